From an optimization exercise on the open Yosys and OpenROAD flow, aimed at small area, a short achievable clock period and few clock cycles; shortcuts taken in it are not production practice.
Only simulation tests tie the RTL to the original design; equivalence was not proved.
Runs are listed by start time; runs that overlapped did not see each other's results, and the first one shown may already differ from the original design.
The series may have gaps, and a smaller design here may also do less where the tests do not look.

**design/flow/config.mk**
```make
export PLATFORM = sky130hd
export DESIGN_NAME = rpn_calc
export DESIGN_NICKNAME = rpn_calc
export VERILOG_FILES = /design/flow/design.v
export SDC_FILE = /design/flow/constraint.sdc
export NUM_CORES = 4
export LEC_CHECK = 0
export CAP_MARGIN = 20
export CORE_MARGIN = 2
export CORE_UTILIZATION = 40
export PLACE_DENSITY = 0.6
export SLEW_MARGIN = 20
```
**design/flow/constraint.sdc**
```tcl
create_clock -name core_clock -period 9.0 [get_ports {i_clk}]
set_input_delay 1.8000 -clock core_clock [delete_from_list [all_inputs] [get_ports {i_clk}]]
set_output_delay 1.8000 -clock core_clock [all_outputs]
set_load 0.01 [all_outputs]
```
**design/flow/design.v**
```verilog
`timescale 1ns / 1ps
module reg_file #(
    parameter REG_WIDTH  = 4,                    
    parameter NUM_REGS   = 4,                    
    parameter ADDR_WIDTH = $clog2(NUM_REGS)      
)(
    input wire                  i_clk,           
    input wire                  i_rst,           
    input wire                  i_wr_en,         
    input wire [ADDR_WIDTH-1:0] i_wr_addr,       
    input wire  [REG_WIDTH-1:0] i_wr_data,       
    input wire [ADDR_WIDTH-1:0] i_rd_addr_a,     
    output wire [REG_WIDTH-1:0] o_rd_data_a,     
    input wire [ADDR_WIDTH-1:0] i_rd_addr_b,     
    output wire [REG_WIDTH-1:0] o_rd_data_b      
);
    reg [REG_WIDTH-1:0] r_mem [NUM_REGS-1:0];
    integer n;
    always @(posedge i_clk) begin
        if (i_rst) begin
            for (n = 0; n < NUM_REGS; n = n + 1) r_mem[n] <= {REG_WIDTH{1'b0}};
        end else if (i_wr_en) begin
            r_mem[i_wr_addr] <= i_wr_data;
        end
    end
    assign o_rd_data_a = r_mem[i_rd_addr_a];
    assign o_rd_data_b = r_mem[i_rd_addr_b];
endmodule
`timescale 1ns / 1ps
module bcd_adder #(
    parameter NUM_DIGITS = 4                 
)(
    input wire  [NUM_DIGITS*4-1:0] i_num_a,  
    input wire  [NUM_DIGITS*4-1:0] i_num_b,  
    input wire                     i_carry,  
    output wire [NUM_DIGITS*4-1:0] o_num,    
    output wire                    o_carry   
);
    wire [4:0] S [NUM_DIGITS-1:0];
    wire [NUM_DIGITS-1:0] G;
    wire [NUM_DIGITS-1:0] P;
    wire [NUM_DIGITS:0] C;
    assign C[0]    = i_carry;
    assign o_carry = C[NUM_DIGITS];
    genvar n, m;
    generate
        for (n = 0; n < NUM_DIGITS; n = n + 1) begin
            assign S[n] = (i_num_a[4*n+:4] + i_num_b[4*n+:4]);
            assign G[n] = (S[n] > 5'd9);
            assign P[n] = (S[n] == 5'd9);
        end
    endgenerate
    generate
        for (n = 0; n < NUM_DIGITS; n = n + 1) begin
            reg [n:0] and_terms;
            for (m = 0; m <= n; m = m + 1) begin
                always @* begin
                    if (m == n) and_terms[m] = (&P[n:0] & C[0]);
                    else        and_terms[m] = (&P[n:n-m] & G[n-m-1]);
                end
            end
            assign C[n+1] = (|and_terms | G[n]);
        end
    endgenerate
    generate
        for (n = 0; n < NUM_DIGITS; n = n + 1) begin
            wire       correct = (G[n] | P[n] & C[n]);
            wire [4:0] result  = (S[n] + {2'b0, {2{correct}}, C[n]});
            assign o_num[4*n+:4] = result[3:0];
        end
    endgenerate
endmodule
`timescale 1ns / 1ps
module bcd_9s_complementor #(
    parameter NUM_DIGITS = 4                 
)(
    input wire  [4*NUM_DIGITS-1:0] i_num,    
    output wire [4*NUM_DIGITS-1:0] o_num     
);
    generate
        genvar n;
        for (n = 0; n < NUM_DIGITS; n = n + 1) begin
            assign o_num[4*n+:4] = (4'd9 - i_num[4*n+:4]);
        end
    endgenerate
endmodule
`timescale 1ns / 1ps
module bcd_comparator #(
    parameter NUM_DIGITS = 4                 
)(
    input wire [NUM_DIGITS*4-1:0] i_num_a,   
    input wire [NUM_DIGITS*4-1:0] i_num_b,   
    output wire                   o_gt,      
    output wire                   o_eq       
);
    assign o_gt = (i_num_a > i_num_b);
    assign o_eq = (i_num_a == i_num_b);
endmodule
`timescale 1ns / 1ps
module bcd_left_shifter #(
    parameter NUM_DIGITS = 4,                    
    parameter NUM_STAGES = $clog2(NUM_DIGITS)    
)(
    input wire  [NUM_DIGITS*4-1:0] i_num,        
    input wire               [3:0] i_digit,      
    input wire    [NUM_STAGES-1:0] i_amt,        
    output wire [NUM_DIGITS*4-1:0] o_num,        
    output wire              [3:0] o_digit       
);
    wire [3:0] dummy_digit;
    assign {o_digit, o_num, dummy_digit} = ({4'b0, i_num, i_digit} << (i_amt * 4));
endmodule
`timescale 1ns / 1ps
module bcd_right_shifter #(
    parameter NUM_DIGITS = 4,                    
    parameter NUM_STAGES = $clog2(NUM_DIGITS)    
)(
    input wire  [NUM_DIGITS*4-1:0] i_num,        
    input wire               [3:0] i_digit,      
    input wire    [NUM_STAGES-1:0] i_amt,        
    output wire [NUM_DIGITS*4-1:0] o_num,        
    output wire              [3:0] o_digit       
);
    wire [3:0] dummy_digit;
    assign {dummy_digit, o_num, o_digit} = ({i_digit, i_num, 4'b0} >> (i_amt * 4));
endmodule
`timescale 1ns / 1ps
module bcd_alu #(
    parameter NUM_DIGITS      = 4,                           
    parameter SHIFT_AMT_WIDTH = $clog2(NUM_DIGITS + 1)       
)(
    input wire [2-1:0] i_op_code,       
    input wire        [SHIFT_AMT_WIDTH-1:0] i_shl_amt,       
    input wire        [SHIFT_AMT_WIDTH-1:0] i_shr_amt,       
    input wire                        [3:0] i_shl_digit,     
    input wire                        [3:0] i_shr_digit,     
    input wire                              i_add_cin,       
    input wire           [NUM_DIGITS*4-1:0] i_num_a,         
    input wire           [NUM_DIGITS*4-1:0] i_num_b,         
    output reg           [NUM_DIGITS*4-1:0] o_num,           
    output wire                       [3:0] o_shl_digit,     
    output wire                       [3:0] o_shr_digit,     
    output wire                             o_shl_zero,      
    output wire                             o_shr_zero,      
    output wire                             o_add_zero,      
    output wire                             o_add_cout,      
    output wire                             o_cmp_gt,        
    output wire                             o_cmp_eq         
);
    wire [NUM_DIGITS*4-1:0] shl_num_out;
    assign o_shl_zero = (shl_num_out == 0);
    bcd_left_shifter #(
        .NUM_DIGITS(NUM_DIGITS),
        .NUM_STAGES(SHIFT_AMT_WIDTH)
    ) u_shl (
        .i_num(i_num_a),
        .i_digit(i_shl_digit),
        .i_amt(i_shl_amt),
        .o_num(shl_num_out),
        .o_digit(o_shl_digit)
    );
    wire [NUM_DIGITS*4-1:0] shr_num_out;
    assign o_shr_zero = (shr_num_out == 0);
    bcd_right_shifter #(
        .NUM_DIGITS(NUM_DIGITS),
        .NUM_STAGES(SHIFT_AMT_WIDTH)
    ) u_shr (
        .i_num(i_num_a),
        .i_digit(i_shr_digit),
        .i_amt(i_shr_amt),
        .o_num(shr_num_out),
        .o_digit(o_shr_digit)
    );
    wire [NUM_DIGITS*4-1:0] add_num_out;
    assign o_add_zero = (add_num_out == 0);
    bcd_adder #(
        .NUM_DIGITS(NUM_DIGITS)
    ) u_add (
        .i_num_a(i_num_a),
        .i_num_b(i_num_b),
        .i_carry(i_add_cin),
        .o_num(add_num_out),
        .o_carry(o_add_cout)
    );
    bcd_comparator #(
        .NUM_DIGITS(NUM_DIGITS)
    ) u_cmp (
        .i_num_a(i_num_a),
        .i_num_b(i_num_b),
        .o_gt(o_cmp_gt),
        .o_eq(o_cmp_eq)
    );
    always @* begin
        o_num = 0;
        case (i_op_code)
            2'h0: begin
                o_num = shl_num_out;
            end
            2'h1: begin
                o_num = shr_num_out;
            end
            2'h2: begin
                o_num = add_num_out;
            end
        endcase
    end
endmodule
`timescale 1ns / 1ps
module bcdu_controller #(
    parameter NUM_DIGITS      = 4,       
    parameter ADDR_WIDTH      = 2,       
    parameter SHIFT_AMT_WIDTH = 3        
)(
    input wire                               i_clk,          
    input wire                               i_rst,          
    input wire                               i_valid,        
    input wire                        [15:0] i_instr,        
    input wire                         [3:0] i_digit,        
    output wire                              o_wr_en,        
    output wire             [ADDR_WIDTH-1:0] o_wr_addr,      
    output wire             [ADDR_WIDTH-1:0] o_rd_addr_a,    
    output wire             [ADDR_WIDTH-1:0] o_rd_addr_b,    
    output wire                              o_ncp_en,       
    output wire [2-1:0] o_alu_op_code,  
    output wire        [SHIFT_AMT_WIDTH-1:0] o_shl_amt,      
    output wire        [SHIFT_AMT_WIDTH-1:0] o_shr_amt,      
    output wire                        [3:0] o_shl_digit,    
    output wire                        [3:0] o_shr_digit,    
    output wire                              o_add_cin,      
    output wire        [5-1:0] o_flags_mask,   
    output wire                              o_flags_save,   
    output wire                              o_ready         
);
    reg       r_mcycle_en, n_mcycle_en;
    reg       r_mcycle_cnt_ld, n_mcycle_cnt_ld;
    reg [3:0] r_mcycle_cnt, n_mcycle_cnt;
    wire [4-1:0] op_code = i_instr[15-:4];
    wire [ADDR_WIDTH-1:0] addr0 = i_instr[8+:ADDR_WIDTH];
    wire [ADDR_WIDTH-1:0] addr1 = i_instr[4+:ADDR_WIDTH];
    wire [ADDR_WIDTH-1:0] addr2 = i_instr[0+:ADDR_WIDTH];
    wire                       shift_wr       = i_instr[7];                      
    wire                       shift_digit_ld = i_instr[6];                      
    wire                 [3:0] shift_digit    = i_instr[3:0];                    
    wire [SHIFT_AMT_WIDTH-1:0] shift_amt      = i_instr[SHIFT_AMT_WIDTH-1:0];    
    wire [SHIFT_AMT_WIDTH-1:0] shift_inv_amt  = (NUM_DIGITS - shift_amt);        
    wire [3:0] acc_digit = i_instr[3:0];
    wire sub = (op_code == 4'h4);
    reg r_wr_en, n_wr_en;                               
    reg [ADDR_WIDTH-1:0] r_wr_addr, n_wr_addr;          
    reg [ADDR_WIDTH-1:0] r_rd_addr_a, n_rd_addr_a;      
    reg [ADDR_WIDTH-1:0] r_rd_addr_b, n_rd_addr_b;      
    assign o_wr_en     = r_wr_en;
    assign o_wr_addr   = r_wr_addr;
    assign o_rd_addr_a = (r_mcycle_en ? r_rd_addr_a : n_rd_addr_a);
    assign o_rd_addr_b = (r_mcycle_en ? r_rd_addr_b : n_rd_addr_b);
    reg r_ncp_en, n_ncp_en;
    assign o_ncp_en = (r_mcycle_en ? r_ncp_en: n_ncp_en);
    reg [2-1:0] r_alu_op_code, n_alu_op_code;
    assign o_alu_op_code = r_alu_op_code;
    reg [SHIFT_AMT_WIDTH-1:0] r_shl_amt, n_shl_amt;
    reg [SHIFT_AMT_WIDTH-1:0] r_shr_amt, n_shr_amt;
    assign o_shl_amt = r_shl_amt;
    assign o_shr_amt = r_shr_amt;
    reg [3:0] r_shl_digit, n_shl_digit;
    reg [3:0] r_shr_digit, n_shr_digit;
    assign o_shl_digit = r_shl_digit;
    assign o_shr_digit = r_shr_digit;
    reg r_add_cin, n_add_cin;
    assign o_add_cin = r_add_cin;
    reg [5-1:0] r_flags_mask, n_flags_mask;
    reg                       r_flags_save, n_flags_save;
    assign o_flags_mask = r_flags_mask;
    assign o_flags_save = r_flags_save;
    assign o_ready = ~r_mcycle_en;
    always @* begin
        n_mcycle_en     = r_mcycle_en;
        n_mcycle_cnt_ld = 1'b0;
        n_mcycle_cnt    = r_mcycle_cnt;
        n_wr_en     = 1'b0;
        n_wr_addr   = addr0;
        n_rd_addr_a = addr0;
        n_rd_addr_b = addr2;
        n_ncp_en    = 1'b0;
        n_alu_op_code = 2'h3;
        n_shl_amt     = 0;
        n_shr_amt     = 0;
        n_shl_digit   = 4'd0;
        n_shr_digit   = 4'd0;
        n_add_cin     = 1'b0;
        n_flags_mask  = 0;
        n_flags_save  = 1'b0;
        if (r_mcycle_cnt_ld) n_mcycle_cnt = i_digit;
        if (r_mcycle_en) begin
            n_flags_save = 1'b1;
            if (r_mcycle_cnt == 4'd0) n_mcycle_en  = 1'b0;
            else                      n_mcycle_cnt = (r_mcycle_cnt - 4'd1);
        end else if (i_valid) begin
            case (op_code)
                4'h1: begin  
                    n_mcycle_cnt_ld = 1'b1;
                    n_wr_en = shift_wr;
                    n_alu_op_code = 2'h0;
                    n_flags_mask[0] = 1'b1;
                    n_flags_mask[1] = 1'b1;
                    if (shift_digit_ld) begin
                        n_shl_digit = (shift_digit > 4'd9) ? i_digit : shift_digit;
                        n_shl_amt   = 1;
                        n_shr_amt   = (NUM_DIGITS - 1);
                    end else begin
                        n_shl_amt = shift_amt;
                        n_shr_amt = shift_inv_amt;
                    end
                end
                4'h2: begin  
                    n_mcycle_cnt_ld = 1'b1;
                    n_wr_en = shift_wr;
                    n_alu_op_code = 2'h1;
                    n_flags_mask[0] = 1'b1;
                    n_flags_mask[1] = 1'b1;
                    if (shift_digit_ld) begin
                        n_shr_digit = shift_digit;
                        n_shr_amt   = 1;
                        n_shl_amt   = (NUM_DIGITS - 1);
                    end else begin
                        n_shr_amt = shift_amt;
                        n_shl_amt = shift_inv_amt;
                    end
                end
                4'h3, 4'h4: begin  
                    n_wr_en     = 1'b1;
                    n_rd_addr_a = addr1;
                    n_ncp_en    = sub;
                    n_alu_op_code = 2'h2;
                    n_add_cin     = sub;
                    n_flags_mask[0] = 1'b1;
                    n_flags_mask[2] = 1'b1;
                end
                4'h5: begin  
                    n_rd_addr_b = addr1;
                    n_flags_mask[3] = 1'b1;
                    n_flags_mask[4] = 1'b1;
                end
                4'h6: begin  
                    n_wr_en = 1'b1;
                end
                4'h7: begin  
                    n_wr_en     = 1'b1;
                    n_rd_addr_a = addr1;
                    n_alu_op_code = 2'h0;
                end
                4'h8: begin  
                    if ((acc_digit != 0) || (i_digit != 0) || (r_mcycle_cnt != 0)) n_wr_en = 1'b1;
                    n_rd_addr_b = addr1;
                    n_alu_op_code = 2'h2;
                    n_flags_mask[0] = 1'b1;
                    n_flags_mask[2] = 1'b1;
                    if (acc_digit > 4'd1) begin
                        n_mcycle_en  = 1'b1;
                        n_mcycle_cnt = (acc_digit - 4'd2);
                    end else if ((i_digit > 4'd2) && (i_digit <= 4'd9)) begin
                        n_mcycle_en  = 1'b1;
                        n_mcycle_cnt = (i_digit - 4'd2);
                    end else if (r_mcycle_cnt > 4'd1) begin
                        n_mcycle_en  = 1'b1;
                        n_mcycle_cnt = (r_mcycle_cnt - 4'd2);
                    end
                end
            endcase
        end
    end
    always @(posedge i_clk) begin
        if (i_rst) begin
            r_mcycle_en     <= 1'b0;
            r_mcycle_cnt_ld <= 1'b0;
            r_mcycle_cnt    <= 0;
            r_wr_en         <= 1'b0;
            r_wr_addr       <= 0;
            r_rd_addr_a     <= 0;
            r_rd_addr_b     <= 0;
            r_ncp_en        <= 1'b0;
            r_alu_op_code   <= 2'h3;
            r_shl_amt       <= 0;
            r_shr_amt       <= 0;
            r_shl_digit     <= 4'd0;
            r_shr_digit     <= 4'd0;
            r_add_cin       <= 1'b0;
            r_flags_mask    <= 0;
            r_flags_save    <= 1'b0;
        end else begin
            r_mcycle_en     <= n_mcycle_en;
            r_mcycle_cnt_ld <= n_mcycle_cnt_ld;
            r_mcycle_cnt    <= n_mcycle_cnt;
            r_flags_save    <= n_flags_save;
            if (!r_mcycle_en) begin
                r_wr_en       <= n_wr_en;
                r_wr_addr     <= n_wr_addr;
                r_rd_addr_a   <= n_rd_addr_a;
                r_rd_addr_b   <= n_rd_addr_b;
                r_ncp_en      <= n_ncp_en;
                r_alu_op_code <= n_alu_op_code;
                r_shl_amt     <= n_shl_amt;
                r_shr_amt     <= n_shr_amt;
                r_shl_digit   <= n_shl_digit;
                r_shr_digit   <= n_shr_digit;
                r_add_cin     <= n_add_cin;
                r_flags_mask  <= n_flags_mask;
            end
        end
    end
endmodule
`timescale 1ns / 1ps
module bcdu #(
    parameter NUM_DIGITS = 4,        
    parameter NUM_REGS   = 4         
)(
    input wire                        i_clk,     
    input wire                        i_rst,     
    input wire                        i_valid,   
    input wire                 [15:0] i_instr,   
    output wire                 [3:0] o_digit,   
    output wire [5-1:0] o_flags,   
    output wire                       o_ready    
);
    wire wr_en;  
    localparam ADDR_WIDTH = $clog2(NUM_REGS);  
    wire [ADDR_WIDTH-1:0] wr_addr;
    wire [ADDR_WIDTH-1:0] rd_addr_a;
    wire [ADDR_WIDTH-1:0] rd_addr_b;
    wire [NUM_DIGITS*4-1:0] wr_num;
    wire [NUM_DIGITS*4-1:0] rd_num_a;
    wire [NUM_DIGITS*4-1:0] rd_num_b;
    reg_file #(
        .REG_WIDTH(NUM_DIGITS * 4),
        .NUM_REGS(NUM_REGS),
        .ADDR_WIDTH(ADDR_WIDTH)
    ) u_reg_file (
        .i_clk(i_clk),
        .i_rst(i_rst),
        .i_wr_en(wr_en),
        .i_wr_addr(wr_addr),
        .i_wr_data(wr_num),
        .i_rd_addr_a(rd_addr_a),
        .o_rd_data_a(rd_num_a),
        .i_rd_addr_b(rd_addr_b),
        .o_rd_data_b(rd_num_b)
    );
    wire [NUM_DIGITS*4-1:0] num_a_mux = ((wr_en && (wr_addr == rd_addr_a)) ? wr_num: rd_num_a);
    wire [NUM_DIGITS*4-1:0] num_b_mux = ((wr_en && (wr_addr == rd_addr_b)) ? wr_num: rd_num_b);
    wire [NUM_DIGITS*4-1:0] ncp_num_b;
    bcd_9s_complementor #(
        .NUM_DIGITS(NUM_DIGITS)
    ) u_ncp (
        .i_num(num_b_mux),
        .o_num(ncp_num_b)
    );
    wire ncp_en;  
    reg  [NUM_DIGITS*4-1:0] r_num_a;
    wire [NUM_DIGITS*4-1:0] n_num_a = num_a_mux;
    reg  [NUM_DIGITS*4-1:0] r_num_b;
    wire [NUM_DIGITS*4-1:0] n_num_b = (ncp_en ? ncp_num_b : num_b_mux);
    wire [2-1:0] alu_op_code;  
    localparam SHIFT_AMT_WIDTH = $clog2(NUM_DIGITS + 1);
    wire [SHIFT_AMT_WIDTH-1:0] shl_amt;
    wire [SHIFT_AMT_WIDTH-1:0] shr_amt;
    wire [3:0] shl_digit_in;
    wire [3:0] shr_digit_in;
    wire [3:0] shl_digit_out;
    wire [3:0] shr_digit_out;
    wire op_shl = (alu_op_code == 2'h0);  
    wire op_shr = (alu_op_code == 2'h1);  
    reg  [3:0] r_digit_out;
    wire [3:0] n_digit_out = (op_shl ? shl_digit_out : (op_shr ? shr_digit_out : 4'hF));
    wire add_cin;  
    wire shl_zero;
    wire shr_zero;
    wire add_zero;
    wire add_cout;
    wire cmp_gt;
    wire cmp_eq;
    wire zero  = (op_shl ? shl_zero : (op_shr ? shr_zero : add_zero));
    wire trunc = ~(op_shl ? shr_zero : shl_zero);
    reg  [5-1:0] r_flags, n_flags;
    wire [5-1:0] flags_mask;
    wire                       flags_save;
    assign o_digit = r_digit_out;
    assign o_flags = r_flags;
    bcd_alu #(
        .NUM_DIGITS(NUM_DIGITS),
        .SHIFT_AMT_WIDTH(SHIFT_AMT_WIDTH)
    ) u_alu (
        .i_op_code(alu_op_code),
        .i_shl_amt(shl_amt),
        .i_shr_amt(shr_amt),
        .i_shl_digit(shl_digit_in),
        .i_shr_digit(shr_digit_in),
        .i_add_cin(add_cin),
        .i_num_a(r_num_a),
        .i_num_b(r_num_b),
        .o_num(wr_num),
        .o_shl_digit(shl_digit_out),
        .o_shr_digit(shr_digit_out),
        .o_shl_zero(shl_zero),
        .o_shr_zero(shr_zero),
        .o_add_zero(add_zero),
        .o_add_cout(add_cout),
        .o_cmp_gt(cmp_gt),
        .o_cmp_eq(cmp_eq)
    );
    bcdu_controller #(
        .NUM_DIGITS(NUM_DIGITS),
        .ADDR_WIDTH(ADDR_WIDTH),
        .SHIFT_AMT_WIDTH(SHIFT_AMT_WIDTH)
    ) u_ctrl (
        .i_clk(i_clk),
        .i_rst(i_rst),
        .i_valid(i_valid),
        .i_instr(i_instr),
        .i_digit(n_digit_out),
        .o_wr_en(wr_en),
        .o_wr_addr(wr_addr),
        .o_rd_addr_a(rd_addr_a),
        .o_rd_addr_b(rd_addr_b),
        .o_ncp_en(ncp_en),
        .o_alu_op_code(alu_op_code),
        .o_shl_amt(shl_amt),
        .o_shr_amt(shr_amt),
        .o_shl_digit(shl_digit_in),
        .o_shr_digit(shr_digit_in),
        .o_add_cin(add_cin),
        .o_flags_mask(flags_mask),
        .o_flags_save(flags_save),
        .o_ready(o_ready)
    );
    wire sub = add_cin;
    always @* begin
        n_flags = ({cmp_eq, cmp_gt, add_cout, trunc, zero} & flags_mask);
        if (flags_save) begin
            if      (!sub && r_flags[2]) n_flags[2] = 1'b1;
            else if (sub && !r_flags[2]) n_flags[2] = 1'b0;
        end
    end
    always @(posedge i_clk) begin
        if (i_rst) begin
            r_num_a     <= 0;
            r_num_b     <= 0;
            r_digit_out <= 4'hF;
            r_flags     <= 0;
        end else begin
            r_num_a     <= n_num_a;
            r_num_b     <= n_num_b;
            r_digit_out <= n_digit_out;
            r_flags     <= n_flags;
        end
    end
endmodule
`timescale 1ns / 1ps
module input_interpreter #(
    parameter NUM_DIGITS  = 4,   
    parameter STACK_DEPTH = 7    
)(
    input wire                   i_clk,                  
    input wire                   i_rst,                  
    input wire                   i_valid,                
    input wire  [5-1:0] i_symbol,               
    input wire             [3:0] i_stack_ptr,            
    input wire                   i_operation_done,       
    output wire                  o_bcdu_instr_valid,     
    output wire           [15:0] o_bcdu_instr,           
    output wire                  o_loopback_en,          
    output wire [5-1:0] o_loopback_symbol,      
    output wire                  o_print_start,          
    output wire                  o_add_start,            
    output wire                  o_sub_start,            
    output wire                  o_mul_start,            
    output wire                  o_div_start,            
    output wire                  o_comma_inc,            
    output wire                  o_comma_clr,            
    output wire                  o_sign_set,             
    output wire                  o_sign_clr,             
    output reg             [3:0] o_stack_ptr_next,       
    output wire                  o_ready                 
);
    localparam DIGIT_CNT_WIDTH = $clog2(NUM_DIGITS / 2 + 1);
    reg [5-1:0] r_symbol_buf, n_symbol_buf;
    reg [DIGIT_CNT_WIDTH-1:0] r_digit_cnt, n_digit_cnt;
    reg r_got_comma, n_got_comma;
    reg r_got_sign, n_got_sign;
    reg r_got_operator, n_got_operator;
    reg r_got_last_num, n_got_last_num;
    reg r_clr, n_clr;
    reg r_internal_rst, n_internal_rst;
    reg        r_bcdu_instr_valid, n_bcdu_instr_valid;
    reg [15:0] r_bcdu_instr, n_bcdu_instr;
    assign o_bcdu_instr_valid = r_bcdu_instr_valid;
    assign o_bcdu_instr       = r_bcdu_instr;
    reg                  r_loopback_en, n_loopback_en;
    reg [5-1:0] r_loopback_symbol, n_loopback_symbol;
    assign o_loopback_en     = r_loopback_en;
    assign o_loopback_symbol = r_loopback_symbol;
    reg r_print_start, n_print_start;
    reg r_add_start, n_add_start;
    reg r_sub_start, n_sub_start;
    reg r_mul_start, n_mul_start;
    reg r_div_start, n_div_start;
    assign o_print_start = r_print_start;
    assign o_add_start   = r_add_start;
    assign o_sub_start   = r_sub_start;
    assign o_mul_start   = r_mul_start;
    assign o_div_start   = r_div_start;
    reg r_comma_inc, n_comma_inc;
    reg r_comma_clr, n_comma_clr;
    reg r_sign_set, n_sign_set;
    reg r_sign_clr, n_sign_clr;
    reg r_ready, n_ready;
    assign o_comma_inc     = r_comma_inc;
    assign o_comma_clr     = r_comma_clr;
    assign o_sign_set      = r_sign_set;
    assign o_sign_clr      = r_sign_clr;
    assign o_ready         = r_ready;
    always @* begin
        n_symbol_buf   = r_symbol_buf;
        n_digit_cnt    = r_digit_cnt;
        n_got_comma    = r_got_comma;
        n_got_sign     = r_got_sign;
        n_got_operator = 1'b0;
        n_got_last_num = r_got_last_num;
        n_clr          = r_clr;
        n_internal_rst = 1'b0;
        n_bcdu_instr_valid = 1'b0;
        n_bcdu_instr       = {4'h0, 12'b0};
        n_loopback_en     = 1'b0;
        n_loopback_symbol = 5'h00;
        n_print_start = 1'b0;
        n_add_start   = 1'b0;
        n_sub_start   = 1'b0;
        n_mul_start   = 1'b0;
        n_div_start   = 1'b0;
        n_comma_inc = 1'b0;
        n_comma_clr = 1'b0;
        n_sign_set  = 1'b0;
        n_sign_clr  = 1'b0;
        n_ready     = r_ready;
        o_stack_ptr_next = i_stack_ptr;
        n_internal_rst = 1'b0;
        if (i_operation_done) n_ready = 1'b1;
        if (r_clr) begin
            if (r_loopback_symbol == 5'h0D) begin
                n_loopback_en     = 1'b1;
                n_loopback_symbol = 5'h0A;
            end
            if (i_stack_ptr == 0) n_internal_rst = 1'b1;
            else                  o_stack_ptr_next = (i_stack_ptr - 1);
            n_comma_clr = 1'b1;
            n_sign_clr  = 1'b1;
            n_bcdu_instr_valid = 1'b1;
            n_bcdu_instr       = {4'h6, i_stack_ptr, 8'b0};
        end
        if (i_valid && r_ready) begin
            if ((i_symbol >= 5'h10) && (i_symbol <= 5'h19) && (r_symbol_buf != 5'h0D) && (i_stack_ptr != STACK_DEPTH)) begin
                if (r_digit_cnt < (NUM_DIGITS / 2)) begin
                    n_digit_cnt = (r_digit_cnt + 1);
                    n_bcdu_instr_valid = 1'b1;
                    n_bcdu_instr       = {4'h1, i_stack_ptr, 2'b11, {6-5{1'b0}}, i_symbol};
                    n_loopback_en     = 1'b1;
                    n_loopback_symbol = i_symbol;
                    if (r_got_comma) n_comma_inc = 1'b1;
                    if ((r_symbol_buf == 5'h1D) && !r_got_sign) begin
                        n_got_sign = 1'b1;
                        n_sign_set = 1'b1;
                    end
                    n_symbol_buf = i_symbol;
                end
            end else if ((i_symbol == 5'h1C) && !r_got_comma) begin
                n_got_comma = 1'b1;
                n_loopback_en     = 1'b1;
                n_loopback_symbol = i_symbol;
                if ((r_symbol_buf == 5'h1D) && !r_got_sign) begin
                    n_got_sign = 1'b1;
                    n_sign_set = 1'b1;
                end
                n_symbol_buf = i_symbol;
            end else if (((i_symbol == 5'h1B) || (i_symbol == 5'h1D)) && ((r_symbol_buf == 5'h00) || (r_symbol_buf == 5'h02))) begin
                n_loopback_en     = 1'b1;
                n_loopback_symbol = i_symbol;
                n_symbol_buf = i_symbol;
            end else if (((i_symbol == 5'h1A) || (i_symbol == 5'h1F)) && (r_symbol_buf == 5'h02)) begin
                n_loopback_en     = 1'b1;
                n_loopback_symbol = i_symbol;
                n_symbol_buf = i_symbol;
            end else if ((i_symbol == 5'h02) && (r_symbol_buf != 5'h02) && (r_symbol_buf != 5'h00)) begin
                if (i_stack_ptr != (STACK_DEPTH - 1)) begin
                    n_digit_cnt = 0;
                    n_got_comma = 1'b0;
                    n_got_sign  = 1'b0;
                end
                n_loopback_en     = 1'b1;
                n_loopback_symbol = i_symbol;
                if ((((r_symbol_buf >= 5'h10) && (r_symbol_buf <= 5'h19)) || (r_symbol_buf == 5'h0D)) && (i_stack_ptr != STACK_DEPTH)) o_stack_ptr_next = (i_stack_ptr + 1);
                if (((r_symbol_buf == 5'h1B) || (r_symbol_buf == 5'h1D) || (r_symbol_buf == 5'h1A) || (r_symbol_buf == 5'h1F)) && (i_stack_ptr > 1)) begin
                    n_add_start = (r_symbol_buf == 5'h1B);
                    n_sub_start = (r_symbol_buf == 5'h1D);
                    n_mul_start = (r_symbol_buf == 5'h1A);
                    n_div_start = (r_symbol_buf == 5'h1F);
                    n_ready     = 1'b0;
                    if (i_stack_ptr != 0) o_stack_ptr_next = (i_stack_ptr - 1);
                end
                n_symbol_buf = i_symbol;
            end else if ((i_symbol == 5'h0D) && (r_symbol_buf == 5'h02)) begin
                n_loopback_en     = 1'b1;
                n_loopback_symbol = i_symbol;
                n_print_start = 1'b1;
                n_ready = 1'b0;
                o_stack_ptr_next = (i_stack_ptr - 1);
                n_symbol_buf = i_symbol;
            end else if (i_symbol == 5'h07) begin
                n_loopback_en     = 1'b1;
                n_loopback_symbol = 5'h0D;
                n_clr = 1'b1;
                n_ready = 1'b0;
            end
        end
    end
    always @(posedge i_clk) begin
        if (i_rst || r_internal_rst) begin
            r_symbol_buf   <= 5'h00;
            r_digit_cnt    <= 0;
            r_got_comma    <= 1'b0;
            r_got_sign     <= 1'b0;
            r_got_operator <= 1'b0;
            r_got_last_num <= 1'b0;
            r_clr          <= 1'b0;
            r_internal_rst <= 1'b0;
            r_bcdu_instr_valid <= 1'b0;
            r_bcdu_instr       <= {4'h0, 12'b0};
            r_loopback_en     <= 1'b0;
            r_loopback_symbol <= 5'h00;
            r_print_start <= 1'b0;
            r_add_start   <= 1'b0;
            r_sub_start   <= 1'b0;
            r_mul_start   <= 1'b0;
            r_div_start   <= 1'b0;
            r_comma_inc <= 1'b0;
            r_comma_clr <= 1'b0;
            r_sign_set  <= 1'b0;
            r_sign_clr  <= 1'b0;
            r_ready     <= 1'b1;
        end else begin
            r_symbol_buf   <= n_symbol_buf;
            r_digit_cnt    <= n_digit_cnt;
            r_got_comma    <= n_got_comma;
            r_got_sign     <= n_got_sign;
            r_got_operator <= n_got_operator;
            r_got_last_num <= n_got_last_num;
            r_clr          <= n_clr;
            r_internal_rst <= n_internal_rst;
            r_bcdu_instr_valid <= n_bcdu_instr_valid;
            r_bcdu_instr       <= n_bcdu_instr;
            r_loopback_en     <= n_loopback_en;
            r_loopback_symbol <= n_loopback_symbol;
            r_print_start <= n_print_start;
            r_add_start   <= n_add_start;
            r_sub_start   <= n_sub_start;
            r_mul_start   <= n_mul_start;
            r_div_start   <= n_div_start;
            r_comma_inc <= n_comma_inc;
            r_comma_clr <= n_comma_clr;
            r_sign_set  <= n_sign_set;
            r_sign_clr  <= n_sign_clr;
            r_ready     <= n_ready;
        end
    end
endmodule
`timescale 1ns / 1ps
module output_formatter #(
    parameter NUM_DIGITS      = 4,  
    parameter COMMA_POS_WIDTH = 2   
)(
    input wire                       i_clk,                  
    input wire                       i_rst,                  
    input wire                       i_loopback_en,          
    input wire      [5-1:0] i_loopback_symbol,      
    input wire                       i_stream_start,         
    input wire                       i_sign,                 
    input wire [COMMA_POS_WIDTH-1:0] i_comma,                
    input wire                 [3:0] i_bcdu_addr,            
    input wire                 [3:0] i_bcdu_digit,           
    input wire [5-1:0] i_bcdu_flags,           
    output wire               [15:0] o_bcdu_instr,           
    output wire                      o_bcdu_instr_valid,     
    output wire     [5-1:0] o_symbol,               
    output wire                      o_symbol_valid,         
    output wire                      o_stream_done           
);
    localparam STATE_WIDTH = 3;
    localparam STATE_LOOPBACK = 0,
               STATE_NEW_LINE = 1,
               STATE_SIGN     = 2,
               STATE_DIGITS   = 3,
               STATE_DONE     = 4;
    reg [STATE_WIDTH-1:0] state_reg, state_next;
    localparam DIGIT_IDX_WIDTH = $clog2(NUM_DIGITS);
    localparam SHIFT_AMT_WIDTH = $clog2(NUM_DIGITS + 1);
    reg [DIGIT_IDX_WIDTH-1:0] digit_idx_reg, digit_idx_next;
    reg [SHIFT_AMT_WIDTH-1:0] shift_amt_reg, shift_amt_next;
    assign o_bcdu_instr       = {4'h2, i_bcdu_addr, 2'b00, {6-SHIFT_AMT_WIDTH{1'b0}}, shift_amt_reg};
    assign o_bcdu_instr_valid = ((state_reg == STATE_DIGITS) && (shift_amt_reg != 0));
    reg  got_msd_reg, got_msd_next;
    wire got_msd = (got_msd_reg ? 1'b1 : got_msd_next);
    reg  got_comma_reg, got_comma_next;
    wire got_comma = (got_comma_reg ? 1'b1 : got_comma_next);
    reg [5-1:0] symbol_buf_reg, symbol_buf_next;
    reg [5-1:0] symbol_out_reg, symbol_out_next;
    reg                      symbol_out_valid_reg, symbol_out_valid_next;
    assign o_symbol       = symbol_out_reg;
    assign o_symbol_valid = symbol_out_valid_reg;
    assign o_stream_done = (state_reg == STATE_DONE);
    wire zero_left = ((i_bcdu_digit == 4'd0) && !i_bcdu_flags[1]);
    reg zero_left_reg;
    always @(posedge i_clk) begin
        if (i_rst) zero_left_reg <= 1'b0;
        else if ((state_reg == STATE_DIGITS) && !zero_left_reg) zero_left_reg <= zero_left;
        else if (state_reg == STATE_LOOPBACK) zero_left_reg <= 1'b0;
    end
    function automatic [5-1:0] digit_to_symbol;
        input [3:0] digit;
        digit_to_symbol = {{5-4{1'b1}}, digit};
    endfunction
    always @* begin
        state_next            = state_reg;
        digit_idx_next        = digit_idx_reg;
        shift_amt_next        = shift_amt_reg;
        got_msd_next          = got_msd_reg;
        got_comma_next        = got_comma_reg;
        symbol_buf_next       = symbol_buf_reg;
        symbol_out_next       = symbol_out_reg;
        symbol_out_valid_next = 1'b0;
        case (state_reg)
            STATE_LOOPBACK: begin
                digit_idx_next = (NUM_DIGITS - 1);
                shift_amt_next = NUM_DIGITS;
                got_msd_next   = 1'b0;
                got_comma_next = 1'b0;
                if (i_loopback_en) begin
                    symbol_out_next       = i_loopback_symbol;
                    symbol_out_valid_next = 1'b1;
                end
                if (i_stream_start) state_next = STATE_NEW_LINE;
            end
            STATE_NEW_LINE: begin
                symbol_out_next       = 5'h0A;
                symbol_out_valid_next = 1'b1;
                state_next = STATE_SIGN;
            end
            STATE_SIGN: begin
                if (i_sign == 1'b1) begin
                    symbol_out_next       = 5'h1D;
                    symbol_out_valid_next = 1'b1;
                end
                state_next = STATE_DIGITS;
            end
            STATE_DIGITS: begin
                if (shift_amt_reg != 0) shift_amt_next = (shift_amt_reg - 1);
                if (i_bcdu_digit != 4'hF) begin
                    digit_idx_next = (digit_idx_reg - 1);
                    if (!got_msd_reg && ((i_bcdu_digit != 4'd0) || (i_comma == digit_idx_reg))) got_msd_next = 1'b1;
                    if ((i_comma != 0) && ((i_comma - 1) == digit_idx_reg)) begin
                        got_comma_next = 1'b1;
                        symbol_buf_next = digit_to_symbol(i_bcdu_digit);
                        symbol_out_next = 5'h1C;
                        if (!zero_left) symbol_out_valid_next = 1'b1;
                    end else if (got_msd_reg || got_msd_next) begin
                        symbol_out_valid_next = 1'b1;
                        if (got_comma_reg) begin
                            symbol_buf_next = digit_to_symbol(i_bcdu_digit);
                            symbol_out_next = symbol_buf_reg;
                        end else begin
                            symbol_out_next = digit_to_symbol(i_bcdu_digit);
                        end
                    end
                end
                if ((digit_idx_reg == 0) || ((got_comma_reg || got_comma_next) && zero_left)) state_next = STATE_DONE;
            end
            STATE_DONE: begin
                state_next = STATE_LOOPBACK;
                if (got_comma_reg && !zero_left_reg) begin
                    symbol_out_next       = symbol_buf_reg;
                    symbol_out_valid_next = 1'b1;
                end
            end
        endcase
    end
    always @(posedge i_clk) begin
        if (i_rst) begin
            state_reg            <= STATE_LOOPBACK;
            digit_idx_reg        <= (NUM_DIGITS - 1);
            shift_amt_reg        <= NUM_DIGITS;
            got_msd_reg          <= 1'b0;
            got_comma_reg        <= 1'b0;
            symbol_buf_reg       <= 5'h00;
            symbol_out_reg       <= 5'h00;
            symbol_out_valid_reg <= 1'b0;
        end else begin
            state_reg            <= state_next;
            digit_idx_reg        <= digit_idx_next;
            shift_amt_reg        <= shift_amt_next;
            got_msd_reg          <= got_msd_next;
            got_comma_reg        <= got_comma_next;
            symbol_buf_reg       <= symbol_buf_next;
            symbol_out_reg       <= symbol_out_next;
            symbol_out_valid_reg <= symbol_out_valid_next;
        end
    end
endmodule
`timescale 1ns / 1ps
module add_sub_seq #(
    parameter COMMA_POS_WIDTH = 4    
)(
    input wire                        i_clk,             
    input wire                        i_rst,             
    input wire                        i_start,           
    input wire                        i_sub,             
    input wire                        i_sign_a,          
    input wire                        i_sign_b,          
    input wire  [COMMA_POS_WIDTH-1:0] i_comma_pos_a,     
    input wire  [COMMA_POS_WIDTH-1:0] i_comma_pos_b,     
    input wire                  [3:0] i_digits_addr_a,   
    input wire                  [3:0] i_digits_addr_b,   
    input wire                        i_gt_flag,         
    input wire                        i_eq_flag,         
    input wire                        i_instr_accept,    
    output wire                       o_instr_valid,     
    output wire                [15:0] o_instr,           
    output wire                       o_sign,            
    output wire [COMMA_POS_WIDTH-1:0] o_comma_pos,       
    output wire                       o_ready            
);
    localparam STATE_IDLE    = 3'h0;     
    localparam STATE_COMPARE = 3'h1;     
    localparam STATE_ADD_SUB = 3'h2;     
    localparam STATE_WAIT    = 3'h3;     
    localparam STATE_CLEAR   = 3'h4;     
    localparam STATE_CORRECT = 3'h5;     
    reg [2:0] r_state, n_state;
    reg                       r_start;
    reg                       r_sub;
    reg                       r_sign_a;
    reg                       r_sign_b;
    reg [COMMA_POS_WIDTH-1:0] r_comma_pos_a;
    reg [COMMA_POS_WIDTH-1:0] r_comma_pos_b;
    reg                 [3:0] r_digits_addr_a;
    reg                 [3:0] r_digits_addr_b;
    always @(posedge i_clk) begin
        if (i_rst) begin
            r_start         <= 1'b0;
            r_sub           <= 1'b0;
            r_sign_a        <= 1'b0;
            r_sign_b        <= 1'b0;
            r_comma_pos_a   <= 0;
            r_comma_pos_b   <= 0;
            r_digits_addr_a <= 4'b0;
            r_digits_addr_b <= 4'b0;
        end else if (r_state == STATE_IDLE) begin
            if (i_start) begin
                r_start         <= 1'b1;
                r_sub           <= i_sub;
                r_sign_a        <= i_sign_a;
                r_sign_b        <= i_sign_b;
                r_comma_pos_a   <= i_comma_pos_a;
                r_comma_pos_b   <= i_comma_pos_b;
                r_digits_addr_a <= i_digits_addr_a;
                r_digits_addr_b <= i_digits_addr_b;
            end
        end else begin
            r_start <= 1'b0;
        end
    end
    reg        r_instr_valid, n_instr_valid;
    reg [15:0] r_instr, n_instr;
    assign o_instr_valid = r_instr_valid;
    assign o_instr       = r_instr;
    assign o_ready = (r_state == STATE_IDLE);
    always @(posedge i_clk) begin
        if (i_rst) begin
            r_state       <= STATE_IDLE;
            r_instr_valid <= 1'b0;
            r_instr       <= {4'h0, 12'b0};
        end else begin
            r_state       <= n_state;
            r_instr_valid <= n_instr_valid;
            r_instr       <= n_instr;
        end
    end
    reg                       r_sign;
    reg [COMMA_POS_WIDTH-1:0] r_comma_pos;
    assign o_sign      = r_sign;
    assign o_comma_pos = r_comma_pos;
    wire comma_pos_a_gt_b = (r_comma_pos_a > r_comma_pos_b);
    always @(posedge i_clk) begin
        if (i_rst) begin
            r_sign      <= 1'b0;
            r_comma_pos <= 0;
        end else if (r_state == STATE_CLEAR) begin
            r_sign      <= ~i_eq_flag & ((i_gt_flag & r_sign_a) | (~i_gt_flag & (r_sub ^ r_sign_b)));
            r_comma_pos <= comma_pos_a_gt_b ? r_comma_pos_a : r_comma_pos_b;
        end
    end
    wire subtract = (r_sub & ~(r_sign_a ^ r_sign_b)) | (~r_sub & (r_sign_a ^ r_sign_b));
    always @* begin
        n_state       = r_state;
        n_instr_valid = 1'b0;
        n_instr       = {4'h0, 12'b0};
        if (r_state == STATE_WAIT) n_state = STATE_CLEAR;
        if (i_instr_accept) begin
            case (r_state)
                STATE_IDLE: begin
                    if (i_start || r_start) begin
                        n_state       = STATE_COMPARE;
                        n_instr_valid = 1'b1;
                    end
                    if (r_start) begin
                        if (r_comma_pos_a > r_comma_pos_b) n_instr = {4'h1, r_digits_addr_b, 2'b10, {6-COMMA_POS_WIDTH{1'b0}}, r_comma_pos_a - r_comma_pos_b};
                        else                               n_instr = {4'h1, r_digits_addr_a, 2'b10, {6-COMMA_POS_WIDTH{1'b0}}, r_comma_pos_b - r_comma_pos_a};
                    end else begin
                        if (i_comma_pos_a > i_comma_pos_b) n_instr = {4'h1, i_digits_addr_b, 2'b10, {6-COMMA_POS_WIDTH{1'b0}}, i_comma_pos_a - i_comma_pos_b};
                        else                               n_instr = {4'h1, i_digits_addr_a, 2'b10, {6-COMMA_POS_WIDTH{1'b0}}, i_comma_pos_b - i_comma_pos_a};
                    end
                end
                STATE_COMPARE: begin
                    n_state       = STATE_ADD_SUB;
                    n_instr_valid = 1'b1;
                    n_instr       = {4'h5, i_digits_addr_a, i_digits_addr_b, 4'b0};
                end
                STATE_ADD_SUB: begin
                    n_state       = STATE_WAIT;
                    n_instr_valid = 1'b1;
                    n_instr       = {(subtract ? 4'h4 : 4'h3), r_digits_addr_a, r_digits_addr_a, r_digits_addr_b};
                end
                STATE_CLEAR: begin
                    n_state       = STATE_CLEAR;
                    n_instr_valid = 1'b1;
                    n_instr       = {4'h6, r_digits_addr_b, 8'b0};
                    if (!i_gt_flag && subtract) n_state = STATE_CORRECT;
                    else                        n_state = STATE_IDLE;
                end
                STATE_CORRECT: begin
                    n_state       = STATE_IDLE;
                    n_instr_valid = 1'b1;
                    n_instr       = {4'h4, r_digits_addr_a, r_digits_addr_b, r_digits_addr_a};
                end
            endcase
        end
    end
endmodule
`timescale 1ns / 1ps
module mul_seq #(
    parameter       NUM_DIGITS      = 4,     
    parameter       COMMA_POS_WIDTH = 4,     
    parameter [3:0] ACC_ADDR        = 7      
)(
    input wire                        i_clk,             
    input wire                        i_rst,             
    input wire                        i_start,           
    input wire                        i_sign_a,          
    input wire                        i_sign_b,          
    input wire  [COMMA_POS_WIDTH-1:0] i_comma_pos_a,     
    input wire  [COMMA_POS_WIDTH-1:0] i_comma_pos_b,     
    input wire                  [3:0] i_digits_addr_a,   
    input wire                  [3:0] i_digits_addr_b,   
    input wire                        i_instr_accept,    
    output wire                       o_instr_valid,     
    output wire                [15:0] o_instr,           
    output wire                       o_sign,            
    output wire [COMMA_POS_WIDTH-1:0] o_comma_pos,       
    output wire                       o_ready            
);
    localparam STATE_IDLE      = 3'h0;   
    localparam STATE_LD_DIGIT  = 3'h1;   
    localparam STATE_SHIFT_ACC = 3'h2;   
    localparam STATE_START_ACC = 3'h3;   
    localparam STATE_WAIT      = 3'h4;   
    localparam STATE_MOVE      = 3'h5;   
    reg [2:0] r_state, n_state;
    reg [$clog2(NUM_DIGITS)-1:0] r_digit_cnt, n_digit_cnt;
    reg       r_start;
    reg [3:0] r_digits_addr_a;
    reg [3:0] r_digits_addr_b;
    always @(posedge i_clk) begin
        if (i_rst) begin
            r_start         <= 1'b0;
            r_digits_addr_a <= 4'b0;
            r_digits_addr_b <= 4'b0;
        end else if (r_state == STATE_IDLE) begin
            if (i_start) begin
                r_start         <= 1'b1;
                r_digits_addr_a <= i_digits_addr_a;
                r_digits_addr_b <= i_digits_addr_b;
            end
        end else begin
            r_start <= 1'b0;
        end
    end
    reg        r_instr_valid, n_instr_valid;
    reg [15:0] r_instr, n_instr;
    assign o_instr_valid = r_instr_valid;
    assign o_instr       = r_instr;
    assign o_ready = (r_state == STATE_IDLE);
    always @(posedge i_clk) begin
        if (i_rst) begin
            r_state       <= STATE_IDLE;
            r_digit_cnt   <= NUM_DIGITS;
            r_instr_valid <= 1'b0;
            r_instr       <= {4'h0, 12'b0};
        end else begin
            r_state       <= n_state;
            r_digit_cnt   <= n_digit_cnt;
            r_instr_valid <= n_instr_valid;
            r_instr       <= n_instr;
        end
    end
    reg                       r_sign;
    reg [COMMA_POS_WIDTH-1:0] r_comma_pos;
    assign o_sign      = r_sign;
    assign o_comma_pos = r_comma_pos;
    always @(posedge i_clk) begin
        if (i_rst) begin
            r_sign      <= 1'b0;
            r_comma_pos <= 0;
        end else if ((r_state == STATE_IDLE) && i_start) begin
            r_sign      <= i_sign_a ^ i_sign_b;
            r_comma_pos <= i_comma_pos_a + i_comma_pos_b;
        end
    end
    always @* begin
        n_state       = r_state;
        n_digit_cnt   = r_digit_cnt;
        n_instr_valid = 1'b0;
        n_instr       = {4'h0, 12'b0};
        if (i_instr_accept) begin
            case (r_state)
                STATE_IDLE: begin
                    if (i_start || r_start) begin
                        n_state       = STATE_LD_DIGIT;
                        n_digit_cnt   = NUM_DIGITS;
                        n_instr_valid = 1'b1;
                        n_instr       = {4'h6, ACC_ADDR, 8'b0};
                    end
                end
                STATE_LD_DIGIT: begin
                    if (r_digit_cnt != 4'd0) begin
                        n_state       = STATE_SHIFT_ACC;
                        n_digit_cnt   = r_digit_cnt - 1;
                        n_instr_valid = 1'b1;
                        n_instr       = {4'h1, r_digits_addr_b, 2'b11, 6'b0};
                    end else begin
                        n_state = STATE_MOVE;
                    end
                end
                STATE_SHIFT_ACC: begin
                    n_state       = STATE_START_ACC;
                    n_instr_valid = 1'b1;
                    n_instr       = {4'h1, ACC_ADDR, 2'b11, 6'b0};
                end
                STATE_START_ACC: begin
                    n_state       = STATE_WAIT;
                    n_instr_valid = 1'b1;
                    n_instr       = {4'h8, ACC_ADDR, r_digits_addr_a, 4'b0};
                end
                STATE_WAIT: begin
                    n_state = STATE_LD_DIGIT;
                end
                STATE_MOVE: begin
                    n_state       = STATE_IDLE;
                    n_instr_valid = 1'b1;
                    n_instr       = {4'h7, r_digits_addr_a, ACC_ADDR, 4'b0};
                end
            endcase
        end
    end
endmodule
`timescale 1ns / 1ps
module div_seq #(
    parameter       NUM_DIGITS      = 4,     
    parameter       COMMA_POS_WIDTH = 4,     
    parameter [3:0] REM_ADDR        = 6,     
    parameter [3:0] QUO_ADDR        = 7      
)(
    input wire                        i_clk,             
    input wire                        i_rst,             
    input wire                        i_start,           
    input wire                        i_sign_a,          
    input wire                        i_sign_b,          
    input wire  [COMMA_POS_WIDTH-1:0] i_comma_pos_a,     
    input wire  [COMMA_POS_WIDTH-1:0] i_comma_pos_b,     
    input wire                  [3:0] i_digits_addr_a,   
    input wire                  [3:0] i_digits_addr_b,   
    input wire  [5-1:0] i_flags,           
    input wire                        i_instr_accept,    
    output wire                       o_instr_valid,     
    output wire                [15:0] o_instr,           
    output wire                       o_sign,            
    output wire [COMMA_POS_WIDTH-1:0] o_comma_pos,       
    output wire                       o_ready            
);
    localparam STATE_IDLE     = 4'h0;    
    localparam STATE_ZERO_CMP = 4'h1;    
    localparam STATE_QUO_CLR  = 4'h2;    
    localparam STATE_DIV_SHL  = 4'h3;    
    localparam STATE_REM_SHL  = 4'h4;    
    localparam STATE_REM_SUB  = 4'h5;    
    localparam STATE_QUO_SHL  = 4'h6;    
    localparam STATE_REM_ADD  = 4'h7;    
    localparam STATE_DVSR_CLR = 4'h8;    
    localparam STATE_QUO_MOV  = 4'h9;    
    localparam [5:0] DIV_DIGIT_LIMIT = 6'd63;
    reg [3:0] r_state, n_state;
    reg [3:0] r_sub_cnt, n_sub_cnt;
    reg [5:0] r_quo_digit_cnt, n_quo_digit_cnt;
    reg [5:0] r_div_digit_cnt, n_div_digit_cnt;
    reg r_got_msd, n_got_msd;
    reg                       r_start;
    reg [COMMA_POS_WIDTH-1:0] r_comma_pos_a;
    reg [COMMA_POS_WIDTH-1:0] r_comma_pos_b;
    reg                 [3:0] r_digits_addr_a;
    reg                 [3:0] r_digits_addr_b;
    always @(posedge i_clk) begin
        if (i_rst) begin
            r_start         <= 1'b0;
            r_comma_pos_a   <= 0;
            r_comma_pos_b   <= 0;
            r_digits_addr_a <= 4'b0;
            r_digits_addr_b <= 4'b0;
        end else if (r_state == STATE_IDLE) begin
            if (i_start) begin
                r_start         <= 1'b1;
                r_comma_pos_a   <= i_comma_pos_a;
                r_comma_pos_b   <= i_comma_pos_b;
                r_digits_addr_a <= i_digits_addr_a;
                r_digits_addr_b <= i_digits_addr_b;
            end
        end else begin
            r_start <= 1'b0;
        end
    end
    reg        r_instr_valid, n_instr_valid;
    reg [15:0] r_instr, n_instr;
    assign o_instr_valid = r_instr_valid;
    assign o_instr       = r_instr;
    assign o_ready = (r_state == STATE_IDLE);
    always @(posedge i_clk) begin
        if (i_rst) begin
            r_state         <= STATE_IDLE;
            r_sub_cnt       <= 4'd0;
            r_quo_digit_cnt <= 6'd0;
            r_div_digit_cnt <= 6'd0;
            r_got_msd       <= 1'b0;
            r_instr_valid   <= 1'b0;
            r_instr         <= {4'h0, 12'b0};
        end else begin
            r_state         <= n_state;
            r_sub_cnt       <= n_sub_cnt;
            r_quo_digit_cnt <= n_quo_digit_cnt;
            r_div_digit_cnt <= n_div_digit_cnt;
            r_got_msd       <= n_got_msd;
            r_instr_valid   <= n_instr_valid;
            r_instr         <= n_instr;
        end
    end
    reg                       r_sign;
    reg [COMMA_POS_WIDTH-1:0] r_comma_pos;
    assign o_sign      = r_sign;
    assign o_comma_pos = r_comma_pos;
    always @(posedge i_clk) begin
        if (i_rst) begin
            r_sign      <= 1'b0;
            r_comma_pos <= 0;
        end else begin
            if ((r_state == STATE_IDLE) && i_start) r_sign <= i_sign_a ^ i_sign_b;
            if (r_state == STATE_QUO_MOV) r_comma_pos <= (r_div_digit_cnt - NUM_DIGITS) + r_comma_pos_a - r_comma_pos_b;
            if ((r_state == STATE_QUO_MOV) && (r_div_digit_cnt == DIV_DIGIT_LIMIT)) begin
                r_sign      <= 1'b0;
                r_comma_pos <= 0;
            end
        end
    end
    always @* begin
        n_state         = r_state;
        n_sub_cnt       = r_sub_cnt;
        n_quo_digit_cnt = r_quo_digit_cnt;
        n_div_digit_cnt = r_div_digit_cnt;
        n_got_msd       = r_got_msd;
        n_instr_valid   = 1'b0;
        n_instr         = {4'h0, 12'b0};
        if (i_instr_accept) begin
            case (r_state)
                STATE_IDLE: begin
                    if (i_start || r_start) begin
                        n_state         = STATE_ZERO_CMP;
                        n_sub_cnt       = 4'd0;
                        n_quo_digit_cnt = 6'd0;
                        n_div_digit_cnt = 6'd0;
                        n_got_msd       = 1'b0;
                        n_instr_valid   = 1'b1;
                        n_instr         = {4'h6, REM_ADDR, 8'b0};
                    end
                end
                STATE_ZERO_CMP: begin
                    n_state       = STATE_QUO_CLR;
                    n_instr_valid = 1'b1;
                    n_instr       = {4'h5, REM_ADDR, r_digits_addr_b, 4'b0};
                end
                STATE_QUO_CLR: begin
                    n_state       = STATE_DIV_SHL;
                    n_instr_valid = 1'b1;
                    n_instr       = {4'h6, QUO_ADDR, 8'b0};
                end
                STATE_DIV_SHL: begin
                    if ((r_quo_digit_cnt != NUM_DIGITS) && (r_div_digit_cnt != DIV_DIGIT_LIMIT)) begin
                        n_state         = STATE_REM_SHL;
                        n_div_digit_cnt = r_div_digit_cnt + 1;
                        n_instr_valid   = 1'b1;
                        n_instr         = {4'h1, r_digits_addr_a, 2'b11, 6'b0};
                    end else begin
                        n_state       = STATE_QUO_MOV;
                        n_instr_valid = 1'b1;
                        n_instr       = {4'h6, r_digits_addr_b, 8'b0};
                    end
                end
                STATE_REM_SHL: begin
                    if (i_flags[4]) begin
                        n_state       = STATE_QUO_MOV;
                        n_instr_valid = 1'b1;
                        n_instr       = {4'h6, r_digits_addr_b, 8'b0};
                    end else begin
                        n_state       = STATE_REM_SUB;
                        n_instr_valid = 1'b1;
                        n_instr       = {4'h1, REM_ADDR, 2'b11, 6'hA};
                    end
                end
                STATE_REM_SUB: begin
                    if ((r_sub_cnt == 4'd1) && !i_flags[1] && !r_got_msd) begin
                        n_state       = STATE_DIV_SHL;
                        n_sub_cnt     = 4'd0;
                        n_instr_valid = 1'b1;
                        n_instr       = {4'h3, REM_ADDR, REM_ADDR, r_digits_addr_b};
                    end else if ((r_sub_cnt >= 4'd2) && i_flags[0] && (r_div_digit_cnt > NUM_DIGITS)) begin
                        n_state       = STATE_DVSR_CLR;
                        n_sub_cnt     = 4'd0;
                        n_instr_valid = 1'b1;
                        n_instr       = {4'h1, QUO_ADDR, 4'b1100, r_sub_cnt - 4'd2};
                    end else if ((r_sub_cnt < 4'd3) || i_flags[2]) begin
                        n_sub_cnt     = r_sub_cnt + 1;
                        n_instr_valid = 1'b1;
                        n_instr       = {4'h4, REM_ADDR, REM_ADDR, r_digits_addr_b};
                    end else begin
                        n_state = STATE_QUO_SHL;
                    end
                    if (r_sub_cnt == 4'd2) n_got_msd = 1'b1;
                end
                STATE_QUO_SHL: begin
                    n_state         = STATE_REM_ADD;
                    n_sub_cnt       = 4'd3;
                    n_quo_digit_cnt = r_quo_digit_cnt + 1;
                    n_instr_valid   = 1'b1;
                    n_instr         = {4'h1, QUO_ADDR, 4'b1100, r_sub_cnt - 4'd3};
                end
                STATE_REM_ADD: begin
                    if (r_sub_cnt != 0) begin
                        n_sub_cnt     = r_sub_cnt - 1;
                        n_instr_valid = 1'b1;
                        n_instr       = {4'h3, REM_ADDR, REM_ADDR, r_digits_addr_b};
                    end else begin
                        n_state = STATE_DIV_SHL;
                    end
                end
                STATE_DVSR_CLR: begin
                    n_state       = STATE_QUO_MOV;
                    n_instr_valid = 1'b1;
                    n_instr       = {4'h6, r_digits_addr_b, 8'b0};
                end
                STATE_QUO_MOV: begin
                    n_state       = STATE_IDLE;
                    n_instr_valid = 1'b1;
                    n_instr       = {4'h7, r_digits_addr_a, QUO_ADDR, 4'b0};
                end
            endcase
        end
    end
endmodule
`timescale 1ns / 1ps
module calc_core #(
    parameter NUM_DIGITS  = 4,   
    parameter STACK_DEPTH = 7    
)(
    input wire                   i_clk,           
    input wire                   i_rst,           
    input wire                   i_valid,         
    input wire  [5-1:0] i_symbol,        
    output wire [5-1:0] o_symbol,        
    output wire                  o_symbol_valid,  
    output wire                  o_ready          
);
    localparam COMMA_POS_WIDTH = $clog2(NUM_DIGITS);
    localparam ADDR_WIDTH      = $clog2(STACK_DEPTH);
    reg  [3:0] stack_ptr_reg;
    wire [3:0] stack_ptr_next;
    wire [3:0] stack_ptr      = stack_ptr_reg;
    wire [3:0] prev_stack_ptr = ((stack_ptr_reg == 0) ? 0 : (stack_ptr_reg - 1));
    reg                     wr_sign_comma_en;
    reg [COMMA_POS_WIDTH:0] wr_sign_comma;
    wire rd_prev_sign;
    wire rd_sign;
    wire [COMMA_POS_WIDTH-1:0] rd_prev_comma;
    wire [COMMA_POS_WIDTH-1:0] rd_comma;
    reg_file #(
        .REG_WIDTH(COMMA_POS_WIDTH + 1),
        .NUM_REGS(1 << ADDR_WIDTH),   
        .ADDR_WIDTH(ADDR_WIDTH)
    ) sign_comma_reg_file_inst (
        .i_clk(i_clk),
        .i_rst(i_rst),
        .i_wr_en(wr_sign_comma_en),
        .i_wr_addr(stack_ptr[ADDR_WIDTH-1:0]),
        .i_wr_data(wr_sign_comma),
        .i_rd_addr_a(prev_stack_ptr[ADDR_WIDTH-1:0]),
        .o_rd_data_a({rd_prev_sign, rd_prev_comma}),
        .i_rd_addr_b(stack_ptr[ADDR_WIDTH-1:0]),
        .o_rd_data_b({rd_sign, rd_comma})
    );
    reg                        bcdu_instr_valid;
    reg                 [15:0] bcdu_instr;
    wire                 [3:0] bcdu_digit;
    wire [5-1:0] bcdu_flags;
    wire                       bcdu_ready;
    bcdu #(
        .NUM_DIGITS(NUM_DIGITS),
        .NUM_REGS(STACK_DEPTH + 2)
    ) bcdu_inst (
        .i_clk(i_clk),
        .i_rst(i_rst),
        .i_valid(bcdu_instr_valid),
        .i_instr(bcdu_instr),
        .o_digit(bcdu_digit),
        .o_flags(bcdu_flags),
        .o_ready(bcdu_ready)
    );
    wire        inp_dec_bcdu_instr_valid;
    wire [15:0] inp_dec_bcdu_instr;
    wire                      loopback_en;
    wire [5-1:0] loopback_symbol;
    wire print_start;
    wire print_done;
    wire add_start;
    wire sub_start;
    wire mul_start;
    wire div_start;
    reg add_sub_done_reg, add_sub_done_next, add_sub_done;
    reg mul_done_reg, mul_done_next, mul_done;
    reg div_done_reg, div_done_next, div_done;
    always @(posedge i_clk) begin
        if (i_rst) begin
            add_sub_done_reg <= 1'b1;
            mul_done_reg     <= 1'b1;
            div_done_reg     <= 1'b1;
        end else begin 
            add_sub_done_reg <= add_sub_done_next;
            mul_done_reg     <= mul_done_next;
            div_done_reg     <= div_done_next;
        end
    end
    wire comma_inc;
    wire comma_clr;
    wire sign_set;
    wire sign_clr;
    wire op_done = print_done | add_sub_done | mul_done | div_done;
    input_interpreter #(
        .NUM_DIGITS(NUM_DIGITS),
        .STACK_DEPTH(STACK_DEPTH)
    ) u_input_interpreter (
        .i_clk(i_clk),
        .i_rst(i_rst),
        .i_valid(i_valid),
        .i_symbol(i_symbol),
        .i_stack_ptr(stack_ptr),
        .i_operation_done(op_done),
        .o_bcdu_instr_valid(inp_dec_bcdu_instr_valid),
        .o_bcdu_instr(inp_dec_bcdu_instr),
        .o_loopback_en(loopback_en),
        .o_loopback_symbol(loopback_symbol),
        .o_print_start(print_start),
        .o_add_start(add_start),
        .o_sub_start(sub_start),
        .o_mul_start(mul_start),
        .o_div_start(div_start),
        .o_comma_inc(comma_inc),
        .o_comma_clr(comma_clr),
        .o_sign_set(sign_set),
        .o_sign_clr(sign_clr),
        .o_stack_ptr_next(stack_ptr_next),
        .o_ready(o_ready)
    );
    wire        out_fmt_bcdu_instr_valid;
    wire [15:0] out_fmt_bcdu_instr;
    output_formatter #(
        .NUM_DIGITS(NUM_DIGITS),
        .COMMA_POS_WIDTH(COMMA_POS_WIDTH)
    ) u_output_formatter (
        .i_clk(i_clk),
        .i_rst(i_rst),
        .i_loopback_en(loopback_en),
        .i_loopback_symbol(loopback_symbol),
        .i_stream_start(print_start),
        .i_sign(rd_sign),
        .i_comma(rd_comma),
        .i_bcdu_addr(stack_ptr),
        .i_bcdu_digit(bcdu_digit),
        .i_bcdu_flags(bcdu_flags),
        .o_bcdu_instr(out_fmt_bcdu_instr),
        .o_bcdu_instr_valid(out_fmt_bcdu_instr_valid),
        .o_symbol(o_symbol),
        .o_symbol_valid(o_symbol_valid),
        .o_stream_done(print_done)
    );
    wire                       add_sub_instr_valid;
    wire                [15:0] add_sub_instr;
    wire                       add_sub_sign;
    wire [COMMA_POS_WIDTH-1:0] add_sub_comma_pos;
    wire                       add_sub_ready;
    add_sub_seq #(
        .COMMA_POS_WIDTH(COMMA_POS_WIDTH)
    ) u_add_sub_seq (
        .i_clk(i_clk),
        .i_rst(i_rst),
        .i_start(add_start | sub_start),
        .i_sub(sub_start),
        .i_sign_a(rd_prev_sign),
        .i_sign_b(rd_sign),
        .i_comma_pos_a(rd_prev_comma),
        .i_comma_pos_b(rd_comma),
        .i_digits_addr_a(prev_stack_ptr),
        .i_digits_addr_b(stack_ptr),
        .i_gt_flag(bcdu_flags[3]),
        .i_eq_flag(bcdu_flags[4]),
        .i_instr_accept(bcdu_ready),
        .o_instr_valid(add_sub_instr_valid),
        .o_instr(add_sub_instr),
        .o_sign(add_sub_sign),
        .o_comma_pos(add_sub_comma_pos),
        .o_ready(add_sub_ready)
    );
    wire                       mul_instr_valid;
    wire                [15:0] mul_instr;
    wire                       mul_sign;
    wire [COMMA_POS_WIDTH-1:0] mul_comma_pos;
    wire                       mul_ready;
    mul_seq #(
        .NUM_DIGITS(NUM_DIGITS),
        .COMMA_POS_WIDTH(COMMA_POS_WIDTH),
        .ACC_ADDR(STACK_DEPTH)
    ) u_mul_seq (
        .i_clk(i_clk),
        .i_rst(i_rst),
        .i_start(mul_start),
        .i_sign_a(rd_prev_sign),
        .i_sign_b(rd_sign),
        .i_comma_pos_a(rd_prev_comma),
        .i_comma_pos_b(rd_comma),
        .i_digits_addr_a(prev_stack_ptr),
        .i_digits_addr_b(stack_ptr),
        .i_instr_accept(bcdu_ready),
        .o_instr_valid(mul_instr_valid),
        .o_instr(mul_instr),
        .o_sign(mul_sign),
        .o_comma_pos(mul_comma_pos),
        .o_ready(mul_ready)
    );
    wire                       div_instr_valid;
    wire                [15:0] div_instr;
    wire                       div_sign;
    wire [COMMA_POS_WIDTH-1:0] div_comma_pos;
    wire                       div_ready;
    div_seq #(
        .NUM_DIGITS(NUM_DIGITS),
        .COMMA_POS_WIDTH(COMMA_POS_WIDTH),
        .REM_ADDR(STACK_DEPTH),
        .QUO_ADDR(STACK_DEPTH + 1)
    ) u_div_seq (
        .i_clk(i_clk),
        .i_rst(i_rst),
        .i_start(div_start),
        .i_sign_a(rd_prev_sign),
        .i_sign_b(rd_sign),
        .i_comma_pos_a(rd_prev_comma),
        .i_comma_pos_b(rd_comma),
        .i_flags(bcdu_flags),
        .i_digits_addr_a(prev_stack_ptr),
        .i_digits_addr_b(stack_ptr),
        .i_instr_accept(bcdu_ready),
        .o_instr_valid(div_instr_valid),
        .o_instr(div_instr),
        .o_sign(div_sign),
        .o_comma_pos(div_comma_pos),
        .o_ready(div_ready)
    );
    localparam BCDU_INSTR_SRC_WIDTH = 3;
    localparam BCDU_INSTR_SRC_INP_DEC = 0,
               BCDU_INSTR_SRC_OUT_FMT = 1,
               BCDU_INSTR_SRC_ADD_SUB_SEQ = 2,
               BCDU_INSTR_SRC_MUL_SEQ = 3,
               BCDU_INSTR_SRC_DIV_SEQ = 4;
    reg [BCDU_INSTR_SRC_WIDTH-1:0] bcdu_instr_src_reg, bcdu_instr_src_next;
    always @* begin
        bcdu_instr_src_next = bcdu_instr_src_reg;
        if                 (print_start) bcdu_instr_src_next = BCDU_INSTR_SRC_OUT_FMT;
        else if (add_start || sub_start) bcdu_instr_src_next = BCDU_INSTR_SRC_ADD_SUB_SEQ;
        else if              (mul_start) bcdu_instr_src_next = BCDU_INSTR_SRC_MUL_SEQ;
        else if              (div_start) bcdu_instr_src_next = BCDU_INSTR_SRC_DIV_SEQ;
        else if                (op_done) bcdu_instr_src_next = BCDU_INSTR_SRC_INP_DEC;
        bcdu_instr_valid = inp_dec_bcdu_instr_valid;
        bcdu_instr       = inp_dec_bcdu_instr;
        case (bcdu_instr_src_reg)
            BCDU_INSTR_SRC_OUT_FMT: begin
                bcdu_instr_valid = out_fmt_bcdu_instr_valid;
                bcdu_instr       = out_fmt_bcdu_instr;
            end
            BCDU_INSTR_SRC_ADD_SUB_SEQ: begin
                bcdu_instr_valid = add_sub_instr_valid;
                bcdu_instr       = add_sub_instr;
            end
            BCDU_INSTR_SRC_MUL_SEQ: begin
                bcdu_instr_valid = mul_instr_valid;
                bcdu_instr       = mul_instr;
            end
            BCDU_INSTR_SRC_DIV_SEQ: begin
                bcdu_instr_valid = div_instr_valid;
                bcdu_instr       = div_instr;
            end
        endcase
    end
    always @(posedge i_clk) begin
        if (i_rst) bcdu_instr_src_reg <= BCDU_INSTR_SRC_INP_DEC;
        else       bcdu_instr_src_reg <= bcdu_instr_src_next;
    end
    always @(posedge i_clk) begin
        if (i_rst) stack_ptr_reg <= 0;
        else if ((add_sub_done_reg && !add_sub_ready) || (mul_done_reg && !mul_ready) || (div_done_reg && !div_ready)) stack_ptr_reg <= stack_ptr_reg - 1;
        else if ((!add_sub_done_reg && add_sub_ready) || (!mul_done_reg && mul_ready) || (!div_done_reg && div_ready)) stack_ptr_reg <= stack_ptr_reg + 1;
        else stack_ptr_reg <= stack_ptr_next;
    end
    always @* begin
        wr_sign_comma_en = 1'b0;
        wr_sign_comma    = {rd_sign, rd_comma};
        add_sub_done_next = add_sub_ready;
        add_sub_done      = 1'b0;
        mul_done_next = mul_ready;
        mul_done      = 1'b0;
        div_done_next = div_ready;
        div_done      = 1'b0;
        if (comma_clr) begin
            wr_sign_comma_en                   = 1'b1;
            wr_sign_comma[COMMA_POS_WIDTH-1:0] = 0;
        end else if (comma_inc) begin
            wr_sign_comma_en                   = 1'b1;
            wr_sign_comma[COMMA_POS_WIDTH-1:0] = (rd_comma + 1);
        end
        if (sign_clr) begin
            wr_sign_comma_en               = 1'b1;
            wr_sign_comma[COMMA_POS_WIDTH] = 1'b0;
        end else if (sign_set) begin
            wr_sign_comma_en               = 1'b1;
            wr_sign_comma[COMMA_POS_WIDTH] = 1'b1;
        end
        if (!add_sub_done_reg && add_sub_ready) begin
            wr_sign_comma_en = 1'b1;
            wr_sign_comma    = {add_sub_sign, add_sub_comma_pos};
            add_sub_done     = 1'b1;
        end else if (add_sub_done_reg && !add_sub_ready) begin
            wr_sign_comma_en = 1'b1;
            wr_sign_comma    = 0;
        end
        if (!mul_done_reg && mul_ready) begin
            wr_sign_comma_en = 1'b1;
            wr_sign_comma    = {mul_sign, mul_comma_pos};
            mul_done         = 1'b1;
        end else if (mul_done_reg && !mul_ready) begin
            wr_sign_comma_en = 1'b1;
            wr_sign_comma    = 0;
        end
        if (!div_done_reg && div_ready) begin
            wr_sign_comma_en = 1'b1;
            wr_sign_comma    = {div_sign, div_comma_pos};
            div_done         = 1'b1;
        end else if (div_done_reg && !div_ready) begin
            wr_sign_comma_en = 1'b1;
            wr_sign_comma    = 0;
        end
    end
endmodule
`timescale 1ns / 1ps
module rpn_calc (
    input wire                   i_clk,           
    input wire                   i_rst,           
    input wire                   i_valid,         
    input wire  [5-1:0] i_symbol,        
    output wire [5-1:0] o_symbol,        
    output wire                  o_symbol_valid,  
    output wire                  o_ready          
);
    localparam NUM_DIGITS  = 20;
    localparam STACK_DEPTH = 6;
    calc_core #(
        .NUM_DIGITS(NUM_DIGITS),
        .STACK_DEPTH(STACK_DEPTH)
    ) u_calc_core (
        .i_clk(i_clk),
        .i_rst(i_rst),
        .i_valid(i_valid),
        .i_symbol(i_symbol),
        .o_symbol(o_symbol),
        .o_symbol_valid(o_symbol_valid),
        .o_ready(o_ready)
    );
endmodule
```
**design/flow/run.sh**
```bash
#!/bin/bash
# synth_recipe.tcl (not shown) runs the flow's synth.tcl, then flattens the netlist and writes it again
# the make line also repeats each setting of config.mk as NAME=value (left out here)
make -C /OpenROAD-flow-scripts/flow DESIGN_CONFIG=/design/flow/config.mk WORK_HOME=/design/flow/orfs CLKGATE_MAP_FILE= SYNTH_SCRIPT=/design/flow/synth_recipe.tcl finish
```
==> reports/qor.yml, run 1 <==
outcome: "finished clean"
fin_crit_ns: 7.84
cp.arrival_ns: 8.56
die_height_um: 436
worstMarginPinSlew_ns: 1.34
critical_path.cell_chain: "ha_1 > inv_1 > fa_1 > nand2b_1 > o31a_1 > nor4_1 > nand2_1 > o311ai_0 > a31oi_1 > or2_1 > a21oi_1 > o31ai_1 > ha_1 > fa_1 > nor4b_1 > nand4_1 > nor3_1 > and4b_1 > nand4_1 > nor2_1 > nor3_1 > nor4b_2"
seq_area_frac_synth: 0.391
unrepaired_setup_endpoints_after_global_routing: "no"
groute.usage.overall: 0.349
core.rowCount: 158
grt_first_pass_wirelength_um: 483000
fin_setup_tns_ns: 0
critical_path_class: "register to register"
final-setup-viol-count: 0
drc: 0
required_ns: 9.72
maxSlewViolCount: 0
layout-drive-gt1-share: 0.100
share_of_the_cycle_needed_by_the_critical_path_after_routing: 0.871
numPortBuffers: 14
slowest_stage_cell_crit_path: "sky130_fd_sc_hd__nor4_1"
largest_register_ffs: 640
area_of_the_die_um2: 190000
number_of_iterations_in_the_first_detailed_routing_pass: 9
syn-instance-count: 8358
fmax_mhz: 128
grt_max_degree: 113
place.detailed.hpwl_um: 240000
synth_ff_type: "sky130_fd_sc_hd__edfxtp_1"
grt_pass1_vias: 65400
cp_max_fanout: 9
gpl.final_weighted_congestion: 1.09
synth.area.top_cells: "sky130_fd_sc_hd__edfxtp_1, sky130_fd_sc_hd__dfxtp_1, sky130_fd_sc_hd__mux2i_1, sky130_fd_sc_hd__nor2_1, sky130_fd_sc_hd__nand2_1"
fp.coreArea_um2: 185000
synth_edf_count: 688
synth_area_leader_cell: "sky130_fd_sc_hd__edfxtp_1"
synth_fp_nets: 8721
post_cts.repair.setup_buffers: 0
route.final.wire_length_um: 343000
asyncSetResetFlopFracSynth: 0
slowest_delay_ns: 0.77
fin_nets: 8450
clkTransAtPathRegs_ns: 0.07
finClkSkew_ns: 0.0561
registers.top_by_ff_count: "u_calc_core.bcdu_inst.u_reg_file.r_mem"
ctsHoldBuffers: 0
mappedNetlistArea_um2: 74600
fin_cells: 10700
worstSetupStartpointType: "register"
clk-insertion-delay-late_ns: 0.83
cts_tree: "done"
postCtsResizedCells: 0
areaGrowthSynthToFinish_pct: 9.71
clock-root-buffer: "sky130_fd_sc_hd__clkbuf_16"
num-fill-cells: 18100
synth.ff_latch_count: 1114
hold_violations: 0
dr_total_vias: 69500
routed_wire_length_per_instance_um: 32.1
placedCellCount: 10400
multiInputGateArea_um2: 41900
dr.first_iter.drc_count: 10100
seq_area_um2: 29200
synth_top_area_frac: 0.277
io_pins: 15
clock_h_tree_levels: 4
die-width_um: 436
cp-end-kind: "register"
synthesis.yosys.warnings: 12
floorplan.initialDensity: 0.402
tritoncts_num_sinks: 1114
slew_headroom: 0.104
globalRoute.totalOverflow: 0
cts_buffer_depth: 3
viasPerCell: 6.51
cts-buffers-inserted: 132
min_path_type: "register to register"
synth.avg_cell_area_um2: 8.93
initial_antenna_violation_count: 42
cap_violations: 0
worst_hold_slack_ns: 0.416
synth_cell_types: 102
drtAntennaViolNets: 0
## cell usage after synthesis (53+ instances only)
| master | number |
|---|---|
| sky130_fd_sc_hd__a211oi_1 | 105 |
| sky130_fd_sc_hd__a21o_1 | 68 |
| sky130_fd_sc_hd__a21oi_1 | 482 |
| sky130_fd_sc_hd__a221oi_1 | 53 |
| sky130_fd_sc_hd__a22oi_1 | 70 |
| sky130_fd_sc_hd__buf_2 | 117 |
| sky130_fd_sc_hd__clkbuf_1 | 437 |
| sky130_fd_sc_hd__dfxtp_1 | 426 |
| sky130_fd_sc_hd__edfxtp_1 | 688 |
| sky130_fd_sc_hd__ha_1 | 306 |
| sky130_fd_sc_hd__inv_1 | 313 |
| sky130_fd_sc_hd__mux2_2 | 84 |
| sky130_fd_sc_hd__mux2i_1 | 517 |
| sky130_fd_sc_hd__mux4_2 | 134 |
| sky130_fd_sc_hd__nand2_1 | 1156 |
| sky130_fd_sc_hd__nand3_1 | 254 |
| sky130_fd_sc_hd__nand4_1 | 165 |
| sky130_fd_sc_hd__nor2_1 | 1256 |
| sky130_fd_sc_hd__nor2b_1 | 63 |
| sky130_fd_sc_hd__nor3_1 | 106 |
| sky130_fd_sc_hd__o2111ai_1 | 77 |
| sky130_fd_sc_hd__o211ai_1 | 86 |
| sky130_fd_sc_hd__o21ai_0 | 210 |
| sky130_fd_sc_hd__or2_2 | 80 |
| sky130_fd_sc_hd__xnor2_1 | 85 |
| sky130_fd_sc_hd__xor2_1 | 56 |
## layer usage
metal  vias up  part of all wire  global-route usage  wire length [µm]
met5         -           0.00086                   0               296
met2      4791              0.41               0.491            140000
met4        42             0.057               0.176             19400
met3       962              0.13               0.107             44900
li1      29600                 -                   -                 -
met1     34100              0.40               0.480            138000
## worst max-delay path, delay by kind of cell, from the launching register on
| kind | cells | cell delay [ns] |
|---|---|---|
| flops | 1 | 0.73 |
| compound gates | 5 | 1.72 |
| buf+inv | 1 | 0.08 |
| fa+ha+maj | 4 | 1.61 |
| simple gates | 12 | 3.55 |
## logic make-up after synthesis
group | Yosys count | share of synthesized area
AND/OR/NAND/NOR | 3376 | 0.198
AO/OA/AOI/OAI | 1670 | 0.153
flip-flops | 1114 | 0.391
buffers and inverters | 958 | 0.0524
multiplexers | 744 | 0.124
adder cells (fa/ha/maj) | 355 | 0.0645
XOR/XNOR | 141 | 0.0166
## through the flow
stage          cell area (µm²)  setup slack [ns]  utilization
5_1_grt                  81800             0.699        0.441
3_5_place_dp             77300              1.20        0.417
3_3_place_gp             77200              1.25        0.416
2_1_floorplan            74600              3.15            -
4_1_cts                  81700              1.17        0.441
6_report                 81800              1.16        0.441
## layout by cell type (no fill, tap or decap), types with 80 or more instances in the layout
cell type and instances:
sky130_fd_sc_hd__nor2_1 1249, sky130_fd_sc_hd__nand2_1 1141, sky130_fd_sc_hd__edfxtp_1 688, sky130_fd_sc_hd__mux2i_1 516, sky130_fd_sc_hd__a21oi_1 469, sky130_fd_sc_hd__dfxtp_1 416
sky130_fd_sc_hd__inv_1 311, sky130_fd_sc_hd__ha_1 306, sky130_fd_sc_hd__nand3_1 250, sky130_fd_sc_hd__o21ai_0 205, sky130_fd_sc_hd__buf_4 197, sky130_fd_sc_hd__nand4_1 165
sky130_fd_sc_hd__clkbuf_16 138, sky130_fd_sc_hd__mux4_2 134, sky130_fd_sc_hd__nor3_1 106, sky130_fd_sc_hd__a211oi_1 100, sky130_fd_sc_hd__o211ai_1 86, sky130_fd_sc_hd__xnor2_1 85
sky130_fd_sc_hd__mux2_2 84, sky130_fd_sc_hd__or2_2 80
## worst paths after layout
path	startpoint	endpoint	slack (ns)	cells past startpoint
worst min register to register	u_calc_core.u_input_interpreter.r_got_sign	u_calc_core.u_input_interpreter.r_sign_set	0.42	1
worst max-delay path	u_calc_core.bcdu_inst.r_num_a[40]	u_calc_core.bcdu_inst.r_flags[0]	1.16	22
worst max register to register	u_calc_core.bcdu_inst.r_num_a[40]	u_calc_core.bcdu_inst.r_flags[0]	1.16	22
worst min-delay path	u_calc_core.u_input_interpreter.r_got_sign	u_calc_core.u_input_interpreter.r_sign_set	0.42	1
## cell type report
cell class              instances  area share
diodes                         13    0.000397
inverters                     326      0.0150
flip-flops and latches       1114       0.357
clock buffers                 169      0.0446
clock inverters                70     0.00983
multi-input cells            6286       0.512
repair buffers                227      0.0234
well taps                    2480      0.0379
Testbench counts, summed over its fixed seeds: cycles 116,805.
Power of run 1 is not shown: the default activity estimate is doubtful for this run.
==> run 2, diff against run 1 <==
==> design/flow/design.v (replaced) <==
`timescale 1ns / 1ps
module bcd_adder #(
    parameter NUM_DIGITS = 4                 
)(
    input wire  [NUM_DIGITS*4-1:0] i_num_a,  
    input wire  [NUM_DIGITS*4-1:0] i_num_b,  
    input wire                     i_carry,  
    output wire [NUM_DIGITS*4-1:0] o_num,    
    output wire                    o_carry   
);
    localparam N      = NUM_DIGITS;
    localparam LEVELS = $clog2(N + 1);
    wire [4*N-1:0] s0, s1;    
    wire [N-1:0]   g0, p0;    
    genvar i, l;
    generate
        for (i = 0; i < N; i = i + 1) begin : g_digit
            wire [4:0] t0 = i_num_a[4*i+:4] + i_num_b[4*i+:4];
            wire [4:0] t1 = t0 + 5'd1;
            assign g0[i] = (t0 > 5'd9);
            assign p0[i] = (t0 == 5'd9);
            assign s0[4*i+:4] = (t0 > 5'd9) ? (t0[3:0] + 4'd6) : t0[3:0];
            assign s1[4*i+:4] = (t1 > 5'd9) ? (t1[3:0] + 4'd6) : t1[3:0];
        end
    endgenerate
    wire [(N+1)*(LEVELS+1)-1:0] G, P;
    assign G[N:0] = {g0, i_carry};
    assign P[N:0] = {p0, 1'b0};
    generate
        for (l = 0; l < LEVELS; l = l + 1) begin : g_level
            for (i = 0; i <= N; i = i + 1) begin : g_pos
                if (i >= (1 << l)) begin : g_comb
                    assign G[(l+1)*(N+1)+i] = G[l*(N+1)+i] | (P[l*(N+1)+i] & G[l*(N+1)+i-(1<<l)]);
                    assign P[(l+1)*(N+1)+i] = P[l*(N+1)+i] & P[l*(N+1)+i-(1<<l)];
                end else begin : g_pass
                    assign G[(l+1)*(N+1)+i] = G[l*(N+1)+i];
                    assign P[(l+1)*(N+1)+i] = P[l*(N+1)+i];
                end
            end
        end
    endgenerate
    wire [N:0] c = G[LEVELS*(N+1)+:(N+1)];
    generate
        for (i = 0; i < N; i = i + 1) begin : g_sum
            assign o_num[4*i+:4] = c[i] ? s1[4*i+:4] : s0[4*i+:4];
        end
    endgenerate
    assign o_carry = c[N];
endmodule
`timescale 1ns / 1ps
module bcd_double #(
    parameter NUM_DIGITS = 4
)(
    input wire  [NUM_DIGITS*4-1:0] i_num,
    output wire [NUM_DIGITS*4+3:0] o_num
);
    function [2:0] dbl_hi;
        input [3:0] d;
        case (d)
            4'd0, 4'd5: dbl_hi = 3'd0;
            4'd1, 4'd6: dbl_hi = 3'd1;
            4'd2, 4'd7: dbl_hi = 3'd2;
            4'd3, 4'd8: dbl_hi = 3'd3;
            4'd4, 4'd9: dbl_hi = 3'd4;
            default:    dbl_hi = 3'd0;
        endcase
    endfunction
    function dbl_carry;
        input [3:0] d;
        dbl_carry = d[3] | (d[2] & (d[1] | d[0]));
    endfunction
    genvar n;
    generate
        for (n = 0; n <= NUM_DIGITS; n = n + 1) begin : g_digit
            wire [3:0] cur = (n < NUM_DIGITS) ? i_num[4*n+:4] : 4'd0;
            wire [3:0] low = (n > 0) ? i_num[4*n-4+:4] : 4'd0;
            assign o_num[4*n+:4] = {dbl_hi(cur), dbl_carry(low)};
        end
    endgenerate
endmodule
module bcd_times5 #(
    parameter NUM_DIGITS = 4
)(
    input wire  [NUM_DIGITS*4-1:0] i_num,
    output wire [NUM_DIGITS*4+3:0] o_num
);
    function [3:0] x5_digit;
        input [2:0] lh;         
        input       odd;
        case ({odd, lh})
            4'b0_000: x5_digit = 4'd0;
            4'b0_001: x5_digit = 4'd1;
            4'b0_010: x5_digit = 4'd2;
            4'b0_011: x5_digit = 4'd3;
            4'b0_100: x5_digit = 4'd4;
            4'b1_000: x5_digit = 4'd5;
            4'b1_001: x5_digit = 4'd6;
            4'b1_010: x5_digit = 4'd7;
            4'b1_011: x5_digit = 4'd8;
            4'b1_100: x5_digit = 4'd9;
            default:  x5_digit = 4'd0;
        endcase
    endfunction
    genvar n;
    generate
        for (n = 0; n <= NUM_DIGITS; n = n + 1) begin : g_digit
            wire [3:0] cur = (n < NUM_DIGITS) ? i_num[4*n+:4] : 4'd0;
            wire [3:0] low = (n > 0) ? i_num[4*n-4+:4] : 4'd0;
            assign o_num[4*n+:4] = x5_digit(low[3:1], cur[0]);
        end
    endgenerate
endmodule
`timescale 1ns / 1ps
module input_interpreter #(
    parameter NUM_DIGITS  = 4,   
    parameter STACK_DEPTH = 7    
)(
    input wire                   i_clk,                  
    input wire                   i_rst,                  
    input wire                   i_valid,                
    input wire  [5-1:0] i_symbol,               
    input wire             [3:0] i_stack_ptr,            
    input wire                   i_operation_done,       
    output wire                  o_bcdu_instr_valid,     
    output wire           [15:0] o_bcdu_instr,           
    output wire                  o_loopback_en,          
    output wire [5-1:0] o_loopback_symbol,      
    output wire                  o_print_start,          
    output wire                  o_add_start,            
    output wire                  o_sub_start,            
    output wire                  o_mul_start,            
    output wire                  o_div_start,            
    output wire                  o_op_accept,            
    output wire                  o_op_sub,               
    output wire                  o_op_mul,               
    output wire                  o_op_div,               
    output wire                  o_comma_inc,            
    output wire                  o_comma_clr,            
    output wire                  o_sign_set,             
    output wire                  o_sign_clr,             
    output reg             [3:0] o_stack_ptr_next,       
    output wire                  o_ready                 
);
    localparam DIGIT_CNT_WIDTH = $clog2(NUM_DIGITS / 2 + 1);
    reg [5-1:0] r_symbol_buf, n_symbol_buf;
    reg [DIGIT_CNT_WIDTH-1:0] r_digit_cnt, n_digit_cnt;
    reg r_got_comma, n_got_comma;
    reg r_got_sign, n_got_sign;
    reg r_got_operator, n_got_operator;
    reg r_got_last_num, n_got_last_num;
    reg r_clr, n_clr;
    reg r_internal_rst, n_internal_rst;
    reg        r_bcdu_instr_valid, n_bcdu_instr_valid;
    reg [15:0] r_bcdu_instr, n_bcdu_instr;
    assign o_bcdu_instr_valid = r_bcdu_instr_valid;
    assign o_bcdu_instr       = r_bcdu_instr;
    reg                  r_loopback_en, n_loopback_en;
    reg [5-1:0] r_loopback_symbol, n_loopback_symbol;
    assign o_loopback_en     = r_loopback_en;
    assign o_loopback_symbol = r_loopback_symbol;
    reg r_print_start, n_print_start;
    reg r_add_start, n_add_start;
    reg r_sub_start, n_sub_start;
    reg r_mul_start, n_mul_start;
    reg r_div_start, n_div_start;
    assign o_print_start = r_print_start;
    assign o_add_start   = r_add_start;
    assign o_sub_start   = r_sub_start;
    assign o_mul_start   = r_mul_start;
    assign o_div_start   = r_div_start;
    assign o_op_accept   = n_add_start | n_sub_start | n_mul_start | n_div_start;
    assign o_op_sub      = n_sub_start;
    assign o_op_mul      = n_mul_start;
    assign o_op_div      = n_div_start;
    reg r_comma_inc, n_comma_inc;
    reg r_comma_clr, n_comma_clr;
    reg r_sign_set, n_sign_set;
    reg r_sign_clr, n_sign_clr;
    reg r_ready, n_ready;
    assign o_comma_inc     = r_comma_inc;
    assign o_comma_clr     = r_comma_clr;
    assign o_sign_set      = r_sign_set;
    assign o_sign_clr      = r_sign_clr;
    assign o_ready         = r_ready;
    always @* begin
        n_symbol_buf   = r_symbol_buf;
        n_digit_cnt    = r_digit_cnt;
        n_got_comma    = r_got_comma;
        n_got_sign     = r_got_sign;
        n_got_operator = 1'b0;
        n_got_last_num = r_got_last_num;
        n_clr          = r_clr;
        n_internal_rst = 1'b0;
        n_bcdu_instr_valid = 1'b0;
        n_bcdu_instr       = {4'h0, 12'b0};
        n_loopback_en     = 1'b0;
        n_loopback_symbol = 5'h00;
        n_print_start = 1'b0;
        n_add_start   = 1'b0;
        n_sub_start   = 1'b0;
        n_mul_start   = 1'b0;
        n_div_start   = 1'b0;
        n_comma_inc = 1'b0;
        n_comma_clr = 1'b0;
        n_sign_set  = 1'b0;
        n_sign_clr  = 1'b0;
        n_ready     = r_ready;
        o_stack_ptr_next = i_stack_ptr;
        n_internal_rst = 1'b0;
        if (i_operation_done) n_ready = 1'b1;
        if (r_clr) begin
            if (r_loopback_symbol == 5'h0D) begin
                n_loopback_en     = 1'b1;
                n_loopback_symbol = 5'h0A;
            end
            if (i_stack_ptr == 0) begin
                n_symbol_buf   = 5'h00;
                n_digit_cnt    = 0;
                n_got_comma    = 1'b0;
                n_got_sign     = 1'b0;
                n_got_last_num = 1'b0;
                n_clr          = 1'b0;
                n_ready        = 1'b1;
            end else begin
                o_stack_ptr_next = (i_stack_ptr - 1);
            end
            n_comma_clr = 1'b1;
            n_sign_clr  = 1'b1;
            n_bcdu_instr_valid = 1'b1;
            n_bcdu_instr       = {4'h6, i_stack_ptr, 8'b0};
        end
        if (i_valid && r_ready) begin
            if ((i_symbol >= 5'h10) && (i_symbol <= 5'h19) && (r_symbol_buf != 5'h0D) && (i_stack_ptr != STACK_DEPTH)) begin
                if (r_digit_cnt < (NUM_DIGITS / 2)) begin
                    n_digit_cnt = (r_digit_cnt + 1);
                    n_bcdu_instr_valid = 1'b1;
                    n_bcdu_instr       = {4'h1, i_stack_ptr, 2'b11, {6-5{1'b0}}, i_symbol};
                    n_loopback_en     = 1'b1;
                    n_loopback_symbol = i_symbol;
                    if (r_got_comma) n_comma_inc = 1'b1;
                    if ((r_symbol_buf == 5'h1D) && !r_got_sign) begin
                        n_got_sign = 1'b1;
                        n_sign_set = 1'b1;
                    end
                    n_symbol_buf = i_symbol;
                end
            end else if ((i_symbol == 5'h1C) && !r_got_comma) begin
                n_got_comma = 1'b1;
                n_loopback_en     = 1'b1;
                n_loopback_symbol = i_symbol;
                if ((r_symbol_buf == 5'h1D) && !r_got_sign) begin
                    n_got_sign = 1'b1;
                    n_sign_set = 1'b1;
                end
                n_symbol_buf = i_symbol;
            end else if (((i_symbol == 5'h1B) || (i_symbol == 5'h1D)) && ((r_symbol_buf == 5'h00) || (r_symbol_buf == 5'h02))) begin
                n_loopback_en     = 1'b1;
                n_loopback_symbol = i_symbol;
                n_symbol_buf = i_symbol;
            end else if (((i_symbol == 5'h1A) || (i_symbol == 5'h1F)) && (r_symbol_buf == 5'h02)) begin
                n_loopback_en     = 1'b1;
                n_loopback_symbol = i_symbol;
                n_symbol_buf = i_symbol;
            end else if ((i_symbol == 5'h02) && (r_symbol_buf != 5'h02) && (r_symbol_buf != 5'h00)) begin
                if (i_stack_ptr != (STACK_DEPTH - 1)) begin
                    n_digit_cnt = 0;
                    n_got_comma = 1'b0;
                    n_got_sign  = 1'b0;
                end
                n_loopback_en     = 1'b1;
                n_loopback_symbol = i_symbol;
                if ((((r_symbol_buf >= 5'h10) && (r_symbol_buf <= 5'h19)) || (r_symbol_buf == 5'h0D)) && (i_stack_ptr != STACK_DEPTH)) o_stack_ptr_next = (i_stack_ptr + 1);
                if (((r_symbol_buf == 5'h1B) || (r_symbol_buf == 5'h1D) || (r_symbol_buf == 5'h1A) || (r_symbol_buf == 5'h1F)) && (i_stack_ptr > 1)) begin
                    n_add_start = (r_symbol_buf == 5'h1B);
                    n_sub_start = (r_symbol_buf == 5'h1D);
                    n_mul_start = (r_symbol_buf == 5'h1A);
                    n_div_start = (r_symbol_buf == 5'h1F);
                    n_ready     = 1'b0;
                    if (i_stack_ptr != 0) o_stack_ptr_next = (i_stack_ptr - 1);
                end
                n_symbol_buf = i_symbol;
            end else if ((i_symbol == 5'h0D) && (r_symbol_buf == 5'h02)) begin
                n_loopback_en     = 1'b1;
                n_loopback_symbol = i_symbol;
                n_print_start = 1'b1;
                n_ready = 1'b0;
                o_stack_ptr_next = (i_stack_ptr - 1);
                n_symbol_buf = i_symbol;
            end else if (i_symbol == 5'h07) begin
                n_loopback_en     = 1'b1;
                n_loopback_symbol = 5'h0D;
                n_clr = 1'b1;
                n_ready = 1'b0;
            end
        end
    end
    always @(posedge i_clk) begin
        if (i_rst || r_internal_rst) begin
            r_symbol_buf   <= 5'h00;
            r_digit_cnt    <= 0;
            r_got_comma    <= 1'b0;
            r_got_sign     <= 1'b0;
            r_got_operator <= 1'b0;
            r_got_last_num <= 1'b0;
            r_clr          <= 1'b0;
            r_internal_rst <= 1'b0;
            r_bcdu_instr_valid <= 1'b0;
            r_bcdu_instr       <= {4'h0, 12'b0};
            r_loopback_en     <= 1'b0;
            r_loopback_symbol <= 5'h00;
            r_print_start <= 1'b0;
            r_add_start   <= 1'b0;
            r_sub_start   <= 1'b0;
            r_mul_start   <= 1'b0;
            r_div_start   <= 1'b0;
            r_comma_inc <= 1'b0;
            r_comma_clr <= 1'b0;
            r_sign_set  <= 1'b0;
            r_sign_clr  <= 1'b0;
            r_ready     <= 1'b1;
        end else begin
            r_symbol_buf   <= n_symbol_buf;
            r_digit_cnt    <= n_digit_cnt;
            r_got_comma    <= n_got_comma;
            r_got_sign     <= n_got_sign;
            r_got_operator <= n_got_operator;
            r_got_last_num <= n_got_last_num;
            r_clr          <= n_clr;
            r_internal_rst <= n_internal_rst;
            r_bcdu_instr_valid <= n_bcdu_instr_valid;
            r_bcdu_instr       <= n_bcdu_instr;
            r_loopback_en     <= n_loopback_en;
            r_loopback_symbol <= n_loopback_symbol;
            r_print_start <= n_print_start;
            r_add_start   <= n_add_start;
            r_sub_start   <= n_sub_start;
            r_mul_start   <= n_mul_start;
            r_div_start   <= n_div_start;
            r_comma_inc <= n_comma_inc;
            r_comma_clr <= n_comma_clr;
            r_sign_set  <= n_sign_set;
            r_sign_clr  <= n_sign_clr;
            r_ready     <= n_ready;
        end
    end
endmodule
`timescale 1ns / 1ps
module output_formatter #(
    parameter NUM_DIGITS      = 4,  
    parameter COMMA_POS_WIDTH = 2   
)(
    input wire                       i_clk,                  
    input wire                       i_rst,                  
    input wire                       i_loopback_en,          
    input wire      [5-1:0] i_loopback_symbol,      
    input wire                       i_stream_start,         
    input wire                       i_sign,                 
    input wire [COMMA_POS_WIDTH-1:0] i_comma,                
    input wire  [NUM_DIGITS*4-1:0]   i_num,                  
    output wire     [5-1:0] o_symbol,               
    output wire                      o_symbol_valid,         
    output wire                      o_stream_done           
);
    localparam STATE_LOOPBACK = 3'd0,
               STATE_NEW_LINE = 3'd1,
               STATE_SIGN     = 3'd2,
               STATE_DIGITS   = 3'd3,
               STATE_DONE     = 3'd4;
    localparam IDX_WIDTH = $clog2(NUM_DIGITS);
    reg [2:0]           state_reg, state_next;
    reg [IDX_WIDTH-1:0] idx_reg, idx_next;
    reg got_msd_reg, got_msd_next;
    reg got_comma_reg, got_comma_next;
    reg zero_left_reg, zero_left_next;
    reg [5-1:0] symbol_buf_reg, symbol_buf_next;
    reg [5-1:0] symbol_out_reg, symbol_out_next;
    reg                  symbol_out_valid_reg, symbol_out_valid_next;
    assign o_symbol       = symbol_out_reg;
    assign o_symbol_valid = symbol_out_valid_reg;
    assign o_stream_done  = (state_reg != STATE_LOOPBACK) && (state_reg != STATE_DONE) && (state_next == STATE_DONE);
    wire [NUM_DIGITS-1:0] nz;           
    wire [NUM_DIGITS-1:0] low_zero;     
    wire [NUM_DIGITS-1:0] first_cand;   
    genvar n;
    generate
        for (n = 0; n < NUM_DIGITS; n = n + 1) begin : g_digit
            assign nz[n]         = |i_num[4*n+:4];
            assign low_zero[n]   = ~|i_num[4*n+3:0];
            assign first_cand[n] = nz[n] | (i_comma == n) | ((i_comma != 0) && (i_comma - 1'b1 == n));
        end
    endgenerate
    reg [IDX_WIDTH-1:0] start_idx;
    integer k;
    always @* begin
        start_idx = 0;
        for (k = 0; k < NUM_DIGITS; k = k + 1)
            if (first_cand[k]) start_idx = k;
    end
    wire       any_cand = |first_cand;
    wire [3:0] digit     = i_num[4*idx_reg+:4];
    wire       zero_left = low_zero[idx_reg];
    wire [5-1:0] digit_sym = {1'b1, digit};
    always @* begin
        state_next            = state_reg;
        idx_next              = idx_reg;
        got_msd_next          = got_msd_reg;
        got_comma_next        = got_comma_reg;
        zero_left_next        = zero_left_reg;
        symbol_buf_next       = symbol_buf_reg;
        symbol_out_next       = symbol_out_reg;
        symbol_out_valid_next = 1'b0;
        case (state_reg)
            STATE_LOOPBACK: begin
                got_msd_next   = 1'b0;
                got_comma_next = 1'b0;
                zero_left_next = 1'b0;
                if (i_loopback_en) begin
                    symbol_out_next       = i_loopback_symbol;
                    symbol_out_valid_next = 1'b1;
                end
                if (i_stream_start) state_next = STATE_NEW_LINE;
            end
            STATE_NEW_LINE: begin
                symbol_out_next       = 5'h0A;
                symbol_out_valid_next = 1'b1;
                idx_next              = start_idx;
                if (i_sign)         state_next = STATE_SIGN;
                else if (any_cand)  state_next = STATE_DIGITS;
                else                state_next = STATE_DONE;
            end
            STATE_SIGN: begin
                symbol_out_next       = 5'h1D;
                symbol_out_valid_next = 1'b1;
                state_next = any_cand ? STATE_DIGITS : STATE_DONE;
            end
            STATE_DIGITS: begin
                idx_next       = idx_reg - 1'b1;
                zero_left_next = zero_left_reg | zero_left;
                if ((digit != 4'd0) || (i_comma == idx_reg)) got_msd_next = 1'b1;
                if ((i_comma != 0) && ((i_comma - 1'b1) == idx_reg)) begin
                    got_comma_next = 1'b1;
                    symbol_buf_next = digit_sym;
                    symbol_out_next = 5'h1C;
                    if (!zero_left) symbol_out_valid_next = 1'b1;
                end else if (got_msd_next) begin
                    symbol_out_valid_next = 1'b1;
                    if (got_comma_reg) begin
                        symbol_buf_next = digit_sym;
                        symbol_out_next = symbol_buf_reg;
                    end else begin
                        symbol_out_next = digit_sym;
                    end
                end
                if ((idx_reg == 0) || (got_comma_next && zero_left)) state_next = STATE_DONE;
            end
            STATE_DONE: begin
                state_next = STATE_LOOPBACK;
                if (got_comma_reg && !zero_left_reg) begin
                    symbol_out_next       = symbol_buf_reg;
                    symbol_out_valid_next = 1'b1;
                end
            end
            default: state_next = STATE_LOOPBACK;
        endcase
    end
    always @(posedge i_clk) begin
        if (i_rst) begin
            state_reg            <= STATE_LOOPBACK;
            idx_reg              <= 0;
            got_msd_reg          <= 1'b0;
            got_comma_reg        <= 1'b0;
            zero_left_reg        <= 1'b0;
            symbol_buf_reg       <= 5'h00;
            symbol_out_reg       <= 5'h00;
            symbol_out_valid_reg <= 1'b0;
        end else begin
            state_reg            <= state_next;
            idx_reg              <= idx_next;
            got_msd_reg          <= got_msd_next;
            got_comma_reg        <= got_comma_next;
            zero_left_reg        <= zero_left_next;
            symbol_buf_reg       <= symbol_buf_next;
            symbol_out_reg       <= symbol_out_next;
            symbol_out_valid_reg <= symbol_out_valid_next;
        end
    end
endmodule
`timescale 1ns / 1ps
module calc_core #(
    parameter NUM_DIGITS  = 4,   
    parameter STACK_DEPTH = 7    
)(
    input wire                   i_clk,           
    input wire                   i_rst,           
    input wire                   i_valid,         
    input wire  [5-1:0] i_symbol,        
    output wire [5-1:0] o_symbol,        
    output wire                  o_symbol_valid,  
    output wire                  o_ready          
);
    localparam CW = $clog2(NUM_DIGITS);           
    localparam AW = $clog2(STACK_DEPTH);          
    localparam W  = NUM_DIGITS * 4;               
    localparam IW = $clog2(NUM_DIGITS);           
    localparam [AW-1:0] ACC_ADDR = STACK_DEPTH;        
    localparam [AW-1:0] QUO_ADDR = STACK_DEPTH + 1;    
    reg  [3:0] stack_ptr_reg;
    wire [3:0] stack_ptr_next;
    wire [3:0] stack_ptr      = stack_ptr_reg;
    wire [3:0] prev_stack_ptr = ((stack_ptr_reg == 0) ? 4'd0 : (stack_ptr_reg - 4'd1));
    wire [2:0] stack_ptr_m1   = stack_ptr_reg[2:0] - 3'd1;
    wire [2:0] stack_ptr_m2   = stack_ptr_reg[2:0] - 3'd2;
    always @(posedge i_clk) begin
        if (i_rst) stack_ptr_reg <= 0;
        else       stack_ptr_reg <= stack_ptr_next;
    end
    reg [CW:0] sc_mem [0:(1<<AW)-1];
    wire [CW:0] sc_cur  = sc_mem[stack_ptr[AW-1:0]];
    wire [CW:0] sc_prev = sc_mem[prev_stack_ptr[AW-1:0]];
    wire          rd_sign       = sc_cur[CW];
    wire [CW-1:0] rd_comma      = sc_cur[CW-1:0];
    wire          rd_prev_sign  = sc_prev[CW];
    wire [CW-1:0] rd_prev_comma = sc_prev[CW-1:0];
    reg          sc_wr_en;
    reg [AW-1:0] sc_wr_addr;
    reg [CW:0]   sc_wr_data;
    integer m;
    always @(posedge i_clk) begin
        if (i_rst) begin
            for (m = 0; m < (1 << AW); m = m + 1) sc_mem[m] <= 0;
        end else if (sc_wr_en) begin
            sc_mem[sc_wr_addr] <= sc_wr_data;
        end
    end
    wire        inp_instr_valid;
    wire [15:0] inp_instr;
    wire                  loopback_en;
    wire [5-1:0] loopback_symbol;
    wire print_start;
    wire print_done;
    wire add_start;
    wire sub_start;
    wire mul_start;
    wire div_start;
    wire op_accept;      
    wire op_accept_sub;
    wire op_accept_mul;
    wire op_accept_div;
    wire comma_inc;
    wire comma_clr;
    wire sign_set;
    wire sign_clr;
    reg  eng_done;
    wire op_done = print_done | eng_done;
    input_interpreter #(
        .NUM_DIGITS(NUM_DIGITS),
        .STACK_DEPTH(STACK_DEPTH)
    ) u_input_interpreter (
        .i_clk(i_clk),
        .i_rst(i_rst),
        .i_valid(i_valid),
        .i_symbol(i_symbol),
        .i_stack_ptr(stack_ptr),
        .i_operation_done(op_done),
        .o_bcdu_instr_valid(inp_instr_valid),
        .o_bcdu_instr(inp_instr),
        .o_loopback_en(loopback_en),
        .o_loopback_symbol(loopback_symbol),
        .o_print_start(print_start),
        .o_add_start(add_start),
        .o_sub_start(sub_start),
        .o_mul_start(mul_start),
        .o_div_start(div_start),
        .o_op_accept(op_accept),
        .o_op_sub(op_accept_sub),
        .o_op_mul(op_accept_mul),
        .o_op_div(op_accept_div),
        .o_comma_inc(comma_inc),
        .o_comma_clr(comma_clr),
        .o_sign_set(sign_set),
        .o_sign_clr(sign_clr),
        .o_stack_ptr_next(stack_ptr_next),
        .o_ready(o_ready)
    );
    wire          inp_shl   = inp_instr_valid && (inp_instr[15:12] == 4'h1);
    wire          inp_clr   = inp_instr_valid && (inp_instr[15:12] == 4'h6);
    wire [AW-1:0] inp_addr  = inp_instr[8+:AW];
    wire [3:0]    inp_digit = inp_instr[3:0];
    localparam S_IDLE   = 5'd0,
               S_AS_LD  = 5'd1,
               S_AS_SHX = 5'd2,
               S_AS_SHA = 5'd3,
               S_AS_CMP = 5'd4,
               S_AS_RES = 5'd5,
               S_MU_FIX = 5'd6,
               S_MU_LD  = 5'd7,
               S_MU_CHK = 5'd8,
               S_MU_DIG = 5'd9,
               S_MU_D2  = 5'd10,
               S_MU_MOV = 5'd11,
               S_DV_LD  = 5'd12,
               S_DV_CHK = 5'd13,
               S_DV_DIG = 5'd14,
               S_DV_T4  = 5'd15,
               S_DV_T2  = 5'd16,
               S_DV_T1  = 5'd17,
               S_DV_ET  = 5'd18,
               S_DV_FIN = 5'd19;
    reg [4:0] state, state_next;
    reg       r_busy;             
    reg  [W-1:0] r_num [0:(1<<AW)-1];
    reg  [AW-1:0] r_rpa, n_rpa;      
    wire [AW-1:0] rp_addr = r_rpa;
    wire [W-1:0]  rp      = r_num[rp_addr];
    reg           wb_en;
    reg  [AW-1:0] wb_addr;
    reg  [W-1:0]  wb_data;
    reg           acc_en;
    reg  [W-1:0]  acc_data;
    reg           quo_en;
    reg  [W-1:0]  quo_data;
    wire [W-1:0] wb_data_g = wb_data & {W{~i_rst}};
    genvar gi;
    generate
        for (gi = 0; gi < (1 << AW); gi = gi + 1) begin : g_row
            wire          row_wb = wb_en && (wb_addr == gi);
            wire          own_en = (gi == ACC_ADDR) ? acc_en : ((gi == QUO_ADDR) ? quo_en : 1'b0);
            wire [W-1:0]  own_d  = (gi == ACC_ADDR) ? acc_data : quo_data;
            wire          en     = i_rst | own_en | row_wb;
            wire [W-1:0]  d      = own_en ? (own_d & {W{~i_rst}}) : wb_data_g;
            always @(posedge i_clk) begin
                if (en) r_num[gi] <= d;
            end
        end
    endgenerate
    wire [W-1:0] acc = r_num[ACC_ADDR];
    wire [W-1:0] quo = r_num[QUO_ADDR];
    wire [NUM_DIGITS-1:0] rp_nz;
    generate
        for (gi = 0; gi < NUM_DIGITS; gi = gi + 1) begin : g_nz
            assign rp_nz[gi] = |rp[4*gi+:4];
        end
    endgenerate
    wire rp_zero = ~|rp_nz;
    reg [IW-1:0] rp_top;    
    integer k;
    always @* begin
        rp_top = 0;
        for (k = 0; k < NUM_DIGITS; k = k + 1)
            if (rp_nz[k]) rp_top = k;
    end
    reg [W-1:0] x_reg, x_next;
    wire [W+3:0] x1 = {4'd0, x_next};
    wire [W+3:0] x2, x4, x8, x5;
    wire [W+7:0] x4w, x8w;
    bcd_double #(.NUM_DIGITS(NUM_DIGITS))     u_dbl1 (.i_num(x_next), .o_num(x2));
    bcd_double #(.NUM_DIGITS(NUM_DIGITS + 1)) u_dbl2 (.i_num(x2),     .o_num(x4w));
    bcd_double #(.NUM_DIGITS(NUM_DIGITS + 1)) u_dbl3 (.i_num(x4),     .o_num(x8w));
    bcd_times5 #(.NUM_DIGITS(NUM_DIGITS))     u_x5   (.i_num(x_next), .o_num(x5));
    assign x4 = x4w[W+3:0];
    assign x8 = x8w[W+3:0];
    localparam Q_ZERO = 3'd0, Q_X1 = 3'd1, Q_X2 = 3'd2, Q_X4 = 3'd3, Q_X5 = 3'd4, Q_X8 = 3'd5;
    localparam P_RP = 2'd0, P_ACC = 2'd1, P_ACC_SH = 2'd2, P_ACC_SH0 = 2'd3;
    reg [1:0] r_psel, n_psel;
    reg       r_sub, n_sub;       
    reg       r_cin, n_cin;       
    reg [3:0] r_din, n_din;       
    reg [2:0] n_qsel;
    reg       n_late;             
    function [3:0] nines;
        input [3:0] d;
        nines = {~(d[3] | d[2] | d[1]), d[2] ^ d[1], d[1], ~d[0]};
    endfunction
    function [W+3:0] pick_multiple;
        input [2:0]   sel;
        input         ncp;
        input [W+3:0] m1, m2, m4, m5, m8;
        reg   [W+3:0] v;
        integer       j;
        begin
            case (sel)
                Q_X1:    v = m1;
                Q_X2:    v = m2;
                Q_X4:    v = m4;
                Q_X5:    v = m5;
                Q_X8:    v = m8;
                default: v = {(W+4){1'b0}};
            endcase
            if (ncp)
                for (j = 0; j <= NUM_DIGITS; j = j + 1) v[4*j+:4] = nines(v[4*j+:4]);
            pick_multiple = v;
        end
    endfunction
    wire [W+3:0] qop_main = pick_multiple(n_qsel,     n_sub, x1, x2, x4, x5, x8);
    wire [W+3:0] qop_alt  = pick_multiple(Q_X1,       1'b1,  x1, x2, x4, x5, x8);    
    reg  [W+3:0] r_qop;
    wire [W+3:0] add_b = r_qop;
    reg [W-1:0] p_val;
    always @* begin
        case (r_psel)
            P_ACC:    p_val = acc;
            P_ACC_SH: p_val = {acc[W-5:0], r_din};
            P_ACC_SH0: p_val = {acc[W-5:0], 4'd0};
            default:  p_val = rp;
        endcase
    end
    wire [W+3:0] sum_full;
    wire         cout;
    bcd_adder #(
        .NUM_DIGITS(NUM_DIGITS + 1)
    ) u_add (
        .i_num_a({4'd0, p_val}),
        .i_num_b(add_b),
        .i_carry(r_cin),
        .o_num(sum_full),
        .o_carry(cout)
    );
    wire [W-1:0] sum      = sum_full[W-1:0];
    wire         sum_zero = (sum == 0);
    wire         acc_zero = (acc == 0);
    wire [W-1:0] sum_ncp;
    generate
        for (gi = 0; gi < NUM_DIGITS; gi = gi + 1) begin : g_sncp
            assign sum_ncp[4*gi+:4] = nines(sum[4*gi+:4]);
        end
    endgenerate
    reg          r_op_sub, n_op_sub;
    reg          r_sa, n_sa, r_sb, n_sb;
    reg [CW-1:0] r_ca, n_ca, r_cb, n_cb;
    reg [AW-1:0] r_aa, n_aa, r_ab, n_ab;
    reg          r_gf, n_gf, r_ef, n_ef;
    reg [4:0]    r_k, n_k;
    reg [IW-1:0] r_idx, n_idx;
    reg          r_past, n_past;
    reg [5:0]    r_dcnt, n_dcnt;
    reg [4:0]    r_qcnt, n_qcnt;
    reg [3:0]    r_q, n_q;
    reg [2:0]    r_t2, n_t2;
    reg          r_xz, n_xz;
    reg          r_fixed, n_fixed;    
    wire          ca_gt_cb  = (r_ca > r_cb);
    wire [CW-1:0] c_diff    = ca_gt_cb ? (r_ca - r_cb) : (r_cb - r_ca);
    wire [4:0]    c_shift   = (c_diff > NUM_DIGITS) ? NUM_DIGITS : c_diff;
    wire          ld_gt     = (rd_prev_comma > rd_comma);
    wire [CW-1:0] ld_diff   = ld_gt ? (rd_prev_comma - rd_comma) : (rd_comma - rd_prev_comma);
    wire [4:0]    ld_shift  = (ld_diff > NUM_DIGITS) ? NUM_DIGITS : ld_diff;
    wire [IW-1:0] idx_dec       = r_idx - 1'b1;
    wire [3:0]    rp_digit      = rp[4*r_idx+:4];
    wire [3:0]    rp_digit_next = rp[4*idx_dec+:4];
    wire [3:0]    rp_digit_top  = rp[4*rp_top+:4];
    reg  [3:0] mul_d, mul_e, mul_n;
    reg  [2:0] mul_t1, mul_t2;
    always @* begin
        if (mul_e > 4'd2)                             mul_n = mul_e;
        else if ((mul_e != 4'd0) && (mul_d < 4'd2))   mul_n = 4'd1;
        else                                          mul_n = mul_d;
        case (mul_n)
            4'd1:    begin mul_t1 = Q_X1; mul_t2 = Q_ZERO; end
            4'd2:    begin mul_t1 = Q_X2; mul_t2 = Q_ZERO; end
            4'd3:    begin mul_t1 = Q_X2; mul_t2 = Q_X1;   end
            4'd4:    begin mul_t1 = Q_X4; mul_t2 = Q_ZERO; end
            4'd5:    begin mul_t1 = Q_X5; mul_t2 = Q_ZERO; end
            4'd6:    begin mul_t1 = Q_X5; mul_t2 = Q_X1;   end
            4'd7:    begin mul_t1 = Q_X5; mul_t2 = Q_X2;   end
            4'd8:    begin mul_t1 = Q_X8; mul_t2 = Q_ZERO; end
            4'd9:    begin mul_t1 = Q_X8; mul_t2 = Q_X1;   end
            default: begin mul_t1 = Q_ZERO; mul_t2 = Q_ZERO; end
        endcase
    end
    wire [3:0] acc_top  = acc[W-1-:4];
    wire       mul_mis  = !r_fixed && ((acc_top > 4'd2) ? (acc_top != r_din)
                                                         : ((acc_top != 4'd0) && (r_din == 4'd0)));
    wire          as_subtract = r_op_sub ^ r_sa ^ r_sb;
    wire          as_equal    = (rp == x_reg);
    wire [3:0]    q_final     = r_q | {3'b0, cout};
    wire [CW-1:0] div_comma   = r_dcnt - NUM_DIGITS + r_ca - r_cb;
    wire          div_exact   = acc_zero && (r_dcnt > NUM_DIGITS);
    wire going_idle = ((state == S_IDLE) && !op_accept) ||
                      (state == S_AS_RES) || (state == S_MU_MOV) || (state == S_DV_FIN);
    always @* begin
        state_next = state;
        n_op_sub = r_op_sub; n_sa = r_sa; n_sb = r_sb; n_ca = r_ca; n_cb = r_cb;
        n_aa   = r_aa;   n_ab = r_ab;
        n_gf   = r_gf;   n_ef = r_ef;
        n_k    = r_k;    n_idx = r_idx; n_past = r_past;
        n_dcnt = r_dcnt; n_qcnt = r_qcnt; n_q = r_q; n_t2 = r_t2; n_xz = r_xz; n_fixed = r_fixed;
        n_din  = r_din;
        n_rpa  = r_rpa;
        n_psel = P_RP;
        n_qsel = Q_ZERO;
        n_late = 1'b0;
        n_sub  = 1'b0;
        n_cin  = 1'b0;
        mul_d  = r_din;
        mul_e  = acc[W-1-:4];
        x_next = x_reg;
        wb_en    = 1'b0;
        wb_addr  = inp_addr;
        wb_data  = {rp[W-5:0], inp_digit};
        acc_en   = 1'b0;
        acc_data = sum;
        quo_en   = 1'b0;
        quo_data = {quo[W-5:0], q_final};
        eng_done = 1'b0;
        sc_wr_en   = 1'b0;
        sc_wr_addr = stack_ptr[AW-1:0];
        sc_wr_data = {rd_sign, rd_comma};
        if (comma_clr) begin
            sc_wr_en             = 1'b1;
            sc_wr_data[CW-1:0]   = 0;
        end else if (comma_inc) begin
            sc_wr_en             = 1'b1;
            sc_wr_data[CW-1:0]   = rd_comma + 1'b1;
        end
        if (sign_clr) begin
            sc_wr_en       = 1'b1;
            sc_wr_data[CW] = 1'b0;
        end else if (sign_set) begin
            sc_wr_en       = 1'b1;
            sc_wr_data[CW] = 1'b1;
        end
        case (state)
            S_IDLE: begin
                if (inp_shl) begin
                    wb_en = 1'b1;
                end else if (inp_clr) begin
                    wb_en   = 1'b1;
                    wb_data = 0;
                end
                n_op_sub = op_accept_sub;
                n_aa     = stack_ptr_m2;
                n_ab     = stack_ptr_m1;
                if (op_accept) begin
                    if (op_accept_mul) begin
                        state_next = S_MU_LD;
                        n_rpa      = stack_ptr_m2;
                    end else begin
                        state_next = op_accept_div ? S_DV_LD : S_AS_LD;
                        n_rpa      = stack_ptr_m1;
                    end
                end
            end
            S_AS_LD: begin
                n_sa = rd_prev_sign;  n_sb = rd_sign;
                n_ca = rd_prev_comma; n_cb = rd_comma;
                x_next  = rp;
                wb_en   = 1'b1;
                wb_addr = r_ab;
                wb_data = 0;
                sc_wr_en   = 1'b1;
                sc_wr_addr = r_ab;
                sc_wr_data = 0;
                n_k   = ld_shift;
                n_rpa = r_aa;
                if (ld_shift == 0) begin
                    state_next = S_AS_CMP;
                    n_qsel = Q_X1; n_sub = 1'b1; n_cin = 1'b1;
                end else if (ld_gt) begin
                    state_next = S_AS_SHX;
                end else begin
                    state_next = S_AS_SHA;
                end
            end
            S_AS_SHX: begin
                if (r_k >= 5'd4) begin
                    x_next = {x_reg[W-17:0], 16'd0};
                    n_k    = r_k - 5'd4;
                end else begin
                    x_next = {x_reg[W-5:0], 4'd0};
                    n_k    = r_k - 5'd1;
                end
                if (n_k == 5'd0) begin
                    state_next = S_AS_CMP;
                    n_qsel = Q_X1; n_sub = 1'b1; n_cin = 1'b1;
                end
            end
            S_AS_SHA: begin
                wb_en   = 1'b1;
                wb_addr = r_aa;
                if (r_k >= 5'd4) begin
                    wb_data = {rp[W-17:0], 16'd0};
                    n_k     = r_k - 5'd4;
                end else begin
                    wb_data = {rp[W-5:0], 4'd0};
                    n_k     = r_k - 5'd1;
                end
                if (n_k == 5'd0) begin
                    state_next = S_AS_CMP;
                    n_qsel = Q_X1; n_sub = 1'b1; n_cin = 1'b1;
                end
            end
            S_AS_CMP: begin
                n_gf = cout & ~as_equal;
                n_ef = as_equal;
                n_qsel = Q_X1;
                n_sub  = as_subtract;
                n_cin  = as_subtract & cout;
                eng_done   = 1'b1;      
                state_next = S_AS_RES;
            end
            S_AS_RES: begin
                wb_en   = 1'b1;
                wb_addr = r_aa;
                wb_data = (r_sub && !r_cin) ? sum_ncp : sum;
                sc_wr_en   = 1'b1;
                sc_wr_addr = r_aa;
                sc_wr_data = {~r_ef & ((r_gf & r_sa) | (~r_gf & (r_op_sub ^ r_sb))), (ca_gt_cb ? r_ca : r_cb)};
                state_next = S_IDLE;
            end
            S_MU_LD: begin
                n_sa = rd_prev_sign;  n_sb = rd_sign;
                n_ca = rd_prev_comma; n_cb = rd_comma;
                x_next   = (r_aa == ACC_ADDR) ? {W{1'b0}} : rp;
                acc_en   = 1'b1;
                acc_data = 0;
                sc_wr_en   = 1'b1;
                sc_wr_addr = r_ab;
                sc_wr_data = 0;
                n_rpa      = r_ab;
                state_next = S_MU_CHK;
            end
            S_MU_CHK: begin
                n_fixed = 1'b0;
                n_idx  = rp_top;
                n_din  = rp_digit_top;
                mul_d  = rp_digit_top;
                n_qsel = mul_t1;
                n_t2   = mul_t2;
                n_psel = P_ACC_SH0;
                if (rp_zero) begin
                    state_next = S_MU_MOV;
                    n_rpa      = ACC_ADDR;
                    n_psel     = P_RP;
                    n_qsel     = Q_ZERO;
                end else begin
                    state_next = S_MU_DIG;
                end
            end
            S_MU_FIX: begin
                mul_d      = r_din;
                mul_e      = acc_top;
                n_qsel     = mul_t1;
                n_t2       = mul_t2;
                n_psel     = P_ACC_SH0;
                n_fixed    = 1'b1;
                state_next = S_MU_DIG;
            end
            S_MU_DIG, S_MU_D2: begin
                acc_en = 1'b1;
                if ((state == S_MU_DIG) && mul_mis) begin
                    acc_en     = 1'b0;
                    state_next = S_MU_FIX;
                end else if ((state == S_MU_DIG) && (r_t2 != Q_ZERO)) begin
                    state_next = S_MU_D2;
                    n_psel     = P_ACC;
                    n_qsel     = r_t2;
                end else if (r_idx == 0) begin
                    wb_en      = 1'b1;
                    wb_addr    = r_ab;
                    wb_data    = 0;
                    state_next = S_MU_MOV;
                    n_rpa      = ACC_ADDR;
                    n_psel     = P_RP;
                    n_qsel     = Q_ZERO;
                end else begin
                    n_idx      = idx_dec;
                    n_din      = rp_digit_next;
                    mul_d      = rp_digit_next;
                    mul_e      = 4'd0;
                    n_qsel     = mul_t1;
                    n_t2       = mul_t2;
                    n_psel     = P_ACC_SH0;
                    n_fixed    = 1'b0;
                    state_next = S_MU_DIG;
                end
            end
            S_MU_MOV: begin
                wb_en   = 1'b1;
                wb_addr = r_aa;
                wb_data = sum;
                sc_wr_en   = 1'b1;
                sc_wr_addr = r_aa;
                sc_wr_data = {r_sa ^ r_sb, r_ca + r_cb};
                state_next = S_IDLE;
            end
            S_DV_LD: begin
                n_sa = rd_prev_sign;  n_sb = rd_sign;
                n_ca = rd_prev_comma; n_cb = rd_comma;
                x_next   = (r_ab == ACC_ADDR) ? {W{1'b0}} : rp;
                n_xz     = (r_ab == ACC_ADDR) | rp_zero;
                wb_en    = 1'b1;
                wb_addr  = r_ab;
                wb_data  = 0;
                acc_en   = 1'b1;
                acc_data = 0;
                quo_en   = 1'b1;
                quo_data = 0;
                sc_wr_en   = 1'b1;
                sc_wr_addr = r_ab;
                sc_wr_data = 0;
                n_rpa      = r_aa;
                state_next = S_DV_CHK;
            end
            S_DV_CHK: begin
                n_idx  = rp_top;
                n_din  = rp_digit_top;
                n_past = 1'b0;
                n_qcnt = 0;
                if (r_xz) begin
                    n_dcnt     = 6'd1;
                    state_next = S_DV_FIN;
                    n_rpa      = QUO_ADDR;
                end else if (rp_zero) begin
                    n_dcnt     = 6'd63;
                    state_next = S_DV_FIN;
                    n_rpa      = QUO_ADDR;
                end else begin
                    n_dcnt     = (NUM_DIGITS - 1) - rp_top;
                    state_next = S_DV_DIG;
                    n_psel     = P_ACC_SH;
                    n_qsel     = Q_X8;
                    n_sub      = 1'b1;
                    n_cin      = 1'b1;
                end
            end
            S_DV_DIG: begin
                if (div_exact) begin
                    state_next = S_DV_ET;
                    n_psel     = P_ACC;
                    n_qsel     = Q_X2;
                    n_sub      = 1'b1;
                    n_cin      = 1'b1;
                end else if (r_qcnt == NUM_DIGITS) begin
                    state_next = S_DV_FIN;
                    n_rpa      = QUO_ADDR;
                end else begin
                    acc_en   = 1'b1;
                    acc_data = cout ? sum : p_val;
                    n_dcnt   = r_dcnt + 1'b1;
                    n_idx    = idx_dec;
                    if (r_idx == 0) n_past = 1'b1;
                    n_psel = P_ACC;
                    n_sub  = 1'b1;
                    n_cin  = 1'b1;
                    n_qsel     = Q_X4;
                    n_late     = cout;
                    if (cout) begin
                        n_q        = 4'd8;
                        state_next = S_DV_T1;
                    end else begin
                        n_q        = 4'd0;
                        state_next = S_DV_T4;
                    end
                end
            end
            S_DV_T4: begin
                acc_en   = 1'b1;
                acc_data = cout ? sum : p_val;
                if (cout) n_q = r_q | 4'd4;
                state_next = S_DV_T2;
                n_psel = P_ACC; n_qsel = Q_X2; n_sub = 1'b1; n_cin = 1'b1;
                n_rpa  = r_aa;
            end
            S_DV_T2: begin
                acc_en   = 1'b1;
                acc_data = cout ? sum : p_val;
                if (cout) n_q = r_q | 4'd2;
                state_next = S_DV_T1;
                n_psel = P_ACC; n_qsel = Q_X1; n_sub = 1'b1; n_cin = 1'b1;
                n_rpa  = r_aa;
            end
            S_DV_T1: begin
                acc_en   = 1'b1;
                acc_data = cout ? sum : p_val;
                quo_en   = 1'b1;
                n_qcnt   = r_qcnt + 1'b1;
                n_din    = r_past ? 4'd0 : rp_digit;
                state_next = S_DV_DIG;
                n_psel = P_ACC_SH; n_qsel = Q_X8; n_sub = 1'b1; n_cin = 1'b1;
            end
            S_DV_ET: begin
                acc_en     = 1'b1;
                state_next = S_DV_FIN;
                n_rpa      = QUO_ADDR;
            end
            S_DV_FIN: begin
                wb_en   = 1'b1;
                wb_addr = r_aa;
                wb_data = sum;
                sc_wr_en   = 1'b1;
                sc_wr_addr = r_aa;
                sc_wr_data = (r_dcnt == 6'd63) ? {(CW+1){1'b0}} : {r_sa ^ r_sb, div_comma};
                state_next = S_IDLE;
            end
            default: state_next = S_IDLE;
        endcase
        if (going_idle) n_rpa = stack_ptr_next[AW-1:0];
        if ((state != S_IDLE) && (state != state_next) &&
            ((state_next == S_MU_MOV) || (state_next == S_DV_FIN)))
            eng_done = 1'b1;
    end
    always @(posedge i_clk) begin
        if (i_rst) begin
            state    <= S_IDLE;
            r_busy   <= 1'b0;
            r_rpa    <= 0;
            r_psel   <= P_RP;
            r_sub    <= 1'b0;
            r_cin    <= 1'b0;
            r_din    <= 0;
            r_qop    <= 0;
            r_op_sub <= 1'b0; r_sa <= 1'b0; r_sb <= 1'b0;
            r_ca     <= 0;    r_cb <= 0;
            r_aa     <= 0;    r_ab <= 0;
            r_gf     <= 1'b0; r_ef <= 1'b0;
            r_k      <= 0;    r_idx <= 0; r_past <= 1'b0;
            r_dcnt   <= 0;    r_qcnt <= 0; r_q <= 0; r_t2 <= 0; r_xz <= 1'b0; r_fixed <= 1'b0;
            x_reg    <= 0;
        end else begin
            state    <= state_next;
            r_busy   <= !going_idle;
            r_rpa    <= n_rpa;
            r_psel   <= n_psel;
            r_sub    <= n_sub;
            r_cin    <= n_cin;
            r_din    <= n_din;
            r_qop    <= n_late ? qop_alt : qop_main;
            r_op_sub <= n_op_sub; r_sa <= n_sa; r_sb <= n_sb;
            r_ca     <= n_ca;   r_cb <= n_cb;
            r_aa     <= n_aa;   r_ab <= n_ab;
            r_gf     <= n_gf;   r_ef <= n_ef;
            r_k      <= n_k;    r_idx <= n_idx; r_past <= n_past;
            r_dcnt   <= n_dcnt; r_qcnt <= n_qcnt; r_q <= n_q; r_t2 <= n_t2; r_xz <= n_xz; r_fixed <= n_fixed;
            x_reg    <= x_next;
        end
    end
    output_formatter #(
        .NUM_DIGITS(NUM_DIGITS),
        .COMMA_POS_WIDTH(CW)
    ) u_output_formatter (
        .i_clk(i_clk),
        .i_rst(i_rst),
        .i_loopback_en(loopback_en),
        .i_loopback_symbol(loopback_symbol),
        .i_stream_start(print_start),
        .i_sign(rd_sign),
        .i_comma(rd_comma),
        .i_num(rp),
        .o_symbol(o_symbol),
        .o_symbol_valid(o_symbol_valid),
        .o_stream_done(print_done)
    );
endmodule
`timescale 1ns / 1ps
module rpn_calc (
    input wire                   i_clk,           
    input wire                   i_rst,           
    input wire                   i_valid,         
    input wire  [5-1:0] i_symbol,        
    output wire [5-1:0] o_symbol,        
    output wire                  o_symbol_valid,  
    output wire                  o_ready          
);
    localparam NUM_DIGITS  = 20;
    localparam STACK_DEPTH = 6;
    calc_core #(
        .NUM_DIGITS(NUM_DIGITS),
        .STACK_DEPTH(STACK_DEPTH)
    ) u_calc_core (
        .i_clk(i_clk),
        .i_rst(i_rst),
        .i_valid(i_valid),
        .i_symbol(i_symbol),
        .o_symbol(o_symbol),
        .o_symbol_valid(o_symbol_valid),
        .o_ready(o_ready)
    );
endmodule
--- a/design/flow/config.mk
+++ b/design/flow/config.mk
@@ -9,4 +9,5 @@
 export CORE_MARGIN = 2
 export CORE_UTILIZATION = 40
 export PLACE_DENSITY = 0.6
+export SETUP_SLACK_MARGIN = 3
 export SLEW_MARGIN = 20
==> run 2 against run 1 <==
Compared with the run above:
- wire length increased by 13%
- non-clock buffer count increased by 655
- cell count increased by 16%
- sequential cell count decreased by 137
- global-route usage increased by 2.0 points
- fmax increased by 10%
- hold slack improved by 0.057 ns
- register-to-register slack improved by 0.74 ns
- first-iteration DRC count increased by 30%
- critical path depth increased by 13
- core utilization increased by 5.5 points
==> reports/qor.yml, run 2 <==
cp-end-kind: "register"
cts_tree: "done"
asyncSetResetFlopFracSynth: 0
die-width_um: 448
place.detailed.hpwl_um: 268000
dr.first_iter.drc_count: 13100
floorplan.initialDensity: 0.404
synth_fp_nets: 9740
outcome: "finished clean"
io_pins: 15
drtAntennaViolNets: 0
hold_violations: 0
numPortBuffers: 14
fmax_mhz: 141
r2r_slack_ns: 1.90
fin_setup_tns_ns: 0
largest_register_ffs: 640
maxSlewViolCount: 0
fin_nets: 9998
clock_h_tree_levels: 3
cts-buffers-inserted: 109
num-fill-cells: 18300
final-setup-viol-count: 0
mappedNetlistArea_um2: 78900
groute.usage.overall: 0.369
finClkSkew_ns: 0.0811
slowest_delay_ns: 0.45
synth.avg_cell_area_um2: 8.43
cap_violations: 0
clkTransAtPathRegs_ns: 0.07
hold_path_depth: 2
slowest_stage_cell_crit_path: "sky130_fd_sc_hd__dfxtp_4"
slew_headroom: 0.145
clock-root-buffer: "sky130_fd_sc_hd__clkbuf_16"
syn-instance-count: 9353
whs_endpoint: "u_calc_core.u_input_interpreter.r_got_sign"
grt_first_pass_wirelength_um: 546000
routed_wire_length_per_instance_um: 31.4
synthesis.yosys.warnings: 7
r2r_cells: 35
grt_max_degree: 121
synth.area.top_cells: "sky130_fd_sc_hd__edfxtp_1, sky130_fd_sc_hd__dfxtp_1, sky130_fd_sc_hd__ha_1, sky130_fd_sc_hd__nand2_1, sky130_fd_sc_hd__nor2_1"
area_of_the_die_um2: 201000
synth_cell_types: 123
globalRoute.totalOverflow: 0
tritoncts_num_sinks: 977
route.final.wire_length_um: 388000
synth_top_area_frac: 0.262
seq_area_frac_synth: 0.335
worstSetupStartpointType: "register"
commonest_cells_after_routing_fill_and_taps_aside: "sky130_fd_sc_hd__nand2_1, sky130_fd_sc_hd__nor2_1, sky130_fd_sc_hd__edfxtp_1, sky130_fd_sc_hd__a21oi_1, sky130_fd_sc_hd__buf_4"
areaGrowthSynthToFinish_pct: 23.0
required_ns: 9.53
cp.arrival_ns: 7.64
drc: 0
fin_crit_ns: 7.10
clk-insertion-delay-late_ns: 0.80
yosysMostFrequentCell: "sky130_fd_sc_hd__nand2_1"
commonest_cells_in_the_netlist: "sky130_fd_sc_hd__nand2_1, sky130_fd_sc_hd__nor2_1, sky130_fd_sc_hd__a21oi_1, sky130_fd_sc_hd__edfxtp_1, sky130_fd_sc_hd__o21ai_0"
timing.rr.end: "u_calc_core.r_num[6][26]"
synth.ff_latch_count: 977
cp_delay_by_family_top: "compound AO/OA/AOI/OAI gates"
grt_pass1_vias: 76000
synth_ff_type: "sky130_fd_sc_hd__edfxtp_1"
dr_total_vias: 83800
core.rowCount: 162
synth_edf_count: 688
initial_antenna_violation_count: 30
cp_max_fanout: 20
number_of_iterations_in_the_first_detailed_routing_pass: 12
fp.coreArea_um2: 195000
layout-drive-gt1-share: 0.212
critical_path_class: "register to register"
number_of_buffers_and_inverters_on_the_critical_path: 9
ctsHoldBuffers: 0
hold_path_startpoint: "u_calc_core.u_input_interpreter.r_got_sign"
unrepaired_setup_endpoints_after_global_routing: "yes"
worstMarginPinSlew_ns: 1.28
mostFrequentLayoutCell: "sky130_fd_sc_hd__nand2_1"
viasPerCell: 6.79
die_height_um: 448
cts_buffer_depth: 3
min_path_type: "register to register"
share_of_the_cycle_needed_by_the_critical_path_after_routing: 0.789
r2r-start: "u_calc_core.r_rpa[0]"
synth_area_leader_cell: "sky130_fd_sc_hd__edfxtp_1"
gpl.final_weighted_congestion: 1.05
[run 2: cell types whose count changed in the layout (fill, tap and decap cells not counted), sizes merged, moves of 215 or more]
| cell | change |
|---|---|
| a21oi | +263 |
| buf | +648 |
| mux2i | -266 |
| nor2 | -237 |
| o21ai | +415 |
| xnor2 | +215 |
[run 2: repair_timing]
| item | CTS | global route |
|---|---|---|
| endpoints found under the hold margin | 0 | 0 |
| setup buffers | 284 | 113 |
| gates cloned | 27 | 3 |
| endpoints found under the setup margin | 864 | 941 |
| gates resized for setup | 691 | 342 |
| pin swaps | 176 | 145 |
[run 2: tightest hold or removal path, delay by kind of cell, from the launching register on]
family / cells / cell delay, ns
AO/OA/AOI/OAI: 1 / 0.06
flip-flops: 1 / 0.31
AND/OR/NAND/NOR: 1 / 0.05
[run 2: worst max path at each step]
stage,startpoint,slack [ns],end,cells past startpoint
floorplan,u_calc_core.r_rpa[1],1.72,u_calc_core.r_num[0][79],39
global placement,u_calc_core.r_rpa[2],0.51,u_calc_core.r_qop[30],29
detailed placement,u_calc_core.r_rpa[2],0.44,u_calc_core.r_qop[71],29
CTS,u_calc_core.r_rpa[0],2.00,u_calc_core.r_num[6][7],36
global route,u_calc_core.r_rpa[2],1.78,u_calc_core.r_num[6][26],35
finish,u_calc_core.r_rpa[0],1.90,u_calc_core.r_num[6][26],35
[run 2: routing by layer]
| metal | wire length [µm] | track usage |
|---|---|---|
| met4 | 28400 | 0.219 |
| met5 | 238 | 0 |
| met2 | 156000 | 0.519 |
| met3 | 54800 | 0.130 |
| met1 | 148000 | 0.484 |
[run 2: logic make-up (layout without fill, tap and decap cells)]
group           count (synthesis)  in the layout  share of synthesized area
simple gates                 3116           3123                      0.177
mux                           381            381                     0.0630
fa+ha+maj                     386            386                     0.0636
buf+inv                      1069           1414                     0.0557
xor+xnor                      394            394                     0.0438
compound gates               3030           3030                      0.262
flops                         977            977                      0.335
other cells                     0             21                          0
[run 2: stage by stage]
step                      std cells  instance area (µm²)  hold WS, ns   util  setup WS [ns]
after detailed placement      11700                84000        0.460  0.430          0.445
after CTS                     12200                94200        0.469  0.482           2.00
final                         12400                97000        0.473  0.496           1.90
after global routing          12300                97000        0.479  0.496           1.78
after global placement        11700                84000        0.455  0.430          0.505
after floorplan                9353                79900        0.436      -           1.72
[run 2: area by class of cell]
cell class              count  area (µm²)  area share
clock inverters            89        1080      0.0111
flip-flops and latches    977       26500       0.273
inverters                 327        1260      0.0130
well taps                2624        3280      0.0338
multi-input cells        7314       53300       0.549
diodes                     21        52.6    0.000542
clock buffers             116        2750      0.0284
repair buffers            882        8810      0.0908
Testbench counts for the RTL of run 2, summed over its fixed seeds: cycles 36,894.
Power of run 2 is not shown: the default activity estimate is doubtful for this run.
==> run 3, diff against run 2 <==
--- a/design/flow/design.v
+++ b/design/flow/design.v
@@ -13,14 +13,39 @@
     wire [4*N-1:0] s0, s1;    
     wire [N-1:0]   g0, p0;    
     genvar i, l;
+    function [7:0] fix_sum;
+        input [4:0] t;
+        case (t)
+            5'd0: fix_sum = {4'd1, 4'd0};
+            5'd1: fix_sum = {4'd2, 4'd1};
+            5'd2: fix_sum = {4'd3, 4'd2};
+            5'd3: fix_sum = {4'd4, 4'd3};
+            5'd4: fix_sum = {4'd5, 4'd4};
+            5'd5: fix_sum = {4'd6, 4'd5};
+            5'd6: fix_sum = {4'd7, 4'd6};
+            5'd7: fix_sum = {4'd8, 4'd7};
+            5'd8: fix_sum = {4'd9, 4'd8};
+            5'd9: fix_sum = {4'd0, 4'd9};
+            5'd10: fix_sum = {4'd1, 4'd0};
+            5'd11: fix_sum = {4'd2, 4'd1};
+            5'd12: fix_sum = {4'd3, 4'd2};
+            5'd13: fix_sum = {4'd4, 4'd3};
+            5'd14: fix_sum = {4'd5, 4'd4};
+            5'd15: fix_sum = {4'd6, 4'd5};
+            5'd16: fix_sum = {4'd7, 4'd6};
+            5'd17: fix_sum = {4'd8, 4'd7};
+            5'd18: fix_sum = {4'd9, 4'd8};
+            default: fix_sum = 8'd0;
+        endcase
+    endfunction
     generate
         for (i = 0; i < N; i = i + 1) begin : g_digit
             wire [4:0] t0 = i_num_a[4*i+:4] + i_num_b[4*i+:4];
-            wire [4:0] t1 = t0 + 5'd1;
-            assign g0[i] = (t0 > 5'd9);
+            wire [7:0] fs = fix_sum(t0);
+            assign g0[i] = t0[4] | (t0[3] & (t0[2] | t0[1]));
             assign p0[i] = (t0 == 5'd9);
-            assign s0[4*i+:4] = (t0 > 5'd9) ? (t0[3:0] + 4'd6) : t0[3:0];
-            assign s1[4*i+:4] = (t1 > 5'd9) ? (t1[3:0] + 4'd6) : t1[3:0];
+            assign s0[4*i+:4] = fs[3:0];
+            assign s1[4*i+:4] = fs[7:4];
         end
     endgenerate
     wire [(N+1)*(LEVELS+1)-1:0] G, P;
@@ -487,8 +512,8 @@
 endmodule
 `timescale 1ns / 1ps
 module calc_core #(
-    parameter NUM_DIGITS  = 4,   
-    parameter STACK_DEPTH = 7    
+    parameter NUM_DIGITS  = 20,  
+    parameter STACK_DEPTH = 6    
 )(
     input wire                   i_clk,           
     input wire                   i_rst,           
@@ -592,6 +617,7 @@
                S_AS_SHA = 5'd3,
                S_AS_CMP = 5'd4,
                S_AS_RES = 5'd5,
+               S_AS_LDA = 5'd20,
                S_MU_FIX = 5'd6,
                S_MU_LD  = 5'd7,
                S_MU_CHK = 5'd8,
@@ -614,20 +640,21 @@
     wire [W-1:0]  rp      = r_num[rp_addr];
     reg           wb_en;
     reg  [AW-1:0] wb_addr;
-    reg  [W-1:0]  wb_data;
+    reg           wb_s_shl, wb_s_sum, wb_s_ncp;    
     reg           acc_en;
     reg  [W-1:0]  acc_data;
     reg           quo_en;
     reg  [W-1:0]  quo_data;
-    wire [W-1:0] wb_data_g = wb_data & {W{~i_rst}};
+    wire [W-1:0] wb_data_g;         
     genvar gi;
     generate
         for (gi = 0; gi < (1 << AW); gi = gi + 1) begin : g_row
             wire          row_wb = wb_en && (wb_addr == gi);
             wire          own_en = (gi == ACC_ADDR) ? acc_en : ((gi == QUO_ADDR) ? quo_en : 1'b0);
             wire [W-1:0]  own_d  = (gi == ACC_ADDR) ? acc_data : quo_data;
+            wire          own    = own_en & ~i_rst;
             wire          en     = i_rst | own_en | row_wb;
-            wire [W-1:0]  d      = own_en ? (own_d & {W{~i_rst}}) : wb_data_g;
+            wire [W-1:0]  d      = own ? own_d : wb_data_g;
             always @(posedge i_clk) begin
                 if (en) r_num[gi] <= d;
             end
@@ -649,41 +676,56 @@
         for (k = 0; k < NUM_DIGITS; k = k + 1)
             if (rp_nz[k]) rp_top = k;
     end
-    reg [W-1:0] x_reg, x_next;
+    reg [W-1:0] x_reg;              
+    reg r_xl, r_xz0, r_xs4, r_xs1;
+    reg n_xl, n_xz0, n_xs4, n_xs1;
+    wire [W-1:0] x_next = r_xl  ? (rp & {W{~r_xz0}}) :
+                          r_xs4 ? {x_reg[W-17:0], 16'd0} :
+                          r_xs1 ? {x_reg[W-5:0], 4'd0} : x_reg;
+    reg [W-1:0] y_reg, y_next;      
     wire [W+3:0] x1 = {4'd0, x_next};
-    wire [W+3:0] x2, x4, x8, x5;
-    wire [W+7:0] x4w, x8w;
+    wire [W+3:0] x2, x5;
     bcd_double #(.NUM_DIGITS(NUM_DIGITS))     u_dbl1 (.i_num(x_next), .o_num(x2));
-    bcd_double #(.NUM_DIGITS(NUM_DIGITS + 1)) u_dbl2 (.i_num(x2),     .o_num(x4w));
-    bcd_double #(.NUM_DIGITS(NUM_DIGITS + 1)) u_dbl3 (.i_num(x4),     .o_num(x8w));
     bcd_times5 #(.NUM_DIGITS(NUM_DIGITS))     u_x5   (.i_num(x_next), .o_num(x5));
-    assign x4 = x4w[W+3:0];
-    assign x8 = x8w[W+3:0];
-    localparam Q_ZERO = 3'd0, Q_X1 = 3'd1, Q_X2 = 3'd2, Q_X4 = 3'd3, Q_X5 = 3'd4, Q_X8 = 3'd5;
-    localparam P_RP = 2'd0, P_ACC = 2'd1, P_ACC_SH = 2'd2, P_ACC_SH0 = 2'd3;
-    reg [1:0] r_psel, n_psel;
+    localparam Q_ZERO = 2'd0, Q_X1 = 2'd1, Q_X2 = 2'd2, Q_X5 = 2'd3;
+    localparam P_Y = 5'b00001, P_ACC = 5'b00010, P_ACC_SH = 5'b00100, P_ACC_SH0 = 5'b01000, P_QUO = 5'b10000;
+    reg [4:0] r_psel, n_psel;       
     reg       r_sub, n_sub;       
     reg       r_cin, n_cin;       
     reg [3:0] r_din, n_din;       
-    reg [2:0] n_qsel;
+    reg [1:0] n_qsel;
     reg       n_late;             
+    function bcd_less;
+        input [W-1:0] a, b;
+        integer j;
+        reg lt, decided;
+        begin
+            lt = 1'b0;
+            decided = 1'b0;
+            for (j = NUM_DIGITS - 1; j >= 0; j = j - 1) begin
+                if (!decided && (a[4*j+:4] != b[4*j+:4])) begin
+                    lt = (a[4*j+:4] < b[4*j+:4]);
+                    decided = 1'b1;
+                end
+            end
+            bcd_less = lt;
+        end
+    endfunction
     function [3:0] nines;
         input [3:0] d;
         nines = {~(d[3] | d[2] | d[1]), d[2] ^ d[1], d[1], ~d[0]};
     endfunction
     function [W+3:0] pick_multiple;
-        input [2:0]   sel;
+        input [1:0]   sel;
         input         ncp;
-        input [W+3:0] m1, m2, m4, m5, m8;
+        input [W+3:0] m1, m2, m5;
         reg   [W+3:0] v;
         integer       j;
         begin
             case (sel)
                 Q_X1:    v = m1;
                 Q_X2:    v = m2;
-                Q_X4:    v = m4;
                 Q_X5:    v = m5;
-                Q_X8:    v = m8;
                 default: v = {(W+4){1'b0}};
             endcase
             if (ncp)
@@ -691,19 +733,15 @@
             pick_multiple = v;
         end
     endfunction
-    wire [W+3:0] qop_main = pick_multiple(n_qsel,     n_sub, x1, x2, x4, x5, x8);
-    wire [W+3:0] qop_alt  = pick_multiple(Q_X1,       1'b1,  x1, x2, x4, x5, x8);    
+    wire [W+3:0] qop_main = pick_multiple(n_qsel, n_sub, x1, x2, x5);
+    wire [W+3:0] qop_alt  = pick_multiple(Q_X1,   1'b1,  x1, x2, x5);    
     reg  [W+3:0] r_qop;
     wire [W+3:0] add_b = r_qop;
-    reg [W-1:0] p_val;
-    always @* begin
-        case (r_psel)
-            P_ACC:    p_val = acc;
-            P_ACC_SH: p_val = {acc[W-5:0], r_din};
-            P_ACC_SH0: p_val = {acc[W-5:0], 4'd0};
-            default:  p_val = rp;
-        endcase
-    end
+    wire [W-1:0] p_val = ({W{r_psel[0]}} & y_reg) |
+                         ({W{r_psel[1]}} & acc) |
+                         ({W{r_psel[2]}} & {acc[W-5:0], r_din}) |
+                         ({W{r_psel[3]}} & {acc[W-5:0], 4'd0}) |
+                         ({W{r_psel[4]}} & quo);
     wire [W+3:0] sum_full;
     wire         cout;
     bcd_adder #(
@@ -724,18 +762,22 @@
             assign sum_ncp[4*gi+:4] = nines(sum[4*gi+:4]);
         end
     endgenerate
+    assign wb_data_g = ({W{wb_s_shl & ~i_rst}} & {rp[W-5:0], inp_digit}) |
+                       ({W{wb_s_sum & ~i_rst}} & sum) |
+                       ({W{wb_s_ncp & ~i_rst}} & sum_ncp);
     reg          r_op_sub, n_op_sub;
     reg          r_sa, n_sa, r_sb, n_sb;
     reg [CW-1:0] r_ca, n_ca, r_cb, n_cb;
     reg [AW-1:0] r_aa, n_aa, r_ab, n_ab;
     reg          r_gf, n_gf, r_ef, n_ef;
     reg [4:0]    r_k, n_k;
+    reg          r_shx, n_shx;    
     reg [IW-1:0] r_idx, n_idx;
     reg          r_past, n_past;
     reg [5:0]    r_dcnt, n_dcnt;
     reg [4:0]    r_qcnt, n_qcnt;
     reg [3:0]    r_q, n_q;
-    reg [2:0]    r_t2, n_t2;
+    reg [4:0]    r_t2, n_t2;
     reg          r_xz, n_xz;
     reg          r_fixed, n_fixed;    
     wire          ca_gt_cb  = (r_ca > r_cb);
@@ -748,33 +790,39 @@
     wire [3:0]    rp_digit      = rp[4*r_idx+:4];
     wire [3:0]    rp_digit_next = rp[4*idx_dec+:4];
     wire [3:0]    rp_digit_top  = rp[4*rp_top+:4];
+    wire [3:0]    y_digit_next  = y_reg[4*idx_dec+:4];
     reg  [3:0] mul_d, mul_e, mul_n;
-    reg  [2:0] mul_t1, mul_t2;
+    localparam [4:0] ST_NONE = 5'b0_0_000;
+    reg  [4:0] mul_t1, mul_t2;
     always @* begin
         if (mul_e > 4'd2)                             mul_n = mul_e;
         else if ((mul_e != 4'd0) && (mul_d < 4'd2))   mul_n = 4'd1;
         else                                          mul_n = mul_d;
         case (mul_n)
-            4'd1:    begin mul_t1 = Q_X1; mul_t2 = Q_ZERO; end
-            4'd2:    begin mul_t1 = Q_X2; mul_t2 = Q_ZERO; end
-            4'd3:    begin mul_t1 = Q_X2; mul_t2 = Q_X1;   end
-            4'd4:    begin mul_t1 = Q_X4; mul_t2 = Q_ZERO; end
-            4'd5:    begin mul_t1 = Q_X5; mul_t2 = Q_ZERO; end
-            4'd6:    begin mul_t1 = Q_X5; mul_t2 = Q_X1;   end
-            4'd7:    begin mul_t1 = Q_X5; mul_t2 = Q_X2;   end
-            4'd8:    begin mul_t1 = Q_X8; mul_t2 = Q_ZERO; end
-            4'd9:    begin mul_t1 = Q_X8; mul_t2 = Q_X1;   end
-            default: begin mul_t1 = Q_ZERO; mul_t2 = Q_ZERO; end
+            4'd1:    begin mul_t1 = {1'b1, 1'b0, 1'b0, Q_X1}; mul_t2 = ST_NONE; end
+            4'd2:    begin mul_t1 = {1'b1, 1'b0, 1'b0, Q_X2}; mul_t2 = ST_NONE; end
+            4'd3:    begin mul_t1 = {1'b1, 1'b0, 1'b0, Q_X2}; mul_t2 = {1'b0, 1'b0, 1'b0, Q_X1}; end
+            4'd4:    begin mul_t1 = {1'b1, 1'b0, 1'b0, Q_X5}; mul_t2 = {1'b0, 1'b1, 1'b0, Q_X1}; end
+            4'd5:    begin mul_t1 = {1'b1, 1'b0, 1'b0, Q_X5}; mul_t2 = ST_NONE; end
+            4'd6:    begin mul_t1 = {1'b1, 1'b0, 1'b0, Q_X5}; mul_t2 = {1'b0, 1'b0, 1'b0, Q_X1}; end
+            4'd7:    begin mul_t1 = {1'b1, 1'b0, 1'b0, Q_X5}; mul_t2 = {1'b0, 1'b0, 1'b0, Q_X2}; end
+            4'd8:    begin mul_t1 = {1'b0, 1'b0, 1'b0, Q_X1}; mul_t2 = {1'b1, 1'b1, 1'b0, Q_X2}; end
+            4'd9:    begin mul_t1 = {1'b0, 1'b0, 1'b0, Q_X1}; mul_t2 = {1'b1, 1'b1, 1'b0, Q_X1}; end
+            default: begin mul_t1 = {1'b1, 1'b0, 1'b0, Q_ZERO}; mul_t2 = ST_NONE; end
         endcase
     end
     wire [3:0] acc_top  = acc[W-1-:4];
     wire       mul_mis  = !r_fixed && ((acc_top > 4'd2) ? (acc_top != r_din)
                                                          : ((acc_top != 4'd0) && (r_din == 4'd0)));
+    wire [4:0]    qcnt_inc    = r_qcnt + 1'b1;
+    wire [3:0]    q_inc       = r_q + 4'd1;
+    wire [3:0]    q_plus2     = r_q + 4'd2;
     wire          as_subtract = r_op_sub ^ r_sa ^ r_sb;
-    wire          as_equal    = (rp == x_reg);
-    wire [3:0]    q_final     = r_q | {3'b0, cout};
+    wire          as_equal    = (y_reg == x_reg);
     wire [CW-1:0] div_comma   = r_dcnt - NUM_DIGITS + r_ca - r_cb;
     wire          div_exact   = acc_zero && (r_dcnt > NUM_DIGITS);
+    wire [W-1:0]  rem_cmp     = (state == S_DV_DIG) ? {acc[W-5:0], r_din} : acc;
+    wire          rem_lt      = bcd_less(rem_cmp, x_reg);
     wire going_idle = ((state == S_IDLE) && !op_accept) ||
                       (state == S_AS_RES) || (state == S_MU_MOV) || (state == S_DV_FIN);
     always @* begin
@@ -782,25 +830,27 @@
         n_op_sub = r_op_sub; n_sa = r_sa; n_sb = r_sb; n_ca = r_ca; n_cb = r_cb;
         n_aa   = r_aa;   n_ab = r_ab;
         n_gf   = r_gf;   n_ef = r_ef;
-        n_k    = r_k;    n_idx = r_idx; n_past = r_past;
+        n_k    = r_k; n_shx = r_shx;    n_idx = r_idx; n_past = r_past;
         n_dcnt = r_dcnt; n_qcnt = r_qcnt; n_q = r_q; n_t2 = r_t2; n_xz = r_xz; n_fixed = r_fixed;
         n_din  = r_din;
         n_rpa  = r_rpa;
-        n_psel = P_RP;
+        n_psel = P_Y;
         n_qsel = Q_ZERO;
         n_late = 1'b0;
         n_sub  = 1'b0;
         n_cin  = 1'b0;
         mul_d  = r_din;
         mul_e  = acc[W-1-:4];
-        x_next = x_reg;
+        y_next = y_reg;
         wb_en    = 1'b0;
         wb_addr  = inp_addr;
-        wb_data  = {rp[W-5:0], inp_digit};
+        wb_s_shl = 1'b0;
+        wb_s_sum = 1'b0;
+        wb_s_ncp = 1'b0;
         acc_en   = 1'b0;
         acc_data = sum;
         quo_en   = 1'b0;
-        quo_data = {quo[W-5:0], q_final};
+        quo_data = quo;
         eng_done = 1'b0;
         sc_wr_en   = 1'b0;
         sc_wr_addr = stack_ptr[AW-1:0];
@@ -822,10 +872,10 @@
         case (state)
             S_IDLE: begin
                 if (inp_shl) begin
-                    wb_en = 1'b1;
+                    wb_en    = 1'b1;
+                    wb_s_shl = 1'b1;
                 end else if (inp_clr) begin
-                    wb_en   = 1'b1;
-                    wb_data = 0;
+                    wb_en    = 1'b1;
                 end
                 n_op_sub = op_accept_sub;
                 n_aa     = stack_ptr_m2;
@@ -833,7 +883,7 @@
                 if (op_accept) begin
                     if (op_accept_mul) begin
                         state_next = S_MU_LD;
-                        n_rpa      = stack_ptr_m2;
+                        n_rpa      = stack_ptr_m1;
                     end else begin
                         state_next = op_accept_div ? S_DV_LD : S_AS_LD;
                         n_rpa      = stack_ptr_m1;
@@ -843,55 +893,35 @@
             S_AS_LD: begin
                 n_sa = rd_prev_sign;  n_sb = rd_sign;
                 n_ca = rd_prev_comma; n_cb = rd_comma;
-                x_next  = rp;
                 wb_en   = 1'b1;
                 wb_addr = r_ab;
-                wb_data = 0;
                 sc_wr_en   = 1'b1;
                 sc_wr_addr = r_ab;
                 sc_wr_data = 0;
                 n_k   = ld_shift;
+                n_shx = ld_gt;
                 n_rpa = r_aa;
-                if (ld_shift == 0) begin
-                    state_next = S_AS_CMP;
-                    n_qsel = Q_X1; n_sub = 1'b1; n_cin = 1'b1;
-                end else if (ld_gt) begin
-                    state_next = S_AS_SHX;
-                end else begin
-                    state_next = S_AS_SHA;
-                end
+                state_next = S_AS_LDA;
             end
-            S_AS_SHX: begin
-                if (r_k >= 5'd4) begin
-                    x_next = {x_reg[W-17:0], 16'd0};
-                    n_k    = r_k - 5'd4;
-                end else begin
-                    x_next = {x_reg[W-5:0], 4'd0};
-                    n_k    = r_k - 5'd1;
+            S_AS_LDA, S_AS_SHX: begin
+                if (state == S_AS_LDA) y_next = rp;
+                if ((state == S_AS_SHX) && (r_k != 5'd0)) begin
+                    if (!r_shx) begin
+                        y_next = (r_k >= 5'd4) ? {y_reg[W-17:0], 16'd0} : {y_reg[W-5:0], 4'd0};
+                    end
+                    n_k = (r_k >= 5'd4) ? (r_k - 5'd4) : (r_k - 5'd1);
                 end
-                if (n_k == 5'd0) begin
+                if ((state == S_AS_LDA) ? (r_k == 5'd0) : (n_k == 5'd0)) begin
                     state_next = S_AS_CMP;
-                    n_qsel = Q_X1; n_sub = 1'b1; n_cin = 1'b1;
-                end
-            end
-            S_AS_SHA: begin
-                wb_en   = 1'b1;
-                wb_addr = r_aa;
-                if (r_k >= 5'd4) begin
-                    wb_data = {rp[W-17:0], 16'd0};
-                    n_k     = r_k - 5'd4;
+                    n_psel = P_Y; n_qsel = Q_X1; n_sub = 1'b1; n_cin = 1'b1;
                 end else begin
-                    wb_data = {rp[W-5:0], 4'd0};
-                    n_k     = r_k - 5'd1;
-                end
-                if (n_k == 5'd0) begin
-                    state_next = S_AS_CMP;
-                    n_qsel = Q_X1; n_sub = 1'b1; n_cin = 1'b1;
+                    state_next = S_AS_SHX;
                 end
             end
             S_AS_CMP: begin
                 n_gf = cout & ~as_equal;
                 n_ef = as_equal;
+                n_psel = P_Y;
                 n_qsel = Q_X1;
                 n_sub  = as_subtract;
                 n_cin  = as_subtract & cout;
@@ -901,7 +931,8 @@
             S_AS_RES: begin
                 wb_en   = 1'b1;
                 wb_addr = r_aa;
-                wb_data = (r_sub && !r_cin) ? sum_ncp : sum;
+                wb_s_ncp = r_sub && !r_cin;
+                wb_s_sum = !(r_sub && !r_cin);
                 sc_wr_en   = 1'b1;
                 sc_wr_addr = r_aa;
                 sc_wr_data = {~r_ef & ((r_gf & r_sa) | (~r_gf & (r_op_sub ^ r_sb))), (ca_gt_cb ? r_ca : r_cb)};
@@ -910,38 +941,45 @@
             S_MU_LD: begin
                 n_sa = rd_prev_sign;  n_sb = rd_sign;
                 n_ca = rd_prev_comma; n_cb = rd_comma;
-                x_next   = (r_aa == ACC_ADDR) ? {W{1'b0}} : rp;
+                y_next   = rp;
+                n_xz     = (r_ab == ACC_ADDR) | rp_zero;
+                n_idx    = rp_top;
+                n_din    = rp_digit_top;
+                wb_en    = 1'b1;
+                wb_addr  = r_ab;
                 acc_en   = 1'b1;
                 acc_data = 0;
                 sc_wr_en   = 1'b1;
                 sc_wr_addr = r_ab;
                 sc_wr_data = 0;
-                n_rpa      = r_ab;
+                n_rpa      = r_aa;
                 state_next = S_MU_CHK;
             end
             S_MU_CHK: begin
-                n_fixed = 1'b0;
-                n_idx  = rp_top;
-                n_din  = rp_digit_top;
-                mul_d  = rp_digit_top;
-                n_qsel = mul_t1;
-                n_t2   = mul_t2;
-                n_psel = P_ACC_SH0;
-                if (rp_zero) begin
+                n_fixed = 1'b1;
+                mul_d   = r_din;
+                mul_e   = acc_top;
+                if (r_xz) begin
                     state_next = S_MU_MOV;
-                    n_rpa      = ACC_ADDR;
-                    n_psel     = P_RP;
+                    n_psel     = P_ACC;
                     n_qsel     = Q_ZERO;
                 end else begin
+                    n_qsel     = mul_t1[1:0];
+                    n_sub      = mul_t1[3];
+                    n_cin      = mul_t1[3];
+                    n_psel     = mul_t1[4] ? P_ACC_SH0 : P_ACC;
+                    n_t2       = mul_t2;
                     state_next = S_MU_DIG;
                 end
             end
             S_MU_FIX: begin
                 mul_d      = r_din;
                 mul_e      = acc_top;
-                n_qsel     = mul_t1;
+                n_qsel     = mul_t1[1:0];
+                n_sub      = mul_t1[3];
+                n_cin      = mul_t1[3];
+                n_psel     = mul_t1[4] ? P_ACC_SH0 : P_ACC;
                 n_t2       = mul_t2;
-                n_psel     = P_ACC_SH0;
                 n_fixed    = 1'b1;
                 state_next = S_MU_DIG;
             end
@@ -950,26 +988,26 @@
                 if ((state == S_MU_DIG) && mul_mis) begin
                     acc_en     = 1'b0;
                     state_next = S_MU_FIX;
-                end else if ((state == S_MU_DIG) && (r_t2 != Q_ZERO)) begin
+                end else if ((state == S_MU_DIG) && (r_t2 != ST_NONE)) begin
                     state_next = S_MU_D2;
-                    n_psel     = P_ACC;
-                    n_qsel     = r_t2;
+                    n_qsel     = r_t2[1:0];
+                    n_sub      = r_t2[3];
+                    n_cin      = r_t2[3];
+                    n_psel     = r_t2[4] ? P_ACC_SH0 : P_ACC;
                 end else if (r_idx == 0) begin
-                    wb_en      = 1'b1;
-                    wb_addr    = r_ab;
-                    wb_data    = 0;
                     state_next = S_MU_MOV;
-                    n_rpa      = ACC_ADDR;
-                    n_psel     = P_RP;
+                    n_psel     = P_ACC;
                     n_qsel     = Q_ZERO;
                 end else begin
                     n_idx      = idx_dec;
-                    n_din      = rp_digit_next;
-                    mul_d      = rp_digit_next;
+                    n_din      = y_digit_next;
+                    mul_d      = y_digit_next;
                     mul_e      = 4'd0;
-                    n_qsel     = mul_t1;
+                    n_qsel     = mul_t1[1:0];
+                    n_sub      = mul_t1[3];
+                    n_cin      = mul_t1[3];
+                    n_psel     = mul_t1[4] ? P_ACC_SH0 : P_ACC;
                     n_t2       = mul_t2;
-                    n_psel     = P_ACC_SH0;
                     n_fixed    = 1'b0;
                     state_next = S_MU_DIG;
                 end
@@ -977,7 +1015,7 @@
             S_MU_MOV: begin
                 wb_en   = 1'b1;
                 wb_addr = r_aa;
-                wb_data = sum;
+                wb_s_sum = 1'b1;
                 sc_wr_en   = 1'b1;
                 sc_wr_addr = r_aa;
                 sc_wr_data = {r_sa ^ r_sb, r_ca + r_cb};
@@ -986,11 +1024,9 @@
             S_DV_LD: begin
                 n_sa = rd_prev_sign;  n_sb = rd_sign;
                 n_ca = rd_prev_comma; n_cb = rd_comma;
-                x_next   = (r_ab == ACC_ADDR) ? {W{1'b0}} : rp;
                 n_xz     = (r_ab == ACC_ADDR) | rp_zero;
                 wb_en    = 1'b1;
                 wb_addr  = r_ab;
-                wb_data  = 0;
                 acc_en   = 1'b1;
                 acc_data = 0;
                 quo_en   = 1'b1;
@@ -1009,16 +1045,16 @@
                 if (r_xz) begin
                     n_dcnt     = 6'd1;
                     state_next = S_DV_FIN;
-                    n_rpa      = QUO_ADDR;
+                    n_psel     = P_QUO;
                 end else if (rp_zero) begin
                     n_dcnt     = 6'd63;
                     state_next = S_DV_FIN;
-                    n_rpa      = QUO_ADDR;
+                    n_psel     = P_QUO;
                 end else begin
                     n_dcnt     = (NUM_DIGITS - 1) - rp_top;
                     state_next = S_DV_DIG;
                     n_psel     = P_ACC_SH;
-                    n_qsel     = Q_X8;
+                    n_qsel     = Q_X5;
                     n_sub      = 1'b1;
                     n_cin      = 1'b1;
                 end
@@ -1032,61 +1068,80 @@
                     n_cin      = 1'b1;
                 end else if (r_qcnt == NUM_DIGITS) begin
                     state_next = S_DV_FIN;
-                    n_rpa      = QUO_ADDR;
+                    n_psel     = P_QUO;
                 end else begin
                     acc_en   = 1'b1;
                     acc_data = cout ? sum : p_val;
                     n_dcnt   = r_dcnt + 1'b1;
                     n_idx    = idx_dec;
                     if (r_idx == 0) n_past = 1'b1;
-                    n_psel = P_ACC;
                     n_sub  = 1'b1;
                     n_cin  = 1'b1;
-                    n_qsel     = Q_X4;
-                    n_late     = cout;
-                    if (cout) begin
-                        n_q        = 4'd8;
-                        state_next = S_DV_T1;
+                    if (rem_lt) begin
+                        quo_en     = 1'b1;
+                        quo_data   = {quo[W-5:0], 4'd0};
+                        n_qcnt     = r_qcnt + 1'b1;
+                        n_din      = (r_past || (r_idx == 0)) ? 4'd0 : rp_digit_next;
+                        n_psel     = P_ACC_SH;
+                        n_qsel     = Q_X5;
+                        state_next = S_DV_DIG;
                     end else begin
-                        n_q        = 4'd0;
+                        n_q        = cout ? 4'd5 : 4'd0;
+                        n_psel     = P_ACC;
+                        n_qsel     = Q_X2;
                         state_next = S_DV_T4;
                     end
                 end
             end
-            S_DV_T4: begin
-                acc_en   = 1'b1;
-                acc_data = cout ? sum : p_val;
-                if (cout) n_q = r_q | 4'd4;
-                state_next = S_DV_T2;
-                n_psel = P_ACC; n_qsel = Q_X2; n_sub = 1'b1; n_cin = 1'b1;
-                n_rpa  = r_aa;
-            end
-            S_DV_T2: begin
-                acc_en   = 1'b1;
-                acc_data = cout ? sum : p_val;
-                if (cout) n_q = r_q | 4'd2;
-                state_next = S_DV_T1;
-                n_psel = P_ACC; n_qsel = Q_X1; n_sub = 1'b1; n_cin = 1'b1;
-                n_rpa  = r_aa;
-            end
-            S_DV_T1: begin
-                acc_en   = 1'b1;
-                acc_data = cout ? sum : p_val;
-                quo_en   = 1'b1;
-                n_qcnt   = r_qcnt + 1'b1;
-                n_din    = r_past ? 4'd0 : rp_digit;
-                state_next = S_DV_DIG;
-                n_psel = P_ACC_SH; n_qsel = Q_X8; n_sub = 1'b1; n_cin = 1'b1;
+            S_DV_T4, S_DV_T2, S_DV_T1: begin
+                n_sub = 1'b1;
+                n_cin = 1'b1;
+                if (rem_lt && (state != S_DV_T1)) begin
+                    quo_en     = 1'b1;
+                    quo_data   = {quo[W-5:0], r_q};
+                    n_qcnt     = r_qcnt + 1'b1;
+                    n_din      = r_past ? 4'd0 : rp_digit;
+                    n_psel     = P_ACC_SH;
+                    n_qsel     = Q_X5;
+                    state_next = S_DV_DIG;
+                end else begin
+                    acc_en   = 1'b1;
+                    acc_data = cout ? sum : p_val;
+                    if (state == S_DV_T4) begin
+                        n_q        = cout ? q_plus2 : r_q;
+                        state_next = cout ? S_DV_T2 : S_DV_T1;
+                        n_psel     = P_ACC;
+                        n_qsel     = Q_X2;
+                        n_late     = ~cout;
+                    end else if (state == S_DV_T2) begin
+                        quo_en     = 1'b1;
+                        quo_data   = cout ? {quo[W-5:0], q_plus2} : quo;
+                        n_qcnt     = cout ? qcnt_inc : r_qcnt;
+                        n_din      = r_past ? 4'd0 : rp_digit;
+                        state_next = cout ? S_DV_DIG : S_DV_T1;
+                        n_psel     = cout ? P_ACC_SH : P_ACC;
+                        n_qsel     = Q_X5;
+                        n_late     = ~cout;
+                    end else begin
+                        quo_en     = 1'b1;
+                        quo_data   = {quo[W-5:0], cout ? q_inc : r_q};
+                        n_qcnt     = r_qcnt + 1'b1;
+                        n_din      = r_past ? 4'd0 : rp_digit;
+                        state_next = S_DV_DIG;
+                        n_psel     = P_ACC_SH;
+                        n_qsel     = Q_X5;
+                    end
+                end
             end
             S_DV_ET: begin
                 acc_en     = 1'b1;
                 state_next = S_DV_FIN;
-                n_rpa      = QUO_ADDR;
+                n_psel     = P_QUO;
             end
             S_DV_FIN: begin
                 wb_en   = 1'b1;
                 wb_addr = r_aa;
-                wb_data = sum;
+                wb_s_sum = 1'b1;
                 sc_wr_en   = 1'b1;
                 sc_wr_addr = r_aa;
                 sc_wr_data = (r_dcnt == 6'd63) ? {(CW+1){1'b0}} : {r_sa ^ r_sb, div_comma};
@@ -1094,6 +1149,11 @@
             end
             default: state_next = S_IDLE;
         endcase
+        n_xl  = (state_next == S_AS_LD) || (state_next == S_DV_LD) || (state_next == S_MU_CHK);
+        n_xz0 = ((state_next == S_DV_LD) && (n_ab == ACC_ADDR)) ||
+                ((state_next == S_MU_CHK) && (n_aa == ACC_ADDR));
+        n_xs4 = (state_next == S_AS_SHX) && n_shx && (n_k >= 5'd4);
+        n_xs1 = (state_next == S_AS_SHX) && n_shx && (n_k != 5'd0) && (n_k < 5'd4);
         if (going_idle) n_rpa = stack_ptr_next[AW-1:0];
         if ((state != S_IDLE) && (state != state_next) &&
             ((state_next == S_MU_MOV) || (state_next == S_DV_FIN)))
@@ -1104,7 +1164,7 @@
             state    <= S_IDLE;
             r_busy   <= 1'b0;
             r_rpa    <= 0;
-            r_psel   <= P_RP;
+            r_psel   <= P_Y;
             r_sub    <= 1'b0;
             r_cin    <= 1'b0;
             r_din    <= 0;
@@ -1113,9 +1173,11 @@
             r_ca     <= 0;    r_cb <= 0;
             r_aa     <= 0;    r_ab <= 0;
             r_gf     <= 1'b0; r_ef <= 1'b0;
-            r_k      <= 0;    r_idx <= 0; r_past <= 1'b0;
+            r_k      <= 0; r_shx <= 1'b0;    r_idx <= 0; r_past <= 1'b0;
             r_dcnt   <= 0;    r_qcnt <= 0; r_q <= 0; r_t2 <= 0; r_xz <= 1'b0; r_fixed <= 1'b0;
             x_reg    <= 0;
+            r_xl     <= 1'b0; r_xz0 <= 1'b0; r_xs4 <= 1'b0; r_xs1 <= 1'b0;
+            y_reg    <= 0;
         end else begin
             state    <= state_next;
             r_busy   <= !going_idle;
@@ -1129,9 +1191,11 @@
             r_ca     <= n_ca;   r_cb <= n_cb;
             r_aa     <= n_aa;   r_ab <= n_ab;
             r_gf     <= n_gf;   r_ef <= n_ef;
-            r_k      <= n_k;    r_idx <= n_idx; r_past <= n_past;
+            r_k      <= n_k; r_shx <= n_shx;    r_idx <= n_idx; r_past <= n_past;
             r_dcnt   <= n_dcnt; r_qcnt <= n_qcnt; r_q <= n_q; r_t2 <= n_t2; r_xz <= n_xz; r_fixed <= n_fixed;
             x_reg    <= x_next;
+            r_xl     <= n_xl; r_xz0 <= n_xz0; r_xs4 <= n_xs4; r_xs1 <= n_xs1;
+            y_reg    <= y_next;
         end
     end
     output_formatter #(
--- a/design/flow/config.mk
+++ b/design/flow/config.mk
@@ -9,5 +9,5 @@
 export CORE_MARGIN = 2
 export CORE_UTILIZATION = 40
 export PLACE_DENSITY = 0.6
-export SETUP_SLACK_MARGIN = 3
+export SETUP_SLACK_MARGIN = 2
 export SLEW_MARGIN = 20
==> run 3 against run 2 <==
Compared with the run above:
- setup slack got worse by 0.021 ns
- highest routed layer unchanged
- area after synthesis decreased by 0.62%
- register-to-register slack got worse by 0.02 ns
- still clean
- critical path depth decreased by 18
- non-clock buffer count decreased by 459
- sequential cell count increased by 91
- critical endpoint is now u_calc_core.r_qop[32]
- via count decreased by 5.0%
- sequential share of layout area increased by 4.9 points
==> reports/qor.yml, run 3 <==
outcome: "finished clean"
final-setup-viol-count: 0
fmax_mhz: 140
r2r_cells: 17
synth_cell_types: 127
core.rowCount: 162
min_path_type: "register to register"
io_pins: 15
layout-drive-gt1-share: 0.122
synth.ff_latch_count: 1068
groute.usage.overall: 0.429
clkTransAtPathRegs_ns: 0.06
required_ns: 9.69
place.detailed.hpwl_um: 327000
commonest_cells_in_the_netlist: "sky130_fd_sc_hd__nand2_1, sky130_fd_sc_hd__nor2_1, sky130_fd_sc_hd__edfxtp_1, sky130_fd_sc_hd__a21oi_1, sky130_fd_sc_hd__clkbuf_1"
synthesis.yosys.warnings: 7
grt_first_pass_wirelength_um: 596000
unrepaired_setup_endpoints_after_global_routing: "no"
synth.area.top_cells: "sky130_fd_sc_hd__edfxtp_1, sky130_fd_sc_hd__dfxtp_1, sky130_fd_sc_hd__ha_1, sky130_fd_sc_hd__nand2_1, sky130_fd_sc_hd__mux2i_1"
fin_setup_tns_ns: 0
routed_wire_length_per_instance_um: 38.8
syn-instance-count: 8664
fin_nets: 9038
maxSlewViolCount: 0
area_of_the_die_um2: 199000
clock-root-buffer: "sky130_fd_sc_hd__clkbuf_16"
finClkSkew_ns: 0.0756
postLayoutCoreUtil: 0.452
cp.arrival_ns: 7.81
gpl.final_weighted_congestion: 1.11
initial_antenna_violation_count: 68
largest_register_ffs: 640
registers.top_by_ff_count: "u_calc_core.r_num"
ctsHoldBuffers: 0
cp_max_fanout: 40
fp.coreArea_um2: 195000
cp-end-kind: "register"
worst_hold_slack_ns: 0.430
setup_ws_ns: 1.88
cts_buffer_depth: 3
commonest_cells_after_routing_fill_and_taps_aside: "sky130_fd_sc_hd__nand2_1, sky130_fd_sc_hd__nor2_1, sky130_fd_sc_hd__edfxtp_1, sky130_fd_sc_hd__a21oi_1, sky130_fd_sc_hd__ha_1"
number_of_iterations_in_the_first_detailed_routing_pass: 13
hold_violations: 0
synth_edf_count: 688
dr.first_iter.drc_count: 13200
critical_path_class: "register to register"
synth_ff_type: "sky130_fd_sc_hd__edfxtp_1"
synth_top_area_frac: 0.264
fin_crit_ns: 7.12
areaGrowthSynthToFinish_pct: 12.3
grt_pass1_vias: 71600
synth_fp_nets: 9075
num-fill-cells: 18800
asyncSetResetFlopFracSynth: 0
slew_headroom: 0.0713
mostFrequentLayoutCell: "sky130_fd_sc_hd__nand2_1"
die_height_um: 447
share_of_the_cycle_needed_by_the_critical_path_after_routing: 0.792
viasPerCell: 7.00
cts-buffers-inserted: 136
dr_total_vias: 79600
drc: 0
mappedNetlistArea_um2: 78400
numPortBuffers: 14
hold_path_depth: 1
cts_tree: "done"
worstMarginPinSlew_ns: 1.38
yosysMostFrequentCell: "sky130_fd_sc_hd__nand2_1"
worstSetupStartpointType: "register"
route.final.wire_length_um: 442000
synth.avg_cell_area_um2: 9.05
synth_area_leader_cell: "sky130_fd_sc_hd__edfxtp_1"
grt_max_degree: 130
drtAntennaViolNets: 0
tritoncts_num_sinks: 1068
clk-insertion-delay-late_ns: 0.87
cap_violations: 0
globalRoute.totalOverflow: 0
clock_h_tree_levels: 4
die-width_um: 447
floorplan.initialDensity: 0.402
seq_area_frac_synth: 0.361
dp_worst_setup_slack_ns: 1.30
-- run 3: area by class of cell --
class,count,area (µm²),area share
Multi-Input combinational cell,6645,46800,0.531
Antenna cell,31,77.6,0.000881
Inverter,353,1330,0.0151
Clock buffer,172,3660,0.0416
Sequential cell,1068,28300,0.322
Clock inverter,70,925,0.0105
Tap cell,2624,3280,0.0373
Timing Repair Buffer,423,3680,0.0418
-- run 3: cell families after synthesis --
kind of cell | share of synthesized area
AND/OR/NAND/NOR | 0.173
AO/OA/AOI/OAI | 0.239
flip-flops | 0.361
buffers and inverters | 0.0512
multiplexers | 0.0834
adder cells (fa/ha/maj) | 0.0671
XOR/XNOR | 0.0260
-- run 3: final timing paths --
kind	slack (ns)	end	from
min reg2reg	0.43	u_calc_core.u_input_interpreter.r_sign_set	u_calc_core.u_input_interpreter.r_got_sign
max reg2reg	1.88	u_calc_core.r_qop[32]	u_calc_core.r_rpa[0]
min	0.43	u_calc_core.u_input_interpreter.r_sign_set	u_calc_core.u_input_interpreter.r_got_sign
max	1.88	u_calc_core.r_qop[32]	u_calc_core.r_rpa[0]
-- run 3: metal layers --
metal	GRT usage	routed length, µm
met1	0.579	176000
met2	0.575	171000
met3	0.187	67900
met4	0.215	26200
met5	0.00733	631
-- run 3: through the flow --
stage | std cells | area [µm²]
6_report | 11400 | 88000
4_1_cts | 11300 | 87700
3_5_place_dp | 11100 | 83000
2_1_floorplan | 8664 | 78400
3_3_place_gp | 11100 | 82900
5_1_grt | 11400 | 88000
-- run 3: worst max-delay path, cell delays in order (launching register included) --
cell,delay [ns]
sky130_fd_sc_hd__dfxtp_4,0.89
sky130_fd_sc_hd__buf_4,0.47
sky130_fd_sc_hd__mux2i_1,0.77
sky130_fd_sc_hd__o32ai_1,0.27
sky130_fd_sc_hd__o32ai_2,0.64
sky130_fd_sc_hd__and4_1,0.67
sky130_fd_sc_hd__nor3b_2,0.63
sky130_fd_sc_hd__nand4_2,0.14
sky130_fd_sc_hd__buf_4,0.23
sky130_fd_sc_hd__o31ai_4,0.36
sky130_fd_sc_hd__buf_4,0.22
sky130_fd_sc_hd__nand2_2,0.08
sky130_fd_sc_hd__buf_4,0.26
sky130_fd_sc_hd__nor2_4,0.38
sky130_fd_sc_hd__buf_4,0.27
sky130_fd_sc_hd__o31ai_1,0.09
sky130_fd_sc_hd__a221oi_1,0.30
sky130_fd_sc_hd__a311oi_1,0.08
-- run 3: timing repair --
item,CTS,global route
pin swaps,1,2
gates resized for setup,19,30
cloned,1,0
endpoints found under the setup margin,310,387
setup buffers,0,7
Testbench counts for the RTL of run 3, summed over its fixed seeds: cycles 32,689.
Power of run 3 is not shown: the default activity estimate is doubtful for this run.

-- what the ideal ports hide --
How much do the figures lean on ideal ports? The routed layouts below were timed once more, with nothing changed but the port constraints. Step 1 (the two cells are an assumption about what drives the block):
set clk [get_ports {i_clk}]
set_driving_cell -lib_cell sky130_fd_sc_hd__clkbuf_16 $clk
set_driving_cell -lib_cell sky130_fd_sc_hd__buf_2 [delete_from_list [all_inputs] $clk]
Step 2 times the ports against the registers' clock, not the clock port: input delays grow and output delays shrink by t, the midpoint of the rising clock arrivals with the driver on. Three values: ideal ports, drivers, drivers and shift; two values: the first two.
run	t (ns)	setup slack, ns	worst register clock-pin slew, ns
run 1	0.891	1.161 / 1.161 / 1.161	0.07 / 0.07
run 2	0.848	1.897 / 1.897 / 1.897	0.07 / 0.07
run 3	0.929	1.876 / 1.876 / 1.876	0.07 / 0.07
After both steps every run listed still meets setup and hold.
